This design comes from an exercise in tuning for small area, a short achievable clock period and few clock cycles on the open sky130 flow, not from production work.
In this exercise RTL edits were held to simulation tests only and were not proved equivalent to the original.
The runs stand in the order in which they began. Some may have run side by side, so a run need not build on the results above it, and the first need not be the original design.
The series may have gaps, and a smaller design here may also do less where the tests do not look.
Power is estimated from default activity; no workload was simulated.

`design/flow/design.v`:
```
`timescale 1ns/1ps
module dut (
    input clk,
    input rst,
    input start,
    input [7:0] a,
    input [7:0] b,
    output reg [7:0] y,
    output reg ready
);
    wire [2:0] L = a[2:0];
    wire [3:0] H = a[6:3];
    wire [5:0] L2 = L * L;
    wire [3:0] P = H * L;                  
    wire c2 = b[7] | b[6];                                         
    wire c1 = (~b[7] & ~b[6] & (b[5] | b[4] | b[3]))               
            | (b[7] & b[6] & (b[5] | (b[4] & b[3])));              
    wire r1 = ~b[7] & ~b[6] & ~b[5] & ~b[4] & ~b[3] & (b[2] | b[1] | b[0]);   
    wire r3 = ~b[7] & ~b[6] & (b[5] | (b[4] & b[3] & (b[2] | (b[1] & b[0]))));  
    wire r5 = (~b[7] & b[6] & b[5] & b[4] & b[3] & b[2] & (b[1] | b[0]))       
            | (b[7] & ~(b[6] & (b[5] | (b[4] & b[3]))));                        
    wire c0 = r1 | r3 | r5;
    wire [5:0] lo = L2 + {3'd0, c2, c1, c0};
    wire [3:0] hi = P + {a[3], 2'b00} + {2'b00, lo[5:4]};
    always @(posedge clk) begin
        y     <= {hi, lo[3:0]};
        ready <= start & ~rst;
    end
endmodule
```
`design/flow/flow/run.sh`:
```
#!/bin/bash
# The standard ORFS layout (standard.sh) with three changes:
#  - synthesis maps the logic with flow/map.abc (see flow/mysynth.tcl);
#  - no full-adder extraction (ADDER_MAP_FILE empty), so ABC sees all logic;
#  - the port buffers are plain buf_1 cells.
set -euo pipefail
here=$(pwd)
bash standard.sh "SYNTH_SCRIPT=$here/flow/mysynth.tcl" ADDER_MAP_FILE= \
  "BUFFER_PORTS_ARGS=-buffer_cell sky130_fd_sc_hd__buf_1" finish > standard_flow.log 2>&1
```
`design/flow/flow/map.abc`:
```
strash
&get -n
&deepsyn -T 30
&put
if -g
strash
dch
map
topo
stime -c
```
`design/flow/flow/mysynth.tcl`:
```
# The standard synthesis script (synth_recipe.tcl), with ORFS's ABC mapping
# script replaced by flow/map.abc.
set my_abc_script [file join [file dirname [file normalize [info script]]] map.abc]
proc synth {args} { yosys synth -nofsm -noshare {*}$args }
proc abc {args} {
  set i [lsearch -exact $args -script]
  if { $i >= 0 } { lset args [expr {$i + 1}] $::my_abc_script }
  yosys abc {*}$args
}
source $::env(SCRIPTS_DIR)/synth.tcl
# left out here: clear keep_hierarchy, flatten, clean up, hide names made inside functions, write 1_2_yosys.v
```
`design/flow/standard.sh`:
```
#!/bin/bash
# synth_recipe.tcl (not shown) runs the flow's synth.tcl, then flattens the netlist and writes it again
# the make line also repeats each setting of config.mk as NAME=value (left out here)
make -C /OpenROAD-flow-scripts/flow DESIGN_CONFIG=/design/flow/config.mk WORK_HOME=/design/flow/orfs CLKGATE_MAP_FILE= SYNTH_SCRIPT=/design/flow/synth_recipe.tcl "${@:-finish}"
```
`design/flow/config.mk`:
```
export PLATFORM = sky130hd
export DESIGN_NAME = dut
export DESIGN_NICKNAME = dut
export VERILOG_FILES = /design/flow/design.v
export SDC_FILE = /design/flow/constraint.sdc
export NUM_CORES = 4
export LEC_CHECK = 0
export CAP_MARGIN = 20
export CORE_AREA = 3 3 61 61
export DIE_AREA = 0 0 64 64
export SETUP_SLACK_MARGIN = 3.3
export SLEW_MARGIN = 20
```
`design/flow/constraint.sdc`:
```
create_clock -name core_clock -period 5.0 [get_ports {clk}]
set_input_delay 1.0000 -clock core_clock [delete_from_list [all_inputs] [get_ports {clk}]]
set_output_delay 1.0000 -clock core_clock [all_outputs]
set_load 0.01 [all_outputs]
```
==> key figures, run 1 <==
Timing
  • Measured slew at the worst slew-check pin: 0.231 ns
  • Setup_tns: 0 ns
  • Final Setup Violations: 0
  • Worst Hold Slack: 0.895 ns
  • Final period utilization: 36.4%
  • Final Hold Vio Count: 0
  • RSZ-0062 raised after global routing: true
  • Relative slew slack: 84.4%
  • Final WS setup: 3.18 ns
  • F_max: 550 MHz
  • Max-slew violation count: 0
  • Fin crit period: 1.82 ns

Placement
  • Area after DPL: 727 um2
  • Last weighted congestion value of the routability-driven placer: 0.826
  • Worst slack at placement: 2.62 ns
  • Input/output buffers: 26
  • Inst Count DP: 151
  • Post-DP HPWL: 1040 um

Yosys
  • Post-synth EDFFs: 0
  • Synth Instances: 81
  • Post-synthesis sequential area ratio: 32.6%
  • Synthesis warning total: 1
  • Yosys top cell by area: dfxtp_1
  • FFs w/ async S/R, synth: 0%
  • Mean Syn Cell Area: 6.83 um2
  • Top cells by area, synth: dfxtp_1, nand2_1, clkinv_1, a21oi_1, xor2_1
  • Most common cell in the netlist: nand2_1
  • Ys flop type: dfxtp_1
  • Yosys reg bits: 9
  • Yosys top cell area share: 32.6%
  • Synth cell count leaders: nand2_1, clkinv_1, dfxtp_1, nor2_1, a21oi_1
  • Syn Std Cell Area: 553 um2
  • Post-synthesis cell type count: 21
  • Net Count, Synth: 100

Hold path
  • Hold Crit Start: rst
  • Worst hold path depth: 2
  • Hold EP: ready$_DFF_P_
  • Worst Hold Class: in -> reg

Global routing
  • Gr ovfl total: 0
  • First-pass GRT wire length: 2160 um
  • Total track usage: 6.55%
  • Initial antenna violation count: 0
  • Number of global-route vias before repair: 571
  • Largest net degree at the start of global routing: 10

Power
  • NetSw: 58.7 uW
  • Clock power share: 25.9%
  • P_int: 144 uW
  • Sequential fraction of design power: 40.6%
  • Cell area power density: 224 nW/um2
  • Switching Fraction: 28.9%
  • Leakage power: 0.405 nW
  • Final total power: 203 uW
  • Logic pwr share: 33.6%
  • Peak VDD IR: 0.0552 mV

Route
  • Antenna Nets Post-Route: 0
  • # DRC: 0
  • Avg WL per Cell: 8.42 um
  • 1st-pass router iterations: 4
  • Total Wirelength: 1360 um
  • Violation count after the first detailed-route iteration: 20
  • Vias: 628
  • Via density per instance: 3.90

Run
  • Max Cap Viol: 0

Die
  • Die area: 4100 um2
  • Initial Util: 17.7%
  • Die height: 64 um
  • Die W: 64 um
  • Core area: 3130 um2
  • Ports: 28
  • Site Rows: 20

Critical path
  • Crit Path Class: in -> reg
  • Cell family with most CP delay: compound AO/OA/AOI/OAI gates
  • Largest fanout on the critical path: 7
  • Max incr delay on CP: 0.22 ns
  • Crit path capture type: register
  • CP max-delay cell: o21bai_1
  • Buf/Inv on CP: 1
  • Startpoint types: input port
  • Crit-path cells: buf_4 > and2_4 > o22ai_4 > a21oi_2 > o21bai_1 > o211a_1 > nor2_2
  • Crit path DAT: 1.96 ns
  • CP required: 5.15 ns

Finish
  • Layout cells sized above 1: 41.0%
  • Final Core Density: 29.0%
  • Diode count: 0
  • P&R area growth vs syn: 64.0%
  • Post-route cell area: 907 um2
  • Fillers: 341
  • Final #Nets: 137
  • Cell Count, Final, Fillers Out: 161

Clock tree
  • Clock buffer depth: 2
  • Clk sink count: 9
  • CTS tree: yes
  • CTS root buffer: clkbuf_4
  • CTS Buf Count: 3
  • Clk slew on worst S/H paths: 0.05 ns
  • H-tree depth: 1

Run status
  • Outcome: no timing/DRC/antenna violations
==> flip-flops by register name, summed over array words and instances (netlist names) <==
| register | count |
|---|---|
| y | 8 |
| ready | 1 |
==> kinds of logic after synthesis <==
| logic type | count (synthesis) | share of synthesized area [%] |
|---|---|---|
| xor+xnor | 6 | 9.50 |
| compound gates | 20 | 22.2 |
| buf+inv | 10 | 6.79 |
| flops | 9 | 32.6 |
| simple gates | 36 | 29.0 |
==> cell type report <==
cell class                 count  area (um2)  area share [%]
timing repair buffer          32         201            22.2
tap                           44        55.1            6.07
multi-input combinational     62         400            44.1
sequential                     9         180            19.9
clock buffer                   4        26.3            2.90
inverter                      10        43.8            4.83
==> power by group through the flow <==
stage	sequential, mW	combinational [mW]	clock, mW
after floorplan	0.0894	0.0264	0
after global placement	0.0842	0.0508	0
after detailed placement	0.0843	0.0509	0
after CTS	0.0826	0.0592	0.0543
after global routing	0.0830	0.0756	0.0606
final	0.0823	0.0681	0.0525
==> worst max path at each step <==
stage,from,slack (ns),cells after the start,end
6_report,a[4],3.18,7,y[7]$_DFF_P_
2_1_floorplan,a[1],3.14,6,y[7]$_DFF_P_
5_1_grt,a[1],3.15,7,y[7]$_DFF_P_
3_5_place_dp,a[0],2.62,7,y[7]$_DFF_P_
4_1_cts,a[1],3.24,7,y[7]$_DFF_P_
3_3_place_gp,a[0],2.62,7,y[7]$_DFF_P_
==> repair_timing <==
item,4_1_cts,5_1_grt
buffers inserted,4,2
endpoints found under the hold margin,0,0
resized for setup,22,29
endpoints found under the setup margin,11,11
pin swaps,5,14
hold buffers,0,0
==> cell usage in the layout (no fill, tap or decap), types with 4 or more instances in the layout <==
cell type	synthesis	final
nand2_1	18	16
buf_2	0	9
dfxtp_1	9	9
buf_1	0	8
buf_4	0	8
nor2_1	9	7
clkinv_1	10	5
xor2_1	4	4
a21oi_1	7	4
clkbuf_2	0	4
==> routing by layer <==
layer / share of wire (%) / GRT usage, %
met1: 47 / 7.31
met2: 44 / 10.8
met3: 7.4 / 1.93
met4: 1.1 / 4.04
met5: 0 / 0
Testbench counts, summed over its fixed seeds: cycles 768.
==> run 2, diff against run 1 <==
--- a/design/flow/config.mk
+++ b/design/flow/config.mk
@@ -9,4 +9,4 @@
 export CORE_AREA = 3 3 61 61
 export DIE_AREA = 0 0 64 64
-export SETUP_SLACK_MARGIN = 3.3
+export SETUP_SLACK_MARGIN = 3.6
 export SLEW_MARGIN = 20
==> key figures, run 2 <==
Run status
  • Outcome: no timing/DRC/antenna violations (unchanged)

Power
  • Cell area power density: 212 nW/um2 (was 224 nW/um2)
  • Peak VDD IR: 0.0536 mV (was 0.0552 mV)
  • Leakage power: 0.441 nW (was 0.405 nW)
  • Final total power: 212 uW (was 203 uW)

Yosys
  • FFs w/ async S/R, synth: 0% (unchanged)
  • Mux cell area share after synthesis: 0% (unchanged)
  • Ys flop type: dfxtp_1 (unchanged)
  • Post-synthesis sequential area ratio: 32.6% (unchanged)
  • Syn Std Cell Area: 553 um2 (unchanged)
  • Post-Synth Adder-Cell Area: 0% (unchanged)
  • Post-synthesis cell type count: 21 (unchanged)
  • Compound-Gate Fraction of Synth Area: 22.2% (unchanged)
  • Post-synthesis xor/xnor area fraction: 9.50% (unchanged)
  • Post-synth EDFFs: 0 (unchanged)
  • Synth cell count leaders: nand2_1, clkinv_1, dfxtp_1, nor2_1, a21oi_1 (unchanged)
  • Yosys top cell by area: dfxtp_1 (unchanged)
  • Post-Synth Simple-Gate Area: 29.0% (unchanged)
  • Yosys top cell area share: 32.6% (unchanged)
  • Largest family of logic cells by synthesized area: simple AND/OR/NAND/NOR gates (unchanged)
  • Top cells by area, synth: dfxtp_1, nand2_1, clkinv_1, a21oi_1, xor2_1 (unchanged)
  • Mean Syn Cell Area: 6.83 um2 (unchanged)
  • Synthesis warning total: 1 (unchanged)
  • Synth Instances: 81 (unchanged)
  • Yosys reg bits: 9 (unchanged)
  • Net Count, Synth: 100 (unchanged)
  • Most common cell in the netlist: nand2_1 (unchanged)

Global routing
  • Number of global-route vias before repair: 579 (was 571)
  • Largest net degree at the start of global routing: 10 (unchanged)
  • First-pass GRT wire length: 2300 um (was 2160 um)
  • Gr ovfl total: 0 (unchanged)
  • Total track usage: 7.11% (was 6.55%)
  • Initial antenna violation count: 0 (unchanged)

Placement
  • Last weighted congestion value of the routability-driven placer: 0.812 (was 0.826)
  • Post-DP HPWL: 1060 um (was 1040 um)
  • Input/output buffers: 26 (unchanged)

Critical path
  • Crit path DAT: 1.94 ns (was 1.96 ns)
  • Crit path capture type: register (unchanged)
  • Largest fanout on the critical path: 6 (was 7)
  • CP required: 5.15 ns (about the same)
  • Startpoint types: input port (unchanged)
  • Crit Path Class: in -> reg (unchanged)

Die
  • Site Rows: 20 (unchanged)
  • Ports: 28 (unchanged)
  • Core area: 3130 um2 (unchanged)
  • Die area: 4100 um2 (unchanged)
  • Die height: 64 um (unchanged)
  • Initial Util: 17.7% (unchanged)
  • Die W: 64 um (unchanged)

Route
  • Vias: 652 (was 628)
  • Via density per instance: 4.00 (was 3.90)
  • 1st-pass router iterations: 2 (was 4)
  • Antenna Nets Post-Route: 0 (unchanged)
  • # DRC: 0 (unchanged)
  • Avg WL per Cell: 9.26 um (was 8.42 um)
  • Total Wirelength: 1510 um (was 1360 um)
  • Violation count after the first detailed-route iteration: 4 (was 20)

Timing
  • Setup_tns: 0 ns (unchanged)
  • Measured slew at the worst slew-check pin: 0.253 ns (was 0.231 ns)
  • Final period utilization: 35.9% (was 36.4%)
  • Fin crit period: 1.79 ns (was 1.82 ns)
  • Relative slew slack: 82.9% (was 84.4%)
  • RSZ-0062 raised after global routing: true (unchanged)
  • Max-slew violation count: 0 (unchanged)
  • Final Hold Vio Count: 0 (unchanged)
  • F_max: 558 MHz (was 550 MHz)
  • Final Setup Violations: 0 (unchanged)

Finish
  • Commonest non-fill, non-tap cells in the layout: nand2_1, buf_4, buf_2, dfxtp_1 (was nand2_1, buf_2, dfxtp_1, buf_1, buf_4)
  • Diode count: 0 (unchanged)
  • Layout cells sized above 1: 48.7% (was 41.0%)
  • Biggest registers after layout: y (8), ready (1) (unchanged)
  • Commonest non-fill, non-tap cell in the layout: nand2_1 (unchanged)
  • Top reg by flops: y (unchanged)
  • Final #Nets: 139 (was 137)
  • P&R area growth vs syn: 81.0% (was 64.0%)
  • Max reg flops: 8 (unchanged)

Hold path
  • Worst Hold Class: in -> reg (unchanged)
  • Worst hold path depth: 2 (unchanged)
  • Hold Crit Start: rst (unchanged)
  • Hold EP: ready$_DFF_P_ (unchanged)

Clock tree
  • Clock buffer depth: 2 (unchanged)
  • CTS Buf Count: 3 (unchanged)
  • CTS tree: yes (unchanged)
  • H-tree depth: 1 (unchanged)
  • CTS root buffer: clkbuf_4 (unchanged)
  • Clk slew on worst S/H paths: 0.06 ns (was 0.05 ns)
  • Clk sink count: 9 (unchanged)

Run
  • Max Cap Viol: 0 (unchanged)
[run 2: cell counts after synthesis]
Identical to the previous run, type by type.
[run 2: per-stage QoR]
stage                     cells  area [um2]  setup WS [ns]  hold slack [ns]  util (%)
after floorplan              81         578           3.14             1.07         -
after global placement      151         731           2.63             1.16      23.4
after CTS                   163         938           3.25            0.887      30.0
after detailed placement    151         731           2.63             1.16      23.4
after global routing        163        1000           3.14            0.894      32.0
final                       163        1000           3.21            0.892      32.0
[run 2: layout make-up]
class | count | area [um2]
Clock buffer | 4 | 26.3
Fill cell | 323 | 2130
Inverter | 10 | 51.3
Tap cell | 44 | 55.1
Sequential cell | 9 | 180
Multi-Input combinational cell | 62 | 428
Timing Repair Buffer | 34 | 260
[run 2: how the worst max path moves through the flow]
stage | from | to | slack [ns] | cells after the start
floorplan | a[1] | y[7]$_DFF_P_ | 3.14 | 6
global placement | a[0] | y[7]$_DFF_P_ | 2.63 | 7
detailed placement | a[0] | y[7]$_DFF_P_ | 2.63 | 7
CTS | a[1] | y[7]$_DFF_P_ | 3.25 | 7
global route | a[1] | y[7]$_DFF_P_ | 3.14 | 7
finish | a[2] | y[7]$_DFF_P_ | 3.21 | 7
[run 2: cells by family (layout without fill, tap and decap cells)]
| kind of cell | count (synthesis) | after routing |
|---|---|---|
| buffers and inverters | 10 | 48 |
| AOI/OAI and AO/OA | 20 | 20 |
| and+or+nand+nor | 36 | 36 |
| xor gates and xnor gates | 6 | 6 |
| DFF | 9 | 9 |
[run 2: metal layers]
layer | up-vias | wire [um] | part of all wire [%] | GRT usage (%)
li1 | 345 | - | - | -
met1 | 285 | 649 | 43 | 7.97
met2 | 18 | 705 | 47 | 11.1
met3 | 4 | 123 | 8.1 | 2.64
met4 | 0 | 31 | 2.1 | 4.85
met5 | - | 0 | 0 | 0
[run 2: critical path, stage by stage]
cell and delay [ns]:
buf_12 0.11, and2b_2 0.22, o22ai_4 0.12, a21oi_2 0.08
o21bai_1 0.20, o211a_1 0.17, nor2_1 0.04
[run 2: power by group]
group          leakage [nW]  internal, mW  switching, mW
Combinational         0.350        0.0388         0.0384
Sequential           0.0757        0.0807        0.00144
Clock                0.0150        0.0306         0.0225
[run 2: what timing repair did]
item	in CTS	in global routing
endpoints found under the setup margin	17	15
buffers inserted	8	0
resized for setup	50	16
hold buffers	0	0
pin swaps	18	11
==> run 3, diff against run 2 <==
--- a/design/flow/config.mk
+++ b/design/flow/config.mk
@@ -9,4 +9,4 @@
 export CORE_AREA = 3 3 61 61
 export DIE_AREA = 0 0 64 64
-export SETUP_SLACK_MARGIN = 3.6
+export SETUP_SLACK_MARGIN = 2.9
 export SLEW_MARGIN = 20
==> key figures, run 3 <==
Run status
  • Outcome: no timing/DRC/antenna violations (unchanged)

Route
  • 1st-pass router iterations: 6 (was 2)
  • Total Wirelength: 1230 um (was 1510 um)
  • # DRC: 0 (unchanged)
  • Via density per instance: 3.82 (was 4.00)
  • Avg WL per Cell: 7.91 um (was 9.26 um)
  • Vias: 592 (was 652)
  • Violation count after the first detailed-route iteration: 15 (was 4)
  • Antenna Nets Post-Route: 0 (unchanged)

Yosys
  • Post-synthesis sequential area ratio: 32.6% (unchanged)
  • Synth Instances: 81 (unchanged)
  • Synthesis warning total: 1 (unchanged)
  • FFs w/ async S/R, synth: 0% (unchanged)
  • Ys flop type: dfxtp_1 (unchanged)
  • Yosys reg bits: 9 (unchanged)
  • Yosys top cell by area: dfxtp_1 (unchanged)
  • Post-synth EDFFs: 0 (unchanged)
  • Syn Std Cell Area: 553 um2 (unchanged)
  • Top cells by area, synth: dfxtp_1, nand2_1, clkinv_1, a21oi_1, xor2_1 (unchanged)
  • Synth cell count leaders: nand2_1, clkinv_1, dfxtp_1, nor2_1, a21oi_1 (unchanged)
  • Net Count, Synth: 100 (unchanged)
  • Yosys top cell area share: 32.6% (unchanged)
  • Post-synthesis cell type count: 21 (unchanged)
  • Mean Syn Cell Area: 6.83 um2 (unchanged)
  • Most common cell in the netlist: nand2_1 (unchanged)

Timing
  • Max-slew violation count: 0 (unchanged)
  • Final WS setup: 3.05 ns (was 3.21 ns)
  • Final period utilization: 39.1% (was 35.9%)
  • F_max: 512 MHz (was 558 MHz)
  • Fin crit period: 1.95 ns (was 1.79 ns)
  • Final Hold Vio Count: 0 (unchanged)
  • Relative slew slack: 79.7% (was 82.9%)
  • Setup_tns: 0 ns (unchanged)
  • Final Setup Violations: 0 (unchanged)
  • Measured slew at the worst slew-check pin: 0.301 ns (was 0.253 ns)
  • RSZ-0062 raised after global routing: false (was true)

Placement
  • Last weighted congestion value of the routability-driven placer: 0.826 (was 0.812)
  • Input/output buffers: 26 (unchanged)
  • Post-DP HPWL: 1040 um (was 1060 um)
  • Worst slack at placement: 2.55 ns (was 2.63 ns)
  • Inst Count DP: 151 (unchanged)

Global routing
  • Initial antenna violation count: 0 (unchanged)
  • Total track usage: 6.12% (was 7.11%)
  • Number of global-route vias before repair: 511 (was 579)
  • Largest net degree at the start of global routing: 10 (unchanged)
  • First-pass GRT wire length: 2030 um (was 2300 um)
  • Gr ovfl total: 0 (unchanged)

Die
  • Site Rows: 20 (unchanged)
  • Die height: 64 um (unchanged)
  • Die W: 64 um (unchanged)
  • Initial Util: 17.7% (unchanged)
  • Ports: 28 (unchanged)
  • Core area: 3130 um2 (unchanged)
  • Die area: 4100 um2 (unchanged)

Clock tree
  • H-tree depth: 1 (unchanged)
  • CTS root buffer: clkbuf_4 (unchanged)
  • CTS Hold Bufs: 0 (unchanged)
  • Clk slew on worst S/H paths: 0.05 ns (was 0.06 ns)
  • Clk sink count: 9 (unchanged)
  • CTS Buf Count: 3 (unchanged)
  • Clock buffer depth: 2 (unchanged)
  • CTS tree: yes (unchanged)

Critical path
  • Buf/Inv on CP: 2 (was 1)
  • Cell family with most CP delay: compound AO/OA/AOI/OAI gates (unchanged)
  • Max incr delay on CP: 0.24 ns (was 0.22 ns)
  • Crit path capture type: register (unchanged)
  • Startpoint types: input port (unchanged)
  • Crit-path cells: buf_2 > clkinv_1 > o22ai_1 > a21oi_1 > o21bai_1 > o211a_1 > nor2_1 (was buf_12 > and2b_2 > o22ai_4 > a21oi_2 > o21bai_1 > o211a_1 > nor2_1)
  • CP startpoint: a[0] (was a[2])
  • Crit path DAT: 2.10 ns (was 1.94 ns)
  • Largest fanout on the critical path: 9 (was 6)
  • CP max-delay cell: o22ai_1 (was and2b_2)
  • Crit Path Class: in -> reg (unchanged)
  • CP required: 5.14 ns (was 5.15 ns)

Finish
  • Max reg flops: 8 (unchanged)
  • Layout cells sized above 1: 9.91% (was 48.7%)
  • Biggest registers after layout: y (8), ready (1) (unchanged)
  • Final #Nets: 131 (was 139)
  • Diode count: 0 (unchanged)
  • Commonest non-fill, non-tap cell in the layout: buf_1 (was nand2_1)
  • Top reg by flops: y (unchanged)
  • P&R area growth vs syn: 33.0% (was 81.0%)
  • Final Core Density: 23.5% (was 32.0%)
  • Commonest non-fill, non-tap cells in the layout: buf_1, nand2_1, clkinv_1, nor2_1, dfxtp_1 (was nand2_1, buf_4, buf_2, dfxtp_1)
  • Cell Count, Final, Fillers Out: 155 (was 163)

Power
  • Leakage power: 0.297 nW (was 0.441 nW)
  • Final total power: 184 uW (was 212 uW)
  • Logic pwr share: 26.7% (was 36.4%)
  • P_int: 131 uW (was 150 uW)
  • NetSw: 52.8 uW (was 62.3 uW)
  • Clock power share: 28.3% (was 25.0%)
  • Sequential fraction of design power: 45.0% (was 38.7%)
  • Switching Fraction: 28.7% (was 29.3%)
  • Cell area power density: 250 nW/um2 (was 212 nW/um2)
  • Peak VDD IR: 0.0408 mV (was 0.0536 mV)

Hold path
  • Hold Crit Start: rst (unchanged)
  • Worst Hold Class: in -> reg (unchanged)

Run
  • Max Cap Viol: 0 (unchanged)
[run 3: cell counts after synthesis]
Identical to the previous run, type by type.
[run 3: cells by family after synthesis]
| kind of cell | count (synthesis) | share of synthesized area [%] |
|---|---|---|
| and+or+nand+nor | 36 | 29.0 |
| xor gates and xnor gates | 6 | 9.50 |
| DFF | 9 | 32.6 |
| AOI/OAI and AO/OA | 20 | 22.2 |
| buffers and inverters | 10 | 6.79 |
[run 3: layout make-up]
type	instances	area (um2)
fill	358	2390
multi-input combinational	62	335
sequential	9	180
timing repair buffer	26	101
tap	44	55.1
inverter	10	37.5
clock buffer	4	26.3
[run 3: worst paths after layout]
| kind | endpoint | slack, ns | depth (start not counted) |
|---|---|---|---|
| setup / recovery | y[7]$_DFF_P_ | 3.05 | 7 |
| hold / removal | ready$_DFF_P_ | 0.90 | 2 |
[run 3: per-layer routing]
layer  GRT usage (%)  routed length [um]  vias up
met2            8.65                 505       21
li1                -                   -      331
met3            1.76                 111        0
met1            7.96                 609      240
met4            4.04                   0        0
met5               0                   0        -
[run 3: metrics by stage]
step                      hold WS, ns  cell area [um2]
final                           0.898              736
after detailed placement         1.16              706
after global placement           1.16              706
after CTS                       0.890              733
after floorplan                  1.07              553
after global routing            0.902              736
[run 3: power groups by stage]
stage | clock, mW | sequential [mW] | combinational [mW]
2_1_floorplan | 0 | 0.0894 | 0.0248
3_3_place_gp | 0 | 0.0842 | 0.0488
3_5_place_dp | 0 | 0.0843 | 0.0489
4_1_cts | 0.0551 | 0.0827 | 0.0493
5_1_grt | 0.0578 | 0.0836 | 0.0561
6_report | 0.0520 | 0.0827 | 0.0491
[run 3: timing repair]
action / 4_1_cts / 5_1_grt
buffers inserted: 0 / 0
resized for setup: 1 / 2
endpoints found under the setup margin: 1 / 1
==> run 4, diff against run 3 <==
--- a/design/flow/config.mk
+++ b/design/flow/config.mk
@@ -9,4 +9,4 @@
 export CORE_AREA = 3 3 61 61
 export DIE_AREA = 0 0 64 64
-export SETUP_SLACK_MARGIN = 2.9
+export SETUP_SLACK_MARGIN = 2.5
 export SLEW_MARGIN = 20
==> key figures, run 4 <==
Route
  • Violation count after the first detailed-route iteration: 15 (unchanged)
  • Via density per instance: 3.82 (unchanged)
  • Total Wirelength: 1230 um (unchanged)
  • Vias: 592 (unchanged)
  • Antenna Nets Post-Route: 0 (unchanged)
  • # DRC: 0 (unchanged)
  • Avg WL per Cell: 7.91 um (unchanged)
  • 1st-pass router iterations: 6 (unchanged)

Placement
  • Last weighted congestion value of the routability-driven placer: 0.826 (unchanged)
  • Worst slack at placement: 2.55 ns (unchanged)
  • Post-DP HPWL: 1040 um (unchanged)
  • Input/output buffers: 26 (unchanged)

Die
  • Die W: 64 um (unchanged)
  • Die height: 64 um (unchanged)
  • Site Rows: 20 (unchanged)
  • Die area: 4100 um2 (unchanged)
  • Initial Util: 17.7% (unchanged)
  • Core area: 3130 um2 (unchanged)
  • Ports: 28 (unchanged)

Power
  • Cell area power density: 251 nW/um2 (was 250 nW/um2)
  • Leakage power: 0.288 nW (was 0.297 nW)
  • Final total power: 183 uW (was 184 uW)
  • Peak VDD IR: 0.0408 mV (about the same)

Finish
  • Top reg by flops: y (unchanged)
  • Commonest non-fill, non-tap cell in the layout: buf_1 (unchanged)
  • Area of the multi-input gates: 335 um2 (unchanged)
  • Area occupied by registers: 180 um2 (unchanged)
  • Fillers: 360 (was 358)
  • P&R area growth vs syn: 32.4% (was 33.0%)
  • Commonest non-fill, non-tap cells in the layout: buf_1, nand2_1, clkinv_1, nor2_1, dfxtp_1 (unchanged)
  • Layout cells sized above 1: 7.21% (was 9.91%)
  • Final Core Density: 23.4% (was 23.5%)
  • Final #Nets: 131 (unchanged)
  • Max reg flops: 8 (unchanged)
  • Diode count: 0 (unchanged)
  • Biggest registers after layout: y (8), ready (1) (unchanged)

Critical path
  • Max incr delay on CP: 0.31 ns (was 0.24 ns)
  • Startpoint types: input port (unchanged)
  • CP required: 5.14 ns (about the same)
  • Crit path DAT: 2.31 ns (was 2.10 ns)
  • Cell family with most CP delay: compound AO/OA/AOI/OAI gates (unchanged)
  • Buf/Inv on CP: 2 (unchanged)
  • Crit path capture type: register (unchanged)
  • Crit-path cells: buf_1 > clkinv_1 > o22ai_1 > a21oi_1 > o21bai_1 > o211a_1 > nor2_1 (was buf_2 > clkinv_1 > o22ai_1 > a21oi_1 > o21bai_1 > o211a_1 > nor2_1)
  • Crit Path Class: in -> reg (unchanged)
  • CP max-delay cell: buf_1 (was o22ai_1)
  • Largest fanout on the critical path: 9 (unchanged)

Yosys
  • Yosys reg bits: 9 (unchanged)
  • Post-synth EDFFs: 0 (unchanged)
  • Net Count, Synth: 100 (unchanged)
  • Yosys top cell area share: 32.6% (unchanged)
  • Top cells by area, synth: dfxtp_1, nand2_1, clkinv_1, a21oi_1, xor2_1 (unchanged)
  • Synth Instances: 81 (unchanged)
  • Synth cell count leaders: nand2_1, clkinv_1, dfxtp_1, nor2_1, a21oi_1 (unchanged)
  • Syn Std Cell Area: 553 um2 (unchanged)
  • Synthesis warning total: 1 (unchanged)
  • FFs w/ async S/R, synth: 0% (unchanged)
  • Yosys top cell by area: dfxtp_1 (unchanged)
  • Mean Syn Cell Area: 6.83 um2 (unchanged)
  • Post-synthesis cell type count: 21 (unchanged)
  • Most common cell in the netlist: nand2_1 (unchanged)
  • Post-synthesis sequential area ratio: 32.6% (unchanged)
  • Ys flop type: dfxtp_1 (unchanged)

Timing
  • F_max: 461 MHz (was 512 MHz)
  • Final Hold Vio Count: 0 (unchanged)
  • Max-slew violation count: 0 (unchanged)
  • Relative slew slack: 73.4% (was 79.7%)
  • Fin crit period: 2.17 ns (was 1.95 ns)
  • RSZ-0062 raised after global routing: false (unchanged)
  • Final Setup Violations: 0 (unchanged)
  • Final period utilization: 43.4% (was 39.1%)
  • Setup_tns: 0 ns (unchanged)
  • Final WS setup: 2.83 ns (was 3.05 ns)
  • Measured slew at the worst slew-check pin: 0.399 ns (was 0.301 ns)

Global routing
  • First-pass GRT wire length: 2030 um (unchanged)
  • Largest net degree at the start of global routing: 10 (unchanged)
  • Gr ovfl total: 0 (unchanged)
  • Number of global-route vias before repair: 511 (unchanged)
  • Initial antenna violation count: 0 (unchanged)
  • Total track usage: 6.12% (unchanged)

Run
  • Max Cap Viol: 0 (unchanged)

Clock tree
  • CTS root buffer: clkbuf_4 (unchanged)
  • Clk slew on worst S/H paths: 0.05 ns (about the same)
  • CTS tree: yes (unchanged)
  • CTS Buf Count: 3 (unchanged)
  • H-tree depth: 1 (unchanged)
  • CTS Hold Bufs: 0 (unchanged)
  • Post-CTS setup buffer count: 0 (unchanged)
  • Resize count post-CTS: 0 (was 1)
  • Clk sink count: 9 (unchanged)
  • Clock buffer depth: 2 (unchanged)

Run status
  • Outcome: no timing/DRC/antenna violations (unchanged)

Hold path
  • Worst Hold Class: in -> reg (unchanged)
  • Hold EP: ready$_DFF_P_ (unchanged)
  • Worst hold path depth: 2 (unchanged)
  • Hold Crit Start: rst (unchanged)
-- run 4: cell counts after synthesis --
Identical to the previous run, type by type.
-- run 4: worst max-delay path by stage --
| stage | depth (start not counted) | slack (ns) | from | to |
|---|---|---|---|---|
| after floorplan | 6 | 3.11 | a[1] | y[7]$_DFF_P_ |
| after detailed placement | 7 | 2.55 | a[0] | y[7]$_DFF_P_ |
| after CTS | 7 | 2.82 | a[0] | y[7]$_DFF_P_ |
| after global routing | 7 | 2.64 | a[0] | y[7]$_DFF_P_ |
| final | 7 | 2.83 | a[0] | y[7]$_DFF_P_ |
| after global placement | 7 | 2.56 | a[0] | y[7]$_DFF_P_ |
-- run 4: kinds of logic (layout without fill, tap and decap cells) --
kind of cell / after synthesis / in the layout / synth area share [%]
AO/OA/AOI/OAI: 20 / 20 / 22.2
XOR/XNOR: 6 / 6 / 9.50
buffers and inverters: 10 / 40 / 6.79
flip-flops: 9 / 9 / 32.6
AND/OR/NAND/NOR: 36 / 36 / 29.0
-- run 4: per-layer routing --
metal	wire length [um]	global-route usage, %	vias up
li1	-	-	331
met5	0	0	-
met4	0	4.04	0
met3	111	1.76	0
met2	505	8.65	21
met1	608	7.96	240
-- run 4: area by class of cell --
type	count	area share, %
multi-input combinational	62	45.8
sequential	9	24.6
timing repair buffer	26	13.3
tap	44	7.52
inverter	10	5.13
clock buffer	4	3.59
-- run 4: power by group --
group | total [mW] | internal [mW] | switching, mW
Clock | 0.0520 | 0.0305 | 0.0215
Sequential | 0.0827 | 0.0808 | 0.00189
Combinational | 0.0488 | 0.0194 | 0.0294
Total | 0.183 | 0.131 | 0.0528
-- run 4: per-stage QoR --
step	cells	hold slack [ns]	area (um2)
after CTS	155	0.890	732
after global routing	155	0.902	732
after global placement	151	1.16	706
final	155	0.898	732
after detailed placement	151	1.16	706
after floorplan	81	1.07	553
==> run 5, diff against run 4 <==
--- a/design/flow/config.mk
+++ b/design/flow/config.mk
@@ -9,4 +9,3 @@
 export CORE_AREA = 3 3 61 61
 export DIE_AREA = 0 0 64 64
-export SETUP_SLACK_MARGIN = 2.5
 export SLEW_MARGIN = 20
==> key figures, run 5 <==
Run status
  • Outcome: no timing/DRC/antenna violations (unchanged)

Timing
  • Final period utilization: 43.4% (unchanged)
  • Final Setup Violations: 0 (unchanged)
  • Final Hold Vio Count: 0 (unchanged)
  • RSZ-0062 raised after global routing: false (unchanged)
  • Fin crit period: 2.17 ns (unchanged)
  • Max-slew violation count: 0 (unchanged)
  • Setup_tns: 0 ns (unchanged)
  • F_max: 461 MHz (unchanged)
  • Relative slew slack: 73.4% (unchanged)
  • Measured slew at the worst slew-check pin: 0.399 ns (unchanged)
  • Final WS setup: 2.83 ns (unchanged)

Yosys
  • Yosys top cell by area: dfxtp_1 (unchanged)
  • Compound-Gate Fraction of Synth Area: 22.2% (unchanged)
  • Syn Std Cell Area: 553 um2 (unchanged)
  • Yosys reg bits: 9 (unchanged)
  • Mean Syn Cell Area: 6.83 um2 (unchanged)
  • Post-Synth Simple-Gate Area: 29.0% (unchanged)
  • Synth cell count leaders: nand2_1, clkinv_1, dfxtp_1, nor2_1, a21oi_1 (unchanged)
  • Ys flop type: dfxtp_1 (unchanged)
  • FFs w/ async S/R, synth: 0% (unchanged)
  • Net Count, Synth: 100 (unchanged)
  • Post-synth EDFFs: 0 (unchanged)
  • Mux cell area share after synthesis: 0% (unchanged)
  • Post-synthesis cell type count: 21 (unchanged)
  • Top cells by area, synth: dfxtp_1, nand2_1, clkinv_1, a21oi_1, xor2_1 (unchanged)
  • Post-synthesis sequential area ratio: 32.6% (unchanged)
  • Synth Instances: 81 (unchanged)
  • Post-synthesis xor/xnor area fraction: 9.50% (unchanged)
  • Synthesis warning total: 1 (unchanged)
  • Most common cell in the netlist: nand2_1 (unchanged)
  • Post-Synth Adder-Cell Area: 0% (unchanged)
  • Yosys top cell area share: 32.6% (unchanged)
  • Largest family of logic cells by synthesized area: simple AND/OR/NAND/NOR gates (unchanged)

Critical path
  • CP startpoint: a[0] (unchanged)
  • Startpoint types: input port (unchanged)
  • Crit Path Class: in -> reg (unchanged)
  • Crit path DAT: 2.31 ns (about the same)
  • Largest fanout on the critical path: 9 (unchanged)
  • CP required: 5.14 ns (about the same)
  • End of the critical path: y[7]$_DFF_P_ (unchanged)
  • Crit path capture type: register (unchanged)

Clock tree
  • Post-CTS setup buffer count: 0 (unchanged)
  • CTS root buffer: clkbuf_4 (unchanged)
  • Clock buffer depth: 2 (unchanged)
  • CTS Buf Count: 3 (unchanged)
  • H-tree depth: 1 (unchanged)
  • CTS Hold Bufs: 0 (unchanged)
  • Clk sink count: 9 (unchanged)
  • Clk slew on worst S/H paths: 0.05 ns (about the same)
  • Resize count post-CTS: 0 (unchanged)
  • CTS tree: yes (unchanged)

Global routing
  • Number of global-route vias before repair: 511 (unchanged)
  • Initial antenna violation count: 0 (unchanged)
  • Total track usage: 6.12% (unchanged)
  • Gr ovfl total: 0 (unchanged)
  • First-pass GRT wire length: 2030 um (unchanged)
  • Largest net degree at the start of global routing: 10 (unchanged)

Hold path
  • Worst hold path depth: 2 (unchanged)
  • Worst Hold Class: in -> reg (unchanged)

Finish
  • Cell Count, Final, Fillers Out: 155 (unchanged)
  • Diode count: 0 (unchanged)
  • P&R area growth vs syn: 32.4% (unchanged)
  • Biggest registers after layout: y (8), ready (1) (unchanged)
  • Layout cells sized above 1: 7.21% (unchanged)
  • Commonest non-fill, non-tap cells in the layout: buf_1, nand2_1, clkinv_1, nor2_1, dfxtp_1 (unchanged)
  • Commonest non-fill, non-tap cell in the layout: buf_1 (unchanged)
  • Max reg flops: 8 (unchanged)
  • Top reg by flops: y (unchanged)
  • Final #Nets: 131 (unchanged)
  • Final Core Density: 23.4% (unchanged)

Die
  • Initial Util: 17.7% (unchanged)
  • Ports: 28 (unchanged)
  • Die W: 64 um (unchanged)
  • Die area: 4100 um2 (unchanged)
  • Core area: 3130 um2 (unchanged)
  • Die height: 64 um (unchanged)
  • Site Rows: 20 (unchanged)

Power
  • Cell area power density: 251 nW/um2 (unchanged)
  • Peak VDD IR: 0.0408 mV (unchanged)
  • Leakage power: 0.288 nW (unchanged)
  • Final total power: 183 uW (unchanged)

Route
  • Violation count after the first detailed-route iteration: 15 (unchanged)
  • Antenna Nets Post-Route: 0 (unchanged)
  • Avg WL per Cell: 7.91 um (unchanged)
  • Vias: 592 (unchanged)
  • Via density per instance: 3.82 (unchanged)
  • 1st-pass router iterations: 6 (unchanged)
  • Total Wirelength: 1230 um (unchanged)
  • # DRC: 0 (unchanged)

Placement
  • Post-DP HPWL: 1040 um (unchanged)
  • Worst slack at placement: 2.55 ns (unchanged)
  • Last weighted congestion value of the routability-driven placer: 0.826 (unchanged)
  • Input/output buffers: 26 (unchanged)
  • Inst Count DP: 151 (unchanged)

Run
  • Max Cap Viol: 0 (unchanged)
[run 5: cell counts after synthesis]
Identical to the previous run, type by type.
[run 5: report_power, final]
part | switching, mW | total [mW] | internal (mW)
clock network | 0.0215 | 0.0520 | 0.0305
registers | 0.00189 | 0.0827 | 0.0808
logic | 0.0294 | 0.0488 | 0.0194
total | 0.0528 | 0.183 | 0.131
[run 5: worst max-delay path, stage by stage]
cell	delay (ns)
buf_1	0.31
clkinv_1	0.24
o22ai_1	0.25
a21oi_1	0.12
o21bai_1	0.18
o211a_1	0.17
nor2_1	0.04
[run 5: layout make-up]
cell class | instances | area, um2
Fill cell | 360 | 2400
Multi-Input combinational cell | 62 | 335
Sequential cell | 9 | 180
Timing Repair Buffer | 26 | 97.6
Tap cell | 44 | 55.1
Inverter | 10 | 37.5
Clock buffer | 4 | 26.3
[run 5: through the flow]
stage | hold WS, ns | instance area [um2]
floorplan | 1.07 | 553
detailed placement | 1.16 | 706
CTS | 0.890 | 732
finish | 0.898 | 732
global placement | 1.16 | 706
global route | 0.902 | 732
[run 5: worst min-delay path by stage]
stage / end / start / slack, ns
2_1_floorplan: ready$_DFF_P_ / rst / 1.07
3_3_place_gp: ready$_DFF_P_ / rst / 1.16
3_5_place_dp: ready$_DFF_P_ / rst / 1.16
4_1_cts: ready$_DFF_P_ / rst / 0.89
5_1_grt: ready$_DFF_P_ / rst / 0.90
6_report: ready$_DFF_P_ / rst / 0.90
[run 5: logic make-up after synthesis]
family / after synthesis
flops: 9
xor+xnor: 6
simple gates: 36
buf+inv: 10
compound gates: 20
[run 5: metal layers]
metal  wire (um)  GRT usage, %  vias to the layer above  share of wire (%)
met2         505          8.65                       21                 41
met3         111          1.76                        0                9.1
met1         608          7.96                      240                 50
li1            -             -                      331                  -
met5           0             0                        -                  0
met4           0          4.04                        0                  0
==> run 6, diff against run 5 <==
==> design/flow/flow/map.abc (replaced) <==
strash
&get -n
&deepsyn -T 30
&put
dch
map
topo
stime -c
--- a/design/flow/config.mk
+++ b/design/flow/config.mk
@@ -9,3 +9,4 @@
 export CORE_AREA = 3 3 61 61
 export DIE_AREA = 0 0 64 64
+export SETUP_SLACK_MARGIN = 2.9
 export SLEW_MARGIN = 20
==> key figures, run 6 <==
Die
  • Ports: 28 (unchanged)
  • Initial Util: 17.8% (was 17.7%)
  • Die area: 4100 um2 (unchanged)
  • Die W: 64 um (unchanged)
  • Die height: 64 um (unchanged)
  • Core area: 3130 um2 (unchanged)
  • Site Rows: 20 (unchanged)

Timing
  • Final Setup Violations: 0 (unchanged)
  • Setup_tns: 0 ns (unchanged)
  • F_max: 519 MHz (was 461 MHz)
  • Relative slew slack: 82.8% (was 73.4%)
  • Worst Hold Slack: 0.893 ns (was 0.898 ns)
  • Final period utilization: 38.6% (was 43.4%)
  • Max-slew violation count: 0 (unchanged)
  • RSZ-0062 raised after global routing: false (unchanged)
  • Final Hold Vio Count: 0 (unchanged)
  • Final WS setup: 3.07 ns (was 2.83 ns)
  • Measured slew at the worst slew-check pin: 0.258 ns (was 0.399 ns)
  • Fin crit period: 1.93 ns (was 2.17 ns)

Yosys
  • Post-synthesis sequential area ratio: 32.4% (was 32.6%)
  • Most common cell in the netlist: nand2_1 (unchanged)
  • Yosys top cell area share: 32.4% (was 32.6%)
  • Ys flop type: dfxtp_1 (unchanged)
  • Yosys reg bits: 9 (unchanged)
  • Synth cell count leaders: nand2_1, clkinv_1, dfxtp_1, a21oi_1, nand3_1 (was nand2_1, clkinv_1, dfxtp_1, nor2_1, a21oi_1)
  • Synthesis warning total: 1 (unchanged)
  • Yosys top cell by area: dfxtp_1 (unchanged)
  • FFs w/ async S/R, synth: 0% (unchanged)
  • Synth Instances: 83 (was 81)
  • Net Count, Synth: 102 (was 100)
  • Mean Syn Cell Area: 6.69 um2 (was 6.83 um2)
  • Post-synthesis cell type count: 19 (was 21)
  • Top cells by area, synth: dfxtp_1, nand2_1, clkinv_1, xor2_1, a21oi_1 (was dfxtp_1, nand2_1, clkinv_1, a21oi_1, xor2_1)
  • Post-synth EDFFs: 0 (unchanged)
  • Syn Std Cell Area: 556 um2 (was 553 um2)

Critical path
  • Crit-path cells: clkbuf_2 > nand2_1 > nand3_1 > nand2_1 > nand3_1 > nand3_1 > clkinv_1 > o22ai_1 > nand2_1 (was buf_1 > clkinv_1 > o22ai_1 > a21oi_1 > o21bai_1 > o211a_1 > nor2_1)
  • CP startpoint: a[0] (unchanged)
  • Crit path DAT: 2.07 ns (was 2.31 ns)
  • Max incr delay on CP: 0.17 ns (was 0.31 ns)
  • Crit Path Class: in -> reg (unchanged)
  • Largest fanout on the critical path: 11 (was 9)
  • CP max-delay cell: clkbuf_2 (was buf_1)
  • Startpoint types: input port (unchanged)
  • End of the critical path: y[7]$_DFF_P_ (unchanged)
  • CP required: 5.14 ns (about the same)
  • Crit path capture type: register (unchanged)

Global routing
  • Total track usage: 7.58% (was 6.12%)
  • Initial antenna violation count: 0 (unchanged)
  • Largest net degree at the start of global routing: 12 (was 10)
  • Gr ovfl total: 0 (unchanged)
  • Number of global-route vias before repair: 560 (was 511)
  • First-pass GRT wire length: 2420 um (was 2030 um)

Route
  • Via density per instance: 4.02 (was 3.82)
  • # DRC: 0 (unchanged)
  • 1st-pass router iterations: 4 (was 6)
  • Total Wirelength: 1390 um (was 1230 um)
  • Antenna Nets Post-Route: 0 (unchanged)
  • Violation count after the first detailed-route iteration: 22 (was 15)
  • Vias: 631 (was 592)
  • Avg WL per Cell: 8.85 um (was 7.91 um)

Finish
  • Diode count: 0 (unchanged)
  • Top reg by flops: y (unchanged)
  • Layout cells sized above 1: 8.85% (was 7.21%)
  • Max reg flops: 8 (unchanged)
  • Commonest non-fill, non-tap cells in the layout: buf_1, nand2_1, clkinv_1, dfxtp_1 (was buf_1, nand2_1, clkinv_1, nor2_1, dfxtp_1)
  • Final #Nets: 133 (was 131)
  • Cell Count, Final, Fillers Out: 157 (was 155)
  • P&R area growth vs syn: 32.9% (was 32.4%)
  • Commonest non-fill, non-tap cell in the layout: buf_1 (unchanged)
  • Biggest registers after layout: y (8), ready (1) (unchanged)
  • Fillers: 370 (was 360)
  • Post-route cell area: 738 um2 (was 732 um2)

Placement
  • Inst Count DP: 153 (was 151)
  • Last weighted congestion value of the routability-driven placer: 0.814 (was 0.826)
  • Worst slack at placement: 2.70 ns (was 2.55 ns)
  • Post-DP HPWL: 1140 um (was 1040 um)
  • Area after DPL: 708 um2 (was 706 um2)
  • Input/output buffers: 26 (unchanged)

Power
  • Leakage power: 0.290 nW (was 0.288 nW)
  • Peak VDD IR: 0.0418 mV (was 0.0408 mV)
  • Cell area power density: 252 nW/um2 (was 251 nW/um2)

Clock tree
  • Clk slew on worst S/H paths: 0.05 ns (about the same)
  • CTS tree: yes (unchanged)
  • Clk sink count: 9 (unchanged)
  • Resize count post-CTS: 0 (unchanged)
  • CTS Buf Count: 3 (unchanged)
  • CTS root buffer: clkbuf_4 (unchanged)
  • Clock buffer depth: 2 (unchanged)
  • Post-CTS setup buffer count: 0 (unchanged)
  • H-tree depth: 1 (unchanged)
  • CTS Hold Bufs: 0 (unchanged)

Run
  • Max Cap Viol: 0 (unchanged)

Run status
  • Outcome: no timing/DRC/antenna violations (unchanged)

Hold path
  • Worst Hold Class: in -> reg (unchanged)
## run 6: cell count changes after synthesis, moves of 2 or more
cell | before | now
nand2_1 | 18 | 22
xnor2_1 | 2 | 0
o31ai_1 | 0 | 2
nand3_1 | 3 | 6
nor2_1 | 9 | 4
o21bai_1 | 2 | 0
## run 6: where the power goes
part | switching (mW) | leakage (nW) | total, mW | internal, mW
Clock | 0.0233 | 0.0150 | 0.0539 | 0.0306
Combinational | 0.0311 | 0.200 | 0.0493 | 0.0183
Sequential | 0.00202 | 0.0757 | 0.0825 | 0.0805
## run 6: cells by family after synthesis
group,Yosys count,synth area share (%)
xor+xnor,4,6.31
buf+inv,11,7.43
flops,9,32.4
compound gates,22,24.8
simple gates,37,29.1
## run 6: worst min path at each step
stage,startpoint,endpoint,slack (ns),cells after the start
finish,rst,ready$_DFF_P_,0.89,2
global route,rst,ready$_DFF_P_,0.89,2
CTS,rst,ready$_DFF_P_,0.88,2
detailed placement,rst,ready$_DFF_P_,1.16,2
global placement,rst,ready$_DFF_P_,1.15,2
floorplan,rst,ready$_DFF_P_,1.07,1
## run 6: metal layers
layer / track usage (%) / up-vias / share of wire, %
met3: 2.11 / 2 / 5.5
li1: - / 348 / -
met2: 10.7 / 20 / 41
met4: 4.85 / 0 / 1.0
met1: 9.97 / 261 / 53
met5: 0 / - / 0
## run 6: through the flow
step | utilization [%] | power, mW
6_report | 23.6 | 0.186
3_5_place_dp | 22.6 | 0.133
5_1_grt | 23.6 | 0.203
4_1_cts | 23.5 | 0.190
2_1_floorplan | - | 0.114
3_3_place_gp | 22.6 | 0.133
## run 6: critical path, delay by kind of cell
family          cells  cell delay [ns]
simple gates        6             0.70
buf+inv             2             0.23
compound gates      1             0.13
## run 6: cell type report
class	count	area (um2)	area share, %
clock buffers	4	26.3	3.56
repair buffers	26	101	13.7
well taps	44	55.1	7.46
multi-input cells	63	334	45.3
inverters	11	41.3	5.59
flip-flops and latches	9	180	24.4
==> run 7, diff against run 6 <==
==> design/flow/flow/map.abc (replaced) <==
strash
&get -n
&deepsyn -T 30
&put
if -g
strash
dch
map
topo
stime -c
--- a/design/flow/config.mk
+++ b/design/flow/config.mk
@@ -9,4 +9,4 @@
 export CORE_AREA = 3 3 61 61
 export DIE_AREA = 0 0 64 64
-export SETUP_SLACK_MARGIN = 2.9
+export SETUP_SLACK_MARGIN = 3.1
 export SLEW_MARGIN = 20
==> key figures, run 7 <==
Yosys
  • FFs w/ async S/R, synth: 0% (unchanged)
  • Synth Instances: 81 (was 83)
  • Syn Std Cell Area: 553 um2 (was 556 um2)
  • Yosys top cell by area: dfxtp_1 (unchanged)
  • Yosys reg bits: 9 (unchanged)
  • Yosys top cell area share: 32.6% (was 32.4%)
  • Net Count, Synth: 100 (was 102)
  • Post-synth EDFFs: 0 (unchanged)
  • Synth cell count leaders: nand2_1, clkinv_1, dfxtp_1, nor2_1, a21oi_1 (was nand2_1, clkinv_1, dfxtp_1, a21oi_1, nand3_1)
  • Post-synthesis sequential area ratio: 32.6% (was 32.4%)
  • Most common cell in the netlist: nand2_1 (unchanged)
  • Ys flop type: dfxtp_1 (unchanged)
  • Synthesis warning total: 1 (unchanged)
  • Mean Syn Cell Area: 6.83 um2 (was 6.69 um2)
  • Top cells by area, synth: dfxtp_1, nand2_1, clkinv_1, a21oi_1, xor2_1 (was dfxtp_1, nand2_1, clkinv_1, xor2_1, a21oi_1)
  • Post-synthesis cell type count: 21 (was 19)

Hold path
  • Worst Hold Class: in -> reg (unchanged)

Timing
  • Final Setup Violations: 0 (unchanged)
  • Max-slew violation count: 0 (unchanged)
  • RSZ-0062 raised after global routing: false (unchanged)
  • Setup_tns: 0 ns (unchanged)
  • Measured slew at the worst slew-check pin: 0.231 ns (was 0.258 ns)
  • Fin crit period: 1.85 ns (was 1.93 ns)
  • Relative slew slack: 84.4% (was 82.8%)
  • F_max: 539 MHz (was 519 MHz)
  • Worst Hold Slack: 0.898 ns (was 0.893 ns)
  • Final WS setup: 3.15 ns (was 3.07 ns)
  • Final Hold Vio Count: 0 (unchanged)
  • Final period utilization: 37.1% (was 38.6%)

Critical path
  • Largest fanout on the critical path: 6 (was 11)
  • CP max-delay cell: and2b_2 (was clkbuf_2)
  • Max incr delay on CP: 0.23 ns (was 0.17 ns)
  • Cell family with most CP delay: compound AO/OA/AOI/OAI gates (was simple AND/OR/NAND/NOR gates)
  • Crit path capture type: register (unchanged)
  • Crit Path Class: in -> reg (unchanged)
  • Buf/Inv on CP: 1 (was 2)
  • Startpoint types: input port (unchanged)
  • End of the critical path: y[7]$_DFF_P_ (unchanged)
  • CP required: 5.15 ns (was 5.14 ns)
  • CP startpoint: a[2] (was a[0])
  • CP Depth: 7 (was 9)
  • Crit path DAT: 2.00 ns (was 2.07 ns)
  • Crit-path cells: buf_2 > and2b_2 > o22ai_4 > a21oi_2 > o21bai_1 > o211a_1 > nor2_1 (was clkbuf_2 > nand2_1 > nand3_1 > nand2_1 > nand3_1 > nand3_1 > clkinv_1 > o22ai_1 > nand2_1)

Power
  • Switching Fraction: 29.2% (was 30.3%)
  • Peak VDD IR: 0.0409 mV (was 0.0418 mV)
  • Clock power share: 27.4% (was 29.0%)
  • Leakage power: 0.318 nW (was 0.290 nW)
  • NetSw: 55.3 uW (was 56.4 uW)
  • Sequential fraction of design power: 43.7% (was 44.4%)
  • Cell area power density: 244 nW/um2 (was 252 nW/um2)
  • Logic pwr share: 28.9% (was 26.6%)
  • P_int: 134 uW (was 129 uW)

Global routing
  • Total track usage: 6.12% (was 7.58%)
  • GRT met1 Usage: 7.96% (was 9.97%)
  • Met2 usage: 8.65% (was 10.7%)
  • First-pass GRT wire length: 2030 um (was 2420 um)
  • Initial antenna violation count: 0 (unchanged)
  • Gr ovfl total: 0 (unchanged)
  • Number of global-route vias before repair: 511 (was 560)
  • Met3 Usage GRT: 1.76% (was 2.11%)
  • Layer with the highest usage: met2 (unchanged)
  • Largest net degree at the start of global routing: 10 (was 12)

Run status
  • Outcome: no timing/DRC/antenna violations (unchanged)

Clock tree
  • Clock buffer depth: 2 (unchanged)
  • CTS root buffer: clkbuf_4 (unchanged)
  • Clk sink count: 9 (unchanged)
  • Clk slew on worst S/H paths: 0.05 ns (about the same)
  • CTS Hold Bufs: 0 (unchanged)
  • CTS Buf Count: 3 (unchanged)
  • CTS tree: yes (unchanged)
  • H-tree depth: 1 (unchanged)
  • Post-CTS setup buffer count: 0 (unchanged)

Route
  • Vias: 612 (was 631)
  • Antenna Nets Post-Route: 0 (unchanged)
  • Total Wirelength: 1270 um (was 1390 um)
  • Via density per instance: 3.95 (was 4.02)
  • Avg WL per Cell: 8.22 um (was 8.85 um)
  • # DRC: 0 (unchanged)
  • Violation count after the first detailed-route iteration: 12 (was 22)
  • 1st-pass router iterations: 4 (unchanged)

Placement
  • Last weighted congestion value of the routability-driven placer: 0.826 (was 0.814)
  • Input/output buffers: 26 (unchanged)
  • Worst slack at placement: 2.55 ns (was 2.70 ns)
  • Post-DP HPWL: 1040 um (was 1140 um)

Die
  • Die area: 4100 um2 (unchanged)
  • Die W: 64 um (unchanged)
  • Core area: 3130 um2 (unchanged)
  • Ports: 28 (unchanged)
  • Site Rows: 20 (unchanged)
  • Die height: 64 um (unchanged)
  • Initial Util: 17.7% (was 17.8%)

Finish
  • Top reg by flops: y (unchanged)
  • Commonest non-fill, non-tap cells in the layout: buf_1, nand2_1, nor2_1, dfxtp_1, clkinv_1 (was buf_1, nand2_1, clkinv_1, dfxtp_1)
  • Final #Nets: 131 (was 133)
  • Diode count: 0 (unchanged)
  • Layout cells sized above 1: 18.0% (was 8.85%)
  • Biggest registers after layout: y (8), ready (1) (unchanged)
  • Max reg flops: 8 (unchanged)
  • Commonest non-fill, non-tap cell in the layout: buf_1 (unchanged)
  • P&R area growth vs syn: 40.3% (was 32.9%)

Run
  • Max Cap Viol: 0 (unchanged)
## run 7: cell count changes in the layout (fill, tap and decap cells not counted), moves of 2 or more
cell / before / now
clkbuf_2: 3 / 1
xnor2_1: 0 / 2
a21oi_2: 0 / 2
nand2_1: 22 / 18
o31ai_1: 2 / 0
nand3_1: 6 / 3
clkinv_1: 10 / 7
nor2_1: 4 / 9
buf_1: 23 / 21
o21bai_1: 0 / 2
buf_2: 0 / 2
o21ai_0: 4 / 2
## run 7: power by group through the flow
stage          sequential, mW  combinational [mW]  clock, mW
5_1_grt                0.0836              0.0615     0.0578
3_5_place_dp           0.0843              0.0489          0
4_1_cts                0.0827              0.0504     0.0551
6_report               0.0827              0.0546     0.0519
3_3_place_gp           0.0842              0.0488          0
2_1_floorplan          0.0894              0.0248          0
## run 7: what timing repair did
item | CTS | global route
endpoints found under the hold margin | 0 | 0
pin swaps | 1 | 3
gates resized for setup | 6 | 16
endpoints found under the setup margin | 2 | 1
## run 7: layout make-up
| type | instances | area (um2) |
|---|---|---|
| clock buffers | 4 | 26.3 |
| fillers | 352 | 2350 |
| multi-input cells | 62 | 362 |
| flip-flops and latches | 9 | 180 |
| well taps | 44 | 55.1 |
| repair buffers | 26 | 113 |
| inverters | 10 | 40.0 |
## run 7: worst min path at each step
stage,startpoint,to,slack (ns),depth (start not counted)
6_report,rst,ready$_DFF_P_,0.90,2
5_1_grt,rst,ready$_DFF_P_,0.90,2
4_1_cts,rst,ready$_DFF_P_,0.89,2
3_5_place_dp,rst,ready$_DFF_P_,1.16,2
3_3_place_gp,rst,ready$_DFF_P_,1.16,2
2_1_floorplan,rst,ready$_DFF_P_,1.07,1
## run 7: cell families (layout without fill, tap and decap cells)
logic type | count (synthesis) | count (layout) | synth area share (%)
buffers and inverters | 10 | 40 | 6.79
AND/OR/NAND/NOR | 36 | 36 | 29.0
AO/OA/AOI/OAI | 20 | 20 | 22.2
flip-flops | 9 | 9 | 32.6
XOR/XNOR | 6 | 6 | 9.50
## run 7: stage by stage
stage	cells	total power, mW	area (um2)	util [%]
CTS	155	0.188	744	23.8
floorplan	81	0.114	553	-
global placement	151	0.133	706	22.6
finish	155	0.189	776	24.8
global route	155	0.203	776	24.8
detailed placement	151	0.133	706	22.6
## run 7: metal layers
layer	vias up	part of all wire [%]
met4	0	0
li1	332	-
met1	258	48
met5	-	0
met2	22	43
met3	0	8.7
==> run 8, diff against run 7 <==
==> design/flow/flow/map.abc (replaced) <==
strash
&get -n
&deepsyn -T 30
&put
if -g
strash
dch
map -a
topo
stime -c
--- a/design/flow/config.mk
+++ b/design/flow/config.mk
@@ -9,4 +9,4 @@
 export CORE_AREA = 3 3 61 61
 export DIE_AREA = 0 0 64 64
-export SETUP_SLACK_MARGIN = 3.1
+export SETUP_SLACK_MARGIN = 2.9
 export SLEW_MARGIN = 20
==> key figures, run 8 <==
Finish
  • Post-route cell area: 785 um2 (was 776 um2)
  • Layout cells sized above 1: 26.9% (was 18.0%)
  • Top reg by flops: y (unchanged)
  • Cell Count, Final, Fillers Out: 152 (was 155)
  • Final #Nets: 128 (was 131)
  • Commonest non-fill, non-tap cells in the layout: buf_1, nand2_1, nor2_1, dfxtp_1, clkinv_1 (unchanged)
  • P&R area growth vs syn: 55.6% (was 40.3%)
  • Max reg flops: 8 (unchanged)
  • Diode count: 0 (unchanged)
  • Commonest non-fill, non-tap cell in the layout: buf_1 (unchanged)
  • Biggest registers after layout: y (8), ready (1) (unchanged)

Placement
  • Area after DPL: 657 um2 (was 706 um2)
  • Last weighted congestion value of the routability-driven placer: 0.846 (was 0.826)
  • Worst slack at placement: 2.46 ns (was 2.55 ns)
  • Input/output buffers: 26 (unchanged)
  • Post-DP HPWL: 1070 um (was 1040 um)
  • Inst Count DP: 144 (was 151)

Timing
  • Final Hold Vio Count: 0 (unchanged)
  • RSZ-0062 raised after global routing: true (was false)
  • Final WS setup: 2.93 ns (was 3.15 ns)
  • Measured slew at the worst slew-check pin: 0.366 ns (was 0.231 ns)
  • Final period utilization: 41.4% (was 37.1%)
  • Fin crit period: 2.07 ns (was 1.85 ns)
  • Final Setup Violations: 0 (unchanged)
  • F_max: 484 MHz (was 539 MHz)
  • Max-slew violation count: 0 (unchanged)
  • Relative slew slack: 75.3% (was 84.4%)
  • Setup_tns: 0 ns (unchanged)

Critical path
  • CP max-delay cell: o22ai_1 (was and2b_2)
  • Crit path capture type: register (unchanged)
  • Crit Path Class: in -> reg (unchanged)
  • Largest fanout on the critical path: 8 (was 6)
  • CP required: 5.13 ns (was 5.15 ns)
  • Crit-path cells: buf_2 > clkinv_2 > o22ai_1 > a21oi_2 > o2111ai_2 > o31ai_2 > xor2_1 (was buf_2 > and2b_2 > o22ai_4 > a21oi_2 > o21bai_1 > o211a_1 > nor2_1)
  • Startpoint types: input port (unchanged)
  • Crit path DAT: 2.20 ns (was 2.00 ns)
  • Max incr delay on CP: 0.29 ns (was 0.23 ns)

Yosys
  • Synth Instances: 74 (was 81)
  • Most common cell in the netlist: nor2_1 (was nand2_1)
  • Yosys top cell area share: 35.7% (was 32.6%)
  • FFs w/ async S/R, synth: 0% (unchanged)
  • Net Count, Synth: 93 (was 100)
  • Mean Syn Cell Area: 6.81 um2 (was 6.83 um2)
  • Post-synth EDFFs: 0 (unchanged)
  • Post-synthesis sequential area ratio: 35.7% (was 32.6%)
  • Ys flop type: dfxtp_1 (unchanged)
  • Top cells by area, synth: dfxtp_1, nor2_1, nand2_1, clkinv_1, xor2_1 (was dfxtp_1, nand2_1, clkinv_1, a21oi_1, xor2_1)
  • Synthesis warning total: 1 (unchanged)
  • Yosys reg bits: 9 (unchanged)
  • Post-synthesis cell type count: 15 (was 21)
  • Synth cell count leaders: nor2_1, nand2_1, clkinv_1, dfxtp_1, o21ai_0 (was nand2_1, clkinv_1, dfxtp_1, nor2_1, a21oi_1)
  • Syn Std Cell Area: 504 um2 (was 553 um2)
  • Yosys top cell by area: dfxtp_1 (unchanged)

Global routing
  • Largest net degree at the start of global routing: 9 (was 10)
  • Total track usage: 6.34% (was 6.12%)
  • First-pass GRT wire length: 2060 um (was 2030 um)
  • Gr ovfl total: 0 (unchanged)
  • Number of global-route vias before repair: 527 (was 511)
  • Initial antenna violation count: 0 (unchanged)

Die
  • Initial Util: 16.1% (was 17.7%)
  • Die area: 4100 um2 (unchanged)
  • Ports: 28 (unchanged)
  • Die height: 64 um (unchanged)
  • Site Rows: 20 (unchanged)
  • Die W: 64 um (unchanged)
  • Core area: 3130 um2 (unchanged)

Clock tree
  • H-tree depth: 1 (unchanged)
  • CTS tree: yes (unchanged)
  • CTS Buf Count: 3 (unchanged)
  • Clk sink count: 9 (unchanged)
  • Clock buffer depth: 2 (unchanged)
  • Clk slew on worst S/H paths: 0.06 ns (was 0.05 ns)
  • CTS root buffer: clkbuf_4 (unchanged)

Power
  • Leakage power: 0.302 nW (was 0.318 nW)
  • Peak VDD IR: 0.0572 mV (was 0.0409 mV)
  • Cell area power density: 246 nW/um2 (was 244 nW/um2)

Run
  • Max Cap Viol: 0 (unchanged)

Route
  • Vias: 580 (was 612)
  • Via density per instance: 3.82 (was 3.95)
  • Antenna Nets Post-Route: 0 (unchanged)
  • Avg WL per Cell: 9.32 um (was 8.22 um)
  • # DRC: 0 (unchanged)
  • 1st-pass router iterations: 3 (was 4)
  • Total Wirelength: 1420 um (was 1270 um)
  • Violation count after the first detailed-route iteration: 7 (was 12)

Run status
  • Outcome: no timing/DRC/antenna violations (unchanged)

Hold path
  • Worst Hold Class: in -> reg (unchanged)
-- run 8: cell count changes after synthesis, sizes merged, moves of 2 or more --
cell / change
o2111ai: +2
a21oi: -3
o21bai: -2
nor2: +6
nand2: -4
o31ai: +2
and3: -2
nand3: -3
-- run 8: final timing paths --
check / cells past startpoint / to / start / slack, ns
max: 7 / y[7]$_DFF_P_ / a[0] / 2.93
min: 2 / ready$_DFF_P_ / rst / 0.90
-- run 8: cell type report --
type,instances,area [um2]
fill,363,2340
multi-input combinational,54,345
sequential,9,180
timing repair buffer,30,134
tap,44,55.1
inverter,11,42.5
clock buffer,3,22.5
clock inverter,1,5.00
-- run 8: metal layers --
layer  vias to the layer above  GRT usage (%)  wire (um)
met4                         0           4.85         21
met5                         -              0          0
met2                        16           9.94        701
met3                         2           2.28        122
li1                        308              -          -
met1                       254           6.91        570
-- run 8: power breakdown --
part           total (mW)  switching, mW  internal [mW]
Clock              0.0534         0.0240         0.0294
Combinational      0.0567         0.0342         0.0225
Sequential         0.0832        0.00210         0.0811
Total               0.193         0.0603          0.133
-- run 8: worst max-delay path: cells and delay by family --
kind                      cells  cell delay [ns]
xor gates and xnor gates      1             0.17
AOI/OAI and AO/OA             4             0.73
buffers and inverters         2             0.29
-- run 8: what timing repair did --
action	4_1_cts	5_1_grt
hold buffers	0	0
pin swaps	0	9
resized for setup	6	18
buffers inserted	0	4
setup endpoints to repair	1	2
-- run 8: cell families after synthesis --
group | count (synthesis) | share of synthesized area [%]
compound gates | 16 | 19.9
xor+xnor | 7 | 12.2
buf+inv | 11 | 8.19
flops | 9 | 35.7
simple gates | 31 | 24.1
-- run 8: metrics by stage --
step                      total power [mW]  hold WS, ns  util (%)
after floorplan                      0.112         1.07         -
after global routing                 0.208        0.886      25.1
after CTS                            0.187        0.894      22.3
final                                0.193        0.898      25.1
after detailed placement             0.131         1.16      21.0
after global placement               0.130         1.16      21.0
==> run 9, diff against run 8 <==
==> design/flow/flow/map.abc (replaced) <==
strash
&get -n
&deepsyn -J 1000
&put
if -g
strash
dch
map
topo
stime -c
--- a/design/flow/config.mk
+++ b/design/flow/config.mk
@@ -9,4 +9,4 @@
 export CORE_AREA = 3 3 61 61
 export DIE_AREA = 0 0 64 64
-export SETUP_SLACK_MARGIN = 2.9
+export SETUP_SLACK_MARGIN = 3.1
 export SLEW_MARGIN = 20
==> key figures, run 9 <==
Yosys
  • Post-synthesis cell type count: 21 (was 15)
  • Synth cell count leaders: nand2_1, clkinv_1, dfxtp_1, nor2_1, a21oi_1 (was nor2_1, nand2_1, clkinv_1, dfxtp_1, o21ai_0)
  • Synthesis warning total: 1 (unchanged)
  • Compound-Gate Fraction of Synth Area: 22.2% (was 19.9%)
  • Post-Synth Simple-Gate Area: 29.0% (was 24.1%)
  • Most common cell in the netlist: nand2_1 (was nor2_1)
  • Yosys reg bits: 9 (unchanged)
  • Synth Instances: 81 (was 74)
  • Yosys top cell by area: dfxtp_1 (unchanged)
  • Post-Synth Adder-Cell Area: 0% (unchanged)
  • Syn Std Cell Area: 553 um2 (was 504 um2)
  • Ys flop type: dfxtp_1 (unchanged)
  • Mux cell area share after synthesis: 0% (unchanged)
  • Mean Syn Cell Area: 6.83 um2 (was 6.81 um2)
  • Post-synth EDFFs: 0 (unchanged)
  • Net Count, Synth: 100 (was 93)
  • Top cells by area, synth: dfxtp_1, nand2_1, clkinv_1, a21oi_1, xor2_1 (was dfxtp_1, nor2_1, nand2_1, clkinv_1, xor2_1)
  • Post-synthesis xor/xnor area fraction: 9.50% (was 12.2%)
  • Post-synthesis sequential area ratio: 32.6% (was 35.7%)
  • Largest family of logic cells by synthesized area: simple AND/OR/NAND/NOR gates (unchanged)
  • FFs w/ async S/R, synth: 0% (unchanged)
  • Yosys top cell area share: 32.6% (was 35.7%)

Global routing
  • Number of global-route vias before repair: 511 (was 527)
  • First-pass GRT wire length: 2030 um (was 2060 um)
  • Total track usage: 6.12% (was 6.34%)
  • Largest net degree at the start of global routing: 10 (was 9)
  • Initial antenna violation count: 0 (unchanged)
  • Gr ovfl total: 0 (unchanged)

Timing
  • Fin crit period: 1.85 ns (was 2.07 ns)
  • F_max: 539 MHz (was 484 MHz)
  • Measured slew at the worst slew-check pin: 0.231 ns (was 0.366 ns)
  • Worst Hold Slack: 0.898 ns (about the same)
  • RSZ-0062 raised after global routing: false (was true)
  • Setup_tns: 0 ns (unchanged)
  • Max-slew violation count: 0 (unchanged)
  • Relative slew slack: 84.4% (was 75.3%)
  • Final Hold Vio Count: 0 (unchanged)
  • Final Setup Violations: 0 (unchanged)
  • Final period utilization: 37.1% (was 41.4%)

Finish
  • Top reg by flops: y (unchanged)
  • P&R area growth vs syn: 40.3% (was 55.6%)
  • Diode count: 0 (unchanged)
  • Commonest non-fill, non-tap cells in the layout: buf_1, nand2_1, nor2_1, dfxtp_1, clkinv_1 (unchanged)
  • Biggest registers after layout: y (8), ready (1) (unchanged)
  • Max reg flops: 8 (unchanged)
  • Final #Nets: 131 (was 128)
  • Fillers: 352 (was 363)
  • Cell Count, Final, Fillers Out: 155 (was 152)
  • Commonest non-fill, non-tap cell in the layout: buf_1 (unchanged)
  • Layout cells sized above 1: 18.0% (was 26.9%)

Critical path
  • Startpoint types: input port (unchanged)
  • CP required: 5.15 ns (was 5.13 ns)
  • Largest fanout on the critical path: 6 (was 8)
  • Crit path capture type: register (unchanged)
  • Crit path DAT: 2.00 ns (was 2.20 ns)
  • Crit Path Class: in -> reg (unchanged)

Route
  • Total Wirelength: 1270 um (was 1420 um)
  • Violation count after the first detailed-route iteration: 12 (was 7)
  • # DRC: 0 (unchanged)
  • Antenna Nets Post-Route: 0 (unchanged)
  • Avg WL per Cell: 8.22 um (was 9.32 um)
  • Vias: 612 (was 580)
  • 1st-pass router iterations: 4 (was 3)
  • Via density per instance: 3.95 (was 3.82)

Die
  • Die height: 64 um (unchanged)
  • Initial Util: 17.7% (was 16.1%)
  • Site Rows: 20 (unchanged)
  • Die W: 64 um (unchanged)
  • Core area: 3130 um2 (unchanged)
  • Ports: 28 (unchanged)
  • Die area: 4100 um2 (unchanged)

Clock tree
  • CTS tree: yes (unchanged)
  • Clk sink count: 9 (unchanged)
  • CTS Buf Count: 3 (unchanged)
  • CTS Hold Bufs: 0 (unchanged)
  • CTS root buffer: clkbuf_4 (unchanged)
  • Clk slew on worst S/H paths: 0.05 ns (was 0.06 ns)
  • H-tree depth: 1 (unchanged)
  • Clock buffer depth: 2 (unchanged)

Power
  • Clock power share: 27.4% (was 27.6%)
  • Sequential fraction of design power: 43.7% (was 43.0%)
  • P_int: 134 uW (was 133 uW)
  • Leakage power: 0.318 nW (was 0.302 nW)
  • Peak VDD IR: 0.0409 mV (was 0.0572 mV)
  • Cell area power density: 244 nW/um2 (was 246 nW/um2)
  • Switching Fraction: 29.2% (was 31.2%)
  • Logic pwr share: 28.9% (was 29.3%)
  • NetSw: 55.3 uW (was 60.3 uW)

Hold path
  • Hold EP: ready$_DFF_P_ (unchanged)
  • Worst hold path depth: 2 (unchanged)
  • Worst Hold Class: in -> reg (unchanged)
  • Hold Crit Start: rst (unchanged)

Placement
  • Inst Count DP: 151 (was 144)
  • Input/output buffers: 26 (unchanged)
  • Last weighted congestion value of the routability-driven placer: 0.826 (was 0.846)
  • Post-DP HPWL: 1040 um (was 1070 um)

Run status
  • Outcome: no timing/DRC/antenna violations (unchanged)

Run
  • Max Cap Viol: 0 (unchanged)
==> run 9: cell count changes in the layout (fill, tap and decap cells not counted), moves of 3 or more <==
cell and delta:
o21ai_0 -3, nand3_1 +3, nor2_2 -3, nand2_1 +5, a21oi_1 +3, buf_4 -4
==> run 9: cells by family (layout without fill, tap and decap cells) <==
logic type,Yosys count,after routing
xor gates and xnor gates,6,6
DFF,9,9
and+or+nand+nor,36,36
buffers and inverters,10,40
AOI/OAI and AO/OA,20,20
==> run 9: worst max-delay path by stage <==
stage          start            to  slack (ns)  cells past startpoint
4_1_cts         a[1]  y[7]$_DFF_P_        3.11                      7
2_1_floorplan   a[1]  y[7]$_DFF_P_        3.11                      6
3_5_place_dp    a[0]  y[7]$_DFF_P_        2.55                      7
6_report        a[2]  y[7]$_DFF_P_        3.15                      7
3_3_place_gp    a[0]  y[7]$_DFF_P_        2.56                      7
5_1_grt         a[2]  y[7]$_DFF_P_        3.10                      7
==> run 9: repair_timing <==
item,in CTS,in global routing
resized for setup,6,16
setup endpoints to repair,2,1
gates cloned,0,0
pin swaps,1,3
buffers inserted,0,0
==> run 9: cell type report <==
cell class              instances  area [um2]  area share, %
well taps                      44        55.1           7.10
clock buffers                   4        26.3           3.39
multi-input cells              62         362           46.6
repair buffers                 26         113           14.5
flip-flops and latches          9         180           23.2
inverters                      10        40.0           5.16
==> run 9: worst max-delay path, cell delays in order <==
cell and delay [ns]:
buf_2 0.14, and2b_2 0.23, o22ai_4 0.12, a21oi_2 0.09, o21bai_1 0.20, o211a_1 0.18, nor2_1 0.04
==> run 9: per-layer routing <==
layer | vias up | part of all wire (%) | global-route usage (%) | routed length, um
li1 | 332 | - | - | -
met1 | 258 | 48 | 7.96 | 614
met2 | 22 | 43 | 8.65 | 548
met3 | 0 | 8.7 | 1.76 | 111
met4 | 0 | 0 | 4.04 | 0
met5 | - | 0 | 0 | 0
==> run 9: power groups by stage <==
| stage | clock (mW) | combinational [mW] | sequential, mW |
|---|---|---|---|
| 2_1_floorplan | 0 | 0.0248 | 0.0894 |
| 3_3_place_gp | 0 | 0.0488 | 0.0842 |
| 3_5_place_dp | 0 | 0.0489 | 0.0843 |
| 4_1_cts | 0.0551 | 0.0504 | 0.0827 |
| 5_1_grt | 0.0578 | 0.0615 | 0.0836 |
| 6_report | 0.0519 | 0.0546 | 0.0827 |
==> run 9: stage by stage <==
step / util [%] / cell area [um2] / power (mW) / setup WS, ns
3_3_place_gp: 22.6 / 706 / 0.133 / 2.56
3_5_place_dp: 22.6 / 706 / 0.133 / 2.55
6_report: 24.8 / 776 / 0.189 / 3.15
2_1_floorplan: - / 553 / 0.114 / 3.11
5_1_grt: 24.8 / 776 / 0.203 / 3.10
4_1_cts: 23.8 / 744 / 0.188 / 3.11
==> run 10, diff against run 9 <==
==> design/flow/flow/map.abc (replaced) <==
strash
&get -n
&deepsyn -J 1000
&put
dch
map
topo
stime -c
--- a/design/flow/config.mk
+++ b/design/flow/config.mk
@@ -9,4 +9,5 @@
 export CORE_AREA = 3 3 61 61
 export DIE_AREA = 0 0 64 64
+export GPL_TIMING_DRIVEN = 1
 export SETUP_SLACK_MARGIN = 3.1
 export SLEW_MARGIN = 20
==> key figures, run 10 <==
Yosys
  • Yosys reg bits: 9 (unchanged)
  • Synth cell count leaders: nand2_1, clkinv_1, dfxtp_1, a21oi_1, nand3_1 (was nand2_1, clkinv_1, dfxtp_1, nor2_1, a21oi_1)
  • Net Count, Synth: 102 (was 100)
  • Syn Std Cell Area: 556 um2 (was 553 um2)
  • Ys flop type: dfxtp_1 (unchanged)
  • Post-synthesis sequential area ratio: 32.4% (was 32.6%)
  • Yosys top cell area share: 32.4% (was 32.6%)
  • Top cells by area, synth: dfxtp_1, nand2_1, clkinv_1, xor2_1, a21oi_1 (was dfxtp_1, nand2_1, clkinv_1, a21oi_1, xor2_1)
  • Most common cell in the netlist: nand2_1 (unchanged)
  • Post-synthesis cell type count: 19 (was 21)
  • Mean Syn Cell Area: 6.69 um2 (was 6.83 um2)
  • Synthesis warning total: 1 (unchanged)
  • Synth Instances: 83 (was 81)
  • Yosys top cell by area: dfxtp_1 (unchanged)
  • FFs w/ async S/R, synth: 0% (unchanged)
  • Post-synth EDFFs: 0 (unchanged)

Timing
  • Fin crit period: 1.83 ns (was 1.85 ns)
  • Final period utilization: 36.6% (was 37.1%)
  • Max-slew violation count: 0 (unchanged)
  • Measured slew at the worst slew-check pin: 0.242 ns (was 0.231 ns)
  • RSZ-0062 raised after global routing: true (was false)
  • Relative slew slack: 83.9% (was 84.4%)
  • F_max: 546 MHz (was 539 MHz)
  • Final Setup Violations: 0 (unchanged)
  • Final Hold Vio Count: 0 (unchanged)
  • Setup_tns: 0 ns (unchanged)
  • Final WS setup: 3.17 ns (was 3.15 ns)

Critical path
  • Largest fanout on the critical path: 10 (was 6)
  • Crit Path Class: in -> reg (unchanged)
  • Crit path capture type: register (unchanged)
  • Crit path DAT: 1.97 ns (was 2.00 ns)
  • CP required: 5.14 ns (was 5.15 ns)
  • Startpoint types: input port (unchanged)

Run status
  • Outcome: no timing/DRC/antenna violations (unchanged)

Power
  • Final total power: 187 uW (was 189 uW)
  • Leakage power: 0.299 nW (was 0.318 nW)
  • Cell area power density: 248 nW/um2 (was 244 nW/um2)
  • Logic pwr share: 27.1% (was 28.9%)
  • NetSw: 57.0 uW (was 55.3 uW)
  • Switching Fraction: 30.5% (was 29.2%)
  • P_int: 130 uW (was 134 uW)
  • Clock power share: 28.8% (was 27.4%)
  • Peak VDD IR: 0.0419 mV (was 0.0409 mV)
  • Sequential fraction of design power: 44.1% (was 43.7%)

Clock tree
  • Clk slew on worst S/H paths: 0.05 ns (about the same)
  • CTS Buf Count: 3 (unchanged)
  • Clock buffer depth: 2 (unchanged)
  • Clk sink count: 9 (unchanged)
  • H-tree depth: 1 (unchanged)
  • CTS Hold Bufs: 0 (unchanged)
  • CTS root buffer: clkbuf_4 (unchanged)
  • CTS tree: yes (unchanged)
  • Post-CTS setup buffer count: 0 (unchanged)

Global routing
  • Gr ovfl total: 0 (unchanged)
  • Total track usage: 7.58% (was 6.12%)
  • Initial antenna violation count: 0 (unchanged)
  • Largest net degree at the start of global routing: 12 (was 10)
  • Number of global-route vias before repair: 560 (was 511)
  • First-pass GRT wire length: 2420 um (was 2030 um)

Die
  • Die W: 64 um (unchanged)
  • Site Rows: 20 (unchanged)
  • Core area: 3130 um2 (unchanged)
  • Die height: 64 um (unchanged)
  • Ports: 28 (unchanged)
  • Die area: 4100 um2 (unchanged)
  • Initial Util: 17.8% (was 17.7%)

Hold path
  • Worst Hold Class: in -> reg (unchanged)

Finish
  • Layout cells sized above 1: 15.0% (was 18.0%)
  • Top reg by flops: y (unchanged)
  • Max reg flops: 8 (unchanged)
  • Diode count: 0 (unchanged)
  • Commonest non-fill, non-tap cells in the layout: buf_1, nand2_1, clkinv_1, dfxtp_1, a21oi_1 (was buf_1, nand2_1, nor2_1, dfxtp_1, clkinv_1)
  • Final #Nets: 133 (was 131)
  • Commonest non-fill, non-tap cell in the layout: buf_1 (unchanged)
  • Post-route cell area: 754 um2 (was 776 um2)
  • Biggest registers after layout: y (8), ready (1) (unchanged)
  • Fillers: 365 (was 352)
  • P&R area growth vs syn: 35.8% (was 40.3%)

Placement
  • Area after DPL: 708 um2 (was 706 um2)
  • Post-DP HPWL: 1140 um (was 1040 um)
  • Input/output buffers: 26 (unchanged)
  • Worst slack at placement: 2.70 ns (was 2.55 ns)
  • Last weighted congestion value of the routability-driven placer: 0.814 (was 0.826)

Route
  • # DRC: 0 (unchanged)
  • 1st-pass router iterations: 4 (unchanged)
  • Antenna Nets Post-Route: 0 (unchanged)
  • Via density per instance: 4.01 (was 3.95)
  • Violation count after the first detailed-route iteration: 25 (was 12)
  • Avg WL per Cell: 8.89 um (was 8.22 um)
  • Vias: 629 (was 612)
  • Total Wirelength: 1400 um (was 1270 um)

Run
  • Max Cap Viol: 0 (unchanged)
[run 10: cell types whose count changed after synthesis, sizes merged, moves of 2 or more]
| cell | before | now |
|---|---|---|
| o31ai | 0 | 2 |
| nand2 | 18 | 22 |
| nand3 | 3 | 6 |
| nor2 | 9 | 4 |
| xnor2 | 2 | 0 |
| o21bai | 2 | 0 |
[run 10: cell type report]
| type | instances | area (um2) | area share [%] |
|---|---|---|---|
| Clock buffer | 4 | 26.3 | 3.48 |
| Sequential cell | 9 | 180 | 23.9 |
| Tap cell | 44 | 55.1 | 7.30 |
| Inverter | 11 | 42.5 | 5.64 |
| Timing Repair Buffer | 26 | 104 | 13.8 |
| Multi-Input combinational cell | 63 | 347 | 45.9 |
[run 10: stage by stage]
step           cells  hold slack (ns)  utilization (%)
6_report         157            0.893             24.1
5_1_grt          157            0.887             24.1
4_1_cts          157            0.878             23.7
3_5_place_dp     153             1.16             22.6
3_3_place_gp     153             1.15             22.6
2_1_floorplan     83             1.07                -
[run 10: logic make-up (layout without fill, tap and decap cells)]
| family | count (synthesis) | after routing | share of synthesized area [%] |
|---|---|---|---|
| flip-flops | 9 | 9 | 32.4 |
| AO/OA/AOI/OAI | 22 | 22 | 24.8 |
| AND/OR/NAND/NOR | 37 | 37 | 29.1 |
| buffers and inverters | 11 | 41 | 7.43 |
| XOR/XNOR | 4 | 4 | 6.31 |
[run 10: power by group through the flow]
stage          sequential (mW)  combinational, mW  clock [mW]
2_1_floorplan           0.0888             0.0247           0
3_3_place_gp            0.0840             0.0488           0
3_5_place_dp            0.0841             0.0491           0
4_1_cts                 0.0825             0.0500      0.0584
5_1_grt                 0.0834             0.0587      0.0628
6_report                0.0825             0.0506      0.0539
[run 10: critical path, stage by stage]
cell      delay (ns)
buf_2           0.16
nand2_2         0.07
o21ai_0         0.07
nand2_1         0.18
nand3_2         0.12
nand3_1         0.10
clkinv_1        0.06
o22ai_1         0.13
nand2_1         0.07
[run 10: worst paths after layout]
path / start / end / slack (ns) / depth (start not counted)
worst max-delay path: a[1] / y[7]$_DFF_P_ / 3.17 / 9
worst min-delay path: rst / ready$_DFF_P_ / 0.89 / 2
[run 10: per-layer routing]
layer | vias up | part of all wire [%] | wire length (um) | GRT usage, %
met1 | 258 | 51 | 718 | 9.97
met4 | 0 | 1.0 | 14 | 4.85
li1 | 351 | - | - | -
met3 | 2 | 5.3 | 74 | 2.11
met2 | 18 | 42 | 588 | 10.7
met5 | - | 0 | 0 | 0
[run 10: what timing repair did]
| action | 4_1_cts | 5_1_grt |
|---|---|---|
| gates resized for setup | 6 | 6 |
| pin swaps | 0 | 2 |
| endpoints found under the setup margin | 1 | 2 |
==> run 11, diff against run 10 <==
--- a/design/flow/config.mk
+++ b/design/flow/config.mk
@@ -9,5 +9,4 @@
 export CORE_AREA = 3 3 61 61
 export DIE_AREA = 0 0 64 64
-export GPL_TIMING_DRIVEN = 1
-export SETUP_SLACK_MARGIN = 3.1
+export SETUP_SLACK_MARGIN = 3.3
 export SLEW_MARGIN = 20
==> key figures, run 11 <==
Finish
  • Layout cells sized above 1: 50.4% (was 15.0%)
  • Biggest registers after layout: y (8), ready (1) (unchanged)
  • Max reg flops: 8 (unchanged)
  • Commonest non-fill, non-tap cell in the layout: nand2_1 (was buf_1)
  • Commonest non-fill, non-tap cells in the layout: nand2_1, buf_6, buf_1, clkinv_1 (was buf_1, nand2_1, clkinv_1, dfxtp_1, a21oi_1)
  • Final #Nets: 137 (was 133)
  • Diode count: 0 (unchanged)
  • P&R area growth vs syn: 88.5% (was 35.8%)
  • Final Core Density: 33.5% (was 24.1%)
  • Top reg by flops: y (unchanged)

Clock tree
  • Clk slew on worst S/H paths: 0.05 ns (about the same)
  • CTS root buffer: clkbuf_4 (unchanged)
  • CTS tree: yes (unchanged)
  • H-tree depth: 1 (unchanged)
  • CTS Buf Count: 3 (unchanged)
  • Clk sink count: 9 (unchanged)
  • Clock buffer depth: 2 (unchanged)

Yosys
  • Ys flop type: dfxtp_1 (unchanged)
  • Synthesis warning total: 1 (unchanged)
  • Synth cell count leaders: nand2_1, clkinv_1, dfxtp_1, a21oi_1, nand3_1 (unchanged)
  • Mean Syn Cell Area: 6.69 um2 (unchanged)
  • Yosys top cell by area: dfxtp_1 (unchanged)
  • Top cells by area, synth: dfxtp_1, nand2_1, clkinv_1, xor2_1, a21oi_1 (unchanged)
  • Syn Std Cell Area: 556 um2 (unchanged)
  • Synth Instances: 83 (unchanged)
  • Yosys top cell area share: 32.4% (unchanged)
  • FFs w/ async S/R, synth: 0% (unchanged)
  • Post-synthesis cell type count: 19 (unchanged)
  • Yosys reg bits: 9 (unchanged)
  • Post-synthesis sequential area ratio: 32.4% (unchanged)
  • Post-synth EDFFs: 0 (unchanged)
  • Most common cell in the netlist: nand2_1 (unchanged)
  • Net Count, Synth: 102 (unchanged)

Timing
  • Final Setup Violations: 0 (unchanged)
  • Fin crit period: 1.70 ns (was 1.83 ns)
  • Setup_tns: 0 ns (unchanged)
  • Max-slew violation count: 0 (unchanged)
  • Final Hold Vio Count: 0 (unchanged)
  • Measured slew at the worst slew-check pin: 0.273 ns (was 0.242 ns)
  • Relative slew slack: 81.7% (was 83.9%)
  • F_max: 590 MHz (was 546 MHz)
  • RSZ-0062 raised after global routing: true (unchanged)
  • Final period utilization: 33.9% (was 36.6%)

Critical path
  • Crit path DAT: 1.83 ns (was 1.97 ns)
  • Max incr delay on CP: 0.21 ns (was 0.18 ns)
  • Crit path capture type: register (unchanged)
  • Largest fanout on the critical path: 11 (was 10)
  • Crit-path cells: buf_6 > nand2_2 > clkinv_1 > a31oi_1 > o21ai_1 > nand3_1 > nand2_1 (was buf_2 > nand2_2 > o21ai_0 > nand2_1 > nand3_2 > nand3_1 > clkinv_1 > o22ai_1 > nand2_1)
  • Crit Path Class: in -> reg (unchanged)
  • CP required: 5.13 ns (was 5.14 ns)
  • CP max-delay cell: a31oi_1 (was nand2_1)
  • Startpoint types: input port (unchanged)

Global routing
  • Initial antenna violation count: 0 (unchanged)
  • Largest net degree at the start of global routing: 12 (unchanged)
  • Gr ovfl total: 0 (unchanged)
  • Total track usage: 7.29% (was 7.58%)
  • First-pass GRT wire length: 2370 um (was 2420 um)
  • Number of global-route vias before repair: 595 (was 560)

Die
  • Core area: 3130 um2 (unchanged)
  • Die W: 64 um (unchanged)
  • Ports: 28 (unchanged)
  • Die area: 4100 um2 (unchanged)
  • Initial Util: 17.8% (unchanged)
  • Site Rows: 20 (unchanged)
  • Die height: 64 um (unchanged)

Route
  • Total Wirelength: 1560 um (was 1400 um)
  • Violation count after the first detailed-route iteration: 19 (was 25)
  • Vias: 671 (was 629)
  • Antenna Nets Post-Route: 0 (unchanged)
  • Avg WL per Cell: 9.66 um (was 8.89 um)
  • # DRC: 0 (unchanged)
  • 1st-pass router iterations: 4 (unchanged)
  • Via density per instance: 4.17 (was 4.01)

Power
  • Cell area power density: 208 nW/um2 (was 248 nW/um2)
  • Leakage power: 0.426 nW (was 0.299 nW)
  • Peak VDD IR: 0.0534 mV (was 0.0419 mV)

Hold path
  • Worst hold path depth: 2 (unchanged)
  • Worst Hold Class: in -> reg (unchanged)
  • Hold EP: ready$_DFF_P_ (unchanged)
  • Hold Crit Start: rst (unchanged)

Run
  • Max Cap Viol: 0 (unchanged)

Run status
  • Outcome: no timing/DRC/antenna violations (unchanged)

Placement
  • Post-DP HPWL: 1190 um (was 1140 um)
  • Last weighted congestion value of the routability-driven placer: 0.762 (was 0.814)
  • Input/output buffers: 26 (unchanged)
-- run 11: cell counts after synthesis --
Identical to the previous run, type by type.
-- run 11: logic make-up after synthesis --
group                     Yosys count  synth area share (%)
buffers and inverters              11                  7.43
AOI/OAI and AO/OA                  22                  24.8
DFF                                 9                  32.4
xor gates and xnor gates            4                  6.31
and+or+nand+nor                    37                  29.1
-- run 11: layout make-up --
cell class	count	area (um2)
repair buffers	30	246
well taps	44	55.1
fillers	330	2080
inverters	11	53.8
flip-flops and latches	9	185
clock buffers	4	26.3
multi-input cells	63	480
-- run 11: worst max path at each step --
stage | start | end | slack, ns | cells past startpoint
2_1_floorplan | a[0] | y[7]$_DFF_P_ | 3.26 | 8
3_3_place_gp | a[0] | y[7]$_DFF_P_ | 2.47 | 8
3_5_place_dp | a[0] | y[7]$_DFF_P_ | 2.49 | 8
4_1_cts | a[2] | y[7]$_DFF_P_ | 3.29 | 9
5_1_grt | a[1] | y[7]$_DFF_P_ | 3.25 | 9
6_report | a[0] | y[7]$_DFF_P_ | 3.30 | 7
-- run 11: timing repair --
item / CTS / global route
endpoints found under the hold margin: 0 / 0
setup endpoints to repair: 15 / 11
hold buffers: 0 / 0
buffers inserted: 1 / 3
gates resized for setup: 24 / 46
pin swaps: 2 / 17
-- run 11: where the power goes --
group          leakage [nW]  internal (mW)  total, mW  switching [mW]
registers            0.0756         0.0814     0.0839         0.00249
clock network        0.0150         0.0305     0.0517          0.0213
logic                 0.335         0.0401     0.0821          0.0420
total                 0.426          0.152      0.218          0.0657
-- run 11: per-stage QoR --
step | hold WS, ns | instance area (um2) | power (mW) | instances | setup WS (ns)
after floorplan | 1.07 | 636 | 0.118 | 83 | 3.26
after global placement | 1.16 | 788 | 0.140 | 153 | 2.47
after detailed placement | 1.16 | 788 | 0.141 | 153 | 2.49
after CTS | 0.887 | 870 | 0.201 | 158 | 3.29
after global routing | 0.884 | 1050 | 0.234 | 161 | 3.25
final | 0.900 | 1050 | 0.218 | 161 | 3.30
-- run 11: critical path, delay by kind of cell --
| kind | cells | cell delay [ns] |
|---|---|---|
| AO/OA/AOI/OAI | 2 | 0.29 |
| AND/OR/NAND/NOR | 3 | 0.25 |
| buffers and inverters | 2 | 0.28 |
-- run 11: per-layer routing --
layer	part of all wire, %	GRT usage (%)
met5	0	0
met4	0.58	4.85
met3	4.4	2.28
met2	52	11.0
met1	43	8.82
==> run 12, diff against run 11 <==
--- a/design/flow/config.mk
+++ b/design/flow/config.mk
@@ -9,4 +9,4 @@
 export CORE_AREA = 3 3 61 61
 export DIE_AREA = 0 0 64 64
-export SETUP_SLACK_MARGIN = 3.3
+export SETUP_SLACK_MARGIN = 3.2
 export SLEW_MARGIN = 20
==> key figures, run 12 <==
Run status
  • Outcome: no timing/DRC/antenna violations (unchanged)

Timing
  • RSZ-0062 raised after global routing: false (was true)
  • Final Setup Violations: 0 (unchanged)
  • Relative slew slack: 87.1% (was 81.7%)
  • Measured slew at the worst slew-check pin: 0.192 ns (was 0.273 ns)
  • Final WS setup: 3.25 ns (was 3.30 ns)
  • Final period utilization: 35.1% (was 33.9%)
  • Max-slew violation count: 0 (unchanged)
  • Final Hold Vio Count: 0 (unchanged)
  • F_max: 570 MHz (was 590 MHz)
  • Fin crit period: 1.75 ns (was 1.70 ns)
  • Setup_tns: 0 ns (unchanged)

Critical path
  • Crit path DAT: 1.89 ns (was 1.83 ns)
  • Crit path capture type: register (unchanged)
  • CP startpoint: a[0] (unchanged)
  • Startpoint types: input port (unchanged)
  • Crit-path cells: buf_4 > nand2_2 > nand3_1 > nand2_2 > nand3_2 > nand3_2 > clkinv_1 > o22ai_1 > nand2_1 (was buf_6 > nand2_2 > clkinv_1 > a31oi_1 > o21ai_1 > nand3_1 > nand2_1)
  • CP required: 5.13 ns (about the same)
  • Crit Path Class: in -> reg (unchanged)
  • Cell family with most CP delay: simple AND/OR/NAND/NOR gates (was compound AO/OA/AOI/OAI gates)
  • Largest fanout on the critical path: 11 (unchanged)
  • Buf/Inv on CP: 2 (unchanged)
  • CP max-delay cell: buf_4 (was a31oi_1)
  • CP Depth: 9 (was 7)
  • Max incr delay on CP: 0.16 ns (was 0.21 ns)
  • End of the critical path: y[7]$_DFF_P_ (unchanged)

Hold path
  • Worst Hold Class: in -> reg (unchanged)

Finish
  • Fillers: 362 (was 330)
  • Final #Nets: 136 (was 137)
  • Commonest non-fill, non-tap cells in the layout: buf_1, nand2_1, dfxtp_1, clkinv_1, clkbuf_4 (was nand2_1, buf_6, buf_1, clkinv_1)
  • Biggest registers after layout: y (8), ready (1) (unchanged)
  • Top reg by flops: y (unchanged)
  • Area occupied by registers: 180 um2 (was 185 um2)
  • Area of the multi-input gates: 384 um2 (was 480 um2)
  • Layout cells sized above 1: 27.6% (was 50.4%)
  • Post-route cell area: 826 um2 (was 1050 um2)
  • Max reg flops: 8 (unchanged)
  • Commonest non-fill, non-tap cell in the layout: buf_1 (was nand2_1)
  • P&R area growth vs syn: 48.6% (was 88.5%)
  • Diode count: 0 (unchanged)

Route
  • Antenna Nets Post-Route: 0 (unchanged)
  • Vias: 648 (was 671)
  • Violation count after the first detailed-route iteration: 16 (was 19)
  • # DRC: 0 (unchanged)
  • 1st-pass router iterations: 4 (unchanged)
  • Via density per instance: 4.05 (was 4.17)
  • Total Wirelength: 1400 um (was 1560 um)
  • Avg WL per Cell: 8.76 um (was 9.66 um)

Global routing
  • Initial antenna violation count: 0 (unchanged)
  • Gr ovfl total: 0 (unchanged)
  • Number of global-route vias before repair: 556 (was 595)
  • Met2 usage: 10.2% (was 11.0%)
  • Layer with the highest usage: met2 (unchanged)
  • Largest net degree at the start of global routing: 12 (unchanged)
  • Met3 Usage GRT: 1.93% (was 2.28%)
  • Total track usage: 6.96% (was 7.29%)
  • GRT met1 Usage: 9.03% (was 8.82%)
  • First-pass GRT wire length: 2260 um (was 2370 um)

Yosys
  • FFs w/ async S/R, synth: 0% (unchanged)
  • Mean Syn Cell Area: 6.69 um2 (unchanged)
  • Most common cell in the netlist: nand2_1 (unchanged)
  • Synth Instances: 83 (unchanged)
  • Syn Std Cell Area: 556 um2 (unchanged)
  • Post-synth EDFFs: 0 (unchanged)
  • Yosys top cell by area: dfxtp_1 (unchanged)
  • Synthesis warning total: 1 (unchanged)
  • Yosys top cell area share: 32.4% (unchanged)
  • Synth cell count leaders: nand2_1, clkinv_1, dfxtp_1, a21oi_1, nand3_1 (unchanged)
  • Net Count, Synth: 102 (unchanged)
  • Yosys reg bits: 9 (unchanged)
  • Top cells by area, synth: dfxtp_1, nand2_1, clkinv_1, xor2_1, a21oi_1 (unchanged)
  • Post-synthesis sequential area ratio: 32.4% (unchanged)
  • Post-synthesis cell type count: 19 (unchanged)
  • Ys flop type: dfxtp_1 (unchanged)

Placement
  • Worst slack at placement: 2.69 ns (was 2.49 ns)
  • Area after DPL: 728 um2 (was 788 um2)
  • Input/output buffers: 26 (unchanged)
  • Last weighted congestion value of the routability-driven placer: 0.835 (was 0.762)
  • Post-DP HPWL: 1140 um (was 1190 um)

Power
  • Leakage power: 0.330 nW (was 0.426 nW)
  • Cell area power density: 233 nW/um2 (was 208 nW/um2)
  • P_int: 134 uW (was 152 uW)
  • Final total power: 192 uW (was 218 uW)
  • Clock power share: 26.8% (was 23.8%)
  • Peak VDD IR: 0.0565 mV (was 0.0534 mV)
  • Switching Fraction: 30.3% (was 30.2%)
  • Sequential fraction of design power: 42.8% (was 38.5%)
  • Logic pwr share: 30.4% (was 37.7%)
  • NetSw: 58.3 uW (was 65.7 uW)

Clock tree
  • CTS tree: yes (unchanged)
  • CTS Hold Bufs: 0 (unchanged)
  • Clk sink count: 9 (unchanged)
  • CTS root buffer: clkbuf_4 (unchanged)
  • Clk slew on worst S/H paths: 0.05 ns (about the same)
  • H-tree depth: 1 (unchanged)
  • Clock buffer depth: 2 (unchanged)
  • CTS Buf Count: 3 (unchanged)

Die
  • Ports: 28 (unchanged)
  • Die W: 64 um (unchanged)
  • Core area: 3130 um2 (unchanged)
  • Die area: 4100 um2 (unchanged)
  • Die height: 64 um (unchanged)
  • Initial Util: 17.8% (unchanged)
  • Site Rows: 20 (unchanged)

Run
  • Max Cap Viol: 0 (unchanged)
-- run 12: cell types whose count changed in the layout (fill, tap and decap cells not counted), moves of 2 or more --
cell,previous run,this run
clkbuf_4,3,5
dfxtp_2,4,0
buf_12,2,0
nand3_4,4,0
nand2_4,2,0
dfxtp_1,5,9
buf_2,5,1
nand3_1,1,4
nand2_1,15,18
buf_1,8,20
buf_6,11,0
-- run 12: how the worst min path moves through the flow --
stage	depth (start not counted)	from	slack (ns)	end
6_report	2	rst	0.90	ready$_DFF_P_
5_1_grt	2	rst	0.90	ready$_DFF_P_
4_1_cts	2	rst	0.89	ready$_DFF_P_
3_5_place_dp	2	rst	1.16	ready$_DFF_P_
3_3_place_gp	2	rst	1.16	ready$_DFF_P_
2_1_floorplan	1	rst	1.07	ready$_DFF_P_
-- run 12: routing by layer --
layer	routed length, um	part of all wire [%]	vias to the layer above
met3	97	6.9	2
met4	13	0.93	0
li1	-	-	358
met5	0	0	-
met2	558	40	21
met1	731	52	267
-- run 12: repair_timing --
action / 4_1_cts / 5_1_grt
hold endpoints to repair: 0 / 0
pin swaps: 1 / 4
resized for setup: 5 / 17
setup buffers: 0 / 3
endpoints found under the setup margin: 1 / 4
-- run 12: cell type report --
type,instances,share of cell area (%)
Multi-Input combinational cell,63,46.5
Timing Repair Buffer,29,16.4
Sequential cell,9,21.8
Clock buffer,4,3.18
Inverter,11,5.45
Tap cell,44,6.67
-- run 12: power by group through the flow --
stage	sequential [mW]	clock (mW)	combinational, mW
global route	0.0831	0.0591	0.0653
CTS	0.0823	0.0547	0.0525
finish	0.0822	0.0516	0.0584
detailed placement	0.0839	0	0.0514
global placement	0.0840	0	0.0508
floorplan	0.0888	0	0.0266
-- run 12: metrics by stage --
step | std cells | hold WS (ns) | utilization (%)
global placement | 153 | 1.16 | 23.3
global route | 160 | 0.900 | 26.4
detailed placement | 153 | 1.16 | 23.3
finish | 160 | 0.903 | 26.4
CTS | 157 | 0.893 | 24.4
floorplan | 83 | 1.07 | -
-- run 12: cell families (layout without fill, tap and decap cells) --
logic type,after synthesis,in the layout,synth area share (%)
flip-flops,9,9,32.4
buffers and inverters,11,44,7.43
AND/OR/NAND/NOR,37,37,29.1
AO/OA/AOI/OAI,22,22,24.8
XOR/XNOR,4,4,6.31
==> run 13, diff against run 12 <==
--- a/design/flow/config.mk
+++ b/design/flow/config.mk
@@ -9,4 +9,4 @@
 export CORE_AREA = 3 3 61 61
 export DIE_AREA = 0 0 64 64
-export SETUP_SLACK_MARGIN = 3.2
+export SETUP_SLACK_MARGIN = 3.0
 export SLEW_MARGIN = 20
==> key figures, run 13 <==
Die
  • Die W: 64 um (unchanged)
  • Core area: 3130 um2 (unchanged)
  • Initial Util: 17.8% (unchanged)
  • Site Rows: 20 (unchanged)
  • Ports: 28 (unchanged)
  • Die height: 64 um (unchanged)
  • Die area: 4100 um2 (unchanged)

Route
  • Violation count after the first detailed-route iteration: 18 (was 16)
  • Antenna Nets Post-Route: 0 (unchanged)
  • 1st-pass router iterations: 2 (was 4)
  • Total Wirelength: 1390 um (was 1400 um)
  • Vias: 642 (was 648)
  • Via density per instance: 4.09 (was 4.05)
  • # DRC: 0 (unchanged)
  • Avg WL per Cell: 8.83 um (was 8.76 um)

Timing
  • Fin crit period: 1.87 ns (was 1.75 ns)
  • Max-slew violation count: 0 (unchanged)
  • Final Hold Vio Count: 0 (unchanged)
  • Measured slew at the worst slew-check pin: 0.242 ns (was 0.192 ns)
  • Final Setup Violations: 0 (unchanged)
  • RSZ-0062 raised after global routing: false (unchanged)
  • Final period utilization: 37.4% (was 35.1%)
  • Setup_tns: 0 ns (unchanged)
  • F_max: 535 MHz (was 570 MHz)
  • Relative slew slack: 83.9% (was 87.1%)

Clock tree
  • CTS Hold Bufs: 0 (unchanged)
  • Clock buffer depth: 2 (unchanged)
  • H-tree depth: 1 (unchanged)
  • Clk slew on worst S/H paths: 0.05 ns (about the same)
  • Clk sink count: 9 (unchanged)
  • Post-CTS setup buffer count: 0 (unchanged)
  • CTS tree: yes (unchanged)
  • CTS root buffer: clkbuf_4 (unchanged)
  • CTS Buf Count: 3 (unchanged)

Global routing
  • Initial antenna violation count: 0 (unchanged)
  • Gr ovfl total: 0 (unchanged)
  • Total track usage: 7.58% (was 6.96%)
  • Largest net degree at the start of global routing: 12 (unchanged)
  • First-pass GRT wire length: 2420 um (was 2260 um)
  • Number of global-route vias before repair: 560 (was 556)

Yosys
  • Synth cell count leaders: nand2_1, clkinv_1, dfxtp_1, a21oi_1, nand3_1 (unchanged)
  • Syn Std Cell Area: 556 um2 (unchanged)
  • Top cells by area, synth: dfxtp_1, nand2_1, clkinv_1, xor2_1, a21oi_1 (unchanged)
  • FFs w/ async S/R, synth: 0% (unchanged)
  • Post-synthesis sequential area ratio: 32.4% (unchanged)
  • Most common cell in the netlist: nand2_1 (unchanged)
  • Yosys top cell by area: dfxtp_1 (unchanged)
  • Synthesis warning total: 1 (unchanged)
  • Yosys reg bits: 9 (unchanged)
  • Ys flop type: dfxtp_1 (unchanged)
  • Synth Instances: 83 (unchanged)
  • Post-synth EDFFs: 0 (unchanged)
  • Net Count, Synth: 102 (unchanged)
  • Mean Syn Cell Area: 6.69 um2 (unchanged)
  • Yosys top cell area share: 32.4% (unchanged)
  • Post-synthesis cell type count: 19 (unchanged)

Placement
  • Area after DPL: 708 um2 (was 728 um2)
  • Last weighted congestion value of the routability-driven placer: 0.814 (was 0.835)
  • Input/output buffers: 26 (unchanged)
  • Post-DP HPWL: 1140 um (about the same)

Power
  • Leakage power: 0.291 nW (was 0.330 nW)
  • Peak VDD IR: 0.0419 mV (was 0.0565 mV)
  • Cell area power density: 251 nW/um2 (was 233 nW/um2)

Critical path
  • Startpoint types: input port (unchanged)
  • Crit Path Class: in -> reg (unchanged)
  • Largest fanout on the critical path: 6 (was 11)
  • CP required: 5.20 ns (was 5.13 ns)
  • Crit path DAT: 2.07 ns (was 1.89 ns)
  • CP startpoint: a[2] (was a[0])
  • Crit path capture type: register (unchanged)

Hold path
  • Hold Crit Start: rst (unchanged)
  • Worst Hold Class: in -> reg (unchanged)
  • Hold EP: ready$_DFF_P_ (unchanged)
  • Worst hold path depth: 2 (unchanged)

Finish
  • Max reg flops: 8 (unchanged)
  • Top reg by flops: y (unchanged)
  • P&R area growth vs syn: 33.8% (was 48.6%)
  • Biggest registers after layout: y (8), ready (1) (unchanged)
  • Commonest non-fill, non-tap cell in the layout: buf_1 (unchanged)
  • Post-route cell area: 743 um2 (was 826 um2)
  • Commonest non-fill, non-tap cells in the layout: buf_1, nand2_1, clkinv_1, dfxtp_1, a21oi_1 (was buf_1, nand2_1, dfxtp_1, clkinv_1, clkbuf_4)
  • Final #Nets: 133 (was 136)
  • Layout cells sized above 1: 9.73% (was 27.6%)
  • Diode count: 0 (unchanged)

Run
  • Max Cap Viol: 0 (unchanged)

Run status
  • Outcome: no timing/DRC/antenna violations (unchanged)
run 13: changes by cell type in the layout (fill, tap and decap cells not counted), sizes merged:
cell and delta:
clkinv +2, inv -2, clkbuf -3
run 13: worst max-delay path by stage:
stage / end / cells after the start
detailed placement: y[7]$_DFF_P_ / 8
global route: y[7]$_DFF_P_ / 8
global placement: y[7]$_DFF_P_ / 8
floorplan: y[7]$_DFF_P_ / 7
CTS: y[7]$_DFF_P_ / 9
finish: y[7]$_DFF_P_ / 9
run 13: kinds of logic after synthesis:
kind of cell           synth area share, %
buffers and inverters                 7.43
AO/OA/AOI/OAI                         24.8
flip-flops                            32.4
AND/OR/NAND/NOR                       29.1
XOR/XNOR                              6.31
run 13: power by group:
part           internal, mW  switching [mW]
logic                0.0184          0.0312
registers            0.0805         0.00198
clock network        0.0307          0.0239
run 13: what timing repair did:
| action | in CTS | in global routing |
|---|---|---|
| pin swaps | 0 | 1 |
| endpoints found under the setup margin | 1 | 1 |
| gates resized for setup | 3 | 3 |
| gates cloned | 0 | 0 |
run 13: layer usage:
metal  vias to the layer above  wire (um)  track usage (%)  part of all wire, %
li1                        351          -                -                    -
met1                       267        694             9.97                   50
met2                        20        584             10.7                   42
met3                         4         79             2.11                  5.7
met4                         0         27             4.85                  1.9
met5                         -          0                0                    0
run 13: stage by stage:
stage / utilization, % / hold WS (ns) / setup slack [ns] / power, mW / instances
after floorplan: - / 1.07 / 3.15 / 0.114 / 83
after global placement: 22.6 / 1.15 / 2.64 / 0.133 / 153
after detailed placement: 22.6 / 1.16 / 2.70 / 0.133 / 153
after CTS: 23.6 / 0.878 / 3.02 / 0.191 / 157
after global routing: 23.8 / 0.887 / 3.01 / 0.204 / 157
final: 23.8 / 0.892 / 3.13 / 0.187 / 157
run 13: worst max-delay path, stage by stage:
cell	delay (ns)
clkbuf_2	0.14
clkinv_1	0.12
o21ai_0	0.16
nand2_1	0.17
nand3_2	0.12
nand2_1	0.05
a21oi_1	0.16
o22ai_1	0.09
nand2_1	0.06
run 13: cell type report:
type / instances / area [um2]
inverters: 11 / 41.3
fillers: 368 / 2380
clock buffers: 4 / 26.3
well taps: 44 / 55.1
repair buffers: 26 / 101
multi-input cells: 63 / 339
flip-flops and latches: 9 / 180
==> run 14, diff against run 13 <==
--- a/design/flow/flow/run.sh
+++ b/design/flow/flow/run.sh
@@ -6,4 +6,4 @@
 set -euo pipefail
 here=$(pwd)
-bash standard.sh "SYNTH_SCRIPT=$here/flow/mysynth.tcl" ADDER_MAP_FILE= \
+bash standard.sh "SYNTH_SCRIPT=$here/flow/mysynth.tcl" ADDER_MAP_FILE= SETUP_MOVE_SEQUENCE=sizeup,swap \
   "BUFFER_PORTS_ARGS=-buffer_cell sky130_fd_sc_hd__buf_1" finish > standard_flow.log 2>&1
--- a/design/flow/config.mk
+++ b/design/flow/config.mk
@@ -9,4 +9,4 @@
 export CORE_AREA = 3 3 61 61
 export DIE_AREA = 0 0 64 64
-export SETUP_SLACK_MARGIN = 3.0
+export SETUP_SLACK_MARGIN = 3.1
 export SLEW_MARGIN = 20
==> key figures, run 14 <==
Run status
  • Outcome: no timing/DRC/antenna violations (unchanged)

Placement
  • Post-DP HPWL: 1140 um (unchanged)
  • Inst Count DP: 153 (unchanged)
  • Input/output buffers: 26 (unchanged)
  • Last weighted congestion value of the routability-driven placer: 0.814 (unchanged)

Critical path
  • CP most frequent cell: nand2_1 (unchanged)
  • Cell family with most CP delay: simple AND/OR/NAND/NOR gates (was compound AO/OA/AOI/OAI gates)
  • Startpoint types: input port (unchanged)
  • Crit path capture type: register (unchanged)
  • Crit Path Class: in -> reg (unchanged)
  • Largest fanout on the critical path: 10 (was 6)
  • Max incr delay on CP: 0.18 ns (was 0.17 ns)
  • Buf/Inv on CP: 2 (unchanged)
  • CP Depth: 9 (unchanged)
  • CP required: 5.14 ns (was 5.20 ns)
  • CP max-delay cell: nand2_1 (unchanged)
  • Crit path DAT: 1.97 ns (was 2.07 ns)
  • Crit-path cells: buf_2 > nand2_2 > o21ai_0 > nand2_1 > nand3_2 > nand3_1 > clkinv_1 > o22ai_1 > nand2_1 (was clkbuf_2 > clkinv_1 > o21ai_0 > nand2_1 > nand3_2 > nand2_1 > a21oi_1 > o22ai_1 > nand2_1)

Timing
  • Final period utilization: 36.6% (was 37.4%)
  • Max-slew violation count: 0 (unchanged)
  • Setup_tns: 0 ns (unchanged)
  • Measured slew at the worst slew-check pin: 0.242 ns (about the same)
  • Final Hold Vio Count: 0 (unchanged)
  • Relative slew slack: 83.9% (about the same)
  • Fin crit period: 1.83 ns (was 1.87 ns)
  • RSZ-0062 raised after global routing: true (was false)
  • Final Setup Violations: 0 (unchanged)
  • Worst Hold Slack: 0.893 ns (was 0.892 ns)
  • F_max: 546 MHz (was 535 MHz)

Finish
  • Final #Nets: 133 (unchanged)
  • Layout cells sized above 1: 15.0% (was 9.73%)
  • Diode count: 0 (unchanged)
  • P&R area growth vs syn: 35.8% (was 33.8%)
  • Fillers: 365 (was 368)
  • Top reg by flops: y (unchanged)
  • Commonest non-fill, non-tap cells in the layout: buf_1, nand2_1, clkinv_1, dfxtp_1, a21oi_1 (unchanged)
  • Final Core Density: 24.1% (was 23.8%)
  • Cell Count, Final, Fillers Out: 157 (unchanged)
  • Max reg flops: 8 (unchanged)
  • Commonest non-fill, non-tap cell in the layout: buf_1 (unchanged)
  • Biggest registers after layout: y (8), ready (1) (unchanged)

Hold path
  • Hold EP: ready$_DFF_P_ (unchanged)
  • Worst hold path depth: 2 (unchanged)
  • Hold Crit Start: rst (unchanged)
  • Worst Hold Class: in -> reg (unchanged)

Clock tree
  • Clock buffer depth: 2 (unchanged)
  • H-tree depth: 1 (unchanged)
  • CTS Hold Bufs: 0 (unchanged)
  • CTS tree: yes (unchanged)
  • Clk slew on worst S/H paths: 0.05 ns (about the same)
  • Clk sink count: 9 (unchanged)
  • CTS Buf Count: 3 (unchanged)
  • CTS root buffer: clkbuf_4 (unchanged)

Global routing
  • First-pass GRT wire length: 2420 um (unchanged)
  • Gr ovfl total: 0 (unchanged)
  • Total track usage: 7.58% (unchanged)
  • Largest net degree at the start of global routing: 12 (unchanged)
  • Number of global-route vias before repair: 560 (unchanged)
  • Initial antenna violation count: 0 (unchanged)

Die
  • Initial Util: 17.8% (unchanged)
  • Core area: 3130 um2 (unchanged)
  • Site Rows: 20 (unchanged)
  • Die height: 64 um (unchanged)
  • Ports: 28 (unchanged)
  • Die W: 64 um (unchanged)
  • Die area: 4100 um2 (unchanged)

Yosys
  • Ys flop type: dfxtp_1 (unchanged)
  • Post-synthesis cell type count: 19 (unchanged)
  • Synthesis warning total: 1 (unchanged)
  • FFs w/ async S/R, synth: 0% (unchanged)
  • Synth Instances: 83 (unchanged)
  • Net Count, Synth: 102 (unchanged)
  • Mean Syn Cell Area: 6.69 um2 (unchanged)
  • Yosys reg bits: 9 (unchanged)
  • Most common cell in the netlist: nand2_1 (unchanged)
  • Top cells by area, synth: dfxtp_1, nand2_1, clkinv_1, xor2_1, a21oi_1 (unchanged)
  • Yosys top cell by area: dfxtp_1 (unchanged)
  • Post-synthesis sequential area ratio: 32.4% (unchanged)
  • Syn Std Cell Area: 556 um2 (unchanged)
  • Post-synth EDFFs: 0 (unchanged)
  • Synth cell count leaders: nand2_1, clkinv_1, dfxtp_1, a21oi_1, nand3_1 (unchanged)
  • Yosys top cell area share: 32.4% (unchanged)

Route
  • Total Wirelength: 1400 um (was 1390 um)
  • Antenna Nets Post-Route: 0 (unchanged)
  • # DRC: 0 (unchanged)
  • Violation count after the first detailed-route iteration: 25 (was 18)
  • 1st-pass router iterations: 4 (was 2)
  • Avg WL per Cell: 8.89 um (was 8.83 um)
  • Via density per instance: 4.01 (was 4.09)
  • Vias: 629 (was 642)

Power
  • Leakage power: 0.299 nW (was 0.291 nW)
  • Cell area power density: 248 nW/um2 (was 251 nW/um2)
  • Peak VDD IR: 0.0419 mV (about the same)

Run
  • Max Cap Viol: 0 (unchanged)
[run 14: stage by stage]
step	worst slack, ns	instance area (um2)	total power, mW
6_report	3.17	754	0.187
5_1_grt	3.07	754	0.205
4_1_cts	3.14	741	0.191
3_5_place_dp	2.70	708	0.133
3_3_place_gp	2.64	708	0.133
2_1_floorplan	3.15	556	0.114
[run 14: layout make-up]
type                    count  area, um2  area share [%]
flip-flops and latches      9        180            23.9
inverters                  11       42.5            5.64
multi-input cells          63        347            45.9
clock buffers               4       26.3            3.48
well taps                  44       55.1            7.30
repair buffers             26        104            13.8
[run 14: per-layer routing]
layer  part of all wire [%]  vias to the layer above  track usage, %
met1                     51                      258            9.97
met4                    1.0                        0            4.85
met5                      0                        -               0
met2                     42                       18            10.7
met3                    5.3                        2            2.11
li1                       -                      351               -
[run 14: power breakdown]
part           internal, mW  switching, mW  total (mW)  leakage (nW)
logic                0.0189         0.0317      0.0506         0.209
registers            0.0805        0.00202      0.0825        0.0757
clock network        0.0306         0.0233      0.0539        0.0150
[run 14: timing repair]
item                                    CTS  global route
resized for setup                         6             6
pin swaps                                 0             2
setup buffers                             0             0
endpoints found under the setup margin    1             2
[run 14: how the worst max path moves through the flow]
stage,from,to
finish,a[1],y[7]$_DFF_P_
global placement,a[0],y[7]$_DFF_P_
global route,a[1],y[7]$_DFF_P_
detailed placement,a[0],y[7]$_DFF_P_
CTS,a[0],y[7]$_DFF_P_
floorplan,a[2],y[7]$_DFF_P_
[run 14: cells by family after synthesis]
group                  share of synthesized area (%)
AND/OR/NAND/NOR                                 29.1
AO/OA/AOI/OAI                                   24.8
buffers and inverters                           7.43
flip-flops                                      32.4
XOR/XNOR                                        6.31
==> run 15, diff against run 14 <==
--- a/design/flow/flow/run.sh
+++ b/design/flow/flow/run.sh
@@ -6,4 +6,4 @@
 set -euo pipefail
 here=$(pwd)
-bash standard.sh "SYNTH_SCRIPT=$here/flow/mysynth.tcl" ADDER_MAP_FILE= SETUP_MOVE_SEQUENCE=sizeup,swap \
+bash standard.sh "SYNTH_SCRIPT=$here/flow/mysynth.tcl" ADDER_MAP_FILE= \
   "BUFFER_PORTS_ARGS=-buffer_cell sky130_fd_sc_hd__buf_1" finish > standard_flow.log 2>&1
--- a/design/flow/config.mk
+++ b/design/flow/config.mk
@@ -6,7 +6,7 @@
 export NUM_CORES = 4
 export LEC_CHECK = 0
-export CAP_MARGIN = 20
+export CAP_MARGIN = 0
 export CORE_AREA = 3 3 61 61
 export DIE_AREA = 0 0 64 64
 export SETUP_SLACK_MARGIN = 3.1
-export SLEW_MARGIN = 20
+export SLEW_MARGIN = 0
==> key figures, run 15 <==
Route
  • Via density per instance: 4.01 (unchanged)
  • Violation count after the first detailed-route iteration: 25 (unchanged)
  • Antenna Nets Post-Route: 0 (unchanged)
  • Total Wirelength: 1400 um (unchanged)
  • 1st-pass router iterations: 4 (unchanged)
  • # DRC: 0 (unchanged)
  • Avg WL per Cell: 8.89 um (unchanged)
  • Vias: 629 (unchanged)

Finish
  • Final Core Density: 24.1% (unchanged)
  • Layout cells sized above 1: 15.0% (unchanged)
  • Max reg flops: 8 (unchanged)
  • Post-route cell area: 754 um2 (unchanged)
  • Commonest non-fill, non-tap cell in the layout: buf_1 (unchanged)
  • Final #Nets: 133 (unchanged)
  • Top reg by flops: y (unchanged)
  • Commonest non-fill, non-tap cells in the layout: buf_1, nand2_1, clkinv_1, dfxtp_1, a21oi_1 (unchanged)
  • Biggest registers after layout: y (8), ready (1) (unchanged)
  • Diode count: 0 (unchanged)
  • P&R area growth vs syn: 35.8% (unchanged)

Critical path
  • CP most frequent cell: nand2_1 (unchanged)
  • Max incr delay on CP: 0.18 ns (about the same)
  • Startpoint types: input port (unchanged)
  • Crit Path Class: in -> reg (unchanged)
  • Crit path capture type: register (unchanged)
  • Cell family with most CP delay: simple AND/OR/NAND/NOR gates (unchanged)
  • Crit path DAT: 1.97 ns (about the same)
  • Buf/Inv on CP: 2 (unchanged)
  • Crit-path cells: buf_2 > nand2_2 > o21ai_0 > nand2_1 > nand3_2 > nand3_1 > clkinv_1 > o22ai_1 > nand2_1 (unchanged)
  • CP required: 5.14 ns (about the same)
  • CP max-delay cell: nand2_1 (unchanged)
  • Largest fanout on the critical path: 10 (unchanged)

Timing
  • Relative slew slack: 83.9% (unchanged)
  • Max-slew violation count: 0 (unchanged)
  • Final Hold Vio Count: 0 (unchanged)
  • Worst Hold Slack: 0.893 ns (unchanged)
  • RSZ-0062 raised after global routing: true (unchanged)
  • Measured slew at the worst slew-check pin: 0.242 ns (unchanged)
  • Fin crit period: 1.83 ns (unchanged)
  • Final Setup Violations: 0 (unchanged)
  • Final period utilization: 36.6% (unchanged)
  • Setup_tns: 0 ns (unchanged)
  • F_max: 546 MHz (unchanged)

Global routing
  • Initial antenna violation count: 0 (unchanged)
  • Number of global-route vias before repair: 560 (unchanged)
  • Total track usage: 7.58% (unchanged)
  • Largest net degree at the start of global routing: 12 (unchanged)
  • Gr ovfl total: 0 (unchanged)
  • First-pass GRT wire length: 2420 um (unchanged)

Yosys
  • Post-synthesis xor/xnor area fraction: 6.31% (unchanged)
  • Net Count, Synth: 102 (unchanged)
  • Compound-Gate Fraction of Synth Area: 24.8% (unchanged)
  • Syn Std Cell Area: 556 um2 (unchanged)
  • Post-synthesis sequential area ratio: 32.4% (unchanged)
  • Yosys top cell by area: dfxtp_1 (unchanged)
  • Post-synthesis cell type count: 19 (unchanged)
  • Post-Synth Simple-Gate Area: 29.1% (unchanged)
  • Post-synth EDFFs: 0 (unchanged)
  • Most common cell in the netlist: nand2_1 (unchanged)
  • Mean Syn Cell Area: 6.69 um2 (unchanged)
  • Post-Synth Adder-Cell Area: 0% (unchanged)
  • Synth cell count leaders: nand2_1, clkinv_1, dfxtp_1, a21oi_1, nand3_1 (unchanged)
  • Yosys reg bits: 9 (unchanged)
  • Ys flop type: dfxtp_1 (unchanged)
  • Largest family of logic cells by synthesized area: simple AND/OR/NAND/NOR gates (unchanged)
  • Synthesis warning total: 1 (unchanged)
  • Synth Instances: 83 (unchanged)
  • Top cells by area, synth: dfxtp_1, nand2_1, clkinv_1, xor2_1, a21oi_1 (unchanged)
  • Yosys top cell area share: 32.4% (unchanged)
  • FFs w/ async S/R, synth: 0% (unchanged)
  • Mux cell area share after synthesis: 0% (unchanged)

Run status
  • Outcome: no timing/DRC/antenna violations (unchanged)

Clock tree
  • CTS root buffer: clkbuf_4 (unchanged)
  • H-tree depth: 1 (unchanged)
  • Clk slew on worst S/H paths: 0.05 ns (about the same)
  • CTS tree: yes (unchanged)
  • Clock buffer depth: 2 (unchanged)
  • Clk sink count: 9 (unchanged)
  • Post-CTS setup buffer count: 0 (unchanged)
  • CTS Buf Count: 3 (unchanged)

Die
  • Ports: 28 (unchanged)
  • Die area: 4100 um2 (unchanged)
  • Die height: 64 um (unchanged)
  • Core area: 3130 um2 (unchanged)
  • Site Rows: 20 (unchanged)
  • Die W: 64 um (unchanged)
  • Initial Util: 17.8% (unchanged)

Power
  • Cell area power density: 248 nW/um2 (unchanged)
  • Final total power: 187 uW (unchanged)
  • Leakage power: 0.299 nW (unchanged)
  • Peak VDD IR: 0.0419 mV (unchanged)

Placement
  • Area after DPL: 708 um2 (unchanged)
  • Last weighted congestion value of the routability-driven placer: 0.814 (unchanged)
  • Post-DP HPWL: 1140 um (unchanged)
  • Input/output buffers: 26 (unchanged)

Hold path
  • Worst Hold Class: in -> reg (unchanged)

Run
  • Max Cap Viol: 0 (unchanged)
[run 15: cell counts in the layout (fill, tap and decap cells not counted)]
Identical to the previous run, type by type.
[run 15: timing repair]
item	4_1_cts	5_1_grt
setup endpoints to repair	1	2
pin swaps	0	2
resized for setup	6	6
hold buffers	0	0
[run 15: worst paths after layout]
kind                  startpoint             to  slack (ns)  cells after the start
worst min-delay path         rst  ready$_DFF_P_        0.89                      2
worst max-delay path        a[1]   y[7]$_DFF_P_        3.17                      9
[run 15: kinds of logic (layout without fill, tap and decap cells)]
family,Yosys count,in the layout
simple gates,37,37
xor+xnor,4,4
flops,9,9
compound gates,22,22
buf+inv,11,41
[run 15: layout make-up]
| type | count | area [um2] |
|---|---|---|
| clock buffer | 4 | 26.3 |
| fill | 365 | 2370 |
| inverter | 11 | 42.5 |
| multi-input combinational | 63 | 347 |
| sequential | 9 | 180 |
| tap | 44 | 55.1 |
| timing repair buffer | 26 | 104 |
[run 15: through the flow]
stage | cells | setup slack [ns]
CTS | 157 | 3.14
detailed placement | 153 | 2.70
global route | 157 | 3.07
global placement | 153 | 2.64
floorplan | 83 | 3.15
finish | 157 | 3.17
[run 15: per-layer routing]
| layer | share of wire, % | global-route usage (%) |
|---|---|---|
| met5 | 0 | 0 |
| met4 | 1.0 | 4.85 |
| met3 | 5.3 | 2.11 |
| met2 | 42 | 10.7 |
| met1 | 51 | 9.97 |
[run 15: report_power, final]
part	switching [mW]	leakage (nW)	total, mW	internal, mW
Combinational	0.0317	0.209	0.0506	0.0189
Clock	0.0233	0.0150	0.0539	0.0306
Sequential	0.00202	0.0757	0.0825	0.0805
==> run 16, diff against run 15 <==
--- a/design/flow/config.mk
+++ b/design/flow/config.mk
@@ -6,7 +6,7 @@
 export NUM_CORES = 4
 export LEC_CHECK = 0
-export CAP_MARGIN = 0
+export CAP_MARGIN = 20
 export CORE_AREA = 3 3 61 61
 export DIE_AREA = 0 0 64 64
 export SETUP_SLACK_MARGIN = 3.1
-export SLEW_MARGIN = 0
+export SLEW_MARGIN = 20
==> key figures, run 16 <==
Yosys
  • Synthesis warning total: 1 (unchanged)
  • Mean Syn Cell Area: 6.69 um2 (unchanged)
  • Yosys top cell by area: dfxtp_1 (unchanged)
  • Largest family of logic cells by synthesized area: simple AND/OR/NAND/NOR gates (unchanged)
  • Post-synthesis cell type count: 19 (unchanged)
  • Compound-Gate Fraction of Synth Area: 24.8% (unchanged)
  • Most common cell in the netlist: nand2_1 (unchanged)
  • Post-synthesis sequential area ratio: 32.4% (unchanged)
  • Net Count, Synth: 102 (unchanged)
  • Post-Synth Adder-Cell Area: 0% (unchanged)
  • Mux cell area share after synthesis: 0% (unchanged)
  • Syn Std Cell Area: 556 um2 (unchanged)
  • Yosys top cell area share: 32.4% (unchanged)
  • Ys flop type: dfxtp_1 (unchanged)
  • Synth cell count leaders: nand2_1, clkinv_1, dfxtp_1, a21oi_1, nand3_1 (unchanged)
  • Post-synthesis xor/xnor area fraction: 6.31% (unchanged)
  • Post-Synth Simple-Gate Area: 29.1% (unchanged)
  • FFs w/ async S/R, synth: 0% (unchanged)
  • Top cells by area, synth: dfxtp_1, nand2_1, clkinv_1, xor2_1, a21oi_1 (unchanged)
  • Yosys reg bits: 9 (unchanged)
  • Post-synth EDFFs: 0 (unchanged)
  • Synth Instances: 83 (unchanged)

Power
  • NetSw: 57.0 uW (unchanged)
  • Cell area power density: 248 nW/um2 (unchanged)
  • Switching Fraction: 30.5% (unchanged)
  • P_int: 130 uW (unchanged)
  • Final total power: 187 uW (unchanged)
  • Leakage power: 0.299 nW (unchanged)
  • Logic pwr share: 27.1% (about the same)
  • Peak VDD IR: 0.0419 mV (unchanged)
  • Sequential fraction of design power: 44.1% (about the same)
  • Clock power share: 28.8% (about the same)

Timing
  • Setup_tns: 0 ns (unchanged)
  • Final period utilization: 36.6% (unchanged)
  • Final Setup Violations: 0 (unchanged)
  • Max-slew violation count: 0 (unchanged)
  • RSZ-0062 raised after global routing: true (unchanged)
  • Final Hold Vio Count: 0 (unchanged)
  • Measured slew at the worst slew-check pin: 0.242 ns (unchanged)
  • Worst Hold Slack: 0.893 ns (unchanged)
  • Fin crit period: 1.83 ns (unchanged)
  • Relative slew slack: 83.9% (unchanged)
  • F_max: 546 MHz (unchanged)
  • Final WS setup: 3.17 ns (unchanged)

Global routing
  • GRT met1 Usage: 9.97% (unchanged)
  • Met2 usage: 10.7% (unchanged)
  • First-pass GRT wire length: 2420 um (unchanged)
  • Met3 Usage GRT: 2.11% (unchanged)
  • Layer with the highest usage: met2 (unchanged)
  • Initial antenna violation count: 0 (unchanged)
  • Gr ovfl total: 0 (unchanged)
  • Largest net degree at the start of global routing: 12 (unchanged)
  • Number of global-route vias before repair: 560 (unchanged)
  • Total track usage: 7.58% (unchanged)

Critical path
  • End of the critical path: y[7]$_DFF_P_ (unchanged)
  • Crit path DAT: 1.97 ns (about the same)
  • CP startpoint: a[1] (unchanged)
  • CP required: 5.14 ns (about the same)
  • CP most frequent cell: nand2_1 (unchanged)
  • Max incr delay on CP: 0.18 ns (about the same)
  • Largest fanout on the critical path: 10 (unchanged)
  • Crit Path Class: in -> reg (unchanged)
  • Startpoint types: input port (unchanged)
  • Crit path capture type: register (unchanged)
  • Crit-path cells: buf_2 > nand2_2 > o21ai_0 > nand2_1 > nand3_2 > nand3_1 > clkinv_1 > o22ai_1 > nand2_1 (unchanged)
  • CP max-delay cell: nand2_1 (unchanged)

Finish
  • Layout cells sized above 1: 15.0% (unchanged)
  • Final #Nets: 133 (unchanged)
  • Diode count: 0 (unchanged)
  • Top reg by flops: y (unchanged)
  • Area of the multi-input gates: 347 um2 (unchanged)
  • P&R area growth vs syn: 35.8% (unchanged)
  • Final Core Density: 24.1% (unchanged)
  • Area occupied by registers: 180 um2 (unchanged)
  • Max reg flops: 8 (unchanged)
  • Commonest non-fill, non-tap cells in the layout: buf_1, nand2_1, clkinv_1, dfxtp_1, a21oi_1 (unchanged)
  • Commonest non-fill, non-tap cell in the layout: buf_1 (unchanged)
  • Fillers: 365 (unchanged)
  • Biggest registers after layout: y (8), ready (1) (unchanged)

Clock tree
  • Clock buffer depth: 2 (unchanged)
  • CTS Hold Bufs: 0 (unchanged)
  • Clk sink count: 9 (unchanged)
  • Post-CTS setup buffer count: 0 (unchanged)
  • CTS tree: yes (unchanged)
  • Clk slew on worst S/H paths: 0.05 ns (about the same)
  • CTS Buf Count: 3 (unchanged)
  • CTS root buffer: clkbuf_4 (unchanged)
  • H-tree depth: 1 (unchanged)

Run status
  • Outcome: no timing/DRC/antenna violations (unchanged)

Placement
  • Last weighted congestion value of the routability-driven placer: 0.814 (unchanged)
  • Worst slack at placement: 2.70 ns (unchanged)
  • Post-DP HPWL: 1140 um (unchanged)
  • Input/output buffers: 26 (unchanged)

Route
  • Violation count after the first detailed-route iteration: 25 (unchanged)
  • Via density per instance: 4.01 (unchanged)
  • Avg WL per Cell: 8.89 um (unchanged)
  • Antenna Nets Post-Route: 0 (unchanged)
  • 1st-pass router iterations: 4 (unchanged)
  • # DRC: 0 (unchanged)
  • Vias: 629 (unchanged)
  • Total Wirelength: 1400 um (unchanged)

Die
  • Die W: 64 um (unchanged)
  • Site Rows: 20 (unchanged)
  • Die area: 4100 um2 (unchanged)
  • Initial Util: 17.8% (unchanged)
  • Die height: 64 um (unchanged)
  • Core area: 3130 um2 (unchanged)
  • Ports: 28 (unchanged)

Run
  • Max Cap Viol: 0 (unchanged)

Hold path
  • Worst Hold Class: in -> reg (unchanged)
  • Hold Crit Start: rst (unchanged)
[run 16: how the worst min path moves through the flow]
stage	end	slack, ns	cells after the start
after floorplan	ready$_DFF_P_	1.07	1
after global placement	ready$_DFF_P_	1.15	2
after detailed placement	ready$_DFF_P_	1.16	2
after CTS	ready$_DFF_P_	0.88	2
after global routing	ready$_DFF_P_	0.89	2
final	ready$_DFF_P_	0.89	2
[run 16: kinds of logic (layout without fill, tap and decap cells)]
| family | count (synthesis) | in the layout |
|---|---|---|
| buffers and inverters | 11 | 41 |
| AND/OR/NAND/NOR | 37 | 37 |
| flip-flops | 9 | 9 |
| AO/OA/AOI/OAI | 22 | 22 |
| XOR/XNOR | 4 | 4 |
[run 16: area by class of cell]
cell class / count / share of cell area, %
timing repair buffer: 26 / 13.8
inverter: 11 / 5.64
clock buffer: 4 / 3.48
sequential: 9 / 23.9
multi-input combinational: 63 / 45.9
tap: 44 / 7.30
[run 16: worst max-delay path: cells and delay by family]
kind	cells	cell delay, ns
compound gates	2	0.20
buf+inv	2	0.22
simple gates	5	0.54
[run 16: routing by layer]
metal | routed length (um) | share of wire [%]
met5 | 0 | 0
met4 | 14 | 1.0
met3 | 74 | 5.3
met2 | 588 | 42
met1 | 718 | 51
[run 16: what timing repair did]
item,4_1_cts,5_1_grt
setup endpoints to repair,1,2
cloned,0,0
resized for setup,6,6
pin swaps,0,2
[run 16: stage by stage]
| stage | cell area [um2] | std cells |
|---|---|---|
| after floorplan | 556 | 83 |
| after detailed placement | 708 | 153 |
| after global placement | 708 | 153 |
| after global routing | 754 | 157 |
| final | 754 | 157 |
| after CTS | 741 | 157 |
[run 16: power groups by stage]
stage	Clock, mW	Combinational, mW	Sequential [mW]
2_1_floorplan	0	0.0247	0.0888
3_3_place_gp	0	0.0488	0.0840
3_5_place_dp	0	0.0491	0.0841
4_1_cts	0.0584	0.0500	0.0825
5_1_grt	0.0628	0.0587	0.0834
6_report	0.0539	0.0506	0.0825
==> run 17, diff against run 16 <==
--- a/design/flow/config.mk
+++ b/design/flow/config.mk
@@ -9,4 +9,5 @@
 export CORE_AREA = 3 3 61 61
 export DIE_AREA = 0 0 64 64
+export PLACE_DENSITY = 0.7
 export SETUP_SLACK_MARGIN = 3.1
 export SLEW_MARGIN = 20
==> key figures, run 17 <==
Run status
  • Outcome: no timing/DRC/antenna violations (unchanged)

Yosys
  • Yosys top cell by area: dfxtp_1 (unchanged)
  • Mean Syn Cell Area: 6.69 um2 (unchanged)
  • Top cells by area, synth: dfxtp_1, nand2_1, clkinv_1, xor2_1, a21oi_1 (unchanged)
  • Post-synthesis cell type count: 19 (unchanged)
  • Post-synth EDFFs: 0 (unchanged)
  • Synth cell count leaders: nand2_1, clkinv_1, dfxtp_1, a21oi_1, nand3_1 (unchanged)
  • Yosys top cell area share: 32.4% (unchanged)
  • Synthesis warning total: 1 (unchanged)
  • FFs w/ async S/R, synth: 0% (unchanged)
  • Synth Instances: 83 (unchanged)
  • Most common cell in the netlist: nand2_1 (unchanged)
  • Net Count, Synth: 102 (unchanged)
  • Post-synthesis sequential area ratio: 32.4% (unchanged)
  • Syn Std Cell Area: 556 um2 (unchanged)
  • Yosys reg bits: 9 (unchanged)
  • Ys flop type: dfxtp_1 (unchanged)

Route
  • Total Wirelength: 1340 um (was 1400 um)
  • Vias: 649 (was 629)
  • Violation count after the first detailed-route iteration: 17 (was 25)
  • Antenna Nets Post-Route: 0 (unchanged)
  • 1st-pass router iterations: 4 (unchanged)
  • Avg WL per Cell: 8.51 um (was 8.89 um)
  • Via density per instance: 4.11 (was 4.01)
  • # DRC: 0 (unchanged)

Clock tree
  • CTS root buffer: clkbuf_4 (unchanged)
  • Clk slew on worst S/H paths: 0.05 ns (about the same)
  • CTS Hold Bufs: 0 (unchanged)
  • CTS tree: yes (unchanged)
  • Clk sink count: 9 (unchanged)
  • Clock buffer depth: 2 (unchanged)
  • CTS Buf Count: 3 (unchanged)
  • H-tree depth: 1 (unchanged)

Global routing
  • First-pass GRT wire length: 2160 um (was 2420 um)
  • Initial antenna violation count: 0 (unchanged)
  • Total track usage: 6.82% (was 7.58%)
  • Largest net degree at the start of global routing: 12 (unchanged)
  • Number of global-route vias before repair: 521 (was 560)
  • Gr ovfl total: 0 (unchanged)

Critical path
  • CP required: 5.14 ns (about the same)
  • Crit path capture type: register (unchanged)
  • Startpoint types: input port (unchanged)
  • Largest fanout on the critical path: 6 (was 10)
  • Crit Path Class: in -> reg (unchanged)
  • Crit path DAT: 1.98 ns (was 1.97 ns)

Hold path
  • Hold EP: ready$_DFF_P_ (unchanged)
  • Worst hold path depth: 2 (unchanged)
  • Worst Hold Class: in -> reg (unchanged)
  • Hold Crit Start: rst (unchanged)

Timing
  • F_max: 543 MHz (was 546 MHz)
  • Setup_tns: 0 ns (unchanged)
  • Final period utilization: 36.8% (was 36.6%)
  • Max-slew violation count: 0 (unchanged)
  • Final Setup Violations: 0 (unchanged)
  • RSZ-0062 raised after global routing: false (was true)
  • Relative slew slack: 85.0% (was 83.9%)
  • Measured slew at the worst slew-check pin: 0.224 ns (was 0.242 ns)
  • Final Hold Vio Count: 0 (unchanged)
  • Fin crit period: 1.84 ns (was 1.83 ns)

Die
  • Ports: 28 (unchanged)
  • Die W: 64 um (unchanged)
  • Initial Util: 17.8% (unchanged)
  • Core area: 3130 um2 (unchanged)
  • Die height: 64 um (unchanged)
  • Site Rows: 20 (unchanged)
  • Die area: 4100 um2 (unchanged)

Finish
  • Diode count: 0 (unchanged)
  • Biggest registers after layout: y (8), ready (1) (unchanged)
  • P&R area growth vs syn: 38.1% (was 35.8%)
  • Cell Count, Final, Fillers Out: 158 (was 157)
  • Final Core Density: 24.5% (was 24.1%)
  • Commonest non-fill, non-tap cells in the layout: nand2_1, buf_1, clkinv_1, dfxtp_1, a21oi_1 (was buf_1, nand2_1, clkinv_1, dfxtp_1, a21oi_1)
  • Layout cells sized above 1: 15.8% (was 15.0%)
  • Top reg by flops: y (unchanged)
  • Fillers: 362 (was 365)
  • Post-route cell area: 767 um2 (was 754 um2)
  • Final #Nets: 134 (was 133)
  • Max reg flops: 8 (unchanged)

Power
  • NetSw: 55.7 uW (was 57.0 uW)
  • Leakage power: 0.306 nW (was 0.299 nW)
  • Clock power share: 28.0% (was 28.8%)
  • Sequential fraction of design power: 44.2% (was 44.1%)
  • Cell area power density: 243 nW/um2 (was 248 nW/um2)
  • Logic pwr share: 27.8% (was 27.1%)
  • Switching Fraction: 29.9% (was 30.5%)
  • P_int: 131 uW (was 130 uW)
  • Peak VDD IR: 0.0462 mV (was 0.0419 mV)
  • Final total power: 186 uW (was 187 uW)

Placement
  • Area after DPL: 708 um2 (unchanged)
  • Input/output buffers: 26 (unchanged)
  • Inst Count DP: 153 (unchanged)
  • Last weighted congestion value of the routability-driven placer: 0.764 (was 0.814)
  • Post-DP HPWL: 1090 um (was 1140 um)

Run
  • Max Cap Viol: 0 (unchanged)
==> run 17: changes by cell type in the layout (fill, tap and decap cells not counted) <==
cell / change
nor2_1: +1
nand3_2: +1
nand2_1: +1
nand2_2: -1
nor2_2: -1
a21oi_1: -1
inv_2: -1
clkinv_2: +1
a21oi_2: +1
nand3_1: -1
buf_4: +1
==> run 17: kinds of logic after synthesis <==
group	count (synthesis)	synth area share, %
simple gates	37	29.1
compound gates	22	24.8
buf+inv	11	7.43
flops	9	32.4
xor+xnor	4	6.31
==> run 17: timing repair <==
item,CTS,global route
pin swaps,0,2
endpoints found under the setup margin,1,1
gates resized for setup,7,5
setup buffers,0,1
==> run 17: cell type report <==
type / instances / area (um2) / share of cell area (%)
Timing Repair Buffer: 27 / 111 / 14.5
Inverter: 11 / 43.8 / 5.71
Multi-Input combinational cell: 63 / 350 / 45.7
Tap cell: 44 / 55.1 / 7.18
Sequential cell: 9 / 180 / 23.5
Clock buffer: 4 / 26.3 / 3.43
==> run 17: critical path: stages <==
cell	delay (ns)
buf_2	0.14
clkinv_2	0.09
o21ai_0	0.14
nand2_1	0.16
a41oi_1	0.20
o21ai_0	0.12
nand3_1	0.08
nand2_1	0.05
==> run 17: power by group through the flow <==
| stage | logic (mW) | registers (mW) | clock network [mW] |
|---|---|---|---|
| after global routing | 0.0584 | 0.0831 | 0.0612 |
| after detailed placement | 0.0487 | 0.0840 | 0 |
| after CTS | 0.0497 | 0.0824 | 0.0552 |
| final | 0.0519 | 0.0823 | 0.0521 |
| after global placement | 0.0479 | 0.0836 | 0 |
| after floorplan | 0.0247 | 0.0888 | 0 |
==> run 17: stage by stage <==
step	hold slack (ns)	setup slack, ns
3_3_place_gp	1.16	2.72
5_1_grt	0.889	3.08
2_1_floorplan	1.07	3.15
6_report	0.911	3.16
4_1_cts	0.905	3.13
3_5_place_dp	1.17	2.69
==> run 17: routing by layer <==
layer | track usage [%] | wire, um
met2 | 10.7 | 670
met1 | 7.33 | 570
met5 | 0 | 0
met3 | 1.76 | 74
met4 | 6.47 | 27
==> run 17: worst max path at each step <==
stage / start / end / slack, ns / cells past startpoint
6_report: a[2] / y[7]$_DFF_P_ / 3.16 / 8
4_1_cts: a[0] / y[7]$_DFF_P_ / 3.13 / 9
2_1_floorplan: a[2] / y[7]$_DFF_P_ / 3.15 / 7
3_5_place_dp: a[0] / y[7]$_DFF_P_ / 2.69 / 9
5_1_grt: a[2] / y[7]$_DFF_P_ / 3.08 / 9
3_3_place_gp: a[2] / y[7]$_DFF_P_ / 2.72 / 8
==> run 18, diff against run 17 <==
--- a/design/flow/config.mk
+++ b/design/flow/config.mk
@@ -9,5 +9,5 @@
 export CORE_AREA = 3 3 61 61
 export DIE_AREA = 0 0 64 64
-export PLACE_DENSITY = 0.7
+export PLACE_DENSITY = 0.9
 export SETUP_SLACK_MARGIN = 3.1
 export SLEW_MARGIN = 20
==> key figures, run 18 <==
Run status
  • Outcome: no timing/DRC/antenna violations (unchanged)

Placement
  • Post-DP HPWL: 1080 um (was 1090 um)
  • Worst slack at placement: 2.73 ns (was 2.69 ns)
  • Input/output buffers: 26 (unchanged)
  • Last weighted congestion value of the routability-driven placer: 0.802 (was 0.764)
  • Area after DPL: 708 um2 (unchanged)
  • Inst Count DP: 153 (unchanged)

Global routing
  • Initial antenna violation count: 0 (unchanged)
  • Number of global-route vias before repair: 537 (was 521)
  • Total track usage: 5.93% (was 6.82%)
  • Largest net degree at the start of global routing: 12 (unchanged)
  • First-pass GRT wire length: 2000 um (was 2160 um)
  • Gr ovfl total: 0 (unchanged)

Finish
  • Final Core Density: 25.4% (was 24.5%)
  • Cell Count, Final, Fillers Out: 158 (unchanged)
  • Commonest non-fill, non-tap cell in the layout: buf_1
  • Max reg flops: 8 (unchanged)
  • Top reg by flops: y (unchanged)
  • P&R area growth vs syn: 43.2% (was 38.1%)
  • Post-route cell area: 796 um2 (was 767 um2)
  • Biggest registers after layout: y (8), ready (1) (unchanged)
  • Diode count: 0 (unchanged)
  • Fillers: 351 (was 362)
  • Final #Nets: 134 (unchanged)
  • Layout cells sized above 1: 21.1% (was 15.8%)
  • Commonest non-fill, non-tap cells in the layout: buf_1, nand2_1, clkinv_1, dfxtp_1, a21oi_1 (was nand2_1, buf_1, clkinv_1, dfxtp_1, a21oi_1)

Hold path
  • Hold EP: ready$_DFF_P_ (unchanged)
  • Worst hold path depth: 2 (unchanged)
  • Hold Crit Start: rst (unchanged)
  • Worst Hold Class: in -> reg (unchanged)

Route
  • Vias: 677 (was 649)
  • Via density per instance: 4.28 (was 4.11)
  • Violation count after the first detailed-route iteration: 19 (was 17)
  • 1st-pass router iterations: 4 (unchanged)
  • Avg WL per Cell: 9.30 um (was 8.51 um)
  • Total Wirelength: 1470 um (was 1340 um)
  • Antenna Nets Post-Route: 0 (unchanged)
  • # DRC: 0 (unchanged)

Yosys
  • Mean Syn Cell Area: 6.69 um2 (unchanged)
  • Synthesis warning total: 1 (unchanged)
  • Top cells by area, synth: dfxtp_1, nand2_1, clkinv_1, xor2_1, a21oi_1 (unchanged)
  • Yosys top cell area share: 32.4% (unchanged)
  • Net Count, Synth: 102 (unchanged)
  • Synth cell count leaders: nand2_1, clkinv_1, dfxtp_1, a21oi_1, nand3_1 (unchanged)
  • Post-synth EDFFs: 0 (unchanged)
  • Synth Instances: 83 (unchanged)
  • Most common cell in the netlist: nand2_1 (unchanged)
  • Ys flop type: dfxtp_1 (unchanged)
  • Post-synthesis sequential area ratio: 32.4% (unchanged)
  • Syn Std Cell Area: 556 um2 (unchanged)
  • Yosys top cell by area: dfxtp_1 (unchanged)
  • Yosys reg bits: 9 (unchanged)
  • FFs w/ async S/R, synth: 0% (unchanged)
  • Post-synthesis cell type count: 19 (unchanged)

Timing
  • Setup_tns: 0 ns (unchanged)
  • Relative slew slack: 85.8% (was 85.0%)
  • Max-slew violation count: 0 (unchanged)
  • Worst Hold Slack: 0.892 ns (was 0.911 ns)
  • Fin crit period: 1.81 ns (was 1.84 ns)
  • F_max: 553 MHz (was 543 MHz)
  • Final period utilization: 36.2% (was 36.8%)
  • RSZ-0062 raised after global routing: false (unchanged)
  • Measured slew at the worst slew-check pin: 0.213 ns (was 0.224 ns)
  • Final Hold Vio Count: 0 (unchanged)
  • Final WS setup: 3.19 ns (was 3.16 ns)
  • Final Setup Violations: 0 (unchanged)

Clock tree
  • CTS Buf Count: 3 (unchanged)
  • H-tree depth: 1 (unchanged)
  • Clock buffer depth: 2 (unchanged)
  • Clk slew on worst S/H paths: 0.06 ns (was 0.05 ns)
  • CTS Hold Bufs: 0 (unchanged)
  • CTS root buffer: clkbuf_4 (unchanged)
  • CTS tree: yes (unchanged)
  • Clk sink count: 9 (unchanged)

Critical path
  • Crit Path Class: in -> reg (unchanged)
  • Buf/Inv on CP: 2 (unchanged)
  • Crit path DAT: 1.96 ns (was 1.98 ns)
  • Crit-path cells: clkbuf_4 > nand2_2 > nand3_1 > nand2_2 > nand3_2 > nand3_2 > clkinv_1 > o22ai_2 > nand2_1 (was buf_2 > clkinv_2 > o21ai_0 > nand2_1 > a41oi_1 > o21ai_0 > nand3_1 > nand2_1)
  • CP required: 5.15 ns (was 5.14 ns)
  • CP max-delay cell: clkbuf_4 (was a41oi_1)
  • Crit path capture type: register (unchanged)
  • Max incr delay on CP: 0.17 ns (was 0.20 ns)
  • Cell family with most CP delay: simple AND/OR/NAND/NOR gates (was compound AO/OA/AOI/OAI gates)
  • Startpoint types: input port (unchanged)
  • Largest fanout on the critical path: 11 (was 6)

Die
  • Core area: 3130 um2 (unchanged)
  • Site Rows: 20 (unchanged)
  • Die area: 4100 um2 (unchanged)
  • Die W: 64 um (unchanged)
  • Initial Util: 17.8% (unchanged)
  • Die height: 64 um (unchanged)
  • Ports: 28 (unchanged)

Power
  • Peak VDD IR: 0.0548 mV (was 0.0462 mV)
  • Leakage power: 0.317 nW (was 0.306 nW)
  • Cell area power density: 241 nW/um2 (was 243 nW/um2)
  • Final total power: 191 uW (was 186 uW)

Run
  • Max Cap Viol: 0 (unchanged)
[run 18: cell counts after synthesis]
No cell type changed its count.
[run 18: worst max-delay path by stage]
stage	from	to	slack (ns)	cells past startpoint
after floorplan	a[2]	y[7]$_DFF_P_	3.15	7
after global placement	a[0]	y[7]$_DFF_P_	2.74	8
final	a[0]	y[7]$_DFF_P_	3.19	9
after CTS	a[2]	y[7]$_DFF_P_	3.11	9
after global routing	a[0]	y[7]$_DFF_P_	3.09	9
after detailed placement	a[0]	y[7]$_DFF_P_	2.73	8
[run 18: logic make-up after synthesis]
group                     count (synthesis)  share of synthesized area, %
and+or+nand+nor                          37                          29.1
AOI/OAI and AO/OA                        22                          24.8
buffers and inverters                    11                          7.43
DFF                                       9                          32.4
xor gates and xnor gates                  4                          6.31
[run 18: metal layers]
| layer | track usage (%) | vias up | routed length (um) |
|---|---|---|---|
| met4 | 3.23 | 0 | 36 |
| met5 | 0 | - | 0 |
| li1 | - | 352 | - |
| met2 | 10.6 | 21 | 765 |
| met3 | 1.23 | 4 | 99 |
| met1 | 6.46 | 300 | 569 |
[run 18: repair_timing]
item                                    CTS  global route
endpoints found under the setup margin    1             1
cloned                                    0             0
pin swaps                                 0             3
gates resized for setup                   5            17
setup buffers                             0             1
[run 18: layout make-up]
| cell class | instances | area, um2 | share of cell area [%] |
|---|---|---|---|
| multi-input cells | 63 | 375 | 47.2 |
| flip-flops and latches | 9 | 180 | 22.6 |
| repair buffers | 27 | 114 | 14.3 |
| well taps | 44 | 55.1 | 6.92 |
| inverters | 11 | 45.0 | 5.66 |
| clock buffers | 4 | 26.3 | 3.30 |
[run 18: where the power goes]
| group | switching, mW | internal, mW | leakage (nW) |
|---|---|---|---|
| Clock | 0.0228 | 0.0306 | 0.0150 |
| Sequential | 0.00177 | 0.0805 | 0.0757 |
| Combinational | 0.0349 | 0.0210 | 0.226 |
| Total | 0.0594 | 0.132 | 0.317 |
==> run 19, diff against run 18 <==
==> design/flow/design.v (replaced) <==
`timescale 1ns/1ps
module dut (
    input clk,
    input rst,
    input start,
    input [7:0] a,
    input [7:0] b,
    output reg [7:0] y,
    output reg ready
);
    wire [2:0] L = a[2:0];
    wire [3:0] H = a[6:3];
    wire [5:0] L2 = L * L;
    wire [3:0] P = H * L;                  
    wire ge24  = b[4] & b[3];
    wire hi216 = b[5] | ge24;              
    wire c2 = b[7] | b[6];                 
    wire c1 = b[7] ? (b[6] & hi216)        
                   : (~b[6] & (b[5] | b[4] | b[3]));    
    wire z00 = b[5] | (ge24 & (b[2] | (b[1] & b[0])))
             | (~(b[5] | b[4] | b[3]) & (b[2] | b[1] | b[0]));
    wire z01 = b[5] & ge24 & b[2] & (b[1] | b[0]);
    wire c0 = b[7] ? ~(b[6] & hi216) : (b[6] ? z01 : z00);
    wire [5:0] lo = L2 + {3'd0, c2, c1, c0};
    wire [3:0] hi = P + {a[3], 2'b00} + {2'b00, lo[5:4]};
    always @(posedge clk) begin
        y     <= {hi, lo[3:0]};
        ready <= start & ~rst;
    end
endmodule
--- a/design/flow/config.mk
+++ b/design/flow/config.mk
@@ -9,5 +9,4 @@
 export CORE_AREA = 3 3 61 61
 export DIE_AREA = 0 0 64 64
-export PLACE_DENSITY = 0.9
 export SETUP_SLACK_MARGIN = 3.1
 export SLEW_MARGIN = 20
==> key figures, run 19 <==
Power
  • Logic pwr share: 26.8% (was 29.2%)
  • Final total power: 184 uW (was 191 uW)
  • Leakage power: 0.297 nW (was 0.317 nW)
  • Cell area power density: 240 nW/um2 (was 241 nW/um2)
  • NetSw: 56.3 uW (was 59.4 uW)
  • Peak VDD IR: 0.0531 mV (was 0.0548 mV)
  • Clock power share: 29.3% (was 27.9%)
  • Sequential fraction of design power: 43.9% (was 43.0%)
  • Switching Fraction: 30.6% (was 31.1%)
  • P_int: 128 uW (was 132 uW)

Critical path
  • CP max-delay cell: clkbuf_4 (unchanged)
  • Startpoint types: input port (unchanged)
  • Crit path DAT: 1.94 ns (was 1.96 ns)
  • Buf/Inv on CP: 2 (unchanged)
  • CP required: 5.15 ns (about the same)
  • Max incr delay on CP: 0.19 ns (was 0.17 ns)
  • Crit Path Class: in -> reg (unchanged)
  • Cell family with most CP delay: buffers and inverters (was simple AND/OR/NAND/NOR gates)
  • Crit-path cells: clkbuf_4 > clkinvlp_4 > nor2_1 > o21ai_0 > a21oi_1 > nor2_1 > nand2_1 > nand2_1 (was clkbuf_4 > nand2_2 > nand3_1 > nand2_2 > nand3_2 > nand3_2 > clkinv_1 > o22ai_2 > nand2_1)
  • Crit path capture type: register (unchanged)
  • Largest fanout on the critical path: 10 (was 11)

Finish
  • Commonest non-fill, non-tap cells in the layout: buf_1, nand2_1, clkinv_1, o21ai_0, nor2_1 (was buf_1, nand2_1, clkinv_1, dfxtp_1, a21oi_1)
  • Diode count: 0 (unchanged)
  • P&R area growth vs syn: 39.9% (was 43.2%)
  • Top reg by flops: y (unchanged)
  • Layout cells sized above 1: 12.4% (was 21.1%)
  • Biggest registers after layout: y (8), ready (1) (unchanged)
  • Commonest non-fill, non-tap cell in the layout: buf_1 (unchanged)
  • Final Core Density: 24.6% (was 25.4%)
  • Final #Nets: 141 (was 134)
  • Max reg flops: 8 (unchanged)
  • Cell Count, Final, Fillers Out: 165 (was 158)

Yosys
  • Yosys reg bits: 9 (unchanged)
  • Yosys top cell by area: dfxtp_1 (unchanged)
  • Net Count, Synth: 107 (was 102)
  • Post-synthesis sequential area ratio: 32.8% (was 32.4%)
  • Ys flop type: dfxtp_1 (unchanged)
  • Syn Std Cell Area: 549 um2 (was 556 um2)
  • Synth Instances: 88 (was 83)
  • Most common cell in the netlist: nand2_1 (unchanged)
  • Top cells by area, synth: dfxtp_1, nand2_1, o21ai_0, a21oi_1, nand3_1 (was dfxtp_1, nand2_1, clkinv_1, xor2_1, a21oi_1)
  • Synth cell count leaders: nand2_1, clkinv_1, o21ai_0, nor2_1 (was nand2_1, clkinv_1, dfxtp_1, a21oi_1, nand3_1)
  • FFs w/ async S/R, synth: 0% (unchanged)
  • Yosys top cell area share: 32.8% (was 32.4%)
  • Post-synthesis cell type count: 15 (was 19)
  • Mean Syn Cell Area: 6.24 um2 (was 6.69 um2)
  • Post-synth EDFFs: 0 (unchanged)
  • Synthesis warning total: 1 (unchanged)

Global routing
  • First-pass GRT wire length: 2480 um (was 2000 um)
  • Met2 usage: 11.9% (was 10.6%)
  • Met3 Usage GRT: 1.93% (was 1.23%)
  • Number of global-route vias before repair: 644 (was 537)
  • Initial antenna violation count: 0 (unchanged)
  • Largest net degree at the start of global routing: 11 (was 12)
  • Total track usage: 7.55% (was 5.93%)
  • Layer with the highest usage: met2 (unchanged)
  • GRT met1 Usage: 8.28% (was 6.46%)
  • Gr ovfl total: 0 (unchanged)

Die
  • Ports: 28 (unchanged)
  • Die area: 4100 um2 (unchanged)
  • Die height: 64 um (unchanged)
  • Initial Util: 17.6% (was 17.8%)
  • Die W: 64 um (unchanged)
  • Site Rows: 20 (unchanged)
  • Core area: 3130 um2 (unchanged)

Timing
  • Setup_tns: 0 ns (unchanged)
  • Max-slew violation count: 0 (unchanged)
  • Final WS setup: 3.21 ns (was 3.19 ns)
  • F_max: 558 MHz (was 553 MHz)
  • Final Hold Vio Count: 0 (unchanged)
  • Relative slew slack: 82.0% (was 85.8%)
  • Measured slew at the worst slew-check pin: 0.269 ns (was 0.213 ns)
  • Final Setup Violations: 0 (unchanged)
  • RSZ-0062 raised after global routing: false (unchanged)
  • Fin crit period: 1.79 ns (was 1.81 ns)
  • Final period utilization: 35.8% (was 36.2%)

Clock tree
  • Clk sink count: 9 (unchanged)
  • CTS root buffer: clkbuf_4 (unchanged)
  • CTS tree: yes (unchanged)
  • CTS Buf Count: 3 (unchanged)
  • CTS Hold Bufs: 0 (unchanged)
  • Clock buffer depth: 2 (unchanged)
  • Clk slew on worst S/H paths: 0.06 ns (about the same)
  • H-tree depth: 1 (unchanged)

Route
  • Total Wirelength: 1400 um (was 1470 um)
  • Antenna Nets Post-Route: 0 (unchanged)
  • Vias: 688 (was 677)
  • Via density per instance: 4.17 (was 4.28)
  • Avg WL per Cell: 8.47 um (was 9.30 um)
  • Violation count after the first detailed-route iteration: 40 (was 19)
  • 1st-pass router iterations: 4 (unchanged)
  • # DRC: 0 (unchanged)

Placement
  • Last weighted congestion value of the routability-driven placer: 0.802 (about the same)
  • Post-DP HPWL: 1160 um (was 1080 um)
  • Worst slack at placement: 2.61 ns (was 2.73 ns)
  • Inst Count DP: 158 (was 153)
  • Input/output buffers: 26 (unchanged)

Hold path
  • Worst Hold Class: in -> reg (unchanged)

Run status
  • Outcome: no timing/DRC/antenna violations (unchanged)

Run
  • Max Cap Viol: 0 (unchanged)
-- run 19: power by group through the flow --
stage / clock network, mW / registers [mW] / logic (mW)
after detailed placement: 0 / 0.0826 / 0.0461
after CTS: 0.0578 / 0.0809 / 0.0465
final: 0.0539 / 0.0809 / 0.0494
after global routing: 0.0630 / 0.0818 / 0.0572
after global placement: 0 / 0.0826 / 0.0461
after floorplan: 0 / 0.0871 / 0.0226
-- run 19: timing repair --
action / 4_1_cts / 5_1_grt
resized for setup: 1 / 7
hold endpoints to repair: 0 / 0
setup endpoints to repair: 2 / 2
buffers inserted: 0 / 3
-- run 19: layout make-up --
cell class | instances | area [um2]
Fill cell | 357 | 2360
Sequential cell | 9 | 180
Clock inverter | 1 | 5.00
Inverter | 12 | 48.8
Multi-Input combinational cell | 67 | 328
Tap cell | 44 | 55.1
Timing Repair Buffer | 29 | 129
Clock buffer | 3 | 22.5
-- run 19: logic make-up (layout without fill, tap and decap cells) --
kind of cell,Yosys count,in the layout,synth area share [%]
AOI/OAI and AO/OA,26,26,26.4
DFF,9,9,32.8
buffers and inverters,12,45,8.20
and+or+nand+nor,41,41,32.6
-- run 19: layer usage --
metal | part of all wire, % | up-vias | wire, um
met3 | 7.7 | 6 | 107
li1 | - | 368 | -
met1 | 44 | 293 | 611
met2 | 45 | 21 | 627
met4 | 3.7 | 0 | 52
met5 | 0 | - | 0
-- run 19: final timing paths --
check	to	depth (start not counted)	start
worst max-delay path	y[6]$_DFF_P_	8	a[0]
worst min-delay path	ready$_DFF_P_	2	rst
-- run 19: through the flow --
step | cell area [um2] | hold slack, ns
finish | 768 | 0.891
global route | 768 | 0.892
CTS | 731 | 0.882
detailed placement | 702 | 1.16
global placement | 702 | 1.16
floorplan | 549 | 1.07
Testbench counts for the RTL of run 19, summed over its fixed seeds: cycles 768.
==> run 20, diff against run 19 <==
==> design/flow/flow/map.abc (replaced) <==
strash
&get -n
&deepsyn -J 1000
&put
if -g
strash
dch
map
topo
stime -c
==> key figures, run 20 <==
Timing
  • Setup_tns: 0 ns (unchanged)
  • Final period utilization: 34.5% (was 35.8%)
  • Final Hold Vio Count: 0 (unchanged)
  • Relative slew slack: 80.4% (was 82.0%)
  • Fin crit period: 1.72 ns (was 1.79 ns)
  • RSZ-0062 raised after global routing: true (was false)
  • Max-slew violation count: 0 (unchanged)
  • Worst Hold Slack: 0.905 ns (was 0.891 ns)
  • F_max: 580 MHz (was 558 MHz)
  • Measured slew at the worst slew-check pin: 0.294 ns (was 0.269 ns)
  • Final Setup Violations: 0 (unchanged)

Finish
  • Commonest non-fill, non-tap cells in the layout: buf_1, nand2_1, clkinv_1, o21ai_0 (was buf_1, nand2_1, clkinv_1, o21ai_0, nor2_1)
  • Biggest registers after layout: y (8), ready (1) (unchanged)
  • Top reg by flops: y (unchanged)
  • Commonest non-fill, non-tap cell in the layout: buf_1 (unchanged)
  • Layout cells sized above 1: 5.88% (was 12.4%)
  • Max reg flops: 8 (unchanged)
  • P&R area growth vs syn: 32.9% (was 39.9%)
  • Diode count: 0 (unchanged)
  • Final #Nets: 139 (was 141)

Hold path
  • Worst Hold Class: in -> reg (unchanged)
  • Hold Crit Start: rst (unchanged)
  • Hold EP: ready$_DFF_P_ (unchanged)
  • Worst hold path depth: 2 (unchanged)

Critical path
  • CP required: 5.17 ns (was 5.15 ns)
  • Startpoint types: input port (unchanged)
  • Crit path DAT: 1.90 ns (was 1.94 ns)
  • Largest fanout on the critical path: 4 (was 10)
  • Crit path capture type: register (unchanged)
  • Crit Path Class: in -> reg (unchanged)

Placement
  • Input/output buffers: 26 (unchanged)
  • Post-DP HPWL: 1120 um (was 1160 um)
  • Last weighted congestion value of the routability-driven placer: 0.711 (was 0.802)

Yosys
  • Top cells by area, synth: dfxtp_1, nand2_1, o21ai_0, clkinv_1, nor2_1 (was dfxtp_1, nand2_1, o21ai_0, a21oi_1, nand3_1)
  • Post-synthesis sequential area ratio: 32.2% (was 32.8%)
  • Synth Instances: 89 (was 88)
  • Mean Syn Cell Area: 6.28 um2 (was 6.24 um2)
  • Post-synthesis cell type count: 17 (was 15)
  • Yosys top cell area share: 32.2% (was 32.8%)
  • Most common cell in the netlist: nand2_1 (unchanged)
  • Synthesis warning total: 1 (unchanged)
  • Synth cell count leaders: nand2_1, clkinv_1, o21ai_0, dfxtp_1, nor2_1 (was nand2_1, clkinv_1, o21ai_0, nor2_1)
  • Syn Std Cell Area: 559 um2 (was 549 um2)
  • FFs w/ async S/R, synth: 0% (unchanged)
  • Net Count, Synth: 108 (was 107)
  • Post-synth EDFFs: 0 (unchanged)
  • Yosys top cell by area: dfxtp_1 (unchanged)
  • Yosys reg bits: 9 (unchanged)
  • Ys flop type: dfxtp_1 (unchanged)

Global routing
  • Initial antenna violation count: 0 (unchanged)
  • Total track usage: 7.40% (was 7.55%)
  • Largest net degree at the start of global routing: 12 (was 11)
  • Number of global-route vias before repair: 612 (was 644)
  • First-pass GRT wire length: 2460 um (was 2480 um)
  • Gr ovfl total: 0 (unchanged)

Power
  • Cell area power density: 241 nW/um2 (was 240 nW/um2)
  • Peak VDD IR: 0.0420 mV (was 0.0531 mV)
  • Leakage power: 0.286 nW (was 0.297 nW)

Die
  • Die area: 4100 um2 (unchanged)
  • Initial Util: 17.9% (was 17.6%)
  • Die height: 64 um (unchanged)
  • Core area: 3130 um2 (unchanged)
  • Site Rows: 20 (unchanged)
  • Ports: 28 (unchanged)
  • Die W: 64 um (unchanged)

Route
  • Antenna Nets Post-Route: 0 (unchanged)
  • Via density per instance: 3.93 (was 4.17)
  • # DRC: 0 (unchanged)
  • 1st-pass router iterations: 4 (unchanged)
  • Total Wirelength: 1340 um (was 1400 um)
  • Avg WL per Cell: 8.25 um (was 8.47 um)
  • Vias: 640 (was 688)
  • Violation count after the first detailed-route iteration: 20 (was 40)

Clock tree
  • CTS tree: yes (unchanged)
  • Resize count post-CTS: 0 (was 1)
  • H-tree depth: 1 (unchanged)
  • Clk sink count: 9 (unchanged)
  • CTS Buf Count: 3 (unchanged)
  • Post-CTS setup buffer count: 0 (unchanged)
  • Clk slew on worst S/H paths: 0.05 ns (was 0.06 ns)
  • CTS root buffer: clkbuf_4 (unchanged)
  • CTS Hold Bufs: 0 (unchanged)
  • Clock buffer depth: 2 (unchanged)

Run status
  • Outcome: no timing/DRC/antenna violations (unchanged)

Run
  • Max Cap Viol: 0 (unchanged)
[run 20: cell types whose count changed after synthesis, sizes merged, moves of 2 or more]
cell    change
o21ai       +2
nor3        +2
nand3b      +2
clkinv      +3
nand3       -3
a21boi      +2
a21oi       -6
[run 20: metal layers]
metal | part of all wire [%] | vias up | track usage [%]
li1 | - | 363 | -
met5 | 0 | - | 0
met4 | 1.3 | 0 | 4.85
met3 | 7.0 | 2 | 1.76
met1 | 51 | 257 | 9.45
met2 | 41 | 18 | 11.0
[run 20: worst max path at each step]
stage	start	to	slack (ns)	cells past startpoint
2_1_floorplan	b[7]	y[0]$_DFF_P_	3.33	5
3_5_place_dp	a[0]	y[6]$_DFF_P_	2.87	8
5_1_grt	a[4]	y[6]$_DFF_P_	3.08	8
6_report	b[3]	y[0]$_DFF_P_	3.28	6
4_1_cts	a[0]	y[6]$_DFF_P_	3.13	8
3_3_place_gp	a[0]	y[6]$_DFF_P_	2.87	8
[run 20: power by group]
group          switching (mW)  internal [mW]
Clock                  0.0203         0.0304
Sequential            0.00157         0.0797
Combinational          0.0297         0.0171
Total                  0.0516          0.127
[run 20: cells by family (layout without fill, tap and decap cells)]
group / after synthesis / count (layout) / synth area share, %
buf+inv: 15 / 45 / 10.1
compound gates: 25 / 25 / 26.4
simple gates: 40 / 40 / 31.3
flops: 9 / 9 / 32.2
[run 20: area by class of cell]
type | count | area [um2]
clock buffers | 4 | 26.3
fillers | 365 | 2380
inverters | 15 | 56.3
multi-input cells | 65 | 323
flip-flops and latches | 9 | 180
well taps | 44 | 55.1
repair buffers | 26 | 103
[run 20: worst max-delay path: stages]
cell	delay [ns]
buf_1	0.15
nand2_1	0.10
a21oi_1	0.18
o21ai_0	0.14
nand4_1	0.14
a21boi_1	0.19
[run 20: metrics by stage]
step	total power, mW	util [%]	setup WS, ns	instances	area [um2]
finish	0.179	23.8	3.28	163	743
global route	0.196	23.8	3.08	163	743
CTS	0.182	23.6	3.13	163	738
detailed placement	0.129	22.8	2.87	159	712
global placement	0.129	22.8	2.87	159	712
floorplan	0.109	-	3.33	89	559
==> run 21, diff against run 20 <==
--- a/design/flow/config.mk
+++ b/design/flow/config.mk
@@ -9,4 +9,4 @@
 export CORE_AREA = 3 3 61 61
 export DIE_AREA = 0 0 64 64
-export SETUP_SLACK_MARGIN = 3.1
+export SETUP_SLACK_MARGIN = 3.0
 export SLEW_MARGIN = 20
==> key figures, run 21 <==
Run status
  • Outcome: no timing/DRC/antenna violations (unchanged)

Hold path
  • Worst Hold Class: in -> reg (unchanged)
  • Hold EP: ready$_DFF_P_ (unchanged)
  • Worst hold path depth: 2 (unchanged)
  • Hold Crit Start: rst (unchanged)

Clock tree
  • Clock buffer depth: 2 (unchanged)
  • Post-CTS setup buffer count: 0 (unchanged)
  • CTS Buf Count: 3 (unchanged)
  • CTS tree: yes (unchanged)
  • H-tree depth: 1 (unchanged)
  • Clk sink count: 9 (unchanged)
  • CTS root buffer: clkbuf_4 (unchanged)
  • Clk slew on worst S/H paths: 0.05 ns (about the same)

Finish
  • Area occupied by registers: 180 um2 (unchanged)
  • P&R area growth vs syn: 32.2% (was 32.9%)
  • Layout cells sized above 1: 3.36% (was 5.88%)
  • Fillers: 368 (was 365)
  • Post-route cell area: 739 um2 (was 743 um2)
  • Max reg flops: 8 (unchanged)
  • Top reg by flops: y (unchanged)
  • Area of the multi-input gates: 323 um2 (unchanged)
  • Final #Nets: 139 (unchanged)
  • Biggest registers after layout: y (8), ready (1) (unchanged)
  • Commonest non-fill, non-tap cells in the layout: buf_1, nand2_1, clkinv_1, o21ai_0 (unchanged)
  • Commonest non-fill, non-tap cell in the layout: buf_1 (unchanged)
  • Diode count: 0 (unchanged)

Power
  • Clock power share: 28.5% (was 28.4%)
  • Logic pwr share: 26.0% (was 26.2%)
  • Switching Fraction: 28.9% (was 28.8%)
  • Peak VDD IR: 0.0420 mV (about the same)
  • NetSw: 51.4 uW (was 51.6 uW)
  • Cell area power density: 241 nW/um2 (about the same)
  • Sequential fraction of design power: 45.6% (was 45.4%)
  • Leakage power: 0.277 nW (was 0.286 nW)
  • P_int: 127 uW (about the same)

Die
  • Ports: 28 (unchanged)
  • Initial Util: 17.9% (unchanged)
  • Die W: 64 um (unchanged)
  • Die height: 64 um (unchanged)
  • Site Rows: 20 (unchanged)
  • Core area: 3130 um2 (unchanged)
  • Die area: 4100 um2 (unchanged)

Route
  • # DRC: 0 (unchanged)
  • Avg WL per Cell: 8.18 um (was 8.25 um)
  • 1st-pass router iterations: 4 (unchanged)
  • Vias: 643 (was 640)
  • Via density per instance: 3.94 (was 3.93)
  • Total Wirelength: 1330 um (was 1340 um)
  • Violation count after the first detailed-route iteration: 24 (was 20)
  • Antenna Nets Post-Route: 0 (unchanged)

Timing
  • Final period utilization: 36.8% (was 34.5%)
  • Final Hold Vio Count: 0 (unchanged)
  • Max-slew violation count: 0 (unchanged)
  • Relative slew slack: 71.3% (was 80.4%)
  • Setup_tns: 0 ns (unchanged)
  • Final WS setup: 3.16 ns (was 3.28 ns)
  • Final Setup Violations: 0 (unchanged)
  • Fin crit period: 1.84 ns (was 1.72 ns)
  • RSZ-0062 raised after global routing: false (was true)
  • Measured slew at the worst slew-check pin: 0.430 ns (was 0.294 ns)
  • F_max: 544 MHz (was 580 MHz)

Yosys
  • Top cells by area, synth: dfxtp_1, nand2_1, o21ai_0, clkinv_1, nor2_1 (unchanged)
  • Net Count, Synth: 108 (unchanged)
  • Yosys reg bits: 9 (unchanged)
  • Synth cell count leaders: nand2_1, clkinv_1, o21ai_0, dfxtp_1, nor2_1 (unchanged)
  • Post-synth EDFFs: 0 (unchanged)
  • Most common cell in the netlist: nand2_1 (unchanged)
  • Ys flop type: dfxtp_1 (unchanged)
  • Post-synthesis cell type count: 17 (unchanged)
  • Yosys top cell area share: 32.2% (unchanged)
  • Synth Instances: 89 (unchanged)
  • Post-synthesis sequential area ratio: 32.2% (unchanged)
  • Syn Std Cell Area: 559 um2 (unchanged)
  • Synthesis warning total: 1 (unchanged)
  • Yosys top cell by area: dfxtp_1 (unchanged)
  • FFs w/ async S/R, synth: 0% (unchanged)
  • Mean Syn Cell Area: 6.28 um2 (unchanged)

Global routing
  • Initial antenna violation count: 0 (unchanged)
  • Number of global-route vias before repair: 612 (unchanged)
  • Total track usage: 7.40% (unchanged)
  • Largest net degree at the start of global routing: 12 (unchanged)
  • Gr ovfl total: 0 (unchanged)
  • First-pass GRT wire length: 2460 um (unchanged)

Critical path
  • CP required: 5.14 ns (was 5.17 ns)
  • Crit path capture type: register (unchanged)
  • Startpoint types: input port (unchanged)
  • Crit path DAT: 1.98 ns (was 1.90 ns)
  • Largest fanout on the critical path: 10 (was 4)
  • Crit Path Class: in -> reg (unchanged)
  • CP startpoint: a[1] (was b[3])

Placement
  • Post-DP HPWL: 1120 um (unchanged)
  • Last weighted congestion value of the routability-driven placer: 0.711 (unchanged)
  • Input/output buffers: 26 (unchanged)
  • Area after DPL: 712 um2 (unchanged)
  • Worst slack at placement: 2.87 ns (unchanged)

Run
  • Max Cap Viol: 0 (unchanged)
-- run 21: cell types whose count changed in the layout (fill, tap and decap cells not counted) --
cell      change
buf_1         +3
clkbuf_2      -3
a21boi_1      -1
a21boi_0      +1
-- run 21: cells by family after synthesis --
kind of cell	Yosys count	synth area share (%)
compound gates	25	26.4
simple gates	40	31.3
flops	9	32.2
buf+inv	15	10.1
-- run 21: what timing repair did --
| item | in CTS | in global routing |
|---|---|---|
| endpoints found under the setup margin | 0 | 2 |
| gates resized for setup | 0 | 1 |
| hold buffers | 0 | 0 |
-- run 21: routing by layer --
layer | vias up | part of all wire (%) | track usage, %
li1 | 363 | - | -
met1 | 260 | 51 | 9.45
met2 | 18 | 41 | 11.0
met3 | 2 | 7.3 | 1.76
met4 | 0 | 1.3 | 4.85
met5 | - | 0 | 0
-- run 21: worst max path at each step --
| stage | to | slack (ns) |
|---|---|---|
| 2_1_floorplan | y[0]$_DFF_P_ | 3.33 |
| 3_3_place_gp | y[6]$_DFF_P_ | 2.87 |
| 3_5_place_dp | y[6]$_DFF_P_ | 2.87 |
| 4_1_cts | y[6]$_DFF_P_ | 3.13 |
| 5_1_grt | y[6]$_DFF_P_ | 3.02 |
| 6_report | y[6]$_DFF_P_ | 3.16 |
-- run 21: cell type report --
class                           instances  area share [%]
Sequential cell                         9            24.4
Timing Repair Buffer                   26            13.4
Inverter                               15            7.61
Tap cell                               44            7.45
Multi-Input combinational cell         65            43.7
Clock buffer                            4            3.55
-- run 21: per-stage QoR --
stage / hold slack (ns) / power (mW) / util, % / std cells
finish: 0.905 / 0.178 / 23.6 / 163
global placement: 1.16 / 0.129 / 22.8 / 159
CTS: 0.898 / 0.182 / 23.6 / 163
global route: 0.903 / 0.195 / 23.6 / 163
floorplan: 1.07 / 0.109 / - / 89
detailed placement: 1.16 / 0.129 / 22.8 / 159
-- run 21: power by group through the flow --
stage	registers (mW)	clock network (mW)	logic (mW)
2_1_floorplan	0.0874	0	0.0217
3_3_place_gp	0.0828	0	0.0460
3_5_place_dp	0.0828	0	0.0466
4_1_cts	0.0813	0.0537	0.0467
5_1_grt	0.0820	0.0591	0.0544
6_report	0.0813	0.0507	0.0463
-- run 21: worst max-delay path, stage by stage --
cell and delay, ns:
buf_1 0.33, a21oi_1 0.18, o21bai_1 0.19, nand3_1 0.11, o211ai_1 0.10, nand2_1 0.07
==> run 22, diff against run 21 <==
==> design/flow/flow/map.abc (replaced) <==
strash
&get -n
&deepsyn -J 1000
&put
dch
map -a
topo
stime -c
--- a/design/flow/config.mk
+++ b/design/flow/config.mk
@@ -9,4 +9,4 @@
 export CORE_AREA = 3 3 61 61
 export DIE_AREA = 0 0 64 64
-export SETUP_SLACK_MARGIN = 3.0
+export SETUP_SLACK_MARGIN = 3.1
 export SLEW_MARGIN = 20
==> key figures, run 22 <==
Run status
  • Outcome: no timing/DRC/antenna violations (unchanged)

Power
  • Final total power: 193 uW (was 178 uW)
  • NetSw: 60.9 uW (was 51.4 uW)
  • Leakage power: 0.302 nW (was 0.277 nW)
  • Sequential fraction of design power: 42.3% (was 45.6%)
  • P_int: 132 uW (was 127 uW)
  • Logic pwr share: 30.6% (was 26.0%)
  • Peak VDD IR: 0.0429 mV (was 0.0420 mV)
  • Cell area power density: 235 nW/um2 (was 241 nW/um2)
  • Clock power share: 27.1% (was 28.5%)
  • Switching Fraction: 31.5% (was 28.9%)

Yosys
  • Post-synthesis sequential area ratio: 35.5% (was 32.2%)
  • Yosys reg bits: 9 (unchanged)
  • Yosys top cell area share: 35.5% (was 32.2%)
  • Most common cell in the netlist: clkinv_1 (was nand2_1)
  • Post-synth EDFFs: 0 (unchanged)
  • Yosys top cell by area: dfxtp_1 (unchanged)
  • Syn Std Cell Area: 508 um2 (was 559 um2)
  • Synthesis warning total: 1 (unchanged)
  • Synth Instances: 79 (was 89)
  • Ys flop type: dfxtp_1 (unchanged)
  • Top cells by area, synth: dfxtp_1, clkinv_1, nor2_1, a21oi_1, nand2_1 (was dfxtp_1, nand2_1, o21ai_0, clkinv_1, nor2_1)
  • Post-synthesis cell type count: 16 (was 17)
  • Net Count, Synth: 98 (was 108)
  • Synth cell count leaders: clkinv_1, nor2_1, nand2_1, a21oi_1, dfxtp_1 (was nand2_1, clkinv_1, o21ai_0, dfxtp_1, nor2_1)
  • FFs w/ async S/R, synth: 0% (unchanged)
  • Mean Syn Cell Area: 6.43 um2 (was 6.28 um2)

Hold path
  • Hold Crit Start: rst (unchanged)
  • Hold EP: ready$_DFF_P_ (unchanged)
  • Worst hold path depth: 2 (unchanged)
  • Worst Hold Class: in -> reg (unchanged)

Timing
  • Worst Hold Slack: 0.894 ns (was 0.905 ns)
  • Final WS setup: 3.07 ns (was 3.16 ns)
  • RSZ-0062 raised after global routing: true (was false)
  • Relative slew slack: 74.3% (was 71.3%)
  • Measured slew at the worst slew-check pin: 0.386 ns (was 0.430 ns)
  • Final Setup Violations: 0 (unchanged)
  • Final period utilization: 38.6% (was 36.8%)
  • F_max: 518 MHz (was 544 MHz)
  • Max-slew violation count: 0 (unchanged)
  • Fin crit period: 1.93 ns (was 1.84 ns)
  • Setup_tns: 0 ns (unchanged)
  • Final Hold Vio Count: 0 (unchanged)

Placement
  • Inst Count DP: 149 (was 159)
  • Post-DP HPWL: 1080 um (was 1120 um)
  • Worst slack at placement: 2.56 ns (was 2.87 ns)
  • Last weighted congestion value of the routability-driven placer: 0.867 (was 0.711)
  • Area after DPL: 704 um2 (was 712 um2)
  • Input/output buffers: 26 (unchanged)

Finish
  • Final #Nets: 129 (was 139)
  • Commonest non-fill, non-tap cell in the layout: buf_1 (unchanged)
  • Diode count: 0 (unchanged)
  • Cell Count, Final, Fillers Out: 153 (was 163)
  • Biggest registers after layout: y (8), ready (1) (unchanged)
  • P&R area growth vs syn: 61.6% (was 32.2%)
  • Max reg flops: 8 (unchanged)
  • Post-route cell area: 821 um2 (was 739 um2)
  • Final Core Density: 26.2% (was 23.6%)
  • Commonest non-fill, non-tap cells in the layout: buf_1, nand2_1, dfxtp_1, clkinv_1, a21oi_1 (was buf_1, nand2_1, clkinv_1, o21ai_0)
  • Top reg by flops: y (unchanged)
  • Fillers: 347 (was 368)
  • Layout cells sized above 1: 29.4% (was 3.36%)

Route
  • 1st-pass router iterations: 4 (unchanged)
  • Violation count after the first detailed-route iteration: 9 (was 24)
  • Antenna Nets Post-Route: 0 (unchanged)
  • Via density per instance: 3.95 (was 3.94)
  • Avg WL per Cell: 9.50 um (was 8.18 um)
  • Vias: 604 (was 643)
  • # DRC: 0 (unchanged)
  • Total Wirelength: 1450 um (was 1330 um)

Clock tree
  • CTS tree: yes (unchanged)
  • H-tree depth: 1 (unchanged)
  • CTS Hold Bufs: 0 (unchanged)
  • CTS Buf Count: 3 (unchanged)
  • Post-CTS setup buffer count: 0 (unchanged)
  • CTS root buffer: clkbuf_4 (unchanged)
  • Clock buffer depth: 2 (unchanged)
  • Clk sink count: 9 (unchanged)
  • Clk slew on worst S/H paths: 0.05 ns (about the same)

Global routing
  • Largest net degree at the start of global routing: 9 (was 12)
  • Gr ovfl total: 0 (unchanged)
  • Total track usage: 6.26% (was 7.40%)
  • Initial antenna violation count: 0 (unchanged)
  • First-pass GRT wire length: 2010 um (was 2460 um)
  • Number of global-route vias before repair: 506 (was 612)

Critical path
  • Largest fanout on the critical path: 3 (was 10)
  • Crit path capture type: register (unchanged)
  • Startpoint types: input port (unchanged)
  • Crit Path Class: in -> reg (unchanged)
  • CP required: 5.18 ns (was 5.14 ns)
  • Crit path DAT: 2.11 ns (was 1.98 ns)

Die
  • Initial Util: 16.2% (was 17.9%)
  • Die W: 64 um (unchanged)
  • Core area: 3130 um2 (unchanged)
  • Die height: 64 um (unchanged)
  • Site Rows: 20 (unchanged)
  • Ports: 28 (unchanged)
  • Die area: 4100 um2 (unchanged)

Run
  • Max Cap Viol: 0 (unchanged)
==> run 22: cell count changes after synthesis, sizes merged, moves of 2 or more <==
cell    before  now
a21boi       2    0
a21oi        3    9
clkinv      15   17
nand2       18   12
nand3        6    2
nand3b       2    0
nand4        3    0
nor2         9   13
o21ai       13    5
xor2         0    2
==> run 22: metal layers <==
layer  GRT usage (%)  part of all wire (%)
met2            9.16                    49
met4            3.77                     0
met5               0                     0
met3            2.11                   8.7
met1            7.85                    42
==> run 22: area by class of cell <==
cell class | instances | area, um2 | area share [%]
Clock buffer | 4 | 26.3 | 3.20
Inverter | 17 | 87.6 | 10.7
Multi-Input combinational cell | 53 | 364 | 44.4
Sequential cell | 9 | 180 | 22.0
Tap cell | 44 | 55.1 | 6.71
Timing Repair Buffer | 26 | 108 | 13.1
==> run 22: worst max-delay path, cell delays in order <==
cell	delay, ns
buf_4	0.13
clkinv_8	0.05
nor2_4	0.11
clkinv_2	0.10
nor4_4	0.21
o32ai_4	0.15
nor2_2	0.18
a211oi_2	0.05
a21oi_1	0.13
==> run 22: worst max-delay path by stage <==
stage                     cells past startpoint           end  startpoint  slack, ns
after global placement                       10  y[1]$_DFF_P_        b[3]       2.57
after CTS                                    10  y[1]$_DFF_P_        b[3]       3.03
after floorplan                               9  y[1]$_DFF_P_        b[3]       2.99
after global routing                          9  y[1]$_DFF_P_        b[3]       3.00
final                                         9  y[1]$_DFF_P_        b[3]       3.07
after detailed placement                     10  y[1]$_DFF_P_        b[3]       2.56
==> run 22: kinds of logic (layout without fill, tap and decap cells) <==
group	Yosys count	in the layout	share of synthesized area, %
DFF	9	9	35.5
buffers and inverters	17	47	12.6
AOI/OAI and AO/OA	22	22	25.9
and+or+nand+nor	29	29	22.7
xor gates and xnor gates	2	2	3.45
==> run 22: timing repair <==
item,CTS,global route
endpoints found under the setup margin,5,4
pin swaps,2,4
gates resized for setup,7,23
hold endpoints to repair,0,0
gates cloned,0,0
==> run 22: power by group through the flow <==
stage,clock network (mW),logic (mW),registers (mW)
after floorplan,0,0.0252,0.0881
after global placement,0,0.0480,0.0834
after detailed placement,0,0.0483,0.0833
after CTS,0.0554,0.0495,0.0817
after global routing,0.0611,0.0655,0.0824
final,0.0524,0.0590,0.0817
==> run 23, diff against run 22 <==
==> design/flow/flow/map.abc (replaced) <==
strash
&get -n
&deepsyn -J 1000
&put
if -g
strash
&get -n
&dch
&nf -p
&put
topo
stime -c
==> key figures, run 23 <==
Run status
  • Outcome: no timing/DRC/antenna violations (unchanged)

Yosys
  • Most common cell in the netlist: nand2_1 (was clkinv_1)
  • Net Count, Synth: 84 (was 98)
  • Post-synth EDFFs: 0 (unchanged)
  • Synthesis warning total: 1 (unchanged)
  • Post-synthesis cell type count: 25 (was 16)
  • Post-synthesis sequential area ratio: 35.6% (was 35.5%)
  • Yosys reg bits: 9 (unchanged)
  • Synth Instances: 65 (was 79)
  • FFs w/ async S/R, synth: 0% (unchanged)
  • Yosys top cell by area: dfxtp_1 (unchanged)
  • Mean Syn Cell Area: 7.80 um2 (was 6.43 um2)
  • Synth cell count leaders: nand2_1, dfxtp_1, nor2_1, o21ai_0, a31oi_1 (was clkinv_1, nor2_1, nand2_1, a21oi_1, dfxtp_1)
  • Yosys top cell area share: 35.6% (was 35.5%)
  • Top cells by area, synth: dfxtp_1, nand2_1, a31oi_1, o21ai_0, nor2_1 (was dfxtp_1, clkinv_1, nor2_1, a21oi_1, nand2_1)
  • Syn Std Cell Area: 507 um2 (was 508 um2)
  • Ys flop type: dfxtp_1 (unchanged)

Timing
  • Final Setup Violations: 0 (unchanged)
  • Final period utilization: 35.4% (was 38.6%)
  • Final Hold Vio Count: 0 (unchanged)
  • Max-slew violation count: 0 (unchanged)
  • RSZ-0062 raised after global routing: false (was true)
  • F_max: 566 MHz (was 518 MHz)
  • Setup_tns: 0 ns (unchanged)
  • Relative slew slack: 82.1% (was 74.3%)
  • Measured slew at the worst slew-check pin: 0.268 ns (was 0.386 ns)
  • Fin crit period: 1.77 ns (was 1.93 ns)
  • Final WS setup: 3.23 ns (was 3.07 ns)

Power
  • Cell area power density: 255 nW/um2 (was 235 nW/um2)
  • Peak VDD IR: 0.0509 mV (was 0.0429 mV)
  • Leakage power: 0.254 nW (was 0.302 nW)

Finish
  • Biggest registers after layout: y (8), ready (1) (unchanged)
  • Top reg by flops: y (unchanged)
  • Fillers: 354 (was 347)
  • Area occupied by registers: 180 um2 (unchanged)
  • Commonest non-fill, non-tap cell in the layout: buf_1 (unchanged)
  • Area of the multi-input gates: 340 um2 (was 364 um2)
  • Final Core Density: 22.5% (was 26.2%)
  • Layout cells sized above 1: 9.47% (was 29.4%)
  • Commonest non-fill, non-tap cells in the layout: buf_1, nand2_1, dfxtp_1, nor2_1, o21ai_0 (was buf_1, nand2_1, dfxtp_1, clkinv_1, a21oi_1)
  • Final #Nets: 115 (was 129)
  • Diode count: 0 (unchanged)
  • P&R area growth vs syn: 39.0% (was 61.6%)
  • Max reg flops: 8 (unchanged)

Die
  • Die area: 4100 um2 (unchanged)
  • Core area: 3130 um2 (unchanged)
  • Die W: 64 um (unchanged)
  • Ports: 28 (unchanged)
  • Initial Util: 16.2% (about the same)
  • Site Rows: 20 (unchanged)
  • Die height: 64 um (unchanged)

Critical path
  • Largest fanout on the critical path: 6 (was 3)
  • CP Depth: 5 (was 9)
  • Startpoint types: input port (unchanged)
  • CP required: 5.13 ns (was 5.18 ns)
  • Buf/Inv on CP: 1 (was 3)
  • Crit-path cells: buf_1 > or2_0 > o211ai_1 > a31oi_1 > xnor2_1 (was buf_4 > clkinv_8 > nor2_4 > clkinv_2 > nor4_4 > o32ai_4 > nor2_2 > a211oi_2 > a21oi_1)
  • CP startpoint: a[4] (was b[3])
  • Crit Path Class: in -> reg (unchanged)
  • Crit path capture type: register (unchanged)
  • Crit path DAT: 1.90 ns (was 2.11 ns)
  • Max incr delay on CP: 0.23 ns (was 0.21 ns)
  • CP max-delay cell: or2_0 (was nor4_4)
  • Cell family with most CP delay: compound AO/OA/AOI/OAI gates (was simple AND/OR/NAND/NOR gates)

Hold path
  • Hold Crit Start: rst (unchanged)
  • Worst Hold Class: in -> reg (unchanged)
  • Hold EP: ready$_DFF_P_ (unchanged)
  • Worst hold path depth: 2 (unchanged)

Clock tree
  • Post-CTS setup buffer count: 0 (unchanged)
  • CTS root buffer: clkbuf_4 (unchanged)
  • Clk sink count: 9 (unchanged)
  • Clock buffer depth: 2 (unchanged)
  • CTS tree: yes (unchanged)
  • Clk slew on worst S/H paths: 0.05 ns (about the same)
  • H-tree depth: 1 (unchanged)
  • CTS Buf Count: 3 (unchanged)
  • CTS Hold Bufs: 0 (unchanged)

Route
  • 1st-pass router iterations: 2 (was 4)
  • Antenna Nets Post-Route: 0 (unchanged)
  • Via density per instance: 4.07 (was 3.95)
  • # DRC: 0 (unchanged)
  • Violation count after the first detailed-route iteration: 14 (was 9)
  • Total Wirelength: 1290 um (was 1450 um)
  • Vias: 566 (was 604)
  • Avg WL per Cell: 9.29 um (was 9.50 um)

Placement
  • Worst slack at placement: 2.79 ns (was 2.56 ns)
  • Input/output buffers: 26 (unchanged)
  • Post-DP HPWL: 1120 um (was 1080 um)
  • Last weighted congestion value of the routability-driven placer: 0.764 (was 0.867)

Run
  • Max Cap Viol: 0 (unchanged)

Global routing
  • Gr ovfl total: 0 (unchanged)
  • Number of global-route vias before repair: 508 (was 506)
  • Largest net degree at the start of global routing: 13 (was 9)
  • Initial antenna violation count: 0 (unchanged)
  • Total track usage: 6.34% (was 6.26%)
  • First-pass GRT wire length: 2110 um (was 2010 um)
## run 23: cell count changes after synthesis, sizes merged, moves of 4 or more
cell	previous run	this run
a21oi	9	3
a31oi	0	4
clkinv	17	0
nor2	13	6
## run 23: worst max path at each step
stage	to	slack, ns
after global routing	y[1]$_DFF_P_	3.12
after detailed placement	y[7]$_DFF_P_	2.79
after CTS	y[7]$_DFF_P_	3.12
final	y[6]$_DFF_P_	3.23
after floorplan	y[0]$_DFF_P_	3.16
after global placement	y[7]$_DFF_P_	2.79
## run 23: per-layer routing
metal	track usage, %	wire length, um	vias up
li1	-	-	304
met1	6.70	536	244
met2	11.4	633	16
met3	1.76	110	2
met4	3.23	12	0
met5	0	0	-
## run 23: through the flow
stage | power (mW) | instances | hold WS [ns] | area (um2)
6_report | 0.180 | 139 | 0.917 | 704
4_1_cts | 0.181 | 139 | 0.914 | 688
2_1_floorplan | 0.109 | 65 | 1.07 | 507
3_5_place_dp | 0.129 | 135 | 1.18 | 659
3_3_place_gp | 0.128 | 135 | 1.16 | 659
5_1_grt | 0.193 | 139 | 0.926 | 704
## run 23: layout make-up
cell class	count	area share [%]
multi-input cells	56	48.3
flip-flops and latches	9	25.6
repair buffers	26	14.6
well taps	44	7.82
clock buffers	4	3.73
## run 23: power by group
part           switching (mW)  internal [mW]  leakage (nW)  total [mW]
logic                  0.0282         0.0189         0.164      0.0472
clock network          0.0203         0.0304        0.0150      0.0508
registers             0.00160         0.0800        0.0757      0.0816
## run 23: kinds of logic after synthesis
kind of cell,count (synthesis),share of synthesized area (%)
flip-flops,9,35.6
AND/OR/NAND/NOR,27,24.2
AO/OA/AOI/OAI,25,32.8
multiplexers,2,3.95
XOR/XNOR,2,3.46
## run 23: repair_timing
item,CTS,global route
setup endpoints to repair,1,3
gates resized for setup,2,4
pin swaps,0,0
==> run 24, diff against run 23 <==
--- a/design/flow/config.mk
+++ b/design/flow/config.mk
@@ -9,4 +9,4 @@
 export CORE_AREA = 3 3 61 61
 export DIE_AREA = 0 0 64 64
-export SETUP_SLACK_MARGIN = 3.1
+export SETUP_SLACK_MARGIN = 3.2
 export SLEW_MARGIN = 20
==> key figures, run 24 <==
Timing
  • Final period utilization: 35.1% (was 35.4%)
  • Final Setup Violations: 0 (unchanged)
  • Max-slew violation count: 0 (unchanged)
  • Final Hold Vio Count: 0 (unchanged)
  • Relative slew slack: 83.1% (was 82.1%)
  • Setup_tns: 0 ns (unchanged)
  • RSZ-0062 raised after global routing: true (was false)
  • Measured slew at the worst slew-check pin: 0.253 ns (was 0.268 ns)
  • F_max: 570 MHz (was 566 MHz)
  • Fin crit period: 1.75 ns (was 1.77 ns)

Yosys
  • Most common cell in the netlist: nand2_1 (unchanged)
  • Synth cell count leaders: nand2_1, dfxtp_1, nor2_1, o21ai_0, a31oi_1 (unchanged)
  • Mean Syn Cell Area: 7.80 um2 (unchanged)
  • Net Count, Synth: 84 (unchanged)
  • Post-synthesis sequential area ratio: 35.6% (unchanged)
  • Post-synth EDFFs: 0 (unchanged)
  • Yosys top cell by area: dfxtp_1 (unchanged)
  • Yosys top cell area share: 35.6% (unchanged)
  • Synth Instances: 65 (unchanged)
  • Yosys reg bits: 9 (unchanged)
  • FFs w/ async S/R, synth: 0% (unchanged)
  • Post-synthesis cell type count: 25 (unchanged)
  • Ys flop type: dfxtp_1 (unchanged)
  • Synthesis warning total: 1 (unchanged)
  • Top cells by area, synth: dfxtp_1, nand2_1, a31oi_1, o21ai_0, nor2_1 (unchanged)
  • Syn Std Cell Area: 507 um2 (unchanged)

Critical path
  • CP startpoint: a[1] (was a[4])
  • CP max-delay cell: a21oi_1 (was or2_0)
  • Crit path DAT: 1.89 ns (was 1.90 ns)
  • Crit Path Class: in -> reg (unchanged)
  • Startpoint types: input port (unchanged)
  • Cell family with most CP delay: compound AO/OA/AOI/OAI gates (unchanged)
  • Max incr delay on CP: 0.24 ns (was 0.23 ns)
  • Largest fanout on the critical path: 10 (was 6)
  • Crit path capture type: register (unchanged)
  • CP required: 5.14 ns (was 5.13 ns)
  • Crit-path cells: buf_2 > a21oi_1 > a21boi_0 > o211ai_1 > mux2i_1 (was buf_1 > or2_0 > o211ai_1 > a31oi_1 > xnor2_1)
  • Buf/Inv on CP: 1 (unchanged)

Run
  • Max Cap Viol: 0 (unchanged)

Clock tree
  • CTS Buf Count: 3 (unchanged)
  • H-tree depth: 1 (unchanged)
  • CTS root buffer: clkbuf_4 (unchanged)
  • CTS tree: yes (unchanged)
  • Clock buffer depth: 2 (unchanged)
  • Clk slew on worst S/H paths: 0.06 ns (was 0.05 ns)
  • Clk sink count: 9 (unchanged)

Finish
  • Biggest registers after layout: y (8), ready (1) (unchanged)
  • Final #Nets: 115 (unchanged)
  • Layout cells sized above 1: 15.8% (was 9.47%)
  • Top reg by flops: y (unchanged)
  • Fillers: 370 (was 354)
  • Commonest non-fill, non-tap cells in the layout: buf_1, nand2_1, dfxtp_1, nor2_1 (was buf_1, nand2_1, dfxtp_1, nor2_1, o21ai_0)
  • P&R area growth vs syn: 44.2% (was 39.0%)
  • Diode count: 0 (unchanged)
  • Commonest non-fill, non-tap cell in the layout: buf_1 (unchanged)
  • Max reg flops: 8 (unchanged)
  • Cell Count, Final, Fillers Out: 139 (unchanged)
  • Final Core Density: 23.4% (was 22.5%)
  • Post-route cell area: 731 um2 (was 704 um2)

Hold path
  • Worst Hold Class: in -> reg (unchanged)
  • Hold Crit Start: rst (unchanged)

Placement
  • Post-DP HPWL: 1140 um (was 1120 um)
  • Input/output buffers: 26 (unchanged)
  • Inst Count DP: 135 (unchanged)
  • Last weighted congestion value of the routability-driven placer: 0.771 (was 0.764)
  • Area after DPL: 667 um2 (was 659 um2)

Power
  • NetSw: 54.1 uW (was 50.2 uW)
  • Logic pwr share: 27.2% (was 26.3%)
  • Sequential fraction of design power: 44.2% (was 45.5%)
  • Final total power: 185 uW (was 180 uW)
  • Clock power share: 28.6% (was 28.3%)
  • Switching Fraction: 29.2% (was 27.9%)
  • Peak VDD IR: 0.0569 mV (was 0.0509 mV)
  • Cell area power density: 253 nW/um2 (was 255 nW/um2)
  • P_int: 131 uW (was 129 uW)
  • Leakage power: 0.274 nW (was 0.254 nW)

Route
  • Violation count after the first detailed-route iteration: 11 (was 14)
  • 1st-pass router iterations: 4 (was 2)
  • Total Wirelength: 1400 um (was 1290 um)
  • Antenna Nets Post-Route: 0 (unchanged)
  • Avg WL per Cell: 10.0 um (was 9.29 um)
  • Vias: 589 (was 566)
  • Via density per instance: 4.24 (was 4.07)
  • # DRC: 0 (unchanged)

Die
  • Die W: 64 um (unchanged)
  • Ports: 28 (unchanged)
  • Core area: 3130 um2 (unchanged)
  • Die height: 64 um (unchanged)
  • Die area: 4100 um2 (unchanged)
  • Site Rows: 20 (unchanged)
  • Initial Util: 16.2% (unchanged)

Global routing
  • Initial antenna violation count: 0 (unchanged)
  • First-pass GRT wire length: 2260 um (was 2110 um)
  • Largest net degree at the start of global routing: 13 (unchanged)
  • Total track usage: 6.86% (was 6.34%)
  • Gr ovfl total: 0 (unchanged)
  • Number of global-route vias before repair: 547 (was 508)

Run status
  • Outcome: no timing/DRC/antenna violations (unchanged)
==> run 24: cell counts after synthesis <==
Identical to the previous run, type by type.
==> run 24: power groups by stage <==
| stage | sequential [mW] | clock, mW | combinational (mW) |
|---|---|---|---|
| after floorplan | 0.0881 | 0 | 0.0214 |
| after global placement | 0.0836 | 0 | 0.0446 |
| after detailed placement | 0.0835 | 0 | 0.0464 |
| after CTS | 0.0820 | 0.0564 | 0.0473 |
| after global routing | 0.0825 | 0.0600 | 0.0564 |
| final | 0.0818 | 0.0529 | 0.0505 |
==> run 24: logic make-up after synthesis <==
family,after synthesis,synth area share [%]
AO/OA/AOI/OAI,25,32.8
XOR/XNOR,2,3.46
flip-flops,9,35.6
multiplexers,2,3.95
AND/OR/NAND/NOR,27,24.2
==> run 24: cell type report <==
type	count	area (um2)	share of cell area, %
Clock buffer	4	26.3	3.60
Sequential cell	9	180	24.7
Multi-Input combinational cell	56	363	49.7
Timing Repair Buffer	26	106	14.6
Tap cell	44	55.1	7.53
==> run 24: repair_timing <==
action                     in CTS  in global routing
gates resized for setup         4                 11
pin swaps                       0                  1
setup endpoints to repair       2                  5
setup buffers                   0                  0
hold buffers                    0                  0
==> run 24: through the flow <==
step	setup slack (ns)	hold WS (ns)
after floorplan	3.21	1.07
after global placement	2.79	1.16
after detailed placement	2.77	1.16
after CTS	3.16	0.887
after global routing	3.16	0.893
final	3.25	0.901
==> run 24: worst paths after layout <==
kind	to	slack, ns	cells past startpoint
max	y[7]$_DFF_P_	3.25	5
min	ready$_DFF_P_	0.90	2
==> run 24: per-layer routing <==
layer | vias up | track usage (%) | routed length (um) | share of wire [%]
li1 | 303 | - | - | -
met1 | 260 | 7.45 | 596 | 43
met2 | 26 | 11.0 | 675 | 48
met3 | 0 | 2.99 | 124 | 8.9
met4 | 0 | 4.04 | 0 | 0
met5 | - | 0 | 0 | 0
==> run 25, diff against run 24 <==
--- a/design/flow/config.mk
+++ b/design/flow/config.mk
@@ -9,4 +9,4 @@
 export CORE_AREA = 3 3 61 61
 export DIE_AREA = 0 0 64 64
-export SETUP_SLACK_MARGIN = 3.2
+export SETUP_SLACK_MARGIN = 3.0
 export SLEW_MARGIN = 20
==> key figures, run 25 <==
Run status
  • Outcome: no timing/DRC/antenna violations (unchanged)

Finish
  • Layout cells sized above 1: 4.21% (was 15.8%)
  • Final #Nets: 115 (unchanged)
  • Biggest registers after layout: y (8), ready (1) (unchanged)
  • Commonest non-fill, non-tap cells in the layout: buf_1, nand2_1, dfxtp_1, nor2_1, o21ai_0 (was buf_1, nand2_1, dfxtp_1, nor2_1)
  • Diode count: 0 (unchanged)
  • Max reg flops: 8 (unchanged)
  • Top reg by flops: y (unchanged)
  • Commonest non-fill, non-tap cell in the layout: buf_1 (unchanged)
  • P&R area growth vs syn: 35.6% (was 44.2%)
  • Post-route cell area: 687 um2 (was 731 um2)

Placement
  • Area after DPL: 659 um2 (was 667 um2)
  • Last weighted congestion value of the routability-driven placer: 0.807 (was 0.771)
  • Input/output buffers: 26 (unchanged)
  • Post-DP HPWL: 1110 um (was 1140 um)
  • Worst slack at placement: 2.76 ns (was 2.77 ns)

Die
  • Die area: 4100 um2 (unchanged)
  • Die W: 64 um (unchanged)
  • Initial Util: 16.2% (unchanged)
  • Core area: 3130 um2 (unchanged)
  • Die height: 64 um (unchanged)
  • Ports: 28 (unchanged)
  • Site Rows: 20 (unchanged)

Timing
  • Measured slew at the worst slew-check pin: 0.409 ns (was 0.253 ns)
  • Final WS setup: 3.13 ns (was 3.25 ns)
  • Relative slew slack: 72.7% (was 83.1%)
  • Final period utilization: 37.5% (was 35.1%)
  • Max-slew violation count: 0 (unchanged)
  • Fin crit period: 1.87 ns (was 1.75 ns)
  • Final Setup Violations: 0 (unchanged)
  • Final Hold Vio Count: 0 (unchanged)
  • RSZ-0062 raised after global routing: true (unchanged)
  • F_max: 533 MHz (was 570 MHz)
  • Setup_tns: 0 ns (unchanged)

Critical path
  • CP required: 5.14 ns (about the same)
  • Crit path capture type: register (unchanged)
  • Max incr delay on CP: 0.32 ns (was 0.24 ns)
  • Buf/Inv on CP: 1 (unchanged)
  • CP Depth: 5 (unchanged)
  • Cell family with most CP delay: compound AO/OA/AOI/OAI gates (unchanged)
  • CP max-delay cell: buf_1 (was a21oi_1)
  • Largest fanout on the critical path: 11 (was 10)
  • Startpoint types: input port (unchanged)
  • Crit-path cells: buf_1 > or2_0 > o211ai_1 > a31oi_1 > xnor2_1 (was buf_2 > a21oi_1 > a21boi_0 > o211ai_1 > mux2i_1)
  • Crit Path Class: in -> reg (unchanged)
  • CP startpoint: a[3] (was a[1])
  • Crit path DAT: 2.01 ns (was 1.89 ns)
  • End of the critical path: y[6]$_DFF_P_ (was y[7]$_DFF_P_)

Global routing
  • Gr ovfl total: 0 (unchanged)
  • Largest net degree at the start of global routing: 13 (unchanged)
  • First-pass GRT wire length: 2240 um (was 2260 um)
  • Total track usage: 6.74% (was 6.86%)
  • Number of global-route vias before repair: 551 (was 547)
  • Initial antenna violation count: 0 (unchanged)

Yosys
  • Post-synth EDFFs: 0 (unchanged)
  • Post-synthesis sequential area ratio: 35.6% (unchanged)
  • Most common cell in the netlist: nand2_1 (unchanged)
  • Mean Syn Cell Area: 7.80 um2 (unchanged)
  • Synth cell count leaders: nand2_1, dfxtp_1, nor2_1, o21ai_0, a31oi_1 (unchanged)
  • Net Count, Synth: 84 (unchanged)
  • Synth Instances: 65 (unchanged)
  • Yosys reg bits: 9 (unchanged)
  • Yosys top cell area share: 35.6% (unchanged)
  • Post-synthesis cell type count: 25 (unchanged)
  • Top cells by area, synth: dfxtp_1, nand2_1, a31oi_1, o21ai_0, nor2_1 (unchanged)
  • Ys flop type: dfxtp_1 (unchanged)
  • FFs w/ async S/R, synth: 0% (unchanged)
  • Syn Std Cell Area: 507 um2 (unchanged)
  • Yosys top cell by area: dfxtp_1 (unchanged)
  • Synthesis warning total: 1 (unchanged)

Route
  • Antenna Nets Post-Route: 0 (unchanged)
  • # DRC: 0 (unchanged)
  • Avg WL per Cell: 9.60 um (was 10.0 um)
  • Vias: 573 (was 589)
  • Via density per instance: 4.12 (was 4.24)
  • Violation count after the first detailed-route iteration: 16 (was 11)
  • Total Wirelength: 1330 um (was 1400 um)
  • 1st-pass router iterations: 4 (unchanged)

Clock tree
  • CTS Hold Bufs: 0 (unchanged)
  • Clk sink count: 9 (unchanged)
  • CTS tree: yes (unchanged)
  • CTS root buffer: clkbuf_4 (unchanged)
  • Clock buffer depth: 2 (unchanged)
  • Clk slew on worst S/H paths: 0.06 ns (about the same)
  • CTS Buf Count: 3 (unchanged)
  • H-tree depth: 1 (unchanged)

Power
  • Peak VDD IR: 0.0578 mV (was 0.0569 mV)
  • Cell area power density: 263 nW/um2 (was 253 nW/um2)
  • Leakage power: 0.243 nW (was 0.274 nW)

Hold path
  • Worst Hold Class: in -> reg (unchanged)
  • Worst hold path depth: 2 (unchanged)

Run
  • Max Cap Viol: 0 (unchanged)
-- run 25: cell count changes in the layout (fill, tap and decap cells not counted), sizes merged --
cell and change:
buf +3, clkbuf -3
-- run 25: power by group --
| part | internal (mW) | switching, mW | total (mW) |
|---|---|---|---|
| combinational | 0.0180 | 0.0280 | 0.0461 |
| sequential | 0.0800 | 0.00179 | 0.0818 |
| clock | 0.0306 | 0.0224 | 0.0530 |
-- run 25: metrics by stage --
step                      power [mW]  util (%)  instances  hold slack (ns)
after floorplan                0.109         -         65             1.07
after global placement         0.127      21.1        135             1.16
after detailed placement       0.129      21.1        135             1.16
after CTS                      0.183      21.9        139            0.901
after global routing           0.195      22.0        139            0.895
final                          0.181      22.0        139            0.905
-- run 25: logic make-up after synthesis --
kind of cell	count (synthesis)	share of synthesized area, %
AOI/OAI and AO/OA	25	32.8
xor gates and xnor gates	2	3.46
DFF	9	35.6
muxes	2	3.95
and+or+nand+nor	27	24.2
-- run 25: repair_timing --
| action | CTS | global route |
|---|---|---|
| setup endpoints to repair | 0 | 5 |
| endpoints found under the hold margin | 0 | 0 |
| buffers inserted | 0 | 0 |
| resized for setup | 0 | 2 |
-- run 25: area by class of cell --
class	count	area, um2
timing repair buffer	26	98.8
tap	44	55.1
multi-input combinational	56	327
sequential	9	180
clock buffer	4	26.3
fill	366	2440
-- run 25: worst min path at each step --
stage               from       endpoint  slack [ns]
finish               rst  ready$_DFF_P_        0.91
global route         rst  ready$_DFF_P_        0.90
CTS                  rst  ready$_DFF_P_        0.90
detailed placement   rst  ready$_DFF_P_        1.16
global placement     rst  ready$_DFF_P_        1.16
floorplan            rst  ready$_DFF_P_        1.07
-- run 25: layer usage --
layer	global-route usage, %	share of wire (%)	vias up	wire length [um]
li1	-	-	306	-
met1	7.73	49	241	651
met2	11.1	44	24	581
met3	2.11	7.0	2	93
met4	3.50	0.60	0	8
met5	0	0	-	0
==> run 26, diff against run 25 <==
--- a/design/flow/config.mk
+++ b/design/flow/config.mk
@@ -9,4 +9,4 @@
 export CORE_AREA = 3 3 61 61
 export DIE_AREA = 0 0 64 64
-export SETUP_SLACK_MARGIN = 3.0
+export SETUP_SLACK_MARGIN = 3.15
 export SLEW_MARGIN = 20
==> key figures, run 26 <==
Timing
  • F_max: 563 MHz (was 533 MHz)
  • Final period utilization: 35.5% (was 37.5%)
  • Final Setup Violations: 0 (unchanged)
  • Final Hold Vio Count: 0 (unchanged)
  • Relative slew slack: 82.4% (was 72.7%)
  • Measured slew at the worst slew-check pin: 0.264 ns (was 0.409 ns)
  • RSZ-0062 raised after global routing: true (unchanged)
  • Setup_tns: 0 ns (unchanged)
  • Max-slew violation count: 0 (unchanged)
  • Fin crit period: 1.78 ns (was 1.87 ns)

Yosys
  • Top cells by area, synth: dfxtp_1, nand2_1, a31oi_1, o21ai_0, nor2_1 (unchanged)
  • Synth Instances: 65 (unchanged)
  • Post-synthesis sequential area ratio: 35.6% (unchanged)
  • Post-synth EDFFs: 0 (unchanged)
  • Most common cell in the netlist: nand2_1 (unchanged)
  • Net Count, Synth: 84 (unchanged)
  • Yosys top cell area share: 35.6% (unchanged)
  • Ys flop type: dfxtp_1 (unchanged)
  • Yosys reg bits: 9 (unchanged)
  • Syn Std Cell Area: 507 um2 (unchanged)
  • FFs w/ async S/R, synth: 0% (unchanged)
  • Mean Syn Cell Area: 7.80 um2 (unchanged)
  • Synthesis warning total: 1 (unchanged)
  • Yosys top cell by area: dfxtp_1 (unchanged)
  • Post-synthesis cell type count: 25 (unchanged)
  • Synth cell count leaders: nand2_1, dfxtp_1, nor2_1, o21ai_0, a31oi_1 (unchanged)

Power
  • Cell area power density: 253 nW/um2 (was 263 nW/um2)
  • Peak VDD IR: 0.0509 mV (was 0.0578 mV)
  • Leakage power: 0.263 nW (was 0.243 nW)

Finish
  • Final #Nets: 115 (unchanged)
  • Biggest registers after layout: y (8), ready (1) (unchanged)
  • Diode count: 0 (unchanged)
  • P&R area growth vs syn: 40.7% (was 35.6%)
  • Commonest non-fill, non-tap cells in the layout: buf_1, nand2_1, dfxtp_1, nor2_1, o21ai_0 (unchanged)
  • Max reg flops: 8 (unchanged)
  • Fillers: 353 (was 366)
  • Final Core Density: 22.8% (was 22.0%)
  • Top reg by flops: y (unchanged)
  • Layout cells sized above 1: 11.6% (was 4.21%)
  • Commonest non-fill, non-tap cell in the layout: buf_1 (unchanged)

Hold path
  • Worst Hold Class: in -> reg (unchanged)

Route
  • Total Wirelength: 1340 um (was 1330 um)
  • Via density per instance: 4.13 (was 4.12)
  • 1st-pass router iterations: 3 (was 4)
  • Violation count after the first detailed-route iteration: 14 (was 16)
  • Vias: 574 (was 573)
  • Avg WL per Cell: 9.63 um (was 9.60 um)
  • Antenna Nets Post-Route: 0 (unchanged)
  • # DRC: 0 (unchanged)

Global routing
  • Initial antenna violation count: 0 (unchanged)
  • Gr ovfl total: 0 (unchanged)
  • Number of global-route vias before repair: 514 (was 551)
  • Largest net degree at the start of global routing: 13 (unchanged)
  • First-pass GRT wire length: 2140 um (was 2240 um)
  • Total track usage: 6.41% (was 6.74%)

Critical path
  • Crit path capture type: register (unchanged)
  • Largest fanout on the critical path: 4 (was 11)
  • Crit path DAT: 1.91 ns (was 2.01 ns)
  • Startpoint types: input port (unchanged)
  • Crit Path Class: in -> reg (unchanged)
  • CP required: 5.14 ns (about the same)

Clock tree
  • Clk slew on worst S/H paths: 0.05 ns (was 0.06 ns)
  • H-tree depth: 1 (unchanged)
  • CTS Buf Count: 3 (unchanged)
  • Clk sink count: 9 (unchanged)
  • CTS root buffer: clkbuf_4 (unchanged)
  • Clock buffer depth: 2 (unchanged)
  • CTS tree: yes (unchanged)
  • Post-CTS setup buffer count: 0 (unchanged)

Die
  • Die height: 64 um (unchanged)
  • Core area: 3130 um2 (unchanged)
  • Initial Util: 16.2% (unchanged)
  • Die area: 4100 um2 (unchanged)
  • Ports: 28 (unchanged)
  • Site Rows: 20 (unchanged)
  • Die W: 64 um (unchanged)

Placement
  • Input/output buffers: 26 (unchanged)
  • Last weighted congestion value of the routability-driven placer: 0.764 (was 0.807)
  • Post-DP HPWL: 1120 um (was 1110 um)

Run
  • Max Cap Viol: 0 (unchanged)

Run status
  • Outcome: no timing/DRC/antenna violations (unchanged)
## run 26: cell counts after synthesis
Identical to the previous run, type by type.
## run 26: final timing paths
| check | start | to | cells after the start |
|---|---|---|---|
| worst max-delay path | b[7] | y[0]$_DFF_P_ | 5 |
| worst min-delay path | rst | ready$_DFF_P_ | 2 |
## run 26: final cells by class
cell class / count / area, um2 / area share [%]
clock buffer: 4 / 26.3 / 3.68
tap: 44 / 55.1 / 7.72
sequential: 9 / 180 / 25.3
timing repair buffer: 26 / 104 / 14.6
multi-input combinational: 56 / 348 / 48.8
## run 26: where the power goes
group          switching, mW  internal, mW
combinational         0.0288        0.0196
clock                 0.0202        0.0304
sequential           0.00160        0.0800
## run 26: through the flow
step	hold WS [ns]	setup WS, ns	area, um2	cells	total power, mW
finish	0.917	3.22	713	139	0.181
global route	0.926	3.14	713	139	0.195
CTS	0.914	3.17	697	139	0.182
detailed placement	1.18	2.79	659	135	0.129
global placement	1.16	2.79	659	135	0.128
floorplan	1.07	3.16	507	65	0.109
## run 26: critical path, cell delays in order
cell and delay (ns):
buf_1 0.11, nand2b_4 0.15, o311ai_2 0.29, nand4_1 0.18
nor2b_1 0.18
## run 26: repair_timing
item	in CTS	in global routing
gates resized for setup	5	4
endpoints found under the setup margin	2	5
cloned	0	0
pin swaps	0	2
hold buffers	0	0
## run 26: cells by family (layout without fill, tap and decap cells)
| family | after synthesis | after routing | share of synthesized area, % |
|---|---|---|---|
| AOI/OAI and AO/OA | 25 | 25 | 32.8 |
| muxes | 2 | 2 | 3.95 |
| DFF | 9 | 9 | 35.6 |
| and+or+nand+nor | 27 | 27 | 24.2 |
| xor gates and xnor gates | 2 | 2 | 3.46 |
| buffers and inverters | 0 | 30 | 0 |
## run 26: per-layer routing
layer | track usage [%] | vias to the layer above | part of all wire [%]
li1 | - | 306 | -
met1 | 6.80 | 250 | 41
met2 | 11.5 | 16 | 50
met3 | 1.76 | 2 | 8.3
met4 | 3.23 | 0 | 0.90
met5 | 0 | - | 0
==> run 27, diff against run 26 <==
==> design/flow/flow/map.abc (replaced) <==
strash
&get -n
&deepsyn -J 1000
&put
if -g
strash
dch
map
topo
stime -c
--- a/design/flow/config.mk
+++ b/design/flow/config.mk
@@ -9,4 +9,4 @@
 export CORE_AREA = 3 3 61 61
 export DIE_AREA = 0 0 64 64
-export SETUP_SLACK_MARGIN = 3.15
+export SETUP_SLACK_MARGIN = 3.2
 export SLEW_MARGIN = 20
==> key figures, run 27 <==
Run status
  • Outcome: no timing/DRC/antenna violations (unchanged)

Placement
  • Last weighted congestion value of the routability-driven placer: 0.711 (was 0.764)
  • Post-DP HPWL: 1120 um (about the same)
  • Input/output buffers: 26 (unchanged)

Yosys
  • Most common cell in the netlist: nand2_1 (unchanged)
  • Mean Syn Cell Area: 6.28 um2 (was 7.80 um2)
  • Synth cell count leaders: nand2_1, clkinv_1, o21ai_0, dfxtp_1, nor2_1 (was nand2_1, dfxtp_1, nor2_1, o21ai_0, a31oi_1)
  • Net Count, Synth: 108 (was 84)
  • FFs w/ async S/R, synth: 0% (unchanged)
  • Synth Instances: 89 (was 65)
  • Synthesis warning total: 1 (unchanged)
  • Yosys top cell area share: 32.2% (was 35.6%)
  • Yosys top cell by area: dfxtp_1 (unchanged)
  • Post-synthesis cell type count: 17 (was 25)
  • Top cells by area, synth: dfxtp_1, nand2_1, o21ai_0, clkinv_1, nor2_1 (was dfxtp_1, nand2_1, a31oi_1, o21ai_0, nor2_1)
  • Post-synthesis sequential area ratio: 32.2% (was 35.6%)
  • Post-synth EDFFs: 0 (unchanged)
  • Yosys reg bits: 9 (unchanged)
  • Syn Std Cell Area: 559 um2 (was 507 um2)
  • Ys flop type: dfxtp_1 (unchanged)

Clock tree
  • Clk sink count: 9 (unchanged)
  • Clock buffer depth: 2 (unchanged)
  • H-tree depth: 1 (unchanged)
  • CTS Buf Count: 3 (unchanged)
  • Clk slew on worst S/H paths: 0.05 ns (about the same)
  • CTS tree: yes (unchanged)
  • CTS root buffer: clkbuf_4 (unchanged)

Route
  • Antenna Nets Post-Route: 0 (unchanged)
  • Via density per instance: 4.02 (was 4.13)
  • Avg WL per Cell: 8.21 um (was 9.63 um)
  • # DRC: 0 (unchanged)
  • 1st-pass router iterations: 4 (was 3)
  • Total Wirelength: 1340 um (about the same)
  • Violation count after the first detailed-route iteration: 31 (was 14)
  • Vias: 655 (was 574)

Die
  • Ports: 28 (unchanged)
  • Site Rows: 20 (unchanged)
  • Die height: 64 um (unchanged)
  • Die W: 64 um (unchanged)
  • Core area: 3130 um2 (unchanged)
  • Initial Util: 17.9% (was 16.2%)
  • Die area: 4100 um2 (unchanged)

Finish
  • Commonest non-fill, non-tap cells in the layout: buf_1, nand2_1, clkinv_1, o21ai_0, dfxtp_1 (was buf_1, nand2_1, dfxtp_1, nor2_1, o21ai_0)
  • Commonest non-fill, non-tap cell in the layout: buf_1 (unchanged)
  • Fillers: 366 (was 353)
  • Layout cells sized above 1: 10.1% (was 11.6%)
  • Biggest registers after layout: y (8), ready (1) (unchanged)
  • P&R area growth vs syn: 35.1% (was 40.7%)
  • Top reg by flops: y (unchanged)
  • Final #Nets: 139 (was 115)
  • Diode count: 0 (unchanged)
  • Max reg flops: 8 (unchanged)

Global routing
  • Total track usage: 7.40% (was 6.41%)
  • First-pass GRT wire length: 2460 um (was 2140 um)
  • Number of global-route vias before repair: 612 (was 514)
  • Initial antenna violation count: 0 (unchanged)
  • Gr ovfl total: 0 (unchanged)
  • Largest net degree at the start of global routing: 12 (was 13)

Power
  • Final total power: 180 uW (was 181 uW)
  • Leakage power: 0.292 nW (was 0.263 nW)
  • Cell area power density: 238 nW/um2 (was 253 nW/um2)
  • Peak VDD IR: 0.0421 mV (was 0.0509 mV)

Critical path
  • CP max-delay cell: dfxtp_1 (was o311ai_2)
  • Crit-path cells: buf_1 (was buf_1 > nand2b_4 > o311ai_2 > nand4_1 > nor2b_1)
  • Crit path DAT: 0.69 ns (was 1.91 ns)
  • Buf/Inv on CP: 1 (unchanged)
  • Crit Path Class: reg -> out (was in -> reg)
  • CP startpoint: y[2]$_DFF_P_ (was b[7])
  • CP required: 4.00 ns (was 5.14 ns)
  • Max incr delay on CP: 0.30 ns (was 0.29 ns)
  • Startpoint types: register (was input port)
  • Cell family with most CP delay: flip-flops (was simple AND/OR/NAND/NOR gates)
  • Crit path capture type: output pin (was register)
  • Largest fanout on the critical path: 1 (was 4)

Hold path
  • Worst Hold Class: in -> reg (unchanged)
  • Hold Crit Start: rst (unchanged)
  • Hold EP: ready$_DFF_P_ (unchanged)
  • Worst hold path depth: 2 (unchanged)

Timing
  • Fin crit period: 1.69 ns (was 1.78 ns)
  • F_max: 591 MHz (was 563 MHz)
  • Final Setup Violations: 0 (unchanged)
  • Final Hold Vio Count: 0 (unchanged)
  • Measured slew at the worst slew-check pin: 0.225 ns (was 0.264 ns)
  • Relative slew slack: 84.8% (was 82.4%)
  • Final period utilization: 33.8% (was 35.5%)
  • RSZ-0062 raised after global routing: true (unchanged)
  • Setup_tns: 0 ns (unchanged)
  • Max-slew violation count: 0 (unchanged)

Run
  • Max Cap Viol: 0 (unchanged)
[run 27: changes by cell type after synthesis, sizes merged, moves of 3 or more]
cell,delta
o21ai,+8
nor2,+3
clkinv,+15
nand3,+4
nand2,+7
a31oi,-4
[run 27: layout make-up]
class	instances	area [um2]	share of cell area, %
Multi-Input combinational cell	65	333	44.0
Sequential cell	9	180	23.8
Timing Repair Buffer	26	105	13.9
Inverter	15	56.3	7.45
Tap cell	44	55.1	7.28
Clock buffer	4	26.3	3.48
[run 27: kinds of logic after synthesis]
family,synth area share [%]
and+or+nand+nor,31.3
buffers and inverters,10.1
AOI/OAI and AO/OA,26.4
DFF,32.2
[run 27: stage by stage]
| step | hold WS [ns] | utilization (%) | instance area, um2 | cells | setup slack (ns) |
|---|---|---|---|---|---|
| floorplan | 1.07 | - | 559 | 89 | 3.33 |
| finish | 0.904 | 24.2 | 756 | 163 | 3.31 |
| detailed placement | 1.16 | 22.8 | 712 | 159 | 2.87 |
| global placement | 1.16 | 22.8 | 712 | 159 | 2.87 |
| global route | 0.903 | 24.2 | 756 | 163 | 3.17 |
| CTS | 0.898 | 23.7 | 741 | 163 | 3.20 |
[run 27: per-layer routing]
metal  up-vias  GRT usage (%)  share of wire (%)
li1        363              -                  -
met1       268           9.45                 49
met2        22           11.0                 41
met3         2           1.76                7.9
met4         0           4.85                1.3
met5         -              0                  0
[run 27: repair_timing]
item                                   CTS  global route
resized for setup                        2             9
buffers inserted                         0             0
hold buffers                             0             0
setup endpoints to repair                2             5
pin swaps                                0             2
cloned                                   0             0
endpoints found under the hold margin    0             0
[run 27: worst max path at each step]
stage	to	slack, ns	depth (start not counted)
after global placement	y[6]$_DFF_P_	2.87	8
after CTS	y[6]$_DFF_P_	3.20	6
after floorplan	y[0]$_DFF_P_	3.33	5
after global routing	y[6]$_DFF_P_	3.17	8
after detailed placement	y[6]$_DFF_P_	2.87	8
final	y[2]	3.31	1
[run 27: where the power goes]
part           switching, mW  internal, mW
Sequential           0.00157        0.0797
Combinational         0.0303        0.0179
Clock                 0.0203        0.0304
==> run 28, diff against run 27 <==
==> design/flow/flow/map.abc (replaced) <==
strash
&get -n
&deepsyn -J 1000
&put
if -g
strash
&get -n
&dch
&nf -p
&put
topo
stime -c
--- a/design/flow/config.mk
+++ b/design/flow/config.mk
@@ -6,7 +6,7 @@
 export NUM_CORES = 4
 export LEC_CHECK = 0
-export CAP_MARGIN = 20
+export CAP_MARGIN = 0
 export CORE_AREA = 3 3 61 61
 export DIE_AREA = 0 0 64 64
-export SETUP_SLACK_MARGIN = 3.2
-export SLEW_MARGIN = 20
+export SETUP_SLACK_MARGIN = 3.1
+export SLEW_MARGIN = 0
==> key figures, run 28 <==
Power
  • Leakage power: 0.254 nW (was 0.292 nW)
  • Cell area power density: 255 nW/um2 (was 238 nW/um2)
  • Peak VDD IR: 0.0509 mV (was 0.0421 mV)

Yosys
  • Compound-Gate Fraction of Synth Area: 32.8% (was 26.4%)
  • Yosys top cell by area: dfxtp_1 (unchanged)
  • Post-synth EDFFs: 0 (unchanged)
  • Largest family of logic cells by synthesized area: compound AO/OA/AOI/OAI gates (was simple AND/OR/NAND/NOR gates)
  • Yosys top cell area share: 35.6% (was 32.2%)
  • Post-Synth Simple-Gate Area: 24.2% (was 31.3%)
  • Mux cell area share after synthesis: 3.95% (was 0%)
  • Synth Instances: 65 (was 89)
  • Synth cell count leaders: nand2_1, dfxtp_1, nor2_1, o21ai_0, a31oi_1 (was nand2_1, clkinv_1, o21ai_0, dfxtp_1, nor2_1)
  • Post-Synth Adder-Cell Area: 0% (unchanged)
  • Ys flop type: dfxtp_1 (unchanged)
  • Post-synthesis cell type count: 25 (was 17)
  • Yosys reg bits: 9 (unchanged)
  • Most common cell in the netlist: nand2_1 (unchanged)
  • Net Count, Synth: 84 (was 108)
  • Post-synthesis sequential area ratio: 35.6% (was 32.2%)
  • Top cells by area, synth: dfxtp_1, nand2_1, a31oi_1, o21ai_0, nor2_1 (was dfxtp_1, nand2_1, o21ai_0, clkinv_1, nor2_1)
  • FFs w/ async S/R, synth: 0% (unchanged)
  • Synthesis warning total: 1 (unchanged)
  • Mean Syn Cell Area: 7.80 um2 (was 6.28 um2)
  • Syn Std Cell Area: 507 um2 (was 559 um2)
  • Post-synthesis xor/xnor area fraction: 3.46% (was 0%)

Hold path
  • Hold Crit Start: rst (unchanged)
  • Worst Hold Class: in -> reg (unchanged)

Route
  • Avg WL per Cell: 9.29 um (was 8.21 um)
  • 1st-pass router iterations: 2 (was 4)
  • Antenna Nets Post-Route: 0 (unchanged)
  • Violation count after the first detailed-route iteration: 14 (was 31)
  • # DRC: 0 (unchanged)
  • Total Wirelength: 1290 um (was 1340 um)
  • Vias: 566 (was 655)
  • Via density per instance: 4.07 (was 4.02)

Global routing
  • Largest net degree at the start of global routing: 13 (was 12)
  • Number of global-route vias before repair: 508 (was 612)
  • Gr ovfl total: 0 (unchanged)
  • Met3 Usage GRT: 1.76% (unchanged)
  • Layer with the highest usage: met2 (unchanged)
  • Initial antenna violation count: 0 (unchanged)
  • Total track usage: 6.34% (was 7.40%)
  • Met2 usage: 11.4% (was 11.0%)
  • First-pass GRT wire length: 2110 um (was 2460 um)
  • GRT met1 Usage: 6.70% (was 9.45%)

Critical path
  • CP max-delay cell: or2_0 (was dfxtp_1)
  • CP required: 5.13 ns (was 4.00 ns)
  • Crit Path Class: in -> reg (was reg -> out)
  • Startpoint types: input port (was register)
  • Largest fanout on the critical path: 6 (was 1)
  • Max incr delay on CP: 0.23 ns (was 0.30 ns)
  • Crit path DAT: 1.90 ns (was 0.69 ns)
  • CP startpoint: a[4] (was y[2]$_DFF_P_)
  • Crit-path cells: buf_1 > or2_0 > o211ai_1 > a31oi_1 > xnor2_1 (was buf_1)
  • Crit path capture type: register (was output pin)

Die
  • Site Rows: 20 (unchanged)
  • Core area: 3130 um2 (unchanged)
  • Die area: 4100 um2 (unchanged)
  • Ports: 28 (unchanged)
  • Die height: 64 um (unchanged)
  • Die W: 64 um (unchanged)
  • Initial Util: 16.2% (was 17.9%)

Placement
  • Last weighted congestion value of the routability-driven placer: 0.764 (was 0.711)
  • Input/output buffers: 26 (unchanged)
  • Inst Count DP: 135 (was 159)
  • Post-DP HPWL: 1120 um (about the same)

Timing
  • Final period utilization: 35.4% (was 33.8%)
  • Final Hold Vio Count: 0 (unchanged)
  • Final Setup Violations: 0 (unchanged)
  • RSZ-0062 raised after global routing: false (was true)
  • Max-slew violation count: 0 (unchanged)
  • Setup_tns: 0 ns (unchanged)
  • Measured slew at the worst slew-check pin: 0.268 ns (was 0.225 ns)
  • F_max: 566 MHz (was 591 MHz)
  • Relative slew slack: 82.1% (was 84.8%)
  • Fin crit period: 1.77 ns (was 1.69 ns)

Clock tree
  • Clock buffer depth: 2 (unchanged)
  • Clk slew on worst S/H paths: 0.05 ns (about the same)
  • Clk sink count: 9 (unchanged)
  • CTS tree: yes (unchanged)
  • H-tree depth: 1 (unchanged)
  • CTS Buf Count: 3 (unchanged)
  • CTS root buffer: clkbuf_4 (unchanged)
  • Post-CTS setup buffer count: 0 (unchanged)

Finish
  • Biggest registers after layout: y (8), ready (1) (unchanged)
  • Cell Count, Final, Fillers Out: 139 (was 163)
  • P&R area growth vs syn: 39.0% (was 35.1%)
  • Layout cells sized above 1: 9.47% (was 10.1%)
  • Top reg by flops: y (unchanged)
  • Commonest non-fill, non-tap cells in the layout: buf_1, nand2_1, dfxtp_1, nor2_1, o21ai_0 (was buf_1, nand2_1, clkinv_1, o21ai_0, dfxtp_1)
  • Final Core Density: 22.5% (was 24.2%)
  • Max reg flops: 8 (unchanged)
  • Diode count: 0 (unchanged)
  • Final #Nets: 115 (was 139)
  • Commonest non-fill, non-tap cell in the layout: buf_1 (unchanged)

Run
  • Max Cap Viol: 0 (unchanged)

Run status
  • Outcome: no timing/DRC/antenna violations (unchanged)
==> run 28: worst max-delay path, delay by kind of cell <==
| family | cells | cell delay (ns) |
|---|---|---|
| xor+xnor | 1 | 0.09 |
| simple gates | 1 | 0.23 |
| compound gates | 2 | 0.35 |
| buf+inv | 1 | 0.22 |
==> run 28: layer usage <==
metal / vias to the layer above / wire, um / share of wire, %
met5: - / 0 / 0
met4: 0 / 12 / 0.93
met3: 2 / 110 / 8.5
met2: 16 / 633 / 49
met1: 244 / 536 / 42
li1: 304 / - / -
==> run 28: per-stage QoR <==
stage | area (um2) | hold slack [ns] | power, mW | setup slack [ns]
after floorplan | 507 | 1.07 | 0.109 | 3.16
after global placement | 659 | 1.16 | 0.128 | 2.79
after detailed placement | 659 | 1.18 | 0.129 | 2.79
after CTS | 688 | 0.914 | 0.181 | 3.12
after global routing | 704 | 0.926 | 0.193 | 3.12
final | 704 | 0.917 | 0.180 | 3.23
==> run 28: what timing repair did <==
item / CTS / global route
resized for setup: 2 / 4
endpoints found under the setup margin: 1 / 3
hold buffers: 0 / 0
==> run 28: cells by family after synthesis <==
kind of cell	after synthesis
mux	2
xor+xnor	2
simple gates	27
flops	9
compound gates	25
==> run 28: final timing paths <==
kind              slack, ns             to  depth (start not counted)
setup / recovery       3.23   y[6]$_DFF_P_                          5
hold / removal         0.92  ready$_DFF_P_                          2
==> run 28: cell type report <==
cell class              instances  area [um2]
multi-input cells              56         340
clock buffers                   4        26.3
repair buffers                 26         103
fillers                       354        2420
well taps                      44        55.1
flip-flops and latches          9         180
==> run 28: power breakdown <==
part	internal [mW]	switching [mW]
logic	0.0189	0.0282
registers	0.0800	0.00160
clock network	0.0304	0.0203
total	0.129	0.0502

[port drivers added, routing unchanged]
How much do the figures lean on ideal ports? The routed layouts below were timed once more, with nothing changed but the port constraints.
Step 1 assumes that a clkbuf_16 drives the clock port and a buf_2 every other input.
Step 2, shift: input delay + t, output delay - t, t = (earliest + latest rising clock arrival at the registers) / 2. This alone moves slack from input paths to output paths.
Three values: ideal ports, drivers, drivers and shift; two values: the first two.
| run | t (ns) | slack for setup (ns) | hold slack, ns |
|---|---|---|---|
| run 1 | 0.267 | 3.181 / 3.138 / 2.871 | 0.895 / 0.902 / 1.169 |
| run 2 | 0.271 | 3.207 / 3.166 / 2.896 | 0.892 / 0.896 / 1.166 |
| run 3 | 0.265 | 3.046 / 3.041 / 2.776 | 0.898 / 0.903 / 1.168 |
| run 4 | 0.265 | 2.829 / 2.823 / 2.558 | 0.898 / 0.903 / 1.168 |
| run 5 | 0.265 | 2.829 / 2.823 / 2.558 | 0.898 / 0.903 / 1.168 |
| run 6 | 0.272 | 3.072 / 3.065 / 2.794 | 0.893 / 0.900 / 1.171 |
| run 7 | 0.265 | 3.146 / 3.140 / 2.875 | 0.898 / 0.904 / 1.169 |
| run 8 | 0.269 | 2.932 / 2.927 / 2.658 | 0.898 / 0.904 / 1.173 |
| run 9 | 0.265 | 3.146 / 3.140 / 2.875 | 0.898 / 0.904 / 1.169 |
| run 10 | 0.272 | 3.168 / 3.166 / 2.894 | 0.893 / 0.900 / 1.171 |
| run 11 | 0.266 | 3.304 / 3.281 / 3.016 | 0.900 / 0.905 / 1.170 |
| run 12 | 0.265 | 3.245 / 3.240 / 2.976 | 0.903 / 0.913 / 1.177 |
| run 13 | 0.274 | 3.132 / 3.125 / 2.851 | 0.892 / 0.898 / 1.172 |
| run 14 | 0.272 | 3.168 / 3.166 / 2.894 | 0.893 / 0.900 / 1.171 |
| run 15 | 0.272 | 3.168 / 3.166 / 2.894 | 0.893 / 0.900 / 1.171 |
| run 16 | 0.272 | 3.168 / 3.166 / 2.894 | 0.893 / 0.900 / 1.171 |
| run 17 | 0.268 | 3.160 / 3.156 / 2.888 | 0.911 / 0.917 / 1.185 |
| run 18 | 0.268 | 3.190 / 3.181 / 2.913 | 0.892 / 0.905 / 1.173 |
| run 19 | 0.271 | 3.208 / 3.198 / 2.928 | 0.891 / 0.896 / 1.167 |
| run 20 | 0.263 | 3.277 / 3.272 / 3.009 | 0.905 / 0.909 / 1.172 |
| run 21 | 0.263 | 3.162 / 3.155 / 2.892 | 0.905 / 0.909 / 1.172 |
| run 22 | 0.264 | 3.069 / 3.059 / 2.795 | 0.894 / 0.904 / 1.168 |
| run 23 | 0.262 | 3.232 / 3.227 / 2.965 | 0.917 / 0.925 / 1.187 |
| run 24 | 0.268 | 3.246 / 3.242 / 2.974 | 0.901 / 0.907 / 1.174 |
| run 25 | 0.267 | 3.125 / 3.121 / 2.855 | 0.905 / 0.912 / 1.179 |
| run 26 | 0.262 | 3.225 / 3.218 / 2.956 | 0.917 / 0.925 / 1.187 |
| run 27 | 0.263 | 3.308 / 3.289 / 3.069 | 0.904 / 0.909 / 1.172 |
| run 28 | 0.262 | 3.232 / 3.227 / 2.965 | 0.917 / 0.925 / 1.187 |
After both steps every run listed still meets setup and hold. For run 2, which loses most, drivers alone change the setup slack by -0.041 ns; drivers and shift together by -0.311 ns.
